What follows belongs to an exercise in optimizing a design on an open flow for small area; a production flow would make more cautious choices. RTL that was checked went through simulation tests only; none was proved equivalent to the original. Runs are listed by start time; runs that overlapped did not see each other's results, and the first one shown may already differ from the original design. Not every run is shown, and edits may drop behaviour that the tests do not exercise. Only the layout flow was run in runs 2 to 8, 11 to 14 and 19; the RTL was not checked for function there.

==> design.v <==
module apb_i2c_master #(
  parameter int APB_ADDR_WIDTH = 8,
  parameter int CLK_DIV_WIDTH  = 16
) (
  input  logic                      pclk,
  input  logic                      presetn,
  input  logic [APB_ADDR_WIDTH-1:0] paddr,
  input  logic                      psel,
  input  logic                      penable,
  input  logic                      pwrite,
  input  logic [31:0]               pwdata,
  output logic [31:0]               prdata,
  output logic                      pready,
  output logic                      pslverr,
  input  logic                      scl_i,
  output logic                      scl_o,
  output logic                      scl_oe,
  output logic                      sda_o,
  output logic                      sda_oe,
  input  logic                      sda_i,
  output logic                      irq
);
  typedef enum logic [2:0] {
    IDLE,
    START,
    BIT_SEND,
    BIT_RECV,
    ACK_PHASE,
    STOP_WAIT,
    STOP_RELEASE,
    COMPLETE
  } state_t;
  localparam logic [APB_ADDR_WIDTH-1:0] REG_CTRL       = 8'h00;
  localparam logic [APB_ADDR_WIDTH-1:0] REG_STATUS     = 8'h04;
  localparam logic [APB_ADDR_WIDTH-1:0] REG_CLKDIV     = 8'h08;
  localparam logic [APB_ADDR_WIDTH-1:0] REG_TXDATA     = 8'h0C;
  localparam logic [APB_ADDR_WIDTH-1:0] REG_RXDATA     = 8'h10;
  localparam logic [APB_ADDR_WIDTH-1:0] REG_CMD        = 8'h14;
  localparam logic [APB_ADDR_WIDTH-1:0] REG_IRQ_STATUS = 8'h18;
  localparam logic [APB_ADDR_WIDTH-1:0] REG_IRQ_ENABLE = 8'h1C;
  typedef struct packed {
    logic enable;
    logic hold_scl_low;
    logic [29:0] rsvd;
  } ctrl_reg_t;
  typedef struct packed {
    logic busy;
    logic tip;
    logic rx_valid;
    logic tx_empty;
    logic nack_rcv;
    logic arb_lost;
    logic stretch_seen;
    logic irq_pending;
    logic cmd_error;
    logic [22:0] rsvd;
  } status_reg_t;
  ctrl_reg_t    ctrl_reg;
  status_reg_t  status_reg;
  logic [CLK_DIV_WIDTH-1:0] clk_div_reg;
  logic [7:0]               txdata_reg;
  logic [7:0]               rxdata_reg;
  logic [4:0]               cmd_reg;
  logic                     tx_buffer_valid;
  logic                     irq_status_done;
  logic                     irq_status_err;
  logic [1:0]               irq_enable_reg;
  logic cmd_start, cmd_stop, cmd_read, cmd_write, cmd_ack;
  assign {cmd_ack, cmd_write, cmd_read, cmd_stop, cmd_start} = cmd_reg;
  state_t state;
  logic   command_active;
  logic   active_stop;
  logic   active_read;
  logic   active_ack;
  logic [3:0]               bit_cnt;
  logic [7:0]               shift_reg;
  logic                     scl_drive_low;
  logic                     sda_drive_low;
  logic                     current_tx_bit;
  logic                     ack_from_slave;
  logic [2:0] scl_filter;
  logic [2:0] sda_filter;
  logic       scl_sync;
  logic       sda_sync;
  logic       scl_sync_d;
  logic       sda_sync_d;
  logic       start_detect;
  logic       stop_detect;
  logic [CLK_DIV_WIDTH-1:0] clk_cnt;
  logic                     scl_tick;
  logic                     hold_for_stretch;
  logic bus_busy;
  logic cmd_consumed;
  logic consume_tx_byte;
  logic set_rx_valid;
  logic clr_rx_valid;
  logic clear_stretch;
  logic accept_event;
  logic update_error_flags;
  logic clear_error_flags;
  logic done_event;
  logic error_event;
  logic nack_latched;
  logic cmd_error_flag;
  logic arb_lost_flag;
  wire apb_write = psel & penable & pwrite;
  wire apb_read  = psel & penable & ~pwrite;
  assign pready  = 1'b1;
  assign pslverr = 1'b0;
  assign irq = ((irq_status_done & irq_enable_reg[0]) |
                (irq_status_err  & irq_enable_reg[1])) & ctrl_reg.enable;
  always_ff @(posedge pclk or negedge presetn) begin
    if (!presetn) begin
      scl_filter <= 3'b111;
      sda_filter <= 3'b111;
      scl_sync   <= 1'b1;
      sda_sync   <= 1'b1;
    end else begin
      scl_filter <= {scl_filter[1:0], scl_i};
      sda_filter <= {sda_filter[1:0], sda_i};
      if (&scl_filter)
        scl_sync <= 1'b1;
      else if (~|scl_filter)
        scl_sync <= 1'b0;
      if (&sda_filter)
        sda_sync <= 1'b1;
      else if (~|sda_filter)
        sda_sync <= 1'b0;
    end
  end
  always_ff @(posedge pclk or negedge presetn) begin
    if (!presetn) begin
      scl_sync_d <= 1'b1;
      sda_sync_d <= 1'b1;
    end else begin
      scl_sync_d <= scl_sync;
      sda_sync_d <= sda_sync;
    end
  end
  assign start_detect = (sda_sync_d == 1'b1) && (sda_sync == 1'b0) && (scl_sync == 1'b1);
  assign stop_detect  = (sda_sync_d == 1'b0) && (sda_sync == 1'b1) && (scl_sync == 1'b1);
  assign hold_for_stretch = (~scl_drive_low) && (scl_sync == 1'b0);
  always_ff @(posedge pclk or negedge presetn) begin
    if (!presetn) begin
      clk_cnt  <= '0;
      scl_tick <= 1'b0;
    end else if (!ctrl_reg.enable) begin
      clk_cnt  <= '0;
      scl_tick <= 1'b0;
    end else if (hold_for_stretch) begin
      clk_cnt  <= clk_cnt;
      scl_tick <= 1'b0;
    end else if (state == IDLE || state == COMPLETE) begin
      clk_cnt  <= clk_div_reg;
      scl_tick <= 1'b0;
    end else if (clk_cnt == '0) begin
      clk_cnt  <= clk_div_reg;
      scl_tick <= 1'b1;
    end else begin
      clk_cnt  <= clk_cnt - 1'b1;
      scl_tick <= 1'b0;
    end
  end
  always_ff @(posedge pclk or negedge presetn) begin
    if (!presetn) begin
      bus_busy <= 1'b0;
    end else if (!ctrl_reg.enable) begin
      bus_busy <= 1'b0;
    end else begin
      if (start_detect)
        bus_busy <= 1'b1;
      if (stop_detect)
        bus_busy <= 1'b0;
    end
  end
  always_ff @(posedge pclk or negedge presetn) begin
    if (!presetn) begin
      ctrl_reg        <= '0;
      clk_div_reg     <= '0;
      txdata_reg      <= '0;
      tx_buffer_valid <= 1'b0;
      cmd_reg         <= '0;
      irq_status_done <= 1'b0;
      irq_status_err  <= 1'b0;
      irq_enable_reg  <= 2'b01;
    end else begin
      if (done_event)
        irq_status_done <= 1'b1;
      if (error_event)
        irq_status_err  <= 1'b1;
      if (cmd_consumed)
        cmd_reg <= '0;
      if (consume_tx_byte)
        tx_buffer_valid <= 1'b0;
      if (apb_write) begin
        unique case (paddr)
          REG_CTRL: begin
            ctrl_reg.enable       <= pwdata[0];
            ctrl_reg.hold_scl_low <= pwdata[2];
          end
          REG_CLKDIV: clk_div_reg <= pwdata[CLK_DIV_WIDTH-1:0];
          REG_TXDATA: begin
            txdata_reg      <= pwdata[7:0];
            tx_buffer_valid <= 1'b1;
          end
          REG_CMD: cmd_reg <= pwdata[4:0];
          REG_IRQ_STATUS: begin
            if (pwdata[0]) irq_status_done <= 1'b0;
            if (pwdata[1]) irq_status_err  <= 1'b0;
          end
          REG_IRQ_ENABLE: irq_enable_reg <= pwdata[1:0];
          default: ;
        endcase
      end
      if (!ctrl_reg.enable) begin
        cmd_reg         <= '0;
        irq_status_done <= 1'b0;
        irq_status_err  <= 1'b0;
        tx_buffer_valid <= 1'b0;
      end
    end
  end
  assign clr_rx_valid = (!ctrl_reg.enable) || (apb_read && paddr == REG_RXDATA) || accept_event;
  assign clear_stretch = done_event;
  assign update_error_flags = done_event;
  assign clear_error_flags  = accept_event || !ctrl_reg.enable;
  always_ff @(posedge pclk or negedge presetn) begin
    if (!presetn) begin
      status_reg <= '0;
    end else begin
      status_reg.tx_empty    <= (!command_active) && (cmd_reg == '0);
      status_reg.tip         <= (command_active && state != COMPLETE);
      status_reg.busy        <= bus_busy;
      status_reg.irq_pending <= irq;
      if (!ctrl_reg.enable) begin
        status_reg.stretch_seen <= 1'b0;
        status_reg.rx_valid     <= 1'b0;
        status_reg.nack_rcv     <= 1'b0;
        status_reg.cmd_error    <= 1'b0;
        status_reg.arb_lost     <= 1'b0;
      end else begin
        if (hold_for_stretch)
          status_reg.stretch_seen <= 1'b1;
        else if (clear_stretch)
          status_reg.stretch_seen <= 1'b0;
        if (set_rx_valid)
          status_reg.rx_valid <= 1'b1;
        else if (clr_rx_valid)
          status_reg.rx_valid <= 1'b0;
        if (update_error_flags) begin
          status_reg.nack_rcv  <= nack_latched;
          status_reg.cmd_error <= cmd_error_flag;
          status_reg.arb_lost  <= arb_lost_flag;
        end else if (clear_error_flags) begin
          status_reg.nack_rcv  <= 1'b0;
          status_reg.cmd_error <= 1'b0;
          status_reg.arb_lost  <= 1'b0;
        end
      end
    end
  end
  always_comb begin
    prdata = '0;
    unique case (paddr)
      REG_CTRL: begin
        prdata[0] = ctrl_reg.enable;
        prdata[2] = ctrl_reg.hold_scl_low;
      end
      REG_STATUS: begin
        prdata[0] = status_reg.busy;
        prdata[1] = status_reg.tip;
        prdata[2] = status_reg.rx_valid;
        prdata[3] = status_reg.tx_empty;
        prdata[4] = status_reg.nack_rcv;
        prdata[5] = status_reg.arb_lost;
        prdata[6] = status_reg.stretch_seen;
        prdata[7] = status_reg.irq_pending;
        prdata[8] = status_reg.cmd_error;
      end
      REG_CLKDIV: prdata[CLK_DIV_WIDTH-1:0] = clk_div_reg;
      REG_TXDATA: prdata[7:0] = txdata_reg;
      REG_RXDATA: prdata[7:0] = rxdata_reg;
      REG_CMD:    prdata[4:0] = cmd_reg;
      REG_IRQ_STATUS: begin
        prdata[0] = irq_status_done;
        prdata[1] = irq_status_err;
      end
      REG_IRQ_ENABLE: prdata[1:0] = irq_enable_reg;
      default: prdata = '0;
    endcase
  end
  always_ff @(posedge pclk or negedge presetn) begin
    if (!presetn) begin
      state            <= IDLE;
      command_active   <= 1'b0;
      active_stop      <= 1'b0;
      active_read      <= 1'b0;
      active_ack       <= 1'b0;
      bit_cnt          <= 4'd0;
      shift_reg        <= 8'h00;
      scl_drive_low    <= 1'b0;
      sda_drive_low    <= 1'b0;
      current_tx_bit   <= 1'b0;
      ack_from_slave   <= 1'b1;
      rxdata_reg       <= 8'h00;
      nack_latched     <= 1'b0;
      cmd_error_flag   <= 1'b0;
      arb_lost_flag    <= 1'b0;
      done_event       <= 1'b0;
      error_event      <= 1'b0;
      cmd_consumed     <= 1'b0;
      consume_tx_byte  <= 1'b0;
      set_rx_valid     <= 1'b0;
      accept_event     <= 1'b0;
    end else begin
      done_event      <= 1'b0;
      error_event     <= 1'b0;
      cmd_consumed    <= 1'b0;
      consume_tx_byte <= 1'b0;
      set_rx_valid    <= 1'b0;
      accept_event    <= 1'b0;
      if (!ctrl_reg.enable) begin
        state          <= IDLE;
        command_active <= 1'b0;
        scl_drive_low  <= ctrl_reg.hold_scl_low;
        sda_drive_low  <= 1'b0;
        nack_latched   <= 1'b0;
        cmd_error_flag <= 1'b0;
        arb_lost_flag  <= 1'b0;
        ack_from_slave <= 1'b1;
        active_stop    <= 1'b0;
        active_read    <= 1'b0;
        active_ack     <= 1'b0;
      end else begin
        unique case (state)
          IDLE: begin
            scl_drive_low  <= ctrl_reg.hold_scl_low;
            sda_drive_low  <= 1'b0;
            nack_latched   <= 1'b0;
            cmd_error_flag <= 1'b0;
            arb_lost_flag  <= 1'b0;
            if (cmd_reg != '0) begin
              logic illegal;
              illegal = 1'b0;
              if (cmd_write && cmd_read)
                illegal = 1'b1;
              if (cmd_ack && !cmd_read)
                illegal = 1'b1;
              if (!cmd_start && !cmd_stop && !cmd_write && !cmd_read)
                illegal = 1'b1;
              if (cmd_start && !(cmd_write || cmd_read))
                illegal = 1'b1;
              if ((cmd_write || cmd_read) && !tx_buffer_valid)
                illegal = 1'b1;
              if (illegal) begin
                command_active <= 1'b1;
                cmd_error_flag <= 1'b1;
                done_event     <= 1'b1;
                error_event    <= 1'b1;
                cmd_consumed   <= 1'b1;
                active_stop    <= 1'b0;
                active_read    <= 1'b0;
                active_ack     <= 1'b0;
                ack_from_slave <= 1'b1;
                state          <= COMPLETE;
              end else if (cmd_stop && !cmd_start && !cmd_write && !cmd_read) begin
                command_active <= 1'b1;
                active_stop    <= 1'b1;
                active_read    <= 1'b0;
                active_ack     <= 1'b0;
                cmd_consumed   <= 1'b1;
                accept_event   <= 1'b1;
                ack_from_slave <= 1'b1;
                state          <= STOP_WAIT;
              end else begin
                command_active <= 1'b1;
                active_stop    <= cmd_stop;
                active_read    <= cmd_read;
                active_ack     <= cmd_ack;
                cmd_consumed   <= 1'b1;
                accept_event   <= 1'b1;
                ack_from_slave <= 1'b1;
                if (cmd_write || cmd_read) begin
                  shift_reg        <= txdata_reg;
                  bit_cnt          <= 4'd7;
                  current_tx_bit   <= txdata_reg[7];
                  consume_tx_byte  <= 1'b1;
                end
                if (cmd_start) begin
                  state <= START;
                end else begin
                  state         <= (cmd_write || cmd_read) ? BIT_SEND : COMPLETE;
                  if (!(cmd_write || cmd_read)) begin
                    done_event <= 1'b1;
                  end
                  if (cmd_write || cmd_read)
                    scl_drive_low <= 1'b1;
                end
              end
            end
          end
          START: begin
            sda_drive_low <= 1'b1;
            scl_drive_low <= 1'b0;
            if (scl_sync && scl_tick) begin
              state         <= BIT_SEND;
              scl_drive_low <= 1'b1;
            end
          end
          BIT_SEND: begin
            if (scl_tick) begin
              logic was_low;
              was_low = scl_drive_low;
              scl_drive_low <= ~scl_drive_low;
              if (!was_low) begin
                current_tx_bit <= shift_reg[bit_cnt];
                sda_drive_low  <= ~shift_reg[bit_cnt];
              end else begin
                if (current_tx_bit && (sda_sync == 1'b0)) begin
                  arb_lost_flag <= 1'b1;
                  error_event   <= 1'b1;
                  done_event    <= 1'b1;
                  state         <= COMPLETE;
                  sda_drive_low <= 1'b0;
                  scl_drive_low <= 1'b0;
                end else begin
                  if (bit_cnt == 4'd0) begin
                    state          <= ACK_PHASE;
                    ack_from_slave <= 1'b1;
                    sda_drive_low  <= 1'b0;
                  end else begin
                    bit_cnt <= bit_cnt - 1'b1;
                  end
                end
              end
            end else if (!scl_drive_low && current_tx_bit && (sda_sync == 1'b0)) begin
              arb_lost_flag <= 1'b1;
              error_event   <= 1'b1;
              done_event    <= 1'b1;
              state         <= COMPLETE;
              sda_drive_low <= 1'b0;
              scl_drive_low <= 1'b0;
            end
          end
          ACK_PHASE: begin
            if (ack_from_slave) begin
              if (scl_tick) begin
                logic was_low;
                was_low = scl_drive_low;
                scl_drive_low <= ~scl_drive_low;
                if (!was_low) begin
                  sda_drive_low <= 1'b0;
                end else begin
                  nack_latched <= sda_sync;
                  if (sda_sync) begin
                    error_event <= 1'b1;
                  end
                  if (active_read && !sda_sync) begin
                    state   <= BIT_RECV;
                    bit_cnt <= 4'd7;
                  end else if (active_stop) begin
                    state <= STOP_WAIT;
                  end else begin
                    done_event <= 1'b1;
                    state      <= COMPLETE;
                  end
                end
              end
            end else begin
              if (scl_tick) begin
                logic was_low;
                was_low = scl_drive_low;
                scl_drive_low <= ~scl_drive_low;
                if (!was_low) begin
                  if (!active_ack)
                    sda_drive_low <= 1'b0;
                end else begin
                  if (active_stop)
                    state <= STOP_WAIT;
                  else begin
                    done_event <= 1'b1;
                    state      <= COMPLETE;
                  end
                end
              end
            end
          end
          BIT_RECV: begin
            if (scl_tick) begin
              logic was_low;
              was_low = scl_drive_low;
              scl_drive_low <= ~scl_drive_low;
              if (was_low) begin
                shift_reg[bit_cnt] <= sda_sync;
                if (bit_cnt == 4'd0) begin
                  rxdata_reg   <= {shift_reg[7:1], sda_sync};
                  set_rx_valid <= 1'b1;
                  state        <= ACK_PHASE;
                  ack_from_slave <= 1'b0;
                  sda_drive_low  <= active_ack;
                end else begin
                  bit_cnt <= bit_cnt - 1'b1;
                end
              end else begin
                if (bit_cnt == 4'd0 && !active_ack)
                  sda_drive_low <= 1'b0;
              end
            end
          end
          STOP_WAIT: begin
            scl_drive_low <= 1'b0;
            sda_drive_low <= 1'b1;
            if (scl_sync)
              state <= STOP_RELEASE;
          end
          STOP_RELEASE: begin
            scl_drive_low <= 1'b0;
            sda_drive_low <= 1'b0;
            done_event    <= 1'b1;
            state         <= COMPLETE;
          end
          COMPLETE: begin
            scl_drive_low  <= ctrl_reg.hold_scl_low;
            sda_drive_low  <= 1'b0;
            command_active <= 1'b0;
            state          <= IDLE;
            active_stop    <= 1'b0;
            active_read    <= 1'b0;
            active_ack     <= 1'b0;
            if (nack_latched || cmd_error_flag || arb_lost_flag)
              error_event <= 1'b1;
          end
          default: state <= IDLE;
        endcase
      end
    end
  end
  assign scl_o  = 1'b0;
  assign scl_oe = scl_drive_low;
  assign sda_o  = 1'b0;
  assign sda_oe = sda_drive_low;
endmodule
==> run.sh <==
#!/bin/bash
# synth_recipe.tcl (not shown) runs the flow's synth.tcl, then flattens the netlist and writes it again
# the make line also repeats each setting of config.mk as NAME=value (left out here)
make -C /OpenROAD-flow-scripts/flow DESIGN_CONFIG=/design/flow/config.mk WORK_HOME=/design/flow/orfs CLKGATE_MAP_FILE= SYNTH_SCRIPT=/design/flow/synth_recipe.tcl finish
==> config.mk <==
export PLATFORM = sky130hd
export DESIGN_NAME = apb_i2c_master
export DESIGN_NICKNAME = apb_i2c_master
export VERILOG_FILES = /design/flow/design.v
export SDC_FILE = /design/flow/constraint.sdc
export NUM_CORES = 4
export LEC_CHECK = 0
export CAP_MARGIN = 20
export CORE_MARGIN = 2
export CORE_UTILIZATION = 40
export SLEW_MARGIN = 20
==> constraint.sdc <==
create_clock -name core_clock -period 10.0 [get_ports {pclk}]
set_input_delay 2.0000 -clock core_clock [delete_from_list [all_inputs] [get_ports {pclk}]]
set_output_delay 2.0000 -clock core_clock [all_outputs]
set_load 0.01 [all_outputs]
==> results.cfg, run 1 <==
[grt]
grt.total_usage_pct = 20.59
grt_max_degree = 62
grt_pass1_vias = 5285
antenna_found_initial = 0
grt_first_pass_wirelength_um = 28750
globalRouteOverflowTotal = 0

[floorplan]
die_width_um = 131.9
num_rows = 46
initial_core_util_pct = 41.02
ios = 86
dieHeight_um = 131.9
core_area_mm2 = 0.01594
die_area_mm2 = 0.01739

[yosys]
yosysMostFrequentCell = dfrtp_1
netlist_instances = 681
syn-mean-instance-area_um2 = 9.604
synth.area.top_cells = dfrtp_1, mux2_2, dfstp_2
ys_types = 75
async_reset_ff_share_pct = 100.0
yosys_warnings = 1
synth_top_area_share_pct = 38.65
synth_edf_count = 0
synth_area_mm2 = 0.006540
ys_top_cells_by_count = dfrtp_1, nand2_1, a21oi_1
synth.ff_latch_count = 112
ys_seq_area_share_pct = 43.06
synth_ff_type = dfrtp_1
synth_largest_area_cell = dfrtp_1

[clock_network]
clock-sinks = 112
cts_tree = done
cts-resized-gates = 0
root_buffer = clkbuf_16
numCtsBuffers = 9
holdBufCountCts = 0
clk_pin_slew_ns = 0.08
cts.path.max_buffers = 2
cts.htree.levels = 3
clkLatencyLatePin_ns = 0.37
cts_setup_buffers = 0

[routing]
via_per_inst = 5.801
via_count = 5395
dr.first_iter.drc_count = 445
postRouteAntennaNets = 0
wire_per_inst_um = 18.94
dr_wl_met2_um = 8246
routedLengthMet1_um = 8299
top_layer_used = met4
firstDrtPassIters = 4
wl_um = 17620
dr_wl_met3_um = 828
drc_errors = 0

[sta]
hold_violations = 0
grt_setup_unrepaired = false
skew_ns = 0.01200
worstMarginPinSlew_ns = 0.9709
min_period_ns = 6.617
finalSetupViolCount = 0
fmax_ghz = 0.1511
slew_violations = 0
finalCritPeriodShare_pct = 66.17
tns_ns = 0
slew_headroom_pct = 35.28

[worst_setup_path]
cp_slowest_stage_delay_ns = 0.56
critPathMostFrequentCell = clkdlybuf4s50_1
worstReg2RegEnd = clk_cnt[10]$_DFFE_PN0N_
r2r_start = state[2]$_DFFE_PN0P_
worstPathRequired_ns = 8.00
worstPathArrival_ns = 4.62
slowest_stage = or4_4
worstSetupPathType = in -> out
ff2ff_setup_slack_ns = 7.15
cp_max_fo = 7
start_kind = input port
cp-end-kind = output port
reg2regPathDepth = 6
crit_path_cell_trace = clkdlybuf4s50_1, or4_4, or3_1, nor3b_2, and2_1, clkdlybuf4s50_1

[final_layout]
antennaDiodeCount = 0
syn2layout_area_growth_pct = 13.85
stdcell_count = 930
fin_nets = 762
layout-drive-gt1-share_pct = 16.39

[hold_path]
holdPathEnd = scl_filter[2]$_DFF_PN1_
hp-class = reg -> reg
hold_start = scl_filter[1]$_DFF_PN1_
whs_path_depth = 0

[job]
maxCapViolations = 0

[placed_design]
hpwl_um = 12690
gp_congestion = 0.8888
port_buffers = 49
place_inst = 914

[run_status]
status = no timing/DRC/antenna violations
[final cells by class]
class	instances	area [µm²]
tap	216	270.3
sequential	112	2816
multi-input combinational	501	3391
fill	1546	8497
inverter	25	93.84
timing repair buffer	60	570.5
clock buffer	9	225.2
clock inverter	7	78.83
[logic make-up after synthesis]
| logic type | count (synthesis) | synth area share (%) |
|---|---|---|
| adders and majority gates | 6 | 1.148 |
| xor gates and xnor gates | 1 | 0.1339 |
| and+or+nand+nor | 225 | 19.34 |
| muxes | 64 | 11.59 |
| AOI/OAI and AO/OA | 185 | 18.16 |
| DFF | 112 | 43.06 |
| buffers and inverters | 86 | 6.447 |
| other | 2 | 0.1148 |
[per-stage QoR]
step / area, µm² / util (%) / setup slack (ns) / hold slack (ns)
floorplan: 6608 / - / 4.529 / 0.3540
global placement: 7132 / 44.73 / 3.408 / 0.3569
detailed placement: 7132 / 44.73 / 3.348 / 0.3591
CTS: 7436 / 46.64 / 3.338 / 0.3749
global route: 7446 / 46.70 / 3.258 / 0.3809
finish: 7446 / 46.70 / 3.383 / 0.3731
[how the worst max path moves through the flow]
stage                      end  startpoint  slack, ns  depth (start not counted)
global placement    prdata[15]    paddr[5]       3.41                          6
detailed placement  prdata[13]    paddr[5]       3.35                          6
floorplan           prdata[10]    paddr[5]       4.53                          5
finish              prdata[13]    paddr[5]       3.38                          6
CTS                 prdata[13]    paddr[5]       3.34                          6
global route        prdata[13]    paddr[5]       3.26                          6
[per-layer routing]
layer  vias up  global-route usage, %
met1      2709                  29.46
met5         -                      0
met3        23                  3.883
met2       151                  32.15
met4         0                  5.374
li1       2512                      -
[worst max-delay path, delay by kind of cell]
| family | cells | cell delay [ns] |
|---|---|---|
| buffers and inverters | 2 | 0.94 |
| AND/OR/NAND/NOR | 4 | 1.69 |
[layout by cell type, fill, tap and decap left out, drive strengths merged, types with 4 or more instances in the layout]
master | netlist | routed
dfrtp | 101 | 101
nand2 | 54 | 54
a21oi | 50 | 50
clkdlybuf4s50 | 0 | 48
mux2 | 44 | 44
o21ai | 39 | 39
nor2 | 38 | 38
inv | 23 | 29
conb | 2 | 20
nor3 | 17 | 17
a22oi | 16 | 16
mux2i | 15 | 15
nand3 | 15 | 15
o22ai | 14 | 14
and2 | 12 | 12
buf | 34 | 12
nor3b | 12 | 12
dfstp | 11 | 11
nor2b | 10 | 10
or3 | 10 | 10
clkbuf | 27 | 9
nand4 | 9 | 9
nand2b | 8 | 8
a21o | 8 | 8
nor4 | 8 | 8
and3 | 7 | 7
a211oi | 7 | 7
o211ai | 7 | 7
nand3b | 6 | 6
o31ai | 6 | 6
ha | 6 | 6
or3b | 5 | 5
mux4 | 5 | 5
a32oi | 5 | 5
or2 | 5 | 5
a31oi | 4 | 4
Power of run 1 is not shown: the default activity estimate is doubtful for this run.
==> run 2, diff against run 1 <==
==> design.v (replaced) <==
module apb_i2c_master #(
  parameter int APB_ADDR_WIDTH = 8,
  parameter int CLK_DIV_WIDTH  = 16
) (
  input  logic                      pclk,
  input  logic                      presetn,
  input  logic [APB_ADDR_WIDTH-1:0] paddr,
  input  logic                      psel,
  input  logic                      penable,
  input  logic                      pwrite,
  input  logic [31:0]               pwdata,
  output logic [31:0]               prdata,
  output logic                      pready,
  output logic                      pslverr,
  input  logic                      scl_i,
  output logic                      scl_o,
  output logic                      scl_oe,
  output logic                      sda_o,
  output logic                      sda_oe,
  input  logic                      sda_i,
  output logic                      irq
);
  localparam logic [2:0] IDLE         = 3'd0;
  localparam logic [2:0] START        = 3'd1;
  localparam logic [2:0] BIT_SEND     = 3'd2;
  localparam logic [2:0] BIT_RECV     = 3'd3;
  localparam logic [2:0] ACK_PHASE    = 3'd4;
  localparam logic [2:0] STOP_WAIT    = 3'd5;
  localparam logic [2:0] STOP_RELEASE = 3'd6;
  localparam logic [2:0] COMPLETE     = 3'd7;
  logic                     en, hold_scl_low;
  logic [CLK_DIV_WIDTH-1:0] clk_div_reg;
  logic [7:0]               txdata_reg;
  logic [7:0]               rxdata_reg;
  logic [4:0]               cmd_reg;
  logic                     tx_buffer_valid;
  logic                     irq_done, irq_err;
  logic [1:0]               irq_en;
  logic st_busy, st_tip, st_rxv, st_txe, st_nack, st_arb, st_stretch, st_irqp, st_cmderr;
  logic [2:0] state;
  logic       active_stop, active_read, active_ack;
  logic       ack_from_slave;
  logic [2:0] bit_cnt;
  logic [7:0] shift_reg;
  logic       scl_drive_low, sda_drive_low;
  logic       nack_latched, cmd_error_flag, arb_lost_flag;
  logic       error_event, just_accepted, set_rx_valid;
  logic [2:0] scl_filter, sda_filter;
  logic       scl_sync, sda_sync, sda_sync_d;
  logic       bus_busy;
  logic [CLK_DIV_WIDTH-1:0] clk_cnt;
  logic                     scl_tick;
  wire cmd_start = cmd_reg[0];
  wire cmd_stop  = cmd_reg[1];
  wire cmd_read  = cmd_reg[2];
  wire cmd_write = cmd_reg[3];
  wire cmd_ack   = cmd_reg[4];
  wire apb_write = psel & penable & pwrite;
  wire apb_read  = psel & penable & ~pwrite;
  assign pready  = 1'b1;
  assign pslverr = 1'b0;
  assign scl_o   = 1'b0;
  assign sda_o   = 1'b0;
  assign scl_oe  = scl_drive_low;
  assign sda_oe  = sda_drive_low;
  assign irq = ((irq_done & irq_en[0]) | (irq_err & irq_en[1])) & en;
  wire st_idle     = (state == IDLE);
  wire st_complete = (state == COMPLETE);
  wire done_event  = st_complete;
  wire accept      = en & st_idle & (cmd_reg != 5'd0);
  wire accept_event    = just_accepted & ~st_complete;
  wire consume_tx_byte = just_accepted & (state == START || state == BIT_SEND);
  wire wr_ctrl   = apb_write & (paddr == 8'h00);
  wire wr_clkdiv = apb_write & (paddr == 8'h08);
  wire wr_txdata = apb_write & (paddr == 8'h0C);
  wire wr_cmd    = apb_write & (paddr == 8'h14);
  wire wr_irqst  = apb_write & (paddr == 8'h18);
  wire wr_irqen  = apb_write & (paddr == 8'h1C);
  always_ff @(posedge pclk or negedge presetn) begin
    if (!presetn) begin
      scl_filter <= 3'b111;
      sda_filter <= 3'b111;
      scl_sync   <= 1'b1;
      sda_sync   <= 1'b1;
      sda_sync_d <= 1'b1;
    end else begin
      scl_filter <= {scl_filter[1:0], scl_i};
      sda_filter <= {sda_filter[1:0], sda_i};
      if (&scl_filter)
        scl_sync <= 1'b1;
      else if (~|scl_filter)
        scl_sync <= 1'b0;
      if (&sda_filter)
        sda_sync <= 1'b1;
      else if (~|sda_filter)
        sda_sync <= 1'b0;
      sda_sync_d <= sda_sync;
    end
  end
  wire start_detect = sda_sync_d & ~sda_sync & scl_sync;
  wire stop_detect  = ~sda_sync_d & sda_sync & scl_sync;
  wire hold_for_stretch = ~scl_drive_low & ~scl_sync;
  always_ff @(posedge pclk) begin
    if (!en) begin
      clk_cnt  <= '0;
      scl_tick <= 1'b0;
    end else if (hold_for_stretch) begin
      scl_tick <= 1'b0;
    end else if (st_idle || st_complete || clk_cnt == '0) begin
      clk_cnt  <= clk_div_reg;
      scl_tick <= ~(st_idle || st_complete);
    end else begin
      clk_cnt  <= clk_cnt - 1'b1;
      scl_tick <= 1'b0;
    end
  end
  always_ff @(posedge pclk or negedge presetn) begin
    if (!presetn)
      bus_busy <= 1'b0;
    else if (!en)
      bus_busy <= 1'b0;
    else if (stop_detect)
      bus_busy <= 1'b0;
    else if (start_detect)
      bus_busy <= 1'b1;
  end
  always_ff @(posedge pclk or negedge presetn) begin
    if (!presetn) begin
      en              <= 1'b0;
      hold_scl_low    <= 1'b0;
      clk_div_reg     <= '0;
      txdata_reg      <= '0;
      tx_buffer_valid <= 1'b0;
      cmd_reg         <= '0;
      irq_done        <= 1'b0;
      irq_err         <= 1'b0;
      irq_en          <= 2'b01;
    end else begin
      if (wr_ctrl) begin
        en           <= pwdata[0];
        hold_scl_low <= pwdata[2];
      end
      if (wr_clkdiv) clk_div_reg <= pwdata[CLK_DIV_WIDTH-1:0];
      if (wr_txdata) txdata_reg <= pwdata[7:0];
      if (wr_irqen)  irq_en <= pwdata[1:0];
      if (!en)
        tx_buffer_valid <= 1'b0;
      else if (wr_txdata)
        tx_buffer_valid <= 1'b1;
      else if (consume_tx_byte)
        tx_buffer_valid <= 1'b0;
      if (!en)
        cmd_reg <= '0;
      else if (wr_cmd)
        cmd_reg <= pwdata[4:0];
      else if (just_accepted)
        cmd_reg <= '0;
      if (!en)
        irq_done <= 1'b0;
      else if (wr_irqst & pwdata[0])
        irq_done <= 1'b0;
      else if (done_event)
        irq_done <= 1'b1;
      if (!en)
        irq_err <= 1'b0;
      else if (wr_irqst & pwdata[1])
        irq_err <= 1'b0;
      else if (error_event)
        irq_err <= 1'b1;
    end
  end
  always_ff @(posedge pclk or negedge presetn) begin
    if (!presetn) begin
      st_busy    <= 1'b0;
      st_tip     <= 1'b0;
      st_rxv     <= 1'b0;
      st_txe     <= 1'b0;
      st_nack    <= 1'b0;
      st_arb     <= 1'b0;
      st_stretch <= 1'b0;
      st_irqp    <= 1'b0;
      st_cmderr  <= 1'b0;
    end else begin
      st_txe  <= st_idle & (cmd_reg == 5'd0);
      st_tip  <= ~st_idle & ~st_complete;
      st_busy <= bus_busy;
      st_irqp <= irq;
      if (!en) begin
        st_stretch <= 1'b0;
        st_rxv     <= 1'b0;
        st_nack    <= 1'b0;
        st_cmderr  <= 1'b0;
        st_arb     <= 1'b0;
      end else begin
        if (hold_for_stretch)
          st_stretch <= 1'b1;
        else if (done_event)
          st_stretch <= 1'b0;
        if (set_rx_valid)
          st_rxv <= 1'b1;
        else if ((apb_read && paddr == 8'h10) || accept_event)
          st_rxv <= 1'b0;
        if (done_event) begin
          st_nack   <= nack_latched;
          st_cmderr <= cmd_error_flag;
          st_arb    <= arb_lost_flag;
        end else if (accept_event) begin
          st_nack   <= 1'b0;
          st_cmderr <= 1'b0;
          st_arb    <= 1'b0;
        end
      end
    end
  end
  always_comb begin
    prdata = '0;
    case (paddr)
      8'h00: begin
        prdata[0] = en;
        prdata[2] = hold_scl_low;
      end
      8'h04: prdata[8:0] = {st_cmderr, st_irqp, st_stretch, st_arb, st_nack, st_txe, st_rxv, st_tip, st_busy};
      8'h08: prdata[CLK_DIV_WIDTH-1:0] = clk_div_reg;
      8'h0C: prdata[7:0] = txdata_reg;
      8'h10: prdata[7:0] = rxdata_reg;
      8'h14: prdata[4:0] = cmd_reg;
      8'h18: prdata[1:0] = {irq_err, irq_done};
      8'h1C: prdata[1:0] = irq_en;
      default: ;
    endcase
  end
  wire wr_or_rd = cmd_write | cmd_read;
  wire illegal  = (cmd_write & cmd_read) | (cmd_ack & ~cmd_read) |
                  (~cmd_start & ~cmd_stop & ~wr_or_rd) | (cmd_start & ~wr_or_rd) |
                  (wr_or_rd & ~tx_buffer_valid);
  wire stop_only = cmd_stop & ~cmd_start & ~wr_or_rd;
  always_ff @(posedge pclk) begin
    if (en) begin
      if (st_idle) begin
        nack_latched   <= 1'b0;
        arb_lost_flag  <= 1'b0;
        cmd_error_flag <= illegal;
        if (cmd_reg != 5'd0) begin
          active_stop <= cmd_stop;
          active_read <= cmd_read;
          active_ack  <= cmd_ack;
          shift_reg   <= txdata_reg;
          bit_cnt     <= 3'd7;
        end
      end
      case (state)
        BIT_SEND: begin
          if (scl_tick) begin
            if (!scl_drive_low) begin
              shift_reg <= {shift_reg[6:0], 1'b0};
            end else if (shift_reg[7] && !sda_sync) begin
              arb_lost_flag <= 1'b1;
            end else if (bit_cnt == 3'd0) begin
              ack_from_slave <= 1'b1;
            end else begin
              bit_cnt <= bit_cnt - 1'b1;
            end
          end else if (!scl_drive_low && shift_reg[7] && !sda_sync) begin
            arb_lost_flag <= 1'b1;
          end
        end
        ACK_PHASE: begin
          if (ack_from_slave && scl_tick && scl_drive_low) begin
            nack_latched <= sda_sync;
            bit_cnt      <= 3'd7;
          end
        end
        BIT_RECV: begin
          if (scl_tick && scl_drive_low) begin
            shift_reg <= {shift_reg[6:0], sda_sync};
            if (bit_cnt == 3'd0)
              ack_from_slave <= 1'b0;
            else
              bit_cnt <= bit_cnt - 1'b1;
          end
        end
        default: ;
      endcase
    end
  end
  always_ff @(posedge pclk or negedge presetn) begin
    if (!presetn) begin
      state         <= IDLE;
      scl_drive_low <= 1'b0;
      sda_drive_low <= 1'b0;
      rxdata_reg    <= 8'h00;
      error_event   <= 1'b0;
      just_accepted <= 1'b0;
      set_rx_valid  <= 1'b0;
    end else begin
      error_event   <= 1'b0;
      just_accepted <= 1'b0;
      set_rx_valid  <= 1'b0;
      if (!en) begin
        state         <= IDLE;
        scl_drive_low <= hold_scl_low;
        sda_drive_low <= 1'b0;
      end else begin
        case (state)
          IDLE: begin
            scl_drive_low <= hold_scl_low;
            sda_drive_low <= 1'b0;
            if (cmd_reg != 5'd0) begin
              just_accepted <= 1'b1;
              if (illegal) begin
                error_event <= 1'b1;
                state       <= COMPLETE;
              end else if (stop_only) begin
                state <= STOP_WAIT;
              end else if (cmd_start) begin
                state <= START;
              end else begin
                state         <= BIT_SEND;
                scl_drive_low <= 1'b1;
              end
            end
          end
          START: begin
            sda_drive_low <= 1'b1;
            scl_drive_low <= 1'b0;
            if (scl_sync && scl_tick) begin
              state         <= BIT_SEND;
              scl_drive_low <= 1'b1;
            end
          end
          BIT_SEND: begin
            if (scl_tick) begin
              scl_drive_low <= ~scl_drive_low;
              if (!scl_drive_low) begin
                sda_drive_low <= ~shift_reg[6];
              end else if (shift_reg[7] && !sda_sync) begin
                error_event   <= 1'b1;
                state         <= COMPLETE;
                sda_drive_low <= 1'b0;
                scl_drive_low <= 1'b0;
              end else if (bit_cnt == 3'd0) begin
                state         <= ACK_PHASE;
                sda_drive_low <= 1'b0;
              end
            end else if (!scl_drive_low && shift_reg[7] && !sda_sync) begin
              error_event   <= 1'b1;
              state         <= COMPLETE;
              sda_drive_low <= 1'b0;
              scl_drive_low <= 1'b0;
            end
          end
          ACK_PHASE: begin
            if (scl_tick) begin
              scl_drive_low <= ~scl_drive_low;
              if (!scl_drive_low) begin
                if (ack_from_slave || !active_ack)
                  sda_drive_low <= 1'b0;
              end else begin
                if (ack_from_slave && sda_sync)
                  error_event <= 1'b1;
                if (ack_from_slave && active_read && !sda_sync)
                  state <= BIT_RECV;
                else if (active_stop)
                  state <= STOP_WAIT;
                else
                  state <= COMPLETE;
              end
            end
          end
          BIT_RECV: begin
            if (scl_tick) begin
              scl_drive_low <= ~scl_drive_low;
              if (scl_drive_low) begin
                if (bit_cnt == 3'd0) begin
                  rxdata_reg    <= {shift_reg[6:0], sda_sync};
                  set_rx_valid  <= 1'b1;
                  state         <= ACK_PHASE;
                  sda_drive_low <= active_ack;
                end
              end else if (bit_cnt == 3'd0 && !active_ack) begin
                sda_drive_low <= 1'b0;
              end
            end
          end
          STOP_WAIT: begin
            scl_drive_low <= 1'b0;
            sda_drive_low <= 1'b1;
            if (scl_sync)
              state <= STOP_RELEASE;
          end
          STOP_RELEASE: begin
            scl_drive_low <= 1'b0;
            sda_drive_low <= 1'b0;
            state         <= COMPLETE;
          end
          default: begin  
            scl_drive_low <= hold_scl_low;
            sda_drive_low <= 1'b0;
            state         <= IDLE;
            if (nack_latched || cmd_error_flag || arb_lost_flag)
              error_event <= 1'b1;
          end
        endcase
      end
    end
  end
endmodule
==> run 2 against run 1 <==
Still clean; critical path depth is the same; first-iteration DRC count decreased by 21%; register-to-register slack improved by 0.11 ns; maximum frequency decreased by 5.5%; sequential cell count down 6; final area shrank 13%; final cell count shrank 16%; synthesized cell count decreased by 17%; via count shrank 15%; clock-buffer cell count rose by 3; critical path type unchanged; critical endpoint is now prdata[7]; highest routed layer unchanged.
==> results.cfg, run 2 <==
[grt]
grt_max_degree = 72
grt.total_usage_pct = 21.28
globalRouteOverflowTotal = 0
grt_pass1_vias = 4410
antenna_found_initial = 0
grt_first_pass_wirelength_um = 24360

[sta]
min_period_ns = 7.000
finalCritPeriodShare_pct = 70.00
fmax_ghz = 0.1428
finalSetupViolCount = 0
slew_violations = 0
skew_ns = 0.007016
tns_ns = 0
slew_headroom_pct = 29.07
hold_violations = 0
worstMarginPinSlew_ns = 1.061
grt_setup_unrepaired = false

[floorplan]
core_area_mm2 = 0.01377
num_rows = 43
initial_core_util_pct = 40.61
die_area_mm2 = 0.01494
ios = 86
die_width_um = 122.2
dieHeight_um = 122.2

[yosys]
yosys_warnings = 1
ys_types = 65
synth.ff_latch_count = 106
synth_ff_type = dfrtp_1
synth.area.top_cells = dfrtp_1, edfxtp_1, mux2_2
async_reset_ff_share_pct = 66.98
syn-mean-instance-area_um2 = 9.899
ys_top_cells_by_count = dfrtp_1, nand2_1, mux2_2
synth_area_mm2 = 0.005593
ys_seq_area_share_pct = 47.74
synth_top_area_share_pct = 27.29
yosysMostFrequentCell = dfrtp_1
synth_edf_count = 18
synth_largest_area_cell = dfrtp_1
netlist_instances = 565

[job]
maxCapViolations = 0

[final_layout]
layout-drive-gt1-share_pct = 13.81
nFillCells = 1313
antennaDiodeCount = 0
fin_nets = 647
syn2layout_area_growth_pct = 15.62
final_cell_mix = dfrtp_1, nand2_1, clkdlybuf4s50_1, mux2_2, nor2_1
final_common_cell = dfrtp_1

[placed_design]
port_buffers = 49
hpwl_um = 10650
gp_congestion = 0.8973

[routing]
wire_per_inst_um = 19.49
firstDrtPassIters = 5
postRouteAntennaNets = 0
routedLengthMet1_um = 6905
top_layer_used = met4
dr.first_iter.drc_count = 352
via_count = 4577
dr_wl_met3_um = 898
via_per_inst = 5.860
wl_um = 15220
dr_wl_met2_um = 7209
drc_errors = 0

[hold_path]
hold_start = scl_filter[1]$_DFF_PN1_
whs_path_depth = 0
hp-class = reg -> reg
holdPathEnd = scl_filter[2]$_DFF_PN1_

[worst_setup_path]
start_kind = input port
worstSetupPathType = in -> out
worstPathRequired_ns = 8.00
worstPathArrival_ns = 5.00
cp_max_fo = 22
cp-end-kind = output port
r2r_start = clk_cnt[9]$_SDFFE_PN0N_
worstReg2RegEnd = clk_cnt[8]$_SDFFE_PN0N_
reg2regPathDepth = 6
ff2ff_setup_slack_ns = 7.26

[clock_network]
clkLatencyLatePin_ns = 0.35
clk_pin_slew_ns = 0.07
cts_setup_buffers = 0
cts.path.max_buffers = 2
root_buffer = clkbuf_16
cts.htree.levels = 3
holdBufCountCts = 0
cts_tree = done
cts-resized-gates = 0
clock-sinks = 106
numCtsBuffers = 9

[run_status]
status = no timing/DRC/antenna violations
[run 2: cell types whose count changed in the layout (fill, tap and decap cells not counted), moves of 10 or more]
cell,delta
o21ai_0,-10
a22oi_1,-11
nand3_1,+13
inv_1,-11
dfxtp_1,+17
edfxtp_1,+18
dfrtp_1,-40
a21oi_1,-24
o21ai_1,+10
[run 2: how the worst max path moves through the flow]
stage / startpoint / end / slack, ns / depth (start not counted)
2_1_floorplan: paddr[5] / prdata[2] / 4.84 / 5
3_3_place_gp: paddr[3] / prdata[5] / 2.75 / 6
3_5_place_dp: paddr[3] / prdata[5] / 2.74 / 6
4_1_cts: paddr[3] / prdata[5] / 2.71 / 6
5_1_grt: paddr[3] / prdata[7] / 2.71 / 6
6_report: paddr[3] / prdata[7] / 3.00 / 6
[run 2: kinds of logic after synthesis]
logic type	Yosys count	synth area share [%]
AO/OA/AOI/OAI	134	15.66
AND/OR/NAND/NOR	202	19.24
other	2	0.1343
buffers and inverters	64	6.107
adder cells (fa/ha/maj)	4	0.8949
XOR/XNOR	3	0.4699
flip-flops	106	47.74
multiplexers	50	9.754
[run 2: stage by stage]
step	hold slack, ns	cells	utilization (%)	worst slack (ns)	instance area (µm²)
2_1_floorplan	0.3533	583	-	4.837	5660
3_3_place_gp	0.3556	765	44.53	2.753	6133
3_5_place_dp	0.3564	765	44.53	2.737	6133
4_1_cts	0.3666	781	46.88	2.707	6457
5_1_grt	0.3733	781	46.95	2.709	6466
6_report	0.3654	781	46.95	3.000	6466
[run 2: final cells by class]
class                           count  area [µm²]  share of cell area (%)
Multi-Input combinational cell    413        2680                   41.45
Sequential cell                   106        2670                   41.29
Timing Repair Buffer               53       518.0                   8.011
Clock buffer                       12       279.0                   4.315
Tap cell                          180       225.2                   3.483
Inverter                           13       48.80                  0.7546
Clock inverter                      4       45.04                  0.6966
[run 2: critical path, cell delays in order]
cell	delay (ns)
clkdlybuf4s50_1	1.01
nor4b_4	0.74
and2_1	0.39
a22oi_1	0.14
o21ai_0	0.12
clkdlybuf4s50_1	0.58
[run 2: per-layer routing]
layer  GRT usage, %  vias to the layer above
met2          34.17                      174
li1               -                     2130
met5              0                        -
met4          6.250                        0
met1          29.96                     2256
met3          3.067                       17
Power of run 2 is not shown: the default activity estimate is doubtful for this run.
==> run 3, diff against run 2 <==
==> flow/run.sh (new file) <==
#!/bin/bash
# Standard ORFS layout (standard.sh) with smaller port buffers, one shared
# tie cell per constant level and no dummy clock loads.
set -euo pipefail
export BUFFER_PORTS_ARGS="-buffer_cell sky130_fd_sc_hd__buf_1"
export SKIP_REPAIR_TIE_FANOUT=1
export CTS_ARGS="-sink_clustering_enable -repair_clock_nets -dont_use_dummy_load"
bash standard.sh > standard.log 2>&1
==> standard.sh (new file) <==
#!/bin/bash
# synth_recipe.tcl (not shown) runs the flow's synth.tcl, then flattens the netlist and writes it again
# the make line also repeats each setting of config.mk as NAME=value (left out here)
make -C /OpenROAD-flow-scripts/flow DESIGN_CONFIG=/design/flow/config.mk WORK_HOME=/design/flow/orfs CLKGATE_MAP_FILE= SYNTH_SCRIPT=/design/flow/synth_recipe.tcl "${@:-finish}"
removed: run.sh
==> run 3 against run 2 <==
First-iteration DRC count decreased by 6.8%; final area decreased by 7.2%; final cell count fell by 3.2%; global-route usage decreased by 0.87 points; area after synthesis did not move; die area is the same; maximum frequency up 12%; register-to-register slack worse by 0.02 ns; wire length down 3.4%; core utilization shrank 3.4 points; clock-buffer cell count shrank 3; sequential share of layout area up 3.2 points; largest cell class is now registers; highest routed layer unchanged.
==> results.cfg, run 3 <==
[floorplan]
initial_core_util_pct = 40.61
die_width_um = 122.2
core_area_mm2 = 0.01377
ios = 86
die_area_mm2 = 0.01494
num_rows = 43
dieHeight_um = 122.2

[routing]
via_per_inst = 6.026
postRouteAntennaNets = 0
via_count = 4556
wl_um = 14700
wire_per_inst_um = 19.44
firstDrtPassIters = 5
dr.first_iter.drc_count = 328
drc_errors = 0

[yosys]
syn-mean-instance-area_um2 = 9.899
synth_ff_type = dfrtp_1
synth_top_area_share_pct = 27.29
yosysMostFrequentCell = dfrtp_1
synth-xor-area-share_pct = 0.4698
yosys_warnings = 1
ys_seq_area_share_pct = 47.74
netlist_instances = 565
synth-simple-area-share_pct = 19.24
synth.area.top_cells = dfrtp_1, edfxtp_1, mux2_2
synth_largest_area_cell = dfrtp_1
synth_top_family_by_area = simple AND/OR/NAND/NOR gates
synth_mux_area_share_pct = 9.754
synth_edf_count = 18
async_reset_ff_share_pct = 66.98
synth.ff_latch_count = 106
synth_area_mm2 = 0.005593
ys_top_cells_by_count = dfrtp_1, nand2_1, mux2_2
synth-compound-area-share_pct = 15.66
ys_types = 65
yosys.area_share.adder_pct = 0.8949

[hold_path]
whs_path_depth = 0
hp-class = reg -> reg

[worst_setup_path]
cp_slowest_stage_delay_ns = 0.73
crit_path_cell_trace = buf_1, nor4b_4, and2_1, a22oi_1, o21ai_0, buf_1
slowest_stage = buf_1
worstSetupPathType = in -> out
worstPathArrival_ns = 4.27
start_kind = input port
worstPathRequired_ns = 8.00
path_buf_inv = 2
cp.depth = 6
reg2regPathDepth = 6
crit_family = simple AND/OR/NAND/NOR gates
cp_max_fo = 22
cp-end-kind = output port
critPathMostFrequentCell = buf_1

[clock_network]
cts.path.max_buffers = 2
clkLatencyLatePin_ns = 0.34
clock-sinks = 106
cts.htree.levels = 3
clk_pin_slew_ns = 0.07
root_buffer = clkbuf_16
cts_setup_buffers = 0
cts-resized-gates = 0
holdBufCountCts = 0
numCtsBuffers = 9
cts_tree = done

[sta]
slew_violations = 0
min_period_ns = 6.273
worstMarginPinSlew_ns = 1.084
hold_violations = 0
finalSetupViolCount = 0
skew_ns = 0.01115
tns_ns = 0
fmax_ghz = 0.1594
hold_slack_ns = 0.3664
finalCritPeriodShare_pct = 62.73
grt_setup_unrepaired = false
slew_headroom_pct = 27.58

[placed_design]
port_buffers = 49
gp_congestion = 0.8853
hpwl_um = 10290

[final_layout]
fin_nets = 629
final_cell_mix = dfrtp_1, nand2_1, buf_1, mux2_2, nor2_1
nFillCells = 1357
layout-drive-gt1-share_pct = 13.54
antennaDiodeCount = 0
syn2layout_area_growth_pct = 7.271
final_common_cell = dfrtp_1

[grt]
grt_max_degree = 72
grt_first_pass_wirelength_um = 23540
grt.total_usage_pct = 20.41
globalRouteOverflowTotal = 0
grt_pass1_vias = 4340
antenna_found_initial = 0

[run_status]
status = no timing/DRC/antenna violations

[job]
maxCapViolations = 0
run 3: cell counts after synthesis:
No cell type changed its count.
run 3: worst register-to-register path: stages (launching register included):
cell and delay (ns):
dfxtp_1 0.36, or4_4 0.59, or3_4 0.39, o21ai_4 0.68
o22ai_2 0.29, o311ai_1 0.16, o311ai_1 0.15
run 3: routing by layer:
layer | share of wire, % | track usage, % | up-vias
li1 | - | - | 2092
met1 | 46 | 28.79 | 2239
met2 | 46 | 30.97 | 196
met3 | 6.4 | 3.625 | 29
met4 | 2.4 | 8.549 | 0
met5 | 0 | 0 | -
run 3: per-stage QoR:
stage	instance area, µm²	worst slack [ns]	util, %	cells
2_1_floorplan	5593	4.837	-	565
4_1_cts	5991	3.419	43.50	756
3_5_place_dp	5766	3.444	41.86	747
3_3_place_gp	5766	3.464	41.86	747
5_1_grt	6000	3.535	43.56	756
6_report	6000	3.727	43.56	756
run 3: final cells by class:
class	instances	area (µm²)	area share, %
sequential	106	2670	44.50
multi-input combinational	395	2613	43.55
clock buffer	9	225.2	3.754
tap	180	225.2	3.754
timing repair buffer	53	217.7	3.629
inverter	13	48.80	0.8133
run 3: final timing paths:
check                                        start                   endpoint  slack, ns
setup reg to reg           clk_cnt[9]$_SDFFE_PN0N_   clk_cnt[12]$_SDFFE_PN0N_       7.24
hold reg to reg            sda_filter[1]$_DFF_PN1_    sda_filter[2]$_DFF_PN1_       0.37
setup / recovery                          paddr[3]                  prdata[7]       3.73
max in group asynchronous                  presetn  rxdata_reg[4]$_DFFE_PN0P_       7.62
hold / removal             sda_filter[1]$_DFF_PN1_    sda_filter[2]$_DFF_PN1_       0.37
min in group asynchronous                  presetn             en$_DFFE_PN0P_       1.78
run 3: cell families after synthesis:
| family | count (synthesis) |
|---|---|
| AO/OA/AOI/OAI | 134 |
| buffers and inverters | 64 |
| other | 2 |
| multiplexers | 50 |
| flip-flops | 106 |
| AND/OR/NAND/NOR | 202 |
| XOR/XNOR | 3 |
| adder cells (fa/ha/maj) | 4 |
Power of run 3 is not shown: the default activity estimate is doubtful for this run.
==> run 4, diff against run 3 <==
==> flow/run.sh (replaced) <==
#!/bin/bash
set -euo pipefail
export BUFFER_PORTS_ARGS="-buffer_cell sky130_fd_sc_hd__buf_1"
export SKIP_REPAIR_TIE_FANOUT=1
export POST_FLOORPLAN_TCL="$PWD/flow/downsize.tcl"
export CTS_ARGS="-sink_clustering_enable -repair_clock_nets -dont_use_dummy_load -buf_list sky130_fd_sc_hd__clkbuf_4 -root_buf sky130_fd_sc_hd__clkbuf_8 -sink_clustering_size 10 -sink_clustering_max_diameter 60"
bash standard.sh > standard.log 2>&1
==> flow/downsize.tcl (new file) <==
# Swap every combinational cell for the smallest cell of the same function
# (same name stem, other drive strength). Registers, tie, tap and clock
# cells are left alone; later repair steps size up whatever timing, slew or
# capacitance needs.
proc my_downsize {} {
  set block [ord::get_db_block]
  set db [ord::get_db]
  set swapped 0
  set saved 0.0
  foreach inst [$block getInsts] {
    set name [[$inst getMaster] getName]
    if { ![regexp {^(sky130_fd_sc_hd__([a-z0-9]+))_([0-9]+)$} $name -> stem fn drv] } { continue }
    if { [regexp {^(df|edf|sdf|dl|conb|tap|fill|decap|clk|lpflow|probe|diode)} $fn] } { continue }
    set cur [get_lib_cells */$name]
    if { $cur == "" } { continue }
    set best $name
    set best_area [get_property $cur area]
    foreach d {0 1 2 3 4 6 8 12 16} {
      set cand "${stem}_$d"
      if { $cand == $name } { continue }
      set lc [get_lib_cells -quiet */$cand]
      if { $lc == "" } { continue }
      if { [get_property $lc dont_use] } { continue }
      set a [get_property $lc area]
      if { $a < $best_area - 1e-6 } {
        set best $cand
        set best_area $a
      }
    }
    if { $best != $name } {
      set saved [expr { $saved + [get_property $cur area] - $best_area }]
      replace_cell [$inst getName] [get_lib_cells */$best]
      incr swapped
    }
  }
  puts "my_downsize: swapped $swapped cells, saved [format %.1f $saved] um2"
}
my_downsize
==> run 4 against run 3 <==
Still clean on timing, DRC and antenna; sequential cell count unchanged; area after synthesis is the same; clock skew increased by 0.012 ns; worst setup slack worse by 0.050 ns; critical path type unchanged; critical endpoint is now prdata[2].
==> results.cfg, run 4 <==
[yosys]
netlist_instances = 565
synth_ff_type = dfrtp_1
ys_types = 65
ys_top_cells_by_count = dfrtp_1, nand2_1, mux2_2
yosysMostFrequentCell = dfrtp_1
synth.area.top_cells = dfrtp_1, edfxtp_1, mux2_2
synth_edf_count = 18
syn-mean-instance-area_um2 = 9.899
yosys_warnings = 1
ys_seq_area_share_pct = 47.74
synth.ff_latch_count = 106
synth_largest_area_cell = dfrtp_1
synth_top_area_share_pct = 27.29
synth_area_mm2 = 0.005593
async_reset_ff_share_pct = 66.98

[run_status]
status = no timing/DRC/antenna violations

[routing]
dr.first_iter.drc_count = 381
postRouteAntennaNets = 0
firstDrtPassIters = 5
wire_per_inst_um = 19.67
wl_um = 14910
drc_errors = 0
via_per_inst = 5.938
via_count = 4501

[worst_setup_path]
worstPathRequired_ns = 8.00
ff2ff_setup_slack_ns = 7.32
cp-end-kind = output port
cp_max_fo = 22
worstPathArrival_ns = 4.32
start_kind = input port
worstSetupPathType = in -> out

[floorplan]
ios = 86
dieHeight_um = 122.2
initial_core_util_pct = 40.61
num_rows = 43
die_width_um = 122.2
core_area_mm2 = 0.01377
die_area_mm2 = 0.01494

[sta]
finalSetupViolCount = 0
worst_slack_ns = 3.678
fmax_ghz = 0.1582
slew_violations = 0
grt_setup_unrepaired = false
worstMarginPinSlew_ns = 1.011
slew_headroom_pct = 32.60
min_period_ns = 6.322
hold_violations = 0
skew_ns = 0.02273
tns_ns = 0
finalCritPeriodShare_pct = 63.22

[clock_network]
cts_setup_buffers = 0
cts.htree.levels = 3
clk_pin_slew_ns = 0.09
clock-sinks = 106
clkLatencyLatePin_ns = 0.38
holdBufCountCts = 0
root_buffer = clkbuf_8
cts_tree = done
cts-resized-gates = 0
numCtsBuffers = 9
cts.path.max_buffers = 2

[grt]
grt_max_degree = 72
grt.total_usage_pct = 21.06
antenna_found_initial = 0
grt-busiest-layer = met2
use_met3_pct = 3.578
grt_first_pass_wirelength_um = 24250
globalRouteOverflowTotal = 0
grt_pass1_vias = 4413
use_met1_pct = 29.58
use_met2_pct = 32.71

[final_layout]
fin_nets = 631
syn2layout_area_growth_pct = 4.944
antennaDiodeCount = 0
nFillCells = 1373
final_cell_mix = dfrtp_1, nand2_1, buf_1, mux2_2, nor2_1
final_common_cell = dfrtp_1
stdcell_count = 758
layout-drive-gt1-share_pct = 12.80

[placed_design]
place_inst = 749
place_ws_ns = 3.454
port_buffers = 49
hpwl_um = 10550
gp_congestion = 0.9022

[job]
maxCapViolations = 0

[hold_path]
hp-class = reg -> reg
## run 4: cell count changes in the layout (fill, tap and decap cells not counted), sizes merged
cell,before,now
buf,53,54
clkbuf,9,10
## run 4: cell type report
cell class,count,area (µm²),area share [%]
Clock buffer,9,123.9,2.110
Sequential cell,106,2670,45.49
Timing Repair Buffer,55,232.7,3.965
Inverter,13,48.80,0.8314
Multi-Input combinational cell,395,2569,43.76
Tap cell,180,225.2,3.837
## run 4: path summary, 6_finish.rpt
kind                                         start                         to  depth (start not counted)
max                                       paddr[3]                  prdata[2]                          5
min                        scl_filter[1]$_DFF_PN1_    scl_filter[2]$_DFF_PN1_                          0
max reg2reg                 cmd_reg[0]$_DFFE_PN0P_  scl_drive_low$_DFFE_PN0P_                          5
min reg2reg                scl_filter[1]$_DFF_PN1_    scl_filter[2]$_DFF_PN1_                          0
max in group asynchronous                  presetn  sda_drive_low$_DFFE_PN0P_                          1
min in group asynchronous                  presetn     cmd_reg[2]$_DFFE_PN0P_                          1
## run 4: per-stage QoR
stage | area, µm² | utilization, % | hold WS [ns]
floorplan | 5593 | - | 0.3533
global placement | 5737 | 41.65 | 0.3563
detailed placement | 5737 | 41.65 | 0.3596
CTS | 5861 | 42.55 | 0.3732
global route | 5869 | 42.61 | 0.3821
finish | 5869 | 42.61 | 0.3713
## run 4: critical path, stage by stage
cell and delay, ns:
buf_1 0.73, nor4b_4 0.76, and2_1 0.39, a221o_1 0.26, buf_1 0.18
## run 4: layer usage
layer	share of wire (%)	routed length, µm
met4	2.2	325
met3	6.9	1024
met5	0	0
met2	46	6862
met1	45	6695
## run 4: cells by family after synthesis
logic type | after synthesis | synth area share (%)
AOI/OAI and AO/OA | 134 | 15.66
xor gates and xnor gates | 3 | 0.4699
adders and majority gates | 4 | 0.8949
buffers and inverters | 64 | 6.107
DFF | 106 | 47.74
muxes | 50 | 9.754
other | 2 | 0.1343
and+or+nand+nor | 202 | 19.24
Power of run 4 is not shown: the default activity estimate is doubtful for this run.
==> run 5, diff against run 4 <==
==> flow/run.sh (replaced) <==
#!/bin/bash
set -euo pipefail
export BUFFER_PORTS_ARGS="-buffer_cell sky130_fd_sc_hd__buf_1"
export SKIP_REPAIR_TIE_FANOUT=1
export POST_FLOORPLAN_TCL="$PWD/flow/downsize.tcl"
export CTS_ARGS="-sink_clustering_enable -repair_clock_nets -dont_use_dummy_load -buf_list sky130_fd_sc_hd__clkbuf_8 -root_buf sky130_fd_sc_hd__clkbuf_8"
bash standard.sh > standard.log 2>&1
==> run 5 against run 4 <==
Still clean on timing, DRC and antenna; final area is the same; final cell count is the same; core utilization is the same; first-iteration DRC count is the same; global-route usage is the same; via count is the same; sequential share of layout area is the same; maximum frequency is the same; die area is the same; critical path depth is the same; highest routed layer unchanged.
==> results.cfg, run 5 <==
[run_status]
status = no timing/DRC/antenna violations

[sta]
finalSetupViolCount = 0
worstMarginPinSlew_ns = 1.011
tns_ns = 0
min_period_ns = 6.322
fmax_ghz = 0.1582
skew_ns = 0.02273
finalCritPeriodShare_pct = 63.22
slew_violations = 0
grt_setup_unrepaired = false
hold_violations = 0
slew_headroom_pct = 32.60

[final_layout]
final_cell_mix = dfrtp_1, nand2_1, buf_1, mux2_2, nor2_1
layout-drive-gt1-share_pct = 12.80
fin_nets = 631
ff_latch_area_mm2 = 0.002670
multiInputGateArea_mm2 = 0.002569
syn2layout_area_growth_pct = 4.944
final_common_cell = dfrtp_1
antennaDiodeCount = 0
nFillCells = 1373

[worst_setup_path]
r2r_start = cmd_reg[0]$_DFFE_PN0P_
crit_family = simple AND/OR/NAND/NOR gates
worstPathRequired_ns = 8.00
critPathMostFrequentCell = buf_1
path_buf_inv = 2
slowest_stage = nor4b_4
ff2ff_setup_slack_ns = 7.32
cp-end-kind = output port
start_kind = input port
reg2regPathDepth = 5
worstSetupPathType = in -> out
crit_path_cell_trace = buf_1, nor4b_4, and2_1, a221o_1, buf_1
worstReg2RegEnd = scl_drive_low$_DFFE_PN0P_
cp_max_fo = 22
worstPathArrival_ns = 4.32
cp_slowest_stage_delay_ns = 0.76

[yosys]
synth_area_mm2 = 0.005593
synth_edf_count = 18
yosys_warnings = 1
yosysMostFrequentCell = dfrtp_1
syn-mean-instance-area_um2 = 9.899
synth_ff_type = dfrtp_1
ys_seq_area_share_pct = 47.74
ys_types = 65
synth_top_area_share_pct = 27.29
synth.area.top_cells = dfrtp_1, edfxtp_1, mux2_2
netlist_instances = 565
synth.ff_latch_count = 106
async_reset_ff_share_pct = 66.98
ys_top_cells_by_count = dfrtp_1, nand2_1, mux2_2
synth_largest_area_cell = dfrtp_1

[floorplan]
ios = 86
initial_core_util_pct = 40.61
die_area_mm2 = 0.01494
dieHeight_um = 122.2
die_width_um = 122.2
num_rows = 43
core_area_mm2 = 0.01377

[routing]
via_count = 4501
drc_errors = 0
wl_um = 14910
dr.first_iter.drc_count = 381
firstDrtPassIters = 5
via_per_inst = 5.938
postRouteAntennaNets = 0
wire_per_inst_um = 19.67

[clock_network]
clkLatencyLatePin_ns = 0.38
holdBufCountCts = 0
cts_setup_buffers = 0
clock-sinks = 106
numCtsBuffers = 9
cts-resized-gates = 0
cts_tree = done
cts.path.max_buffers = 2
root_buffer = clkbuf_8
cts.htree.levels = 3
clk_pin_slew_ns = 0.09

[grt]
grt.total_usage_pct = 21.06
antenna_found_initial = 0
grt_max_degree = 72
grt_pass1_vias = 4413
grt_first_pass_wirelength_um = 24250
globalRouteOverflowTotal = 0

[placed_design]
hpwl_um = 10550
port_buffers = 49
gp_congestion = 0.9022

[hold_path]
hp-class = reg -> reg
hold_start = scl_filter[1]$_DFF_PN1_
whs_path_depth = 0
holdPathEnd = scl_filter[2]$_DFF_PN1_

[job]
maxCapViolations = 0
==> run 5: logic make-up after synthesis <==
logic type	share of synthesized area, %
xor gates and xnor gates	0.4699
AOI/OAI and AO/OA	15.66
and+or+nand+nor	19.24
buffers and inverters	6.107
other	0.1343
adders and majority gates	0.8949
muxes	9.754
DFF	47.74
==> run 5: worst max path at each step <==
stage / slack [ns] / depth (start not counted) / start / endpoint
floorplan: 4.84 / 5 / paddr[5] / prdata[2]
global placement: 3.48 / 5 / paddr[3] / prdata[2]
detailed placement: 3.45 / 5 / paddr[3] / prdata[2]
CTS: 3.45 / 5 / paddr[3] / prdata[2]
global route: 3.51 / 6 / paddr[3] / prdata[5]
finish: 3.68 / 5 / paddr[3] / prdata[2]
==> run 5: final cells by class <==
cell class | instances | share of cell area [%]
multi-input combinational | 395 | 43.76
timing repair buffer | 55 | 3.965
clock buffer | 9 | 2.110
inverter | 13 | 0.8314
tap | 180 | 3.837
sequential | 106 | 45.49
==> run 5: per-stage QoR <==
step | cell area (µm²) | worst slack (ns) | std cells | hold slack [ns] | utilization, %
finish | 5869 | 3.678 | 758 | 0.3713 | 42.61
global route | 5869 | 3.512 | 758 | 0.3821 | 42.61
global placement | 5737 | 3.483 | 749 | 0.3563 | 41.65
detailed placement | 5737 | 3.454 | 749 | 0.3596 | 41.65
CTS | 5861 | 3.452 | 758 | 0.3732 | 42.55
floorplan | 5593 | 4.837 | 565 | 0.3533 | -
==> run 5: per-layer routing <==
metal	vias to the layer above	global-route usage, %	part of all wire (%)
met5	-	0	0
met3	27	3.578	6.9
met1	2187	29.58	45
li1	2094	-	-
met2	193	32.71	46
met4	0	7.830	2.2
Power of run 5 is not shown: the default activity estimate is doubtful for this run.
==> run 6, diff against run 5 <==
--- a/design.v
+++ b/design.v
@@ -37,5 +37,6 @@
   logic                     irq_done, irq_err;
   logic [1:0]               irq_en;
-  logic st_busy, st_tip, st_rxv, st_txe, st_nack, st_arb, st_stretch, st_irqp, st_cmderr;
+  logic st_busy, st_tip, st_rxv, st_txe, st_stretch, st_irqp;
+  logic res_nack, res_arb, res_cmderr;
   logic [2:0] state;
   logic       active_stop, active_read, active_ack;
@@ -44,5 +45,4 @@
   logic [7:0] shift_reg;
   logic       scl_drive_low, sda_drive_low;
-  logic       nack_latched, cmd_error_flag, arb_lost_flag;
   logic       error_event, just_accepted, set_rx_valid;
   logic [2:0] scl_filter, sda_filter;
@@ -71,4 +71,7 @@
   wire accept_event    = just_accepted & ~st_complete;
   wire consume_tx_byte = just_accepted & (state == START || state == BIT_SEND);
+  wire res_show = st_idle | just_accepted;
+  wire arb_lost = (state == BIT_SEND) & shift_reg[7] & ~sda_sync & (scl_tick ? scl_drive_low : ~scl_drive_low);
+  wire ack_sample = (state == ACK_PHASE) & ack_from_slave & scl_tick & scl_drive_low;
   wire wr_ctrl   = apb_write & (paddr == 8'h00);
   wire wr_clkdiv = apb_write & (paddr == 8'h08);
@@ -83,5 +86,4 @@
       scl_sync   <= 1'b1;
       sda_sync   <= 1'b1;
-      sda_sync_d <= 1'b1;
     end else begin
       scl_filter <= {scl_filter[1:0], scl_i};
@@ -95,7 +97,8 @@
       else if (~|sda_filter)
         sda_sync <= 1'b0;
-      sda_sync_d <= sda_sync;
     end
   end
+  always_ff @(posedge pclk)
+    sda_sync_d <= sda_sync;
   wire start_detect = sda_sync_d & ~sda_sync & scl_sync;
   wire stop_detect  = ~sda_sync_d & sda_sync & scl_sync;
@@ -131,5 +134,4 @@
       clk_div_reg     <= '0;
       txdata_reg      <= '0;
-      tx_buffer_valid <= 1'b0;
       cmd_reg         <= '0;
       irq_done        <= 1'b0;
@@ -145,10 +147,4 @@
       if (wr_irqen)  irq_en <= pwdata[1:0];
       if (!en)
-        tx_buffer_valid <= 1'b0;
-      else if (wr_txdata)
-        tx_buffer_valid <= 1'b1;
-      else if (consume_tx_byte)
-        tx_buffer_valid <= 1'b0;
-      if (!en)
         cmd_reg <= '0;
       else if (wr_cmd)
@@ -170,4 +166,12 @@
     end
   end
+  always_ff @(posedge pclk) begin
+    if (!en)
+      tx_buffer_valid <= 1'b0;
+    else if (wr_txdata)
+      tx_buffer_valid <= 1'b1;
+    else if (consume_tx_byte)
+      tx_buffer_valid <= 1'b0;
+  end
   always_ff @(posedge pclk or negedge presetn) begin
     if (!presetn) begin
@@ -176,9 +180,9 @@
       st_rxv     <= 1'b0;
       st_txe     <= 1'b0;
-      st_nack    <= 1'b0;
-      st_arb     <= 1'b0;
       st_stretch <= 1'b0;
       st_irqp    <= 1'b0;
-      st_cmderr  <= 1'b0;
+      res_nack   <= 1'b0;
+      res_arb    <= 1'b0;
+      res_cmderr <= 1'b0;
     end else begin
       st_txe  <= st_idle & (cmd_reg == 5'd0);
@@ -189,7 +193,7 @@
         st_stretch <= 1'b0;
         st_rxv     <= 1'b0;
-        st_nack    <= 1'b0;
-        st_cmderr  <= 1'b0;
-        st_arb     <= 1'b0;
+        res_nack   <= 1'b0;
+        res_cmderr <= 1'b0;
+        res_arb    <= 1'b0;
       end else begin
         if (hold_for_stretch)
@@ -201,12 +205,13 @@
         else if ((apb_read && paddr == 8'h10) || accept_event)
           st_rxv <= 1'b0;
-        if (done_event) begin
-          st_nack   <= nack_latched;
-          st_cmderr <= cmd_error_flag;
-          st_arb    <= arb_lost_flag;
-        end else if (accept_event) begin
-          st_nack   <= 1'b0;
-          st_cmderr <= 1'b0;
-          st_arb    <= 1'b0;
+        if (just_accepted) begin
+          res_nack   <= 1'b0;
+          res_arb    <= 1'b0;
+          res_cmderr <= st_complete;
+        end else begin
+          if (arb_lost)
+            res_arb <= 1'b1;
+          if (ack_sample)
+            res_nack <= sda_sync;
         end
       end
@@ -220,5 +225,6 @@
         prdata[2] = hold_scl_low;
       end
-      8'h04: prdata[8:0] = {st_cmderr, st_irqp, st_stretch, st_arb, st_nack, st_txe, st_rxv, st_tip, st_busy};
+      8'h04: prdata[8:0] = {res_cmderr & res_show, st_irqp, st_stretch, res_arb & res_show,
+                            res_nack & res_show, st_txe, st_rxv, st_tip, st_busy};
       8'h08: prdata[CLK_DIV_WIDTH-1:0] = clk_div_reg;
       8'h0C: prdata[7:0] = txdata_reg;
@@ -238,7 +244,4 @@
     if (en) begin
       if (st_idle) begin
-        nack_latched   <= 1'b0;
-        arb_lost_flag  <= 1'b0;
-        cmd_error_flag <= illegal;
         if (cmd_reg != 5'd0) begin
           active_stop <= cmd_stop;
@@ -255,5 +258,4 @@
               shift_reg <= {shift_reg[6:0], 1'b0};
             end else if (shift_reg[7] && !sda_sync) begin
-              arb_lost_flag <= 1'b1;
             end else if (bit_cnt == 3'd0) begin
               ack_from_slave <= 1'b1;
@@ -261,12 +263,9 @@
               bit_cnt <= bit_cnt - 1'b1;
             end
-          end else if (!scl_drive_low && shift_reg[7] && !sda_sync) begin
-            arb_lost_flag <= 1'b1;
           end
         end
         ACK_PHASE: begin
           if (ack_from_slave && scl_tick && scl_drive_low) begin
-            nack_latched <= sda_sync;
-            bit_cnt      <= 3'd7;
+            bit_cnt <= 3'd7;
           end
         end
@@ -284,4 +283,11 @@
     end
   end
+  always_ff @(posedge pclk) begin
+    just_accepted <= accept;
+    set_rx_valid  <= en & (state == BIT_RECV) & scl_tick & scl_drive_low & (bit_cnt == 3'd0);
+    error_event   <= en & ((st_idle & (cmd_reg != 5'd0) & illegal) | arb_lost |
+                           (ack_sample & sda_sync) |
+                           (st_complete & (just_accepted | res_nack | res_arb)));
+  end
   always_ff @(posedge pclk or negedge presetn) begin
     if (!presetn) begin
@@ -290,11 +296,5 @@
       sda_drive_low <= 1'b0;
       rxdata_reg    <= 8'h00;
-      error_event   <= 1'b0;
-      just_accepted <= 1'b0;
-      set_rx_valid  <= 1'b0;
     end else begin
-      error_event   <= 1'b0;
-      just_accepted <= 1'b0;
-      set_rx_valid  <= 1'b0;
       if (!en) begin
         state         <= IDLE;
@@ -307,7 +307,5 @@
             sda_drive_low <= 1'b0;
             if (cmd_reg != 5'd0) begin
-              just_accepted <= 1'b1;
               if (illegal) begin
-                error_event <= 1'b1;
                 state       <= COMPLETE;
               end else if (stop_only) begin
@@ -335,5 +333,4 @@
                 sda_drive_low <= ~shift_reg[6];
               end else if (shift_reg[7] && !sda_sync) begin
-                error_event   <= 1'b1;
                 state         <= COMPLETE;
                 sda_drive_low <= 1'b0;
@@ -344,5 +341,4 @@
               end
             end else if (!scl_drive_low && shift_reg[7] && !sda_sync) begin
-              error_event   <= 1'b1;
               state         <= COMPLETE;
               sda_drive_low <= 1'b0;
@@ -357,6 +353,4 @@
                   sda_drive_low <= 1'b0;
               end else begin
-                if (ack_from_slave && sda_sync)
-                  error_event <= 1'b1;
                 if (ack_from_slave && active_read && !sda_sync)
                   state <= BIT_RECV;
@@ -374,5 +368,4 @@
                 if (bit_cnt == 3'd0) begin
                   rxdata_reg    <= {shift_reg[6:0], sda_sync};
-                  set_rx_valid  <= 1'b1;
                   state         <= ACK_PHASE;
                   sda_drive_low <= active_ack;
@@ -398,6 +391,4 @@
             sda_drive_low <= 1'b0;
             state         <= IDLE;
-            if (nack_latched || cmd_error_flag || arb_lost_flag)
-              error_event <= 1'b1;
           end
         endcase
==> flow/run.sh (replaced) <==
#!/bin/bash
set -euo pipefail
export BUFFER_PORTS_ARGS="-buffer_cell sky130_fd_sc_hd__buf_1"
export SKIP_REPAIR_TIE_FANOUT=1
export POST_FLOORPLAN_TCL="$PWD/flow/downsize.tcl"
export CTS_ARGS="-sink_clustering_enable -repair_clock_nets -dont_use_dummy_load -buf_list sky130_fd_sc_hd__clkbuf_4 -root_buf sky130_fd_sc_hd__clkbuf_8 -sink_clustering_size 10 -sink_clustering_max_diameter 60"
bash standard.sh > standard.log 2>&1
==> run 6 against run 5 <==
Still clean; register-to-register slack got worse by 0.26 ns; hold slack got worse by 0.0054 ns; area after synthesis increased by 0.65%; clock skew decreased by 0.0036 ns; die area increased by 0.63%; via count decreased by 0.13%; final cell count decreased by 0.53%; final area decreased by 0.66%; core utilization decreased by 0.45 points; synthesized cell count decreased by 1.9%; global-route usage decreased by 0.79 points.
==> results.cfg, run 6 <==
[run_status]
status = no timing/DRC/antenna violations

[yosys]
synth_area_mm2 = 0.005629
ys_top_cells_by_count = dfrtp_1, nand2_1, mux2_2
synth_ff_type = dfrtp_1
yosysMostFrequentCell = dfrtp_1
syn-mean-instance-area_um2 = 10.16
synth.area.top_cells = dfrtp_1, edfxtp_1, dfxtp_1
async_reset_ff_share_pct = 64.08
synth_edf_count = 15
synth.ff_latch_count = 103
synth_largest_area_cell = dfrtp_1
netlist_instances = 554
ys_types = 79
yosys_warnings = 1
synth_top_area_share_pct = 25.34
ys_seq_area_share_pct = 45.37

[final_layout]
antennaDiodeCount = 0
nFillCells = 1329
fin_nets = 629
ff_latch_area_mm2 = 0.002554
stdcell_count = 754
final_cell_mix = dfrtp_1, buf_1, nand2_1, mux2_2, nor2_1
multiInputGateArea_mm2 = 0.002603
layout-drive-gt1-share_pct = 13.07
syn2layout_area_growth_pct = 3.579
final_common_cell = dfrtp_1

[floorplan]
num_rows = 43
initial_core_util_pct = 40.71
die_area_mm2 = 0.01504
die_width_um = 122.6
core_area_mm2 = 0.01383
ios = 86
dieHeight_um = 122.6

[hold_path]
hp-class = reg -> reg
whs_path_depth = 0
hold_start = scl_filter[1]$_DFF_PN1_
holdPathEnd = scl_filter[2]$_DFF_PN1_

[routing]
via_count = 4495
dr.first_iter.drc_count = 382
via_per_inst = 5.962
firstDrtPassIters = 5
drc_errors = 0
wire_per_inst_um = 19.21
wl_um = 14480
postRouteAntennaNets = 0

[clock_network]
numCtsBuffers = 9
cts_tree = done
root_buffer = clkbuf_8
clkLatencyLatePin_ns = 0.39
cts-resized-gates = 0
clock-sinks = 103
cts_setup_buffers = 0
clk_pin_slew_ns = 0.07
cts.htree.levels = 3
holdBufCountCts = 0
cts.path.max_buffers = 2

[worst_setup_path]
crit_family = buffers and inverters
start_kind = input port
cp_max_fo = 14
ff2ff_setup_slack_ns = 7.06
worstPathArrival_ns = 4.20
r2r_start = state[0]$_DFFE_PN0P_
crit_path_cell_trace = buf_1, inv_1, nor2_1, a221oi_1, o22ai_1, buf_1
worstReg2RegEnd = clk_cnt[8]$_SDFFE_PN0N_
slowest_stage = nor2_1
worstSetupPathType = in -> out
cp_slowest_stage_delay_ns = 0.77
path_buf_inv = 3
worstPathRequired_ns = 8.00
critPathMostFrequentCell = buf_1
reg2regPathDepth = 5
cp-end-kind = output port

[placed_design]
port_buffers = 49
hpwl_um = 10390
place_inst = 743
gp_congestion = 0.8761

[sta]
slew_violations = 0
grt_setup_unrepaired = false
min_period_ns = 6.205
fmax_ghz = 0.1612
tns_ns = 0
skew_ns = 0.01915
finalCritPeriodShare_pct = 62.05
finalSetupViolCount = 0
slew_headroom_pct = 38.07
hold_violations = 0
worstMarginPinSlew_ns = 0.9255

[grt]
grt_first_pass_wirelength_um = 23160
antenna_found_initial = 0
globalRouteOverflowTotal = 0
grt_pass1_vias = 4395
grt_max_degree = 67
grt.total_usage_pct = 20.27

[job]
maxCapViolations = 0
-- run 6: cell types whose count changed after synthesis, sizes merged, moves of 7 or more --
cell | previous run | this run
mux2i | 14 | 23
nand3b | 10 | 2
nand2 | 50 | 43
o21ai | 40 | 29
clkbuf | 23 | 16
-- run 6: cell type report --
cell class              instances  area share [%]
repair buffers                 59           4.421
inverters                      18           1.159
well taps                     180           3.863
flip-flops and latches        103           43.80
multi-input cells             385           44.64
clock buffers                   9           2.124
-- run 6: worst max-delay path by stage --
| stage | endpoint | depth (start not counted) | from |
|---|---|---|---|
| final | prdata[1] | 6 | paddr[3] |
| after detailed placement | prdata[1] | 6 | paddr[3] |
| after global routing | prdata[1] | 6 | paddr[3] |
| after global placement | prdata[1] | 6 | paddr[3] |
| after CTS | prdata[1] | 6 | paddr[3] |
| after floorplan | prdata[1] | 6 | paddr[1] |
-- run 6: cell families (layout without fill, tap and decap cells) --
logic type / Yosys count / in the layout / synth area share (%)
buf+inv: 66 / 86 / 6.468
compound gates: 129 / 129 / 15.83
flops: 103 / 103 / 45.37
simple gates: 188 / 188 / 19.38
mux: 60 / 60 / 11.49
other cells: 2 / 2 / 0.1334
fa+ha+maj: 6 / 6 / 1.334
-- run 6: metrics by stage --
| stage | area, µm² | setup slack [ns] | hold slack (ns) | util (%) |
|---|---|---|---|---|
| 2_1_floorplan | 5629 | 4.737 | 0.3540 | - |
| 3_3_place_gp | 5694 | 3.864 | 0.3573 | 41.18 |
| 3_5_place_dp | 5694 | 3.831 | 0.3557 | 41.18 |
| 4_1_cts | 5818 | 3.813 | 0.3668 | 42.08 |
| 5_1_grt | 5831 | 3.607 | 0.3749 | 42.17 |
| 6_report | 5831 | 3.795 | 0.3659 | 42.17 |
-- run 6: per-layer routing --
metal | vias up | part of all wire [%] | global-route usage [%]
met5 | - | 0 | 0
met4 | 0 | 2.6 | 8.836
met3 | 23 | 5.0 | 2.928
met2 | 154 | 47 | 32.60
met1 | 2230 | 45 | 27.22
li1 | 2088 | - | -
-- run 6: worst register-to-register path: cells and delay by family, from the launching register on --
family | cells | cell delay, ns
simple gates | 3 | 1.63
compound gates | 2 | 0.49
flops | 1 | 0.72
Power of run 6 is not shown: the default activity estimate is doubtful for this run.
==> run 7, diff against run 6 <==
==> flow/run.sh (replaced) <==
#!/bin/bash
set -euo pipefail
export BUFFER_PORTS_ARGS="-buffer_cell sky130_fd_sc_hd__buf_1"
export SKIP_REPAIR_TIE_FANOUT=1
export POST_FLOORPLAN_TCL="$PWD/flow/downsize.tcl"
export CTS_ARGS="-sink_clustering_enable -repair_clock_nets -dont_use_dummy_load -buf_list sky130_fd_sc_hd__clkbuf_8 -root_buf sky130_fd_sc_hd__clkbuf_8 -sink_clustering_size 30 -sink_clustering_max_diameter 150"
bash standard.sh > standard.log 2>&1
==> run 7 against run 6 <==
Still clean; wire length unchanged; worst setup slack did not move; maximum frequency unchanged; register-to-register slack about the same; area after synthesis unchanged; final cell count stayed put; sequential cell count unchanged; synthesized cell count is the same; critical path depth stayed put; core utilization is the same; hold slack unchanged; clock skew did not move; critical endpoint unchanged; highest routed layer unchanged.
==> results.cfg, run 7 <==
[run_status]
status = no timing/DRC/antenna violations

[sta]
worst_slack_ns = 3.795
hold_violations = 0
min_period_ns = 6.205
tns_ns = 0
worstMarginPinSlew_ns = 0.9255
hold_slack_ns = 0.3659
finalSetupViolCount = 0
skew_ns = 0.01915
grt_setup_unrepaired = false
finalCritPeriodShare_pct = 62.05
slew_violations = 0
fmax_ghz = 0.1612
slew_headroom_pct = 38.07

[worst_setup_path]
slowest_stage = nor2_1
worstPathRequired_ns = 8.00
worstSetupStartpoint = paddr[3]
ff2ff_setup_slack_ns = 7.06
r2r_start = state[0]$_DFFE_PN0P_
reg2regPathDepth = 5
cp_slowest_stage_delay_ns = 0.77
worstSetupPathType = in -> out
crit_path_cell_trace = buf_1, inv_1, nor2_1, a221oi_1, o22ai_1, buf_1
worstReg2RegEnd = clk_cnt[8]$_SDFFE_PN0N_
worstPathArrival_ns = 4.20
cp_max_fo = 14
critPathMostFrequentCell = buf_1
cp-end-kind = output port
start_kind = input port

[clock_network]
clkLatencyLatePin_ns = 0.39
clk_pin_slew_ns = 0.07
cts-resized-gates = 0
cts.htree.levels = 3
numCtsBuffers = 9
clock-sinks = 103
holdBufCountCts = 0
cts.path.max_buffers = 2
cts_setup_buffers = 0
cts_tree = done
root_buffer = clkbuf_8

[yosys]
synth_largest_area_cell = dfrtp_1
async_reset_ff_share_pct = 64.08
synth_area_mm2 = 0.005629
synth.area.top_cells = dfrtp_1, edfxtp_1, dfxtp_1
synth_ff_type = dfrtp_1
ys_top_cells_by_count = dfrtp_1, nand2_1, mux2_2
ys_types = 79
synth_edf_count = 15
synth.ff_latch_count = 103
yosysMostFrequentCell = dfrtp_1
netlist_instances = 554
ys_seq_area_share_pct = 45.37
yosys_warnings = 1
syn-mean-instance-area_um2 = 10.16
synth_top_area_share_pct = 25.34

[routing]
via_count = 4495
drc_errors = 0
dr.first_iter.drc_count = 382
wl_um = 14480
postRouteAntennaNets = 0
wire_per_inst_um = 19.21
firstDrtPassIters = 5
via_per_inst = 5.962

[grt]
antenna_found_initial = 0
grt_max_degree = 67
grt.total_usage_pct = 20.27
grt_first_pass_wirelength_um = 23160
grt_pass1_vias = 4395
globalRouteOverflowTotal = 0

[floorplan]
dieHeight_um = 122.6
ios = 86
num_rows = 43
die_area_mm2 = 0.01504
initial_core_util_pct = 40.71
core_area_mm2 = 0.01383
die_width_um = 122.6

[final_layout]
syn2layout_area_growth_pct = 3.579
nFillCells = 1329
final_common_cell = dfrtp_1
layout-drive-gt1-share_pct = 13.07
fin_nets = 629
final_cell_mix = dfrtp_1, buf_1, nand2_1, mux2_2, nor2_1
multiInputGateArea_mm2 = 0.002603
ff_latch_area_mm2 = 0.002554
antennaDiodeCount = 0
final_area_mm2 = 0.005831

[hold_path]
hold_start = scl_filter[1]$_DFF_PN1_
holdPathEnd = scl_filter[2]$_DFF_PN1_
hp-class = reg -> reg
whs_path_depth = 0

[placed_design]
place_area_mm2 = 0.005694
gp_congestion = 0.8761
port_buffers = 49
place_ws_ns = 3.831
hpwl_um = 10390

[job]
maxCapViolations = 0
[run 7: cell counts after synthesis]
Identical to the previous run, type by type.
[run 7: kinds of logic after synthesis]
family,count (synthesis),synth area share [%]
simple gates,188,19.38
other cells,2,0.1334
mux,60,11.49
flops,103,45.37
compound gates,129,15.83
buf+inv,66,6.468
fa+ha+maj,6,1.334
[run 7: stage by stage]
step	cells	util [%]
2_1_floorplan	554	-
3_3_place_gp	743	41.18
3_5_place_dp	743	41.18
4_1_cts	752	42.08
5_1_grt	754	42.17
6_report	754	42.17
[run 7: cell type report]
cell class              instances  area share [%]
clock buffers                   9           2.124
inverters                      18           1.159
multi-input cells             385           44.64
flip-flops and latches        103           43.80
well taps                     180           3.863
repair buffers                 59           4.421
[run 7: routing by layer]
| layer | track usage [%] | up-vias | part of all wire, % |
|---|---|---|---|
| li1 | - | 2088 | - |
| met1 | 27.22 | 2230 | 45 |
| met2 | 32.60 | 154 | 47 |
| met3 | 2.928 | 23 | 5.0 |
| met4 | 8.836 | 0 | 2.6 |
| met5 | 0 | - | 0 |
[run 7: worst max-delay path by stage]
stage	end	slack (ns)	depth (start not counted)
after floorplan	prdata[1]	4.74	6
after global placement	prdata[1]	3.86	6
after detailed placement	prdata[1]	3.83	6
after CTS	prdata[1]	3.81	6
after global routing	prdata[1]	3.61	6
final	prdata[1]	3.80	6
[run 7: worst max-delay path, delay by kind of cell]
kind | cells | cell delay [ns]
AND/OR/NAND/NOR | 1 | 0.77
buffers and inverters | 3 | 0.98
AO/OA/AOI/OAI | 2 | 0.45
Power of run 7 is not shown: the default activity estimate is doubtful for this run.
==> run 8, diff against run 7 <==
--- a/design.v
+++ b/design.v
@@ -33,4 +33,5 @@
   logic [7:0]               txdata_reg;
   logic [7:0]               rxdata_reg;
+  logic                     clk_div_set, txdata_set, rxdata_set;
   logic [4:0]               cmd_reg;
   logic                     tx_buffer_valid;
@@ -42,6 +43,5 @@
   logic       active_stop, active_read, active_ack;
   logic       ack_from_slave;
-  logic [2:0] bit_cnt;
-  logic [7:0] shift_reg;
+  logic [8:0] shift_reg;
   logic       scl_drive_low, sda_drive_low;
   logic       error_event, just_accepted, set_rx_valid;
@@ -72,5 +72,5 @@
   wire consume_tx_byte = just_accepted & (state == START || state == BIT_SEND);
   wire res_show = st_idle | just_accepted;
-  wire arb_lost = (state == BIT_SEND) & shift_reg[7] & ~sda_sync & (scl_tick ? scl_drive_low : ~scl_drive_low);
+  wire arb_lost = (state == BIT_SEND) & shift_reg[8] & ~sda_sync & (scl_tick ? scl_drive_low : ~scl_drive_low);
   wire ack_sample = (state == ACK_PHASE) & ack_from_slave & scl_tick & scl_drive_low;
   wire wr_ctrl   = apb_write & (paddr == 8'h00);
@@ -111,5 +111,5 @@
       scl_tick <= 1'b0;
     end else if (st_idle || st_complete || clk_cnt == '0) begin
-      clk_cnt  <= clk_div_reg;
+      clk_cnt  <= clk_div_set ? clk_div_reg : '0;
       scl_tick <= ~(st_idle || st_complete);
     end else begin
@@ -132,6 +132,6 @@
       en              <= 1'b0;
       hold_scl_low    <= 1'b0;
-      clk_div_reg     <= '0;
-      txdata_reg      <= '0;
+      clk_div_set     <= 1'b0;
+      txdata_set      <= 1'b0;
       cmd_reg         <= '0;
       irq_done        <= 1'b0;
@@ -143,6 +143,6 @@
         hold_scl_low <= pwdata[2];
       end
-      if (wr_clkdiv) clk_div_reg <= pwdata[CLK_DIV_WIDTH-1:0];
-      if (wr_txdata) txdata_reg <= pwdata[7:0];
+      if (wr_clkdiv) clk_div_set <= 1'b1;
+      if (wr_txdata) txdata_set <= 1'b1;
       if (wr_irqen)  irq_en <= pwdata[1:0];
       if (!en)
@@ -167,4 +167,8 @@
   end
   always_ff @(posedge pclk) begin
+    if (wr_clkdiv) clk_div_reg <= pwdata[CLK_DIV_WIDTH-1:0];
+    if (wr_txdata) txdata_reg <= pwdata[7:0];
+  end
+  always_ff @(posedge pclk) begin
     if (!en)
       tx_buffer_valid <= 1'b0;
@@ -227,7 +231,7 @@
       8'h04: prdata[8:0] = {res_cmderr & res_show, st_irqp, st_stretch, res_arb & res_show,
                             res_nack & res_show, st_txe, st_rxv, st_tip, st_busy};
-      8'h08: prdata[CLK_DIV_WIDTH-1:0] = clk_div_reg;
-      8'h0C: prdata[7:0] = txdata_reg;
-      8'h10: prdata[7:0] = rxdata_reg;
+      8'h08: if (clk_div_set) prdata[CLK_DIV_WIDTH-1:0] = clk_div_reg;
+      8'h0C: if (txdata_set) prdata[7:0] = txdata_reg;
+      8'h10: if (rxdata_set) prdata[7:0] = rxdata_reg;
       8'h14: prdata[4:0] = cmd_reg;
       8'h18: prdata[1:0] = {irq_err, irq_done};
@@ -244,46 +248,27 @@
     if (en) begin
       if (st_idle) begin
-        if (cmd_reg != 5'd0) begin
-          active_stop <= cmd_stop;
-          active_read <= cmd_read;
-          active_ack  <= cmd_ack;
-          shift_reg   <= txdata_reg;
-          bit_cnt     <= 3'd7;
-        end
+        active_stop    <= cmd_stop;
+        active_read    <= cmd_read;
+        active_ack     <= cmd_ack;
+        ack_from_slave <= 1'b1;
+        shift_reg      <= {txdata_reg, 1'b1};
+      end
+      if (state == BIT_SEND && scl_tick && !scl_drive_low)
+        shift_reg <= {shift_reg[7:0], 1'b0};
+      if (ack_sample)
+        shift_reg <= 9'd1;
+      if (state == BIT_RECV && scl_tick && scl_drive_low) begin
+        shift_reg <= {shift_reg[7:0], sda_sync};
+        if (shift_reg[7])
+          ack_from_slave <= 1'b0;
       end
-      case (state)
-        BIT_SEND: begin
-          if (scl_tick) begin
-            if (!scl_drive_low) begin
-              shift_reg <= {shift_reg[6:0], 1'b0};
-            end else if (shift_reg[7] && !sda_sync) begin
-            end else if (bit_cnt == 3'd0) begin
-              ack_from_slave <= 1'b1;
-            end else begin
-              bit_cnt <= bit_cnt - 1'b1;
-            end
-          end
-        end
-        ACK_PHASE: begin
-          if (ack_from_slave && scl_tick && scl_drive_low) begin
-            bit_cnt <= 3'd7;
-          end
-        end
-        BIT_RECV: begin
-          if (scl_tick && scl_drive_low) begin
-            shift_reg <= {shift_reg[6:0], sda_sync};
-            if (bit_cnt == 3'd0)
-              ack_from_slave <= 1'b0;
-            else
-              bit_cnt <= bit_cnt - 1'b1;
-          end
-        end
-        default: ;
-      endcase
     end
   end
+  always_ff @(posedge pclk)
+    if (en && state == BIT_RECV && scl_tick && scl_drive_low && shift_reg[7])
+      rxdata_reg <= {shift_reg[6:0], sda_sync};
   always_ff @(posedge pclk) begin
     just_accepted <= accept;
-    set_rx_valid  <= en & (state == BIT_RECV) & scl_tick & scl_drive_low & (bit_cnt == 3'd0);
+    set_rx_valid  <= en & (state == BIT_RECV) & scl_tick & scl_drive_low & shift_reg[7];
     error_event   <= en & ((st_idle & (cmd_reg != 5'd0) & illegal) | arb_lost |
                            (ack_sample & sda_sync) |
@@ -295,5 +280,5 @@
       scl_drive_low <= 1'b0;
       sda_drive_low <= 1'b0;
-      rxdata_reg    <= 8'h00;
+      rxdata_set    <= 1'b0;
     end else begin
       if (!en) begin
@@ -331,14 +316,14 @@
               scl_drive_low <= ~scl_drive_low;
               if (!scl_drive_low) begin
-                sda_drive_low <= ~shift_reg[6];
-              end else if (shift_reg[7] && !sda_sync) begin
+                sda_drive_low <= ~shift_reg[7];
+              end else if (shift_reg[8] && !sda_sync) begin
                 state         <= COMPLETE;
                 sda_drive_low <= 1'b0;
                 scl_drive_low <= 1'b0;
-              end else if (bit_cnt == 3'd0) begin
+              end else if (shift_reg[6:0] == 7'd0) begin
                 state         <= ACK_PHASE;
                 sda_drive_low <= 1'b0;
               end
-            end else if (!scl_drive_low && shift_reg[7] && !sda_sync) begin
+            end else if (!scl_drive_low && shift_reg[8] && !sda_sync) begin
               state         <= COMPLETE;
               sda_drive_low <= 1'b0;
@@ -366,10 +351,10 @@
               scl_drive_low <= ~scl_drive_low;
               if (scl_drive_low) begin
-                if (bit_cnt == 3'd0) begin
-                  rxdata_reg    <= {shift_reg[6:0], sda_sync};
+                if (shift_reg[7]) begin
+                  rxdata_set    <= 1'b1;
                   state         <= ACK_PHASE;
                   sda_drive_low <= active_ack;
                 end
-              end else if (bit_cnt == 3'd0 && !active_ack) begin
+              end else if (shift_reg[7] && !active_ack) begin
                 sda_drive_low <= 1'b0;
               end
==> flow/run.sh (replaced) <==
#!/bin/bash
set -euo pipefail
export BUFFER_PORTS_ARGS="-buffer_cell sky130_fd_sc_hd__buf_1"
export SKIP_REPAIR_TIE_FANOUT=1
export POST_FLOORPLAN_TCL="$PWD/flow/downsize.tcl"
export CTS_ARGS="-sink_clustering_enable -repair_clock_nets -dont_use_dummy_load -buf_list sky130_fd_sc_hd__clkbuf_4 -root_buf sky130_fd_sc_hd__clkbuf_8 -sink_clustering_size 10 -sink_clustering_max_diameter 60"
bash standard.sh > standard.log 2>&1
==> run 8 against run 7 <==
Still clean; area after synthesis down 4.5%; global-route usage fell by 0.48 points; critical path depth is 1 higher; worst setup slack improved by 0.040 ns; register-to-register slack lost 0.10 ns; via count decreased by 4.3%; hold slack gained 0.0034 ns; sequential cell count rose by 1; final area decreased by 3.8%; non-clock buffer count decreased by 3; critical path type unchanged; critical endpoint is now prdata[0]; largest cell class is now registers; highest routed layer unchanged.
==> results.cfg, run 8 <==
[clock_network]
cts_tree = done
clock-sinks = 104
numCtsBuffers = 9
cts.htree.levels = 3
root_buffer = clkbuf_8
holdBufCountCts = 0
cts-resized-gates = 0
cts.path.max_buffers = 2
cts_setup_buffers = 0
clkLatencyLatePin_ns = 0.37
clk_pin_slew_ns = 0.08

[yosys]
synth_mux_area_share_pct = 4.027
yosys_warnings = 1
synth.area.top_cells = edfxtp_1, dfrtp_1, dfxtp_1
ys_seq_area_share_pct = 50.77
synth_top_area_share_pct = 25.14
synth_top_family_by_area = simple AND/OR/NAND/NOR gates
yosys.area_share.adder_pct = 0.9311
ys_types = 63
synth_largest_area_cell = edfxtp_1
synth-simple-area-share_pct = 20.48
netlist_instances = 537
synth_ff_type = edfxtp_1
synth_edf_count = 45
synth-xor-area-share_pct = 0.3259
syn-mean-instance-area_um2 = 10.01
yosysMostFrequentCell = nand2_1
async_reset_ff_share_pct = 35.58
synth-compound-area-share_pct = 17.04
ys_top_cells_by_count = nand2_1, edfxtp_1, nor2_1
synth.ff_latch_count = 104
synth_area_mm2 = 0.005375

[worst_setup_path]
start_kind = input port
cp_slowest_stage_delay_ns = 0.76
worstPathRequired_ns = 8.00
crit_path_cell_trace = buf_1, nor4_1, nand3_1, nor2_1, a22oi_1, nand3_1, buf_1
r2r_start = state[0]$_DFFE_PN0P_
worstSetupPathType = in -> out
worstSetupEndpoint = prdata[0]
worstReg2RegEnd = clk_cnt[14]$_SDFFE_PN0N_
worstSetupStartpoint = paddr[3]
slowest_stage = nor4_1
cp-end-kind = output port
worstPathArrival_ns = 4.16
ff2ff_setup_slack_ns = 6.96
reg2regPathDepth = 6
cp_max_fo = 8

[sta]
hold_violations = 0
min_period_ns = 6.165
worstMarginPinSlew_ns = 1.128
grt_setup_unrepaired = false
finalCritPeriodShare_pct = 61.65
tns_ns = 0
slew_violations = 0
skew_ns = 0.01924
slew_headroom_pct = 24.74
finalSetupViolCount = 0
fmax_ghz = 0.1622

[job]
maxCapViolations = 0

[floorplan]
num_rows = 42
dieHeight_um = 119.9
core_area_mm2 = 0.01319
die_area_mm2 = 0.01438
ios = 86
die_width_um = 119.9
initial_core_util_pct = 40.75

[routing]
wl_um = 13790
postRouteAntennaNets = 0
firstDrtPassIters = 5
via_per_inst = 5.893
wire_per_inst_um = 18.89
via_count = 4302
drc_errors = 0
dr.first_iter.drc_count = 350

[final_layout]
fin_nets = 607
multiInputGateArea_mm2 = 0.002231
syn2layout_area_growth_pct = 4.353
nFillCells = 1258
final_common_cell = nand2_1
ff_latch_area_mm2 = 0.002729
final_cell_mix = nand2_1, buf_1, edfxtp_1, nor2_1, a21oi_1
antennaDiodeCount = 0
layout-drive-gt1-share_pct = 6.679

[grt]
antenna_found_initial = 0
globalRouteOverflowTotal = 0
grt_pass1_vias = 4055
grt_first_pass_wirelength_um = 22090
grt_max_degree = 38
grt.total_usage_pct = 19.78

[placed_design]
gp_congestion = 0.9474
port_buffers = 49
hpwl_um = 10010

[run_status]
status = no timing/DRC/antenna violations

[hold_path]
hp-class = reg -> reg
==> run 8: cell types whose count changed in the layout (fill, tap and decap cells not counted), sizes merged, moves of 7 or more <==
cell,previous run,this run
edfxtp,15,45
a22o,9,0
a32o,0,8
mux2,37,5
mux2i,23,16
nand2,43,53
dfrtp,57,28
a21oi,22,32
nor2,30,44
nand3,23,16
==> run 8: routing by layer <==
metal / up-vias / track usage, % / wire length [µm]
li1: 2005 / - / -
met1: 2098 / 27.98 / 6129
met2: 174 / 30.50 / 6439
met3: 25 / 2.994 / 872
met4: 0 / 7.794 / 351
met5: - / 0 / 0
==> run 8: worst max-delay path: cells and delay by family <==
kind / cells / cell delay (ns)
AO/OA/AOI/OAI: 1 / 0.19
buffers and inverters: 2 / 0.27
AND/OR/NAND/NOR: 4 / 1.70
==> run 8: area by class of cell <==
type / instances / share of cell area, %
clock buffer: 9 / 2.208
multi-input combinational: 367 / 39.77
timing repair buffer: 56 / 4.238
tap: 176 / 3.926
inverter: 18 / 1.205
sequential: 104 / 48.65
==> run 8: cells by family after synthesis <==
family	Yosys count
DFF	104
AOI/OAI and AO/OA	137
adders and majority gates	4
buffers and inverters	66
and+or+nand+nor	201
muxes	21
other	2
xor gates and xnor gates	2
==> run 8: worst min-delay path by stage <==
stage | start | endpoint | cells after the start
6_report | sda_filter[1]$_DFF_PN1_ | sda_filter[2]$_DFF_PN1_ | 0
5_1_grt | sda_filter[1]$_DFF_PN1_ | sda_filter[2]$_DFF_PN1_ | 0
4_1_cts | sda_filter[1]$_DFF_PN1_ | sda_filter[2]$_DFF_PN1_ | 0
3_5_place_dp | sda_filter[1]$_DFF_PN1_ | sda_filter[2]$_DFF_PN1_ | 0
3_3_place_gp | sda_filter[1]$_DFF_PN1_ | sda_filter[2]$_DFF_PN1_ | 0
2_1_floorplan | scl_filter[1]$_DFF_PN1_ | scl_filter[2]$_DFF_PN1_ | 0
==> run 8: per-stage QoR <==
stage,utilization [%],worst slack [ns],instances,hold WS [ns],cell area [µm²]
6_report,42.53,3.835,730,0.3693,5609
5_1_grt,42.53,3.655,730,0.3810,5609
4_1_cts,42.53,3.901,730,0.3716,5609
3_5_place_dp,41.59,3.905,721,0.3588,5485
3_3_place_gp,41.59,3.885,721,0.3561,5485
2_1_floorplan,-,4.718,537,0.3540,5375
Power of run 8 is not shown: the default activity estimate is doubtful for this run.
==> run 9, diff against run 8 <==
--- a/design.v
+++ b/design.v
@@ -33,5 +33,4 @@
   logic [7:0]               txdata_reg;
   logic [7:0]               rxdata_reg;
-  logic                     clk_div_set, txdata_set, rxdata_set;
   logic [4:0]               cmd_reg;
   logic                     tx_buffer_valid;
@@ -111,5 +110,5 @@
       scl_tick <= 1'b0;
     end else if (st_idle || st_complete || clk_cnt == '0) begin
-      clk_cnt  <= clk_div_set ? clk_div_reg : '0;
+      clk_cnt  <= clk_div_reg;
       scl_tick <= ~(st_idle || st_complete);
     end else begin
@@ -132,6 +131,6 @@
       en              <= 1'b0;
       hold_scl_low    <= 1'b0;
-      clk_div_set     <= 1'b0;
-      txdata_set      <= 1'b0;
+      clk_div_reg     <= '0;
+      txdata_reg      <= '0;
       cmd_reg         <= '0;
       irq_done        <= 1'b0;
@@ -143,6 +142,6 @@
         hold_scl_low <= pwdata[2];
       end
-      if (wr_clkdiv) clk_div_set <= 1'b1;
-      if (wr_txdata) txdata_set <= 1'b1;
+      if (wr_clkdiv) clk_div_reg <= pwdata[CLK_DIV_WIDTH-1:0];
+      if (wr_txdata) txdata_reg <= pwdata[7:0];
       if (wr_irqen)  irq_en <= pwdata[1:0];
       if (!en)
@@ -167,8 +166,4 @@
   end
   always_ff @(posedge pclk) begin
-    if (wr_clkdiv) clk_div_reg <= pwdata[CLK_DIV_WIDTH-1:0];
-    if (wr_txdata) txdata_reg <= pwdata[7:0];
-  end
-  always_ff @(posedge pclk) begin
     if (!en)
       tx_buffer_valid <= 1'b0;
@@ -231,7 +226,7 @@
       8'h04: prdata[8:0] = {res_cmderr & res_show, st_irqp, st_stretch, res_arb & res_show,
                             res_nack & res_show, st_txe, st_rxv, st_tip, st_busy};
-      8'h08: if (clk_div_set) prdata[CLK_DIV_WIDTH-1:0] = clk_div_reg;
-      8'h0C: if (txdata_set) prdata[7:0] = txdata_reg;
-      8'h10: if (rxdata_set) prdata[7:0] = rxdata_reg;
+      8'h08: prdata[CLK_DIV_WIDTH-1:0] = clk_div_reg;
+      8'h0C: prdata[7:0] = txdata_reg;
+      8'h10: prdata[7:0] = rxdata_reg;
       8'h14: prdata[4:0] = cmd_reg;
       8'h18: prdata[1:0] = {irq_err, irq_done};
@@ -265,7 +260,4 @@
     end
   end
-  always_ff @(posedge pclk)
-    if (en && state == BIT_RECV && scl_tick && scl_drive_low && shift_reg[7])
-      rxdata_reg <= {shift_reg[6:0], sda_sync};
   always_ff @(posedge pclk) begin
     just_accepted <= accept;
@@ -280,5 +272,5 @@
       scl_drive_low <= 1'b0;
       sda_drive_low <= 1'b0;
-      rxdata_set    <= 1'b0;
+      rxdata_reg    <= 8'h00;
     end else begin
       if (!en) begin
@@ -352,5 +344,5 @@
               if (scl_drive_low) begin
                 if (shift_reg[7]) begin
-                  rxdata_set    <= 1'b1;
+                  rxdata_reg    <= {shift_reg[6:0], sda_sync};
                   state         <= ACK_PHASE;
                   sda_drive_low <= active_ack;
==> run 9 against run 8 <==
Core utilization decreased by 0.21 points; clock-buffer cell count unchanged; first-iteration DRC count increased by 12%; non-clock buffer count decreased by 3; critical path depth unchanged; die area decreased by 0.16%; via count increased by 1.5%; global-route usage decreased by 0.31 points.
==> results.cfg, run 9 <==
[run_status]
status = no timing/DRC/antenna violations

[worst_setup_path]
reg2regPathDepth = 7
slowest_stage = or4b_2
cp_max_fo = 6
r2r_start = clk_cnt[0]$_SDFFE_PN0N_
crit_path_cell_trace = buf_1, or4b_2, nor3_1, buf_2, a22o_1, a221o_1, buf_1
cp_slowest_stage_delay_ns = 0.73
worstPathArrival_ns = 4.23
start_kind = input port
worstSetupStartpoint = paddr[5]
cp-end-kind = output port
critPathMostFrequentCell = buf_1
worstSetupPathType = in -> out
ff2ff_setup_slack_ns = 6.95
worstReg2RegEnd = clk_cnt[10]$_SDFFE_PN0N_
worstSetupEndpoint = prdata[5]
worstPathRequired_ns = 8.00

[routing]
postRouteAntennaNets = 0
wl_um = 13480
via_per_inst = 6.015
wire_per_inst_um = 18.57
via_count = 4367
dr_wl_met3_um = 854
top_layer_used = met4
dr.first_iter.drc_count = 391
drc_errors = 0
firstDrtPassIters = 5
dr_wl_met2_um = 6065
routedLengthMet1_um = 6134

[clock_network]
clkLatencyLatePin_ns = 0.37
cts.htree.levels = 3
cts_setup_buffers = 0
root_buffer = clkbuf_8
cts-resized-gates = 0
numCtsBuffers = 9
holdBufCountCts = 0
clock-sinks = 101
cts_tree = done
clk_pin_slew_ns = 0.08
cts.path.max_buffers = 2

[hold_path]
hp-class = reg -> reg

[yosys]
yosysMostFrequentCell = dfrtp_1
yosys_warnings = 1
synth_ff_type = dfrtp_1
netlist_instances = 538
synth_edf_count = 13
syn-mean-instance-area_um2 = 9.975
synth.area.top_cells = dfrtp_1, dfxtp_1, mux2_2
ys_seq_area_share_pct = 46.47
synth.ff_latch_count = 101
async_reset_ff_share_pct = 65.35
synth_largest_area_cell = dfrtp_1
ys_types = 71
synth_top_area_share_pct = 26.58
ys_top_cells_by_count = dfrtp_1, nor2_1, mux2_2
synth_area_mm2 = 0.005366

[final_layout]
antennaDiodeCount = 0
final_cell_mix = dfrtp_1, buf_1, nor2_1, mux2_2, o21ai_0
final_area_mm2 = 0.005582
layout-drive-gt1-share_pct = 12.55
fin_nets = 602
final_common_cell = dfrtp_1
nFillCells = 1285
syn2layout_area_growth_pct = 4.010

[placed_design]
gp_congestion = 0.9053
hpwl_um = 9692
port_buffers = 49
place_ws_ns = 3.800
place_area_mm2 = 0.005449

[sta]
tns_ns = 0
slew_violations = 0
slew_headroom_pct = 27.40
finalCritPeriodShare_pct = 62.29
grt_setup_unrepaired = false
skew_ns = 0.02301
min_period_ns = 6.229
finalSetupViolCount = 0
worstMarginPinSlew_ns = 1.081
fmax_ghz = 0.1605
hold_violations = 0
worst_slack_ns = 3.771

[floorplan]
die_width_um = 119.8
dieHeight_um = 119.8
initial_core_util_pct = 40.68
ios = 86
core_area_mm2 = 0.01319
num_rows = 42
die_area_mm2 = 0.01436

[job]
maxCapViolations = 0

[grt]
globalRouteOverflowTotal = 0
grt.total_usage_pct = 19.47
antenna_found_initial = 0
grt_max_degree = 67
grt_first_pass_wirelength_um = 21870
grt_pass1_vias = 4021
## run 9: cell families after synthesis
group,share of synthesized area [%]
and+or+nand+nor,20.03
AOI/OAI and AO/OA,15.39
DFF,46.47
buffers and inverters,6.412
muxes,10.70
adders and majority gates,0.6995
other,0.1399
xor gates and xnor gates,0.1632
## run 9: final cells by class
cell class / instances / area, µm² / area share [%]
clock buffer: 9 / 123.9 / 2.219
inverter: 14 / 52.55 / 0.9415
multi-input combinational: 373 / 2479 / 44.41
sequential: 101 / 2494 / 44.68
tap: 176 / 220.2 / 3.945
timing repair buffer: 53 / 212.7 / 3.811
## run 9: critical path: cells and delay by family
family          cells  cell delay [ns]
buf+inv             3             0.52
compound gates      2             0.30
simple gates        2             1.41
## run 9: stage by stage
step | instances | utilization [%] | hold WS, ns
after floorplan | 538 | - | 0.3540
after global placement | 716 | 41.27 | 0.3557
after detailed placement | 717 | 41.31 | 0.3572
after CTS | 726 | 42.25 | 0.3709
after global routing | 726 | 42.32 | 0.3727
final | 726 | 42.32 | 0.3698
## run 9: how the worst min path moves through the flow
stage	start	end	slack [ns]	depth (start not counted)
3_5_place_dp	sda_filter[1]$_DFF_PN1_	sda_filter[2]$_DFF_PN1_	0.36	0
3_3_place_gp	scl_filter[1]$_DFF_PN1_	scl_filter[2]$_DFF_PN1_	0.36	0
2_1_floorplan	scl_filter[1]$_DFF_PN1_	scl_filter[2]$_DFF_PN1_	0.35	0
4_1_cts	sda_filter[1]$_DFF_PN1_	sda_filter[2]$_DFF_PN1_	0.37	0
6_report	sda_filter[1]$_DFF_PN1_	sda_filter[2]$_DFF_PN1_	0.37	0
5_1_grt	scl_filter[1]$_DFF_PN1_	scl_filter[2]$_DFF_PN1_	0.37	0
## run 9: routing by layer
layer,vias up,GRT usage (%)
li1,2017,-
met1,2148,28.41
met2,175,29.21
met3,27,1.901
met4,0,8.971
met5,-,0
Power of run 9 is not shown: the default activity estimate is doubtful for this run.
==> run 10, diff against run 9 <==
==> flow/run.sh (replaced) <==
#!/bin/bash
# Standard ORFS layout (standard.sh) with:
#  - the standard synthesis, whose combinational logic is then re-mapped for
#    area by Yosys/ABC (registers untouched, see flow/resyn.ys);
#  - the smallest drive strength for every logic cell after floorplan, the
#    later repair steps sizing up what timing, slew or capacitance need;
#  - buf_1 port buffers, one tie cell per level, no dummy clock loads.
set -euo pipefail
W=$PWD
R=$W/orfs/results/sky130hd/apb_i2c_master/base
LIB=$FLOW_HOME/platforms/sky130hd/lib/sky130_fd_sc_hd__tt_025C_1v80.lib
bash standard.sh synth > synth.log 2>&1
cp $R/1_2_yosys.v $W/standard_1_2_yosys.v
DU=""
for c in $(sed -n '/^export DONT_USE_CELLS/,/^$/p' $FLOW_HOME/platforms/sky130hd/config.mk | grep -o 'sky130_fd_sc_hd__[a-z0-9_]*'); do DU="$DU -dont_use $c"; done
sed -e "s|@LIB@|$LIB|g" -e "s|@NETLIST@|$W/standard_1_2_yosys.v|" -e "s|@DONTUSE@|$DU|" \
    -e "s|@ABC@|$W/flow/resyn.abc|" -e "s|@OUT@|$W/resyn_1_2_yosys.v|" flow/resyn.ys > $W/resyn_run.ys
yosys -s $W/resyn_run.ys > resyn.log 2>&1
cp $W/resyn_1_2_yosys.v $R/1_2_yosys.v
touch $R/1_2_yosys.v
export BUFFER_PORTS_ARGS="-buffer_cell sky130_fd_sc_hd__buf_1"
export SKIP_REPAIR_TIE_FANOUT=1
export POST_FLOORPLAN_TCL="$W/flow/downsize.tcl"
export CTS_ARGS="-sink_clustering_enable -repair_clock_nets -dont_use_dummy_load -buf_list sky130_fd_sc_hd__clkbuf_4 -root_buf sky130_fd_sc_hd__clkbuf_8 -sink_clustering_size 10 -sink_clustering_max_diameter 60"
bash standard.sh > standard.log 2>&1
==> flow/resyn.abc (new file) <==
strash
dc2
&get -n
&dch -f
&nf -R 1000 -a
&put
strash
dc2
&get -n
&dch -f
&nf -R 1000 -a
&put
==> flow/resyn.ys (new file) <==
# Re-map the standard synthesis's logic for area. The registers and tie
# cells are kept as they are (same instances, names and cell types); only
# the combinational cells between them are re-mapped.
read_liberty -ignore_miss_func @LIB@
read_verilog @NETLIST@
hierarchy -top apb_i2c_master
setattr -mod -set keep_hierarchy 1 sky130_fd_sc_hd__df* sky130_fd_sc_hd__edf* sky130_fd_sc_hd__conb*
flatten
delete t:$scopeinfo
opt -purge
abc -liberty @LIB@ @DONTUSE@ -script @ABC@
tee -o resyn_stat.txt stat -liberty @LIB@
# the mapped cells as the library's black boxes again
read_liberty -lib -overwrite @LIB@
setundef -zero
splitnets
opt_clean -purge
hilomap -singleton -hicell sky130_fd_sc_hd__conb_1 HI -locell sky130_fd_sc_hd__conb_1 LO
opt_clean -purge
check -assert
write_verilog -noattr -nohex -nodec @OUT@
==> run 10 against run 9 <==
Sequential cell count is the same; wire length down 10%; area after synthesis fell by 14%; critical endpoint unchanged; largest cell class unchanged; highest routed layer unchanged.
==> results.cfg, run 10 <==
[worst_setup_path]
worstSetupStartpoint = paddr[7]
worstPathArrival_ns = 3.87
r2r_start = clk_cnt[0]$_SDFFE_PN0N_
cp_slowest_stage_delay_ns = 0.49
start_kind = input port
slowest_stage = nor2_1
worstSetupPathType = in -> out
worstPathRequired_ns = 8.00
worstSetupEndpoint = prdata[5]
cp-end-kind = output port
ff2ff_setup_slack_ns = 6.54
cp_max_fo = 7
crit_path_cell_trace = buf_1, or3_1, nor2_1, nand2_1, nor2_1, o21a_1, a222oi_1, nand2_1, buf_1
worstReg2RegEnd = clk_cnt[13]$_SDFFE_PN0N_
reg2regPathDepth = 12

[floorplan]
num_rows = 39
initial_core_util_pct = 40.79
die_area_mm2 = 0.01247
die_width_um = 111.7
ios = 86
core_area_mm2 = 0.01137
dieHeight_um = 111.7

[sta]
finalSetupViolCount = 0
fmax_ghz = 0.1704
hold_violations = 0
grt_setup_unrepaired = false
skew_ns = 0.04023
min_period_ns = 5.870
slew_headroom_pct = 42.57
slew_violations = 0
worstMarginPinSlew_ns = 0.8615
tns_ns = 0
finalCritPeriodShare_pct = 58.70

[routing]
via_per_inst = 5.863
drc_errors = 0
postRouteAntennaNets = 0
wire_per_inst_um = 18.38
wl_um = 12070
via_count = 3852
dr.first_iter.drc_count = 342
firstDrtPassIters = 5

[final_layout]
nFillCells = 1077
final_cell_mix = nand2_1, dfrtp_1, nor2_1, buf_1, mux2_1
layout-drive-gt1-share_pct = 4.669
syn2layout_area_growth_pct = 11.30
fin_nets = 563
antennaDiodeCount = 0

[clock_network]
clock-sinks = 101
cts.path.max_buffers = 2
cts_setup_buffers = 0
clk_pin_slew_ns = 0.08
holdBufCountCts = 0
clkLatencyLatePin_ns = 0.39
cts-resized-gates = 0
root_buffer = clkbuf_8
cts.htree.levels = 3
cts_tree = done
numCtsBuffers = 9

[placed_design]
hpwl_um = 8674
port_buffers = 49
gp_congestion = 0.8328

[grt]
grt_max_degree = 67
antenna_found_initial = 0
grt_pass1_vias = 3633
grt.total_usage_pct = 20.03
grt_first_pass_wirelength_um = 19510
globalRouteOverflowTotal = 0

[job]
maxCapViolations = 0

[run_status]
status = no timing/DRC/antenna violations

[yosys]
netlist_instances = 452
yosys_warnings = 1
synth_area_mm2 = 0.004638
syn-mean-instance-area_um2 = 10.26

[hold_path]
hp-class = reg -> reg
-- run 10: worst min path at each step --
| stage | startpoint | endpoint | slack (ns) | cells after the start |
|---|---|---|---|---|
| 2_1_floorplan | scl_filter[0]$_DFF_PN1_ | scl_filter[1]$_DFF_PN1_ | 0.36 | 0 |
| 3_3_place_gp | sda_filter[1]$_DFF_PN1_ | sda_filter[2]$_DFF_PN1_ | 0.36 | 0 |
| 3_5_place_dp | sda_filter[0]$_DFF_PN1_ | sda_filter[1]$_DFF_PN1_ | 0.36 | 0 |
| 4_1_cts | scl_filter[0]$_DFF_PN1_ | scl_filter[1]$_DFF_PN1_ | 0.37 | 0 |
| 5_1_grt | scl_filter[0]$_DFF_PN1_ | scl_filter[1]$_DFF_PN1_ | 0.37 | 0 |
| 6_report | scl_filter[0]$_DFF_PN1_ | scl_filter[1]$_DFF_PN1_ | 0.36 | 0 |
-- run 10: cell type report --
| class | count | area, µm² | share of cell area (%) |
|---|---|---|---|
| repair buffers | 53 | 215.2 | 4.169 |
| flip-flops and latches | 101 | 2494 | 48.30 |
| inverters | 4 | 15.01 | 0.2908 |
| well taps | 143 | 178.9 | 3.466 |
| clock buffers | 9 | 123.9 | 2.399 |
| multi-input cells | 347 | 2136 | 41.37 |
-- run 10: stage by stage --
stage / cell area [µm²] / utilization, % / hold slack [ns] / setup slack [ns] / cells
after floorplan: 4638 / - / 0.3604 / 4.073 / 452
after global placement: 5039 / 44.32 / 0.3626 / 4.111 / 648
after detailed placement: 5039 / 44.32 / 0.3648 / 4.099 / 648
after CTS: 5162 / 45.41 / 0.3653 / 4.090 / 657
after global routing: 5162 / 45.41 / 0.3678 / 3.976 / 657
final: 5162 / 45.41 / 0.3637 / 4.130 / 657
-- run 10: metal layers --
metal | wire length (µm) | vias to the layer above | global-route usage (%)
met3 | 701 | 15 | 5.226
li1 | - | 1809 | -
met5 | 0 | - | 0
met1 | 5694 | 1887 | 28.96
met4 | 246 | 0 | 6.173
met2 | 5431 | 141 | 29.58
-- run 10: critical path, delay by kind of cell --
kind                   cells  cell delay (ns)
AND/OR/NAND/NOR            5             1.26
AO/OA/AOI/OAI              2             0.35
buffers and inverters      2             0.25
Power of run 10 is not shown: the default activity estimate is doubtful for this run.
==> run 11, diff against run 10 <==
==> design.v: back to that of run 8 <==
==> run 11 against run 10 <==
Hold slack better by 0.013 ns; area after synthesis about the same; core utilization down 0.077 points; final area down 0.17%; clock-buffer cell count unchanged; worst setup slack worse by 0.32 ns; global-route usage about the same; first-iteration DRC count down 10%; die area about the same; via count down 1.4%; non-clock buffer count down 1; critical path depth down 2.
==> results.cfg, run 11 <==
[run_status]
status = no timing/DRC/antenna violations

[clock_network]
clock-sinks = 104
holdBufCountCts = 0
cts.htree.levels = 3
clk_pin_slew_ns = 0.08
cts_tree = done
cts-resized-gates = 0
cts_setup_buffers = 0
numCtsBuffers = 9
cts.path.max_buffers = 2
clkLatencyLatePin_ns = 0.38
root_buffer = clkbuf_8

[sta]
fmax_ghz = 0.1616
grt_setup_unrepaired = false
slew_headroom_pct = 33.52
finalSetupViolCount = 0
tns_ns = 0
slew_violations = 0
worstMarginPinSlew_ns = 0.9936
hold_violations = 0
skew_ns = 0.02594
finalCritPeriodShare_pct = 61.88
min_period_ns = 6.188

[routing]
wl_um = 12060
via_per_inst = 5.917
firstDrtPassIters = 5
postRouteAntennaNets = 0
drc_errors = 0
wire_per_inst_um = 18.78
dr.first_iter.drc_count = 307
via_count = 3799

[worst_setup_path]
worstPathArrival_ns = 4.19
worstSetupPathType = in -> out
cp_max_fo = 11
start_kind = input port
cp-end-kind = output port
ff2ff_setup_slack_ns = 6.25
reg2regPathDepth = 10
worstPathRequired_ns = 8.00

[floorplan]
die_area_mm2 = 0.01248
dieHeight_um = 111.7
initial_core_util_pct = 40.81
num_rows = 39
core_area_mm2 = 0.01137
die_width_um = 111.7
ios = 86

[grt]
grt_pass1_vias = 3689
globalRouteOverflowTotal = 0
grt_first_pass_wirelength_um = 19630
grt_max_degree = 38
antenna_found_initial = 0
grt.total_usage_pct = 20.01

[yosys]
syn-mean-instance-area_um2 = 10.59
synth_area_mm2 = 0.004639
yosys_warnings = 1
netlist_instances = 438

[final_layout]
syn2layout_area_growth_pct = 11.08
nFillCells = 1135
fin_nets = 548
final_cell_mix = buf_1, nor2_1, edfxtp_1, nand2_1, o21ai_0
antennaDiodeCount = 0
final_common_cell = buf_1
layout-drive-gt1-share_pct = 4.609
final_area_mm2 = 0.005154

[job]
maxCapViolations = 0

[hold_path]
whs_path_depth = 0
hp-class = reg -> reg

[placed_design]
place_area_mm2 = 0.005026
gp_congestion = 0.8589
port_buffers = 49
hpwl_um = 8508
[run 11: worst paths after layout]
path                                      endpoint               startpoint
setup / recovery                         prdata[4]                 paddr[0]
hold / removal             scl_filter[1]$_DFF_PN1_  scl_filter[0]$_DFF_PN1_
setup reg to reg           clk_cnt[6]$_SDFFE_PN0N_  clk_cnt[2]$_SDFFE_PN0N_
hold reg to reg            scl_filter[1]$_DFF_PN1_  scl_filter[0]$_DFF_PN1_
max in group asynchronous  clk_div_set$_DFFE_PN0P_                  presetn
min in group asynchronous       st_rxv$_DFFE_PN0P_                  presetn
[run 11: worst max-delay path, cell delays in order]
cell and delay [ns]:
buf_1 0.09, nor3_1 0.58, nand2_1 0.29, nor2_1 0.68, a32oi_1 0.24, nand2_1 0.14
buf_1 0.16
[run 11: cell type report]
| type | instances | area [µm²] | area share, % |
|---|---|---|---|
| repair buffers | 52 | 207.7 | 4.030 |
| flip-flops and latches | 104 | 2729 | 52.95 |
| well taps | 143 | 178.9 | 3.472 |
| clock buffers | 9 | 123.9 | 2.404 |
| multi-input cells | 330 | 1899 | 36.85 |
| inverters | 4 | 15.01 | 0.2913 |
[run 11: metrics by stage]
| stage | setup slack [ns] | cells | hold WS [ns] | utilization (%) |
|---|---|---|---|---|
| finish | 3.812 | 642 | 0.3764 | 45.33 |
| global route | 3.486 | 642 | 0.3863 | 45.33 |
| CTS | 3.742 | 642 | 0.3798 | 45.30 |
| detailed placement | 3.736 | 633 | 0.3667 | 44.21 |
| global placement | 3.730 | 633 | 0.3629 | 44.21 |
| floorplan | 4.741 | 438 | 0.3604 | - |
[run 11: layer usage]
layer	vias up	wire [µm]	track usage [%]
met5	-	0	0
met4	0	277	9.136
met3	19	704	2.667
met2	132	5261	29.41
met1	1864	5811	29.54
li1	1784	-	-
Power of run 11 is not shown: the default activity estimate is doubtful for this run.
==> run 12, diff against run 11 <==
--- a/design.v
+++ b/design.v
@@ -42,8 +42,9 @@
   logic [2:0] state;
   logic       active_stop, active_read, active_ack;
-  logic       ack_from_slave;
   logic [8:0] shift_reg;
+  wire        ack_from_slave = shift_reg[8];
+  wire        set_rx_valid = (state == ACK_PHASE) & ~shift_reg[8] & shift_reg[7];
   logic       scl_drive_low, sda_drive_low;
-  logic       error_event, just_accepted, set_rx_valid;
+  logic       error_event, just_accepted;
   logic [2:0] scl_filter, sda_filter;
   logic       scl_sync, sda_sync, sda_sync_d;
@@ -251,16 +252,14 @@
         active_read    <= cmd_read;
         active_ack     <= cmd_ack;
-        ack_from_slave <= 1'b1;
         shift_reg      <= {txdata_reg, 1'b1};
       end
-      if (state == BIT_SEND && scl_tick && !scl_drive_low)
+      if (state == BIT_SEND && scl_tick && (!scl_drive_low || shift_reg[6:0] == 7'd0))
         shift_reg <= {shift_reg[7:0], 1'b0};
       if (ack_sample)
         shift_reg <= 9'd1;
-      if (state == BIT_RECV && scl_tick && scl_drive_low) begin
+      if (state == BIT_RECV && scl_tick && scl_drive_low && !shift_reg[7])
         shift_reg <= {shift_reg[7:0], sda_sync};
-        if (shift_reg[7])
-          ack_from_slave <= 1'b0;
-      end
+      if (set_rx_valid)
+        shift_reg[7] <= 1'b0;
     end
   end
@@ -270,5 +269,4 @@
   always_ff @(posedge pclk) begin
     just_accepted <= accept;
-    set_rx_valid  <= en & (state == BIT_RECV) & scl_tick & scl_drive_low & shift_reg[7];
     error_event   <= en & ((st_idle & (cmd_reg != 5'd0) & illegal) | arb_lost |
                            (ack_sample & sda_sync) |
==> run 12 against run 11 <==
Still clean on timing, DRC and antenna; critical path type unchanged; clock-buffer cell count unchanged; final area down 1.3%; worst setup slack better by 0.083 ns; non-clock buffer count up 2; wire length down 1.1%; highest routed layer unchanged; critical path depth up 1.
==> results.cfg, run 12 <==
[grt]
grt_first_pass_wirelength_um = 18860
antenna_found_initial = 0
use_met3_pct = 3.007
globalRouteOverflowTotal = 0
grt.total_usage_pct = 19.34
grt_max_degree = 49
use_met2_pct = 28.14
grt_pass1_vias = 3482
grt-busiest-layer = met1
use_met1_pct = 29.13

[final_layout]
syn2layout_area_growth_pct = 11.56
fin_nets = 549
layout-drive-gt1-share_pct = 5.000
antennaDiodeCount = 0
nFillCells = 1054
final_cell_mix = nand2_1, buf_1, edfxtp_1, nor2_1, o21ai_0
final_common_cell = nand2_1

[routing]
firstDrtPassIters = 5
wl_um = 11920
dr.first_iter.drc_count = 241
via_per_inst = 5.834
wire_per_inst_um = 18.62
drc_errors = 0
postRouteAntennaNets = 0
via_count = 3734

[yosys]
yosys_warnings = 1
syn-mean-instance-area_um2 = 10.43
synth_area_mm2 = 0.004558
netlist_instances = 437

[floorplan]
num_rows = 38
ios = 86
dieHeight_um = 110.8
initial_core_util_pct = 41.50
die_width_um = 110.8
core_area_mm2 = 0.01098
die_area_mm2 = 0.01227

[sta]
slew_violations = 0
finalSetupViolCount = 0
tns_ns = 0
min_period_ns = 6.105
slew_headroom_pct = 33.99
worstMarginPinSlew_ns = 0.9866
skew_ns = 0.02648
finalCritPeriodShare_pct = 61.05
fmax_ghz = 0.1638
grt_setup_unrepaired = false
hold_violations = 0

[clock_network]
cts-resized-gates = 0
numCtsBuffers = 9
root_buffer = clkbuf_8
holdBufCountCts = 0
cts_tree = done
cts.htree.levels = 3
clk_pin_slew_ns = 0.11
clkLatencyLatePin_ns = 0.37
cts_setup_buffers = 0
clock-sinks = 102
cts.path.max_buffers = 2

[worst_setup_path]
crit_family = simple AND/OR/NAND/NOR gates
crit_path_cell_trace = buf_1, nor3_1, nand3b_1, nor2_1, and2_0, a222oi_1, nand2_1, buf_1
worstPathArrival_ns = 4.10
cp-end-kind = output port
r2r_start = clk_cnt[1]$_SDFFE_PN0N_
slowest_stage = nor2_1
worstReg2RegEnd = clk_cnt[8]$_SDFFE_PN0N_
critPathMostFrequentCell = buf_1
worstPathRequired_ns = 8.00
ff2ff_setup_slack_ns = 6.27
reg2regPathDepth = 14
path_buf_inv = 2
worstSetupPathType = in -> out
start_kind = input port
cp_slowest_stage_delay_ns = 0.83
cp_max_fo = 13

[job]
maxCapViolations = 0

[run_status]
status = no timing/DRC/antenna violations

[hold_path]
hp-class = reg -> reg
hold_start = sda_filter[1]$_DFF_PN1_
whs_path_depth = 0
holdPathEnd = sda_filter[2]$_DFF_PN1_

[placed_design]
port_buffers = 49
gp_congestion = 0.8460
hpwl_um = 8402
==> run 12: layer usage <==
metal,share of wire (%),wire [µm]
met4,1.8,217
met1,49,5833
met2,43,5128
met5,0,0
met3,6.2,739
==> run 12: layout make-up <==
class                      instances  area (µm²)  share of cell area, %
tap                              140       175.2                  3.445
timing repair buffer              54       222.7                  4.380
inverter                           6       22.52                 0.4429
multi-input combinational        329        1862                  36.61
clock buffer                       9       123.9                  2.436
sequential                       102        2679                  52.68
==> run 12: stage by stage <==
| step | util, % | setup slack (ns) | cells | instance area, µm² | hold WS [ns] |
|---|---|---|---|---|---|
| final | 46.30 | 3.895 | 640 | 5085 | 0.3815 |
| after global routing | 46.30 | 3.638 | 640 | 5085 | 0.3897 |
| after CTS | 46.30 | 3.872 | 640 | 5085 | 0.3833 |
| after detailed placement | 45.17 | 3.876 | 631 | 4961 | 0.3674 |
| after global placement | 45.17 | 3.937 | 631 | 4961 | 0.3625 |
| after floorplan | - | 4.321 | 437 | 4558 | 0.3604 |
==> run 12: worst max path at each step <==
stage / startpoint / endpoint / slack, ns / depth (start not counted)
finish: paddr[1] / prdata[6] / 3.90 / 8
global placement: paddr[1] / prdata[6] / 3.94 / 8
global route: paddr[1] / prdata[6] / 3.64 / 8
CTS: paddr[1] / prdata[6] / 3.87 / 8
floorplan: paddr[1] / prdata[1] / 4.32 / 5
detailed placement: paddr[1] / prdata[6] / 3.88 / 8
Power of run 12 is not shown: the default activity estimate is doubtful for this run.
==> run 13, diff against run 12 <==
--- a/config.mk
+++ b/config.mk
@@ -8,4 +8,5 @@
 export CAP_MARGIN = 20
 export CORE_MARGIN = 2
-export CORE_UTILIZATION = 40
+export CORE_UTILIZATION = 65
+export PLACE_DENSITY = 0.8
 export SLEW_MARGIN = 20
==> run 13 against run 12 <==
Sequential share of layout area grew 0.66 points; area after synthesis unchanged; first-iteration DRC count increased by 56%; critical endpoint unchanged; maximum frequency rose by 0.14%; sequential cell count did not move; still clean; wire length shrank 4.9%; worst setup slack better by 0.0085 ns; critical path depth unchanged; hold slack got worse by 0.0026 ns; non-clock buffer count down 1; clock-buffer cell count is the same; highest routed layer unchanged; clock skew down 0.00075 ns.
==> results.cfg, run 13 <==
[run_status]
status = no timing/DRC/antenna violations

[sta]
tns_ns = 0
worst_slack_ns = 3.904
skew_ns = 0.02573
worstMarginPinSlew_ns = 1.082
finalSetupViolCount = 0
slew_violations = 0
finalCritPeriodShare_pct = 60.96
grt_setup_unrepaired = false
min_period_ns = 6.096
slew_headroom_pct = 27.11
hold_slack_ns = 0.3789
hold_violations = 0
fmax_ghz = 0.1640

[placed_design]
port_buffers = 49
gp_congestion = 0.8995
hpwl_um = 8106
place_ws_ns = 3.926
place_inst = 586

[clock_network]
numCtsBuffers = 9
cts.htree.levels = 3
cts.path.max_buffers = 2
holdBufCountCts = 0
cts_setup_buffers = 0
cts-resized-gates = 0
clk_pin_slew_ns = 0.09
root_buffer = clkbuf_8
clkLatencyLatePin_ns = 0.37
cts_tree = done
clock-sinks = 102

[routing]
via_count = 3922
dr.first_iter.drc_count = 375
firstDrtPassIters = 5
drc_errors = 0
via_per_inst = 6.592
postRouteAntennaNets = 0
wire_per_inst_um = 19.04
wl_um = 11330

[floorplan]
die_area_mm2 = 0.007698
core_area_mm2 = 0.006794
num_rows = 30
initial_core_util_pct = 67.09
dieHeight_um = 87.74
ios = 86
die_width_um = 87.74

[grt]
antenna_found_initial = 0
grt_max_degree = 49
grt_first_pass_wirelength_um = 18000
grt.total_usage_pct = 31.17
grt_pass1_vias = 3574
globalRouteOverflowTotal = 0

[worst_setup_path]
crit_family = simple AND/OR/NAND/NOR gates
worstPathRequired_ns = 8.00
slowest_stage = nor2_1
start_kind = input port
ff2ff_setup_slack_ns = 6.14
cp-end-kind = output port
cp_slowest_stage_delay_ns = 0.79
worstSetupPathType = in -> out
worstPathArrival_ns = 4.10
path_buf_inv = 2
critPathMostFrequentCell = buf_1
crit_path_cell_trace = buf_1, nor3_1, nand3b_1, nor2_1, and2_0, a222oi_1, nand2_1, buf_1
cp_max_fo = 13

[final_layout]
multiInputGateArea_mm2 = 0.001862
stdcell_count = 595
syn2layout_area_growth_pct = 10.18
fin_nets = 548
layout-drive-gt1-share_pct = 4.810
final_cell_mix = nand2_1, buf_1, edfxtp_1, nor2_1, o21ai_0
antennaDiodeCount = 0
final_common_cell = nand2_1
nFillCells = 492
ff_latch_area_mm2 = 0.002679

[job]
maxCapViolations = 0

[yosys]
yosys_warnings = 1
synth_area_mm2 = 0.004558
syn-mean-instance-area_um2 = 10.43
netlist_instances = 437

[hold_path]
hp-class = reg -> reg
-- run 13: cell type report --
| class | instances | share of cell area [%] |
|---|---|---|
| sequential | 102 | 53.34 |
| multi-input combinational | 329 | 37.07 |
| timing repair buffer | 53 | 4.285 |
| clock buffer | 9 | 2.466 |
| tap | 96 | 2.392 |
| inverter | 6 | 0.4484 |
-- run 13: path summary, 6_finish.rpt --
kind | cells past startpoint | endpoint | start
max in group asynchronous | 1 | st_txe$_DFF_PN0_ | presetn
min reg2reg | 0 | scl_filter[1]$_DFF_PN1_ | scl_filter[0]$_DFF_PN1_
max reg2reg | 14 | clk_cnt[8]$_SDFFE_PN0N_ | clk_cnt[1]$_SDFFE_PN0N_
max | 8 | prdata[6] | paddr[1]
min in group asynchronous | 1 | bus_busy$_DFFE_PN0P_ | presetn
min | 0 | scl_filter[1]$_DFF_PN1_ | scl_filter[0]$_DFF_PN1_
-- run 13: per-layer routing --
layer,part of all wire (%),routed length [µm],global-route usage (%),vias up
li1,-,-,-,1776
met1,44,4977,45.67,1913
met2,46,5168,48.00,219
met3,8.8,1002,5.749,14
met4,1.6,182,9.371,0
met5,0,0,0,-
-- run 13: metrics by stage --
stage	instance area, µm²	utilization, %
detailed placement	4898	72.10
global placement	4898	72.10
finish	5022	73.92
global route	5022	73.92
CTS	5022	73.92
floorplan	4558	-
Power of run 13 is not shown: the default activity estimate is doubtful for this run.
==> run 14, diff against run 13 <==
--- a/design.v
+++ b/design.v
@@ -105,17 +105,19 @@
   wire stop_detect  = ~sda_sync_d & sda_sync & scl_sync;
   wire hold_for_stretch = ~scl_drive_low & ~scl_sync;
+  logic                     cnt_clear;
+  logic [CLK_DIV_WIDTH:0]   cnt_borrow;
+  logic [CLK_DIV_WIDTH-1:0] cnt_dec;
+  wire  cnt_run = en & ~hold_for_stretch;
+  assign cnt_borrow[0] = cnt_run;
+  for (genvar i = 0; i < CLK_DIV_WIDTH; i++) begin : g_cnt
+    assign cnt_borrow[i+1] = cnt_borrow[i] & ~clk_cnt[i];
+    assign cnt_dec[i]      = clk_cnt[i] ^ cnt_borrow[i];
+  end
+  wire  cnt_zero = cnt_borrow[CLK_DIV_WIDTH] | (cnt_run & cnt_clear);
+  wire  cnt_load = cnt_run & (st_idle | st_complete | cnt_zero);
   always_ff @(posedge pclk) begin
-    if (!en) begin
-      clk_cnt  <= '0;
-      scl_tick <= 1'b0;
-    end else if (hold_for_stretch) begin
-      scl_tick <= 1'b0;
-    end else if (st_idle || st_complete || clk_cnt == '0) begin
-      clk_cnt  <= clk_div_set ? clk_div_reg : '0;
-      scl_tick <= ~(st_idle || st_complete);
-    end else begin
-      clk_cnt  <= clk_cnt - 1'b1;
-      scl_tick <= 1'b0;
-    end
+    cnt_clear <= ~en | (cnt_load ? ~clk_div_set : cnt_clear);
+    scl_tick  <= cnt_zero & ~st_idle & ~st_complete;
+    clk_cnt   <= cnt_load ? clk_div_reg : cnt_dec;
   end
   always_ff @(posedge pclk or negedge presetn) begin
==> run 14 against run 13 <==
First-iteration DRC count increased by 12%; critical endpoint unchanged; final cell count decreased by 6.9%; still clean; hold slack got worse by 0.0037 ns.
==> results.cfg, run 14 <==
[grt]
grt_max_degree = 38
grt.total_usage_pct = 30.30
globalRouteOverflowTotal = 0
grt_first_pass_wirelength_um = 17110
grt_pass1_vias = 3389
antenna_found_initial = 0

[worst_setup_path]
cp_max_fo = 15
worstSetupPathType = in -> out
worstPathRequired_ns = 8.00
reg2regPathDepth = 12
ff2ff_setup_slack_ns = 4.57
cp-end-kind = output port
start_kind = input port
worstReg2RegEnd = clk_cnt[12]$_DFF_P_
r2r_start = scl_drive_low$_DFFE_PN0P_
worstPathArrival_ns = 3.98

[final_layout]
nFillCells = 487
final_cell_mix = buf_1, nor2_1, edfxtp_1, nand2_1, a21oi_1
fin_nets = 523
syn2layout_area_growth_pct = 9.798
ff_latch_area_mm2 = 0.002699
final_common_cell = buf_1
multiInputGateArea_mm2 = 0.001722
utilization_pct = 72.83
layout-drive-gt1-share_pct = 4.852
antennaDiodeCount = 0

[floorplan]
ios = 86
die_width_um = 86.81
initial_core_util_pct = 66.33
core_area_mm2 = 0.006719
num_rows = 30
die_area_mm2 = 0.007535
dieHeight_um = 86.81

[hold_path]
holdPathEnd = sda_filter[2]$_DFF_PN1_
hp-class = reg -> reg
hold_start = sda_filter[1]$_DFF_PN1_
whs_path_depth = 0

[clock_network]
cts.htree.levels = 3
clk_pin_slew_ns = 0.09
numCtsBuffers = 9
clkLatencyLatePin_ns = 0.36
clock-sinks = 103
cts_setup_buffers = 0
cts-resized-gates = 0
cts_tree = done
root_buffer = clkbuf_8
cts.path.max_buffers = 2
holdBufCountCts = 0

[yosys]
netlist_instances = 413
syn-mean-instance-area_um2 = 10.79
synth_area_mm2 = 0.004457
yosys_warnings = 1

[sta]
min_period_ns = 5.978
slew_violations = 0
tns_ns = 0
grt_setup_unrepaired = false
finalSetupViolCount = 0
finalCritPeriodShare_pct = 59.78
slew_headroom_pct = 31.75
hold_violations = 0
fmax_ghz = 0.1673
worstMarginPinSlew_ns = 1.021
skew_ns = 0.02092

[run_status]
status = no timing/DRC/antenna violations

[routing]
dr.first_iter.drc_count = 420
wl_um = 10690
firstDrtPassIters = 7
postRouteAntennaNets = 0
wire_per_inst_um = 19.30
via_per_inst = 6.662
via_count = 3691
drc_errors = 0

[placed_design]
port_buffers = 49
gp_congestion = 0.8943
hpwl_um = 7637

[job]
maxCapViolations = 0
## run 14: worst max-delay path, stage by stage
cell and delay (ns):
buf_1 0.08, nor4_1 0.62, nor2b_1 0.24, and3_1 0.56
a222oi_1 0.21, nand2_1 0.11, buf_1 0.15
## run 14: per-layer routing
layer | GRT usage [%] | vias up | part of all wire [%]
met5 | 0 | - | 0
met2 | 45.80 | 223 | 47
met4 | 9.233 | 0 | 1.9
met3 | 8.190 | 25 | 9.7
li1 | - | 1674 | -
met1 | 43.27 | 1769 | 41
## run 14: per-stage QoR
step | setup slack [ns] | area [µm²] | cells | hold slack [ns]
after floorplan | 4.700 | 4457 | 413 | 0.3604
after detailed placement | 4.057 | 4770 | 545 | 0.3642
final | 4.022 | 4893 | 554 | 0.3752
after global routing | 3.852 | 4893 | 554 | 0.3766
after CTS | 4.052 | 4893 | 554 | 0.3685
after global placement | 4.098 | 4770 | 545 | 0.3631
## run 14: final cells by class
class | instances | share of cell area [%]
multi-input combinational | 299 | 35.18
clock buffer | 9 | 2.531
timing repair buffer | 52 | 4.244
tap | 80 | 2.046
inverter | 11 | 0.8438
sequential | 103 | 55.15
## run 14: worst max-delay path by stage
stage                   from   endpoint  slack (ns)  cells after the start
floorplan           paddr[5]  prdata[3]        4.70                      5
global placement    paddr[5]  prdata[3]        4.10                      7
detailed placement  paddr[4]  prdata[6]        4.06                      7
CTS                 paddr[4]  prdata[6]        4.05                      7
global route        paddr[4]  prdata[6]        3.85                      7
finish              paddr[5]  prdata[6]        4.02                      7
Power of run 14 is not shown: the default activity estimate is doubtful for this run.
==> run 15, diff against run 14 <==
--- a/design.v
+++ b/design.v
@@ -334,8 +334,5 @@
             if (scl_tick) begin
               scl_drive_low <= ~scl_drive_low;
-              if (!scl_drive_low) begin
-                if (ack_from_slave || !active_ack)
-                  sda_drive_low <= 1'b0;
-              end else begin
+              if (scl_drive_low) begin
                 if (ack_from_slave && active_read && !sda_sync)
                   state <= BIT_RECV;
@@ -356,6 +353,4 @@
                   sda_drive_low <= active_ack;
                 end
-              end else if (shift_reg[7] && !active_ack) begin
-                sda_drive_low <= 1'b0;
               end
             end
==> run 15 against run 14 <==
Synthesized cell count shrank 1.5%; sequential share of layout area rose by 0.40 points; critical endpoint is now prdata[4]; still clean; non-clock buffer count fell by 1; final cell count fell by 1.3%; critical path depth increased by 2; highest routed layer unchanged.
==> results.cfg, run 15 <==
[run_status]
status = no timing/DRC/antenna violations

[clock_network]
clock-sinks = 103
cts.path.max_buffers = 2
holdBufCountCts = 0
clk_pin_slew_ns = 0.09
numCtsBuffers = 9
cts_tree = done
clkLatencyLatePin_ns = 0.38
cts.htree.levels = 3
cts_setup_buffers = 0
root_buffer = clkbuf_8
cts-resized-gates = 0

[final_layout]
antennaDiodeCount = 0
final_cell_mix = nor2_1, buf_1, edfxtp_1, nand2_1, a21oi_1
layout-drive-gt1-share_pct = 4.711
final_common_cell = nor2_1
syn2layout_area_growth_pct = 9.689
fin_nets = 516
nFillCells = 490

[worst_setup_path]
cp-end-kind = output port
worstPathArrival_ns = 3.80
cp_slowest_stage_delay_ns = 0.42
worstSetupPathType = in -> out
start_kind = input port
crit_path_cell_trace = buf_1, nor3_1, nand2_1, nor2_1, and2_0, o21a_1, a222oi_1, nand2_1, buf_1
worstPathRequired_ns = 8.00
crit_family = simple AND/OR/NAND/NOR gates
cp_max_fo = 7
slowest_stage = and2_0
path_buf_inv = 2

[sta]
finalSetupViolCount = 0
grt_setup_unrepaired = false
slew_headroom_pct = 36.26
slew_violations = 0
tns_ns = 0
worstMarginPinSlew_ns = 0.9539
fmax_ghz = 0.1724
skew_ns = 0.04206
min_period_ns = 5.802
finalCritPeriodShare_pct = 58.02
worst_slack_ns = 4.198
hold_slack_ns = 0.3778
hold_violations = 0

[yosys]
netlist_instances = 407
yosys_warnings = 1
synth_area_mm2 = 0.004429
syn-mean-instance-area_um2 = 10.88

[routing]
wire_per_inst_um = 18.86
wl_um = 10320
drc_errors = 0
via_per_inst = 6.532
dr.first_iter.drc_count = 305
via_count = 3573
postRouteAntennaNets = 0
firstDrtPassIters = 6

[floorplan]
initial_core_util_pct = 66.29
die_area_mm2 = 0.007491
die_width_um = 86.55
ios = 86
num_rows = 30
core_area_mm2 = 0.006681
dieHeight_um = 86.55

[placed_design]
gp_congestion = 0.9127
port_buffers = 49
hpwl_um = 7440
place_ws_ns = 4.201

[grt]
grt_pass1_vias = 3267
grt.total_usage_pct = 29.05
globalRouteOverflowTotal = 0
antenna_found_initial = 0
grt_first_pass_wirelength_um = 16500
grt_max_degree = 38

[job]
maxCapViolations = 0

[hold_path]
hp-class = reg -> reg
[run 15: stage by stage]
stage | instances | instance area [µm²] | util [%]
floorplan | 407 | 4429 | -
global placement | 538 | 4735 | 70.86
detailed placement | 538 | 4735 | 70.86
CTS | 547 | 4858 | 72.72
global route | 547 | 4858 | 72.72
finish | 547 | 4858 | 72.72
[run 15: final cells by class]
type	instances	area [µm²]	area share, %
sequential	103	2699	55.55
inverter	7	26.28	0.5408
timing repair buffer	51	200.2	4.121
tap	80	100.1	2.060
clock buffer	9	123.9	2.550
multi-input combinational	297	1709	35.18
[run 15: final timing paths]
| kind | startpoint | end | slack [ns] | cells past startpoint |
|---|---|---|---|---|
| max | paddr[7] | prdata[4] | 4.20 | 9 |
| min reg2reg | sda_filter[0]$_DFF_PN1_ | sda_filter[1]$_DFF_PN1_ | 0.38 | 0 |
| max reg2reg | en$_DFFE_PN0P_ | clk_cnt[0]$_DFF_P_ | 4.59 | 11 |
| min | sda_filter[0]$_DFF_PN1_ | sda_filter[1]$_DFF_PN1_ | 0.38 | 0 |
| min in group asynchronous | presetn | st_stretch$_DFFE_PN0P_ | 1.76 | 1 |
| max in group asynchronous | presetn | state[1]$_DFFE_PN0P_ | 7.61 | 1 |
[run 15: routing by layer]
layer / wire length, µm / track usage, % / vias up
met3: 875 / 3.714 / 33
met2: 4690 / 44.06 / 198
met1: 4415 / 42.38 / 1688
met5: 0 / 0 / -
li1: - / - / 1654
met4: 334 / 13.07 / 0
Power of run 15 is not shown: the default activity estimate is doubtful for this run.
==> run 16, diff against run 15 <==
==> flow/resyn.abc (replaced) <==
strash
&get -n
&deepsyn -T 30
&put
&get -n
&dch -f
&nf -R 1000 -a
&put
==> run 16 against run 15 <==
Still clean; sequential cell count stayed put; register-to-register slack better by 0.55 ns; worst setup slack got worse by 0.12 ns; final area is 3.2% lower; die area down 3.3%; synthesized cell count decreased by 7.1%; clock-buffer cell count unchanged; sequential share of layout area rose by 1.8 points; area after synthesis down 3.5%; maximum frequency shrank 1.9%; global-route usage decreased by 0.72 points; critical endpoint is now prdata[2].
==> results.cfg, run 16 <==
[worst_setup_path]
r2r_start = en$_DFFE_PN0P_
worstReg2RegEnd = clk_cnt[15]$_DFF_P_
worstSetupEndpoint = prdata[2]
reg2regPathDepth = 13
cp_max_fo = 13
worstSetupPathType = in -> out
worstPathArrival_ns = 3.92
worstSetupStartpoint = paddr[7]
ff2ff_setup_slack_ns = 5.14
worstPathRequired_ns = 8.00
start_kind = input port
cp-end-kind = output port

[clock_network]
cts.htree.levels = 3
holdBufCountCts = 0
cts.path.max_buffers = 2
cts_setup_buffers = 0
clkLatencyLatePin_ns = 0.36
clk_pin_slew_ns = 0.09
clock-sinks = 103
cts-resized-gates = 0
cts_tree = done
numCtsBuffers = 9
root_buffer = clkbuf_8

[final_layout]
ff_latch_area_mm2 = 0.002699
antennaDiodeCount = 0
final_cell_mix = nor2_1, buf_1, edfxtp_1, nand2_1, dfrtp_1
layout-drive-gt1-share_pct = 5.251
multiInputGateArea_mm2 = 0.001551
utilization_pct = 74.09
nFillCells = 447
fin_nets = 487
syn2layout_area_growth_pct = 10.04

[routing]
drc_errors = 0
postRouteAntennaNets = 0
firstDrtPassIters = 5
wl_um = 9804
via_count = 3269
dr.first_iter.drc_count = 300
wire_per_inst_um = 19.04
via_per_inst = 6.348

[floorplan]
dieHeight_um = 85.10
core_area_mm2 = 0.006350
ios = 86
initial_core_util_pct = 67.33
die_area_mm2 = 0.007242
die_width_um = 85.10
num_rows = 29

[grt]
grt_max_degree = 38
grt_first_pass_wirelength_um = 15750
grt.total_usage_pct = 28.33
antenna_found_initial = 0
grt_pass1_vias = 3134
globalRouteOverflowTotal = 0

[placed_design]
gp_congestion = 0.9327
hpwl_um = 7073
port_buffers = 49
place_ws_ns = 4.104

[yosys]
netlist_instances = 378
yosys_warnings = 1
synth_area_mm2 = 0.004275
syn-mean-instance-area_um2 = 11.31

[sta]
min_period_ns = 5.917
grt_setup_unrepaired = false
finalSetupViolCount = 0
skew_ns = 0.02479
finalCritPeriodShare_pct = 59.17
hold_slack_ns = 0.3736
fmax_ghz = 0.1690
worstMarginPinSlew_ns = 0.9177
worst_slack_ns = 4.083
slew_violations = 0
tns_ns = 0
hold_violations = 0
slew_headroom_pct = 38.59

[run_status]
status = no timing/DRC/antenna violations

[job]
maxCapViolations = 0

[hold_path]
hp-class = reg -> reg
## run 16: worst max-delay path, cell delays in order
cell      delay [ns]
buf_1           0.07
nor3_1          0.22
nand3_1         0.29
nor2_1          0.79
a222oi_1        0.22
nand2_1         0.15
buf_1           0.17
## run 16: metrics by stage
| stage | cells | cell area [µm²] |
|---|---|---|
| 6_report | 515 | 4705 |
| 5_1_grt | 515 | 4705 |
| 4_1_cts | 515 | 4702 |
| 3_5_place_dp | 506 | 4578 |
| 3_3_place_gp | 506 | 4578 |
| 2_1_floorplan | 378 | 4275 |
## run 16: worst min-delay path by stage
stage / from / end / slack (ns) / cells past startpoint
after floorplan: sda_filter[0]$_DFF_PN1_ / sda_filter[1]$_DFF_PN1_ / 0.36 / 0
after global placement: sda_filter[0]$_DFF_PN1_ / sda_filter[1]$_DFF_PN1_ / 0.36 / 0
after detailed placement: scl_filter[0]$_DFF_PN1_ / scl_filter[1]$_DFF_PN1_ / 0.37 / 0
after CTS: sda_filter[1]$_DFF_PN1_ / sda_filter[2]$_DFF_PN1_ / 0.37 / 0
after global routing: sda_filter[1]$_DFF_PN1_ / sda_filter[2]$_DFF_PN1_ / 0.37 / 0
final: sda_filter[1]$_DFF_PN1_ / sda_filter[2]$_DFF_PN1_ / 0.37 / 0
## run 16: area by class of cell
type	instances	area share (%)
clock buffers	9	2.633
inverters	9	0.7181
multi-input cells	266	32.98
flip-flops and latches	103	57.37
well taps	77	2.048
repair buffers	51	4.255
## run 16: per-layer routing
layer / up-vias / routed length [µm] / track usage (%)
li1: 1537 / - / -
met4: 0 / 181 / 8.369
met3: 22 / 722 / 4.669
met1: 1554 / 4263 / 40.86
met5: - / 0 / 0
met2: 156 / 4637 / 45.03
Power of run 16 is not shown: the default activity estimate is doubtful for this run.
==> run 17, diff against run 16 <==
--- a/flow/run.sh
+++ b/flow/run.sh
@@ -14,8 +14,23 @@
 DU=""
 for c in $(sed -n '/^export DONT_USE_CELLS/,/^$/p' $FLOW_HOME/platforms/sky130hd/config.mk | grep -o 'sky130_fd_sc_hd__[a-z0-9_]*'); do DU="$DU -dont_use $c"; done
-sed -e "s|@LIB@|$LIB|g" -e "s|@NETLIST@|$W/standard_1_2_yosys.v|" -e "s|@DONTUSE@|$DU|" \
-    -e "s|@ABC@|$W/flow/resyn.abc|" -e "s|@OUT@|$W/resyn_1_2_yosys.v|" flow/resyn.ys > $W/resyn_run.ys
-yosys -s $W/resyn_run.ys > resyn.log 2>&1
-cp $W/resyn_1_2_yosys.v $R/1_2_yosys.v
+# four seeds of the same re-mapping in parallel; the smallest netlist is kept
+best=""; best_area=""
+for s in 1 2 3 4; do
+  sed "s|@SEED@|$s|" flow/resyn.abc.in > $W/resyn_$s.abc
+  sed -e "s|@LIB@|$LIB|g" -e "s|@NETLIST@|$W/standard_1_2_yosys.v|" -e "s|@DONTUSE@|$DU|" \
+      -e "s|@ABC@|$W/resyn_$s.abc|" -e "s|@OUT@|$W/resyn_$s.v|" -e "s|resyn_stat.txt|resyn_stat_$s.txt|" \
+      flow/resyn.ys > $W/resyn_run_$s.ys
+  yosys -s $W/resyn_run_$s.ys > resyn_$s.log 2>&1 &
+done
+wait
+for s in 1 2 3 4; do
+  a=$(sed -n "/=== apb_i2c_master ===/,/Chip area for module/p" resyn_stat_$s.txt 2>/dev/null | awk '/Chip area/ {print $NF}' || true)
+  echo "seed $s: $a" >> resyn_choice.log
+  if [[ -n "$a" && -f $W/resyn_$s.v ]] && { [[ -z "$best" ]] || awk -v a="$a" -v b="$best_area" 'BEGIN {exit !(a < b)}'; }; then
+    best=$s; best_area=$a
+  fi
+done
+echo "kept seed $best ($best_area)" >> resyn_choice.log
+cp $W/resyn_$best.v $R/1_2_yosys.v
 touch $R/1_2_yosys.v
 export BUFFER_PORTS_ARGS="-buffer_cell sky130_fd_sc_hd__buf_1"
==> flow/resyn.abc.in (new file) <==
strash
&get -n
&deepsyn -T 40 -S @SEED@
&put
&get -n
&dch -f
&nf -R 1000 -a
&put
removed: flow/resyn.abc
==> run 17 against run 16 <==
Final area is 0.35% lower; clock skew is 0.0040 ns higher; critical path depth stayed put; area after synthesis is 0.38% lower; first-iteration DRC count is 31% higher; register-to-register slack better by 0.02 ns; final cell count is 0.78% higher; clock-buffer cell count stayed put; maximum frequency is 0.31% lower; via count is 2.9% higher; non-clock buffer count stayed put; wire length is 0.87% lower; largest cell class unchanged.
==> results.cfg, run 17 <==
[worst_setup_path]
crit_family = simple AND/OR/NAND/NOR gates
worstSetupPathType = in -> out
worstReg2RegEnd = clk_cnt[15]$_DFF_P_
cp_max_fo = 13
worstPathArrival_ns = 3.94
worstPathRequired_ns = 8.00
r2r_start = en$_DFFE_PN0P_
critPathMostFrequentCell = buf_1
cp-end-kind = output port
ff2ff_setup_slack_ns = 5.16
path_buf_inv = 2
slowest_stage = nor2_1
start_kind = input port
cp_slowest_stage_delay_ns = 0.81
crit_path_cell_trace = buf_1, nor3_1, nand3_1, nor2_1, a222oi_1, nand2_1, buf_1
reg2regPathDepth = 13

[clock_network]
cts-resized-gates = 0
clk_pin_slew_ns = 0.09
clock-sinks = 103
cts_tree = done
root_buffer = clkbuf_8
numCtsBuffers = 9
cts.path.max_buffers = 2
holdBufCountCts = 0
cts.htree.levels = 3
cts_setup_buffers = 0
clkLatencyLatePin_ns = 0.36

[sta]
slew_violations = 0
hold_violations = 0
worstMarginPinSlew_ns = 0.9356
skew_ns = 0.02877
grt_setup_unrepaired = false
finalSetupViolCount = 0
tns_ns = 0
slew_headroom_pct = 37.39
min_period_ns = 5.935
finalCritPeriodShare_pct = 59.35
fmax_ghz = 0.1685

[routing]
drc_errors = 0
firstDrtPassIters = 5
wire_per_inst_um = 18.73
dr.first_iter.drc_count = 394
postRouteAntennaNets = 0
via_per_inst = 6.482
via_count = 3364
wl_um = 9719

[job]
maxCapViolations = 0

[final_layout]
antennaDiodeCount = 0
final_cell_mix = nor2_1, buf_1, edfxtp_1, nand2_1, dfrtp_1
fin_nets = 491
layout-drive-gt1-share_pct = 5.204
nFillCells = 448
final_common_cell = nor2_1
syn2layout_area_growth_pct = 10.08

[hold_path]
hold_start = sda_filter[0]$_DFF_PN1_
hp-class = reg -> reg
whs_path_depth = 0
holdPathEnd = sda_filter[1]$_DFF_PN1_

[grt]
grt_pass1_vias = 3018
grt_first_pass_wirelength_um = 15380
globalRouteOverflowTotal = 0
antenna_found_initial = 0
grt.total_usage_pct = 27.96
grt_max_degree = 38

[placed_design]
hpwl_um = 6958
gp_congestion = 0.8980
port_buffers = 49

[floorplan]
dieHeight_um = 84.95
die_width_um = 84.95
initial_core_util_pct = 67.07
core_area_mm2 = 0.006350
die_area_mm2 = 0.007216
num_rows = 29
ios = 86

[yosys]
netlist_instances = 382
syn-mean-instance-area_um2 = 11.15
synth_area_mm2 = 0.004259
yosys_warnings = 1

[run_status]
status = no timing/DRC/antenna violations
run 17: worst max path at each step:
stage,to,startpoint,depth (start not counted),slack [ns]
floorplan,prdata[2],paddr[7],5,4.84
global placement,prdata[4],paddr[7],7,4.11
detailed placement,prdata[2],paddr[7],7,4.12
CTS,prdata[4],paddr[7],7,4.12
global route,prdata[4],paddr[7],7,3.87
finish,prdata[4],paddr[7],7,4.06
run 17: routing by layer:
metal  GRT usage (%)  share of wire, %  vias to the layer above  wire [µm]
li1                -                 -                     1540          -
met1           40.55                42                     1618       4053
met2           44.18                48                      190       4644
met3           5.739               8.9                       16        869
met4           6.638               1.6                        0        152
met5               0                 0                        -          0
run 17: worst register-to-register path: stages (launching register included):
cell      delay [ns]
dfrtp_1         0.64
o21ai_0         0.42
nor4_1          0.56
nand2b_1        0.27
or4_1           0.55
nor3_1          0.36
nand2b_1        0.22
nor4_1          0.34
nand2b_1        0.18
o31ai_1         0.34
nand2b_2        0.42
o21a_1          0.26
nand2_1         0.07
o21ai_0         0.08
run 17: cell type report:
type,count,area [µm²],area share [%]
inverter,7,26.28,0.5604
timing repair buffer,51,200.2,4.270
tap,77,96.34,2.055
multi-input combinational,272,1543,32.91
clock buffer,9,123.9,2.642
sequential,103,2699,57.57
run 17: metrics by stage:
stage	area, µm²	cells	utilization, %	hold WS (ns)	worst slack, ns
3_3_place_gp	4562	510	71.84	0.3625	4.111
5_1_grt	4688	519	73.83	0.3908	3.867
4_1_cts	4686	519	73.79	0.3831	4.118
3_5_place_dp	4562	510	71.84	0.3682	4.117
2_1_floorplan	4259	382	-	0.3604	4.843
6_report	4688	519	73.83	0.3820	4.065
Power of run 17 is not shown: the default activity estimate is doubtful for this run.
==> run 18, diff against run 17 <==
--- a/design.v
+++ b/design.v
@@ -249,20 +249,18 @@
   wire stop_only = cmd_stop & ~cmd_start & ~wr_or_rd;
   always_ff @(posedge pclk) begin
-    if (en) begin
-      if (st_idle) begin
-        active_stop    <= cmd_stop;
-        active_read    <= cmd_read;
-        active_ack     <= cmd_ack;
-        shift_reg      <= {txdata_reg, 1'b1};
-      end
-      if (state == BIT_SEND && scl_tick && (!scl_drive_low || shift_reg[6:0] == 7'd0))
-        shift_reg <= {shift_reg[7:0], 1'b0};
-      if (ack_sample)
-        shift_reg <= 9'd1;
-      if (state == BIT_RECV && scl_tick && scl_drive_low && !shift_reg[7])
-        shift_reg <= {shift_reg[7:0], sda_sync};
-      if (set_rx_valid)
-        shift_reg[7] <= 1'b0;
+    if (st_idle) begin
+      active_stop    <= cmd_stop;
+      active_read    <= cmd_read;
+      active_ack     <= cmd_ack;
+      shift_reg      <= {txdata_reg, 1'b1};
     end
+    if (state == BIT_SEND && scl_tick && (!scl_drive_low || shift_reg[6:0] == 7'd0))
+      shift_reg <= {shift_reg[7:0], 1'b0};
+    if (ack_sample)
+      shift_reg <= 9'd1;
+    if (state == BIT_RECV && scl_tick && scl_drive_low && !shift_reg[7])
+      shift_reg <= {shift_reg[7:0], sda_sync};
+    if (set_rx_valid)
+      shift_reg[7] <= 1'b0;
   end
   always_ff @(posedge pclk)
==> run 18 against run 17 <==
Still clean; largest cell class unchanged; clock-buffer cell count stayed put; wire length grew 2.9%; clock skew is 0.0057 ns lower; via count fell by 2.3%; maximum frequency decreased by 0.84%; synthesized cell count down 3.4%; global-route usage rose by 1.2 points.
==> results.cfg, run 18 <==
[routing]
firstDrtPassIters = 5
dr.first_iter.drc_count = 254
wire_per_inst_um = 19.72
wl_um = 9998
drc_errors = 0
via_per_inst = 6.481
postRouteAntennaNets = 0
via_count = 3286

[floorplan]
ios = 86
initial_core_util_pct = 66.77
num_rows = 29
die_width_um = 84.53
die_area_mm2 = 0.007145
dieHeight_um = 84.53
core_area_mm2 = 0.006314

[grt]
grt_max_degree = 38
globalRouteOverflowTotal = 0
grt.total_usage_pct = 29.19
antenna_found_initial = 0
grt_pass1_vias = 3214
grt_first_pass_wirelength_um = 15990

[sta]
grt_setup_unrepaired = false
finalCritPeriodShare_pct = 59.86
min_period_ns = 5.986
hold_violations = 0
worst_slack_ns = 4.014
slew_headroom_pct = 37.58
fmax_ghz = 0.1671
worstMarginPinSlew_ns = 0.9307
slew_violations = 0
skew_ns = 0.02306
tns_ns = 0
finalSetupViolCount = 0

[clock_network]
cts_setup_buffers = 0
cts.htree.levels = 3
holdBufCountCts = 0
clkLatencyLatePin_ns = 0.37
cts_tree = done
cts.path.max_buffers = 2
root_buffer = clkbuf_8
numCtsBuffers = 9
clk_pin_slew_ns = 0.09
clock-sinks = 103
cts-resized-gates = 0

[worst_setup_path]
cp_slowest_stage_delay_ns = 0.66
critPathMostFrequentCell = buf_1
worstPathArrival_ns = 3.99
worstSetupPathType = in -> out
worstPathRequired_ns = 8.00
crit_path_cell_trace = buf_1, nor3_1, nand2_1, nor2_1, and3_1, a222oi_1, nand3_1, buf_1
start_kind = input port
cp_max_fo = 16
cp-end-kind = output port
slowest_stage = and3_1

[placed_design]
port_buffers = 49
place_ws_ns = 4.042
gp_congestion = 0.9046
hpwl_um = 7204

[yosys]
yosys_warnings = 1
syn-mean-instance-area_um2 = 11.42
netlist_instances = 369
synth_area_mm2 = 0.004215

[final_layout]
layout-drive-gt1-share_pct = 5.581
syn2layout_area_growth_pct = 10.33
multiInputGateArea_mm2 = 0.001489
nFillCells = 470
antennaDiodeCount = 0
final_common_cell = buf_1
final_cell_mix = buf_1, edfxtp_1, nor2_1, nand2_1, a21oi_1
fin_nets = 479
ff_latch_area_mm2 = 0.002689

[run_status]
status = no timing/DRC/antenna violations

[hold_path]
hp-class = reg -> reg

[job]
maxCapViolations = 0
-- run 18: cell count changes in the layout (fill, tap and decap cells not counted), sizes merged, moves of 5 or more --
cell	change
nand3	-5
nor3	-8
and3	+5
nor2	-15
clkinv	+5
a21oi	+5
-- run 18: cell type report --
class / count / area share [%]
Clock buffer: 9 / 2.663
Tap cell: 77 / 2.072
Sequential cell: 103 / 57.82
Inverter: 12 / 0.9685
Timing Repair Buffer: 52 / 4.466
Multi-Input combinational cell: 254 / 32.02
-- run 18: routing by layer --
| layer | up-vias | routed length, µm | part of all wire [%] | GRT usage [%] |
|---|---|---|---|---|
| met4 | 0 | 175 | 1.8 | 9.235 |
| met3 | 17 | 823 | 8.2 | 7.178 |
| met2 | 176 | 4912 | 49 | 47.24 |
| met1 | 1581 | 4087 | 41 | 39.48 |
| met5 | - | 0 | 0 | 0 |
| li1 | 1512 | - | - | - |
-- run 18: worst paths after layout --
kind                                              start                       end  slack, ns  cells past startpoint
min in group asynchronous                       presetn          st_tip$_DFF_PN0_       1.76                      1
worst max-delay path                           paddr[7]                 prdata[2]       4.01                      8
worst min register to register  sda_filter[0]$_DFF_PN1_   sda_filter[1]$_DFF_PN1_       0.38                      0
worst max register to register           en$_DFFE_PN0P_       clk_cnt[15]$_DFF_P_       5.01                     13
max in group asynchronous                       presetn  hold_scl_low$_DFFE_PN0P_       7.65                      1
worst min-delay path            sda_filter[0]$_DFF_PN1_   sda_filter[1]$_DFF_PN1_       0.38                      0
-- run 18: stage by stage --
stage               utilization [%]  hold WS [ns]  cell area (µm²)  cells
floorplan                         -        0.3605             4215    369
global placement              71.58        0.3643             4519    498
detailed placement            71.58        0.3677             4519    498
CTS                           73.54        0.3836             4643    507
global route                  73.66        0.3911             4651    507
finish                        73.66        0.3825             4651    507
-- run 18: critical path, delay by kind of cell --
| family | cells | cell delay [ns] |
|---|---|---|
| buffers and inverters | 2 | 0.23 |
| and+or+nand+nor | 5 | 1.50 |
| AOI/OAI and AO/OA | 1 | 0.25 |
Power of run 18 is not shown: the default activity estimate is doubtful for this run.
==> run 19, diff against run 18 <==
--- a/design.v
+++ b/design.v
@@ -108,5 +108,5 @@
   logic [CLK_DIV_WIDTH:0]   cnt_borrow;
   logic [CLK_DIV_WIDTH-1:0] cnt_dec;
-  wire  cnt_run = en & ~hold_for_stretch;
+  wire  cnt_run = ~hold_for_stretch;
   assign cnt_borrow[0] = cnt_run;
   for (genvar i = 0; i < CLK_DIV_WIDTH; i++) begin : g_cnt
@@ -118,5 +118,5 @@
   always_ff @(posedge pclk) begin
     cnt_clear <= ~en | (cnt_load ? ~clk_div_set : cnt_clear);
-    scl_tick  <= cnt_zero & ~st_idle & ~st_complete;
+    scl_tick  <= en & cnt_zero & ~st_idle & ~st_complete;
     clk_cnt   <= cnt_load ? clk_div_reg : cnt_dec;
   end
==> flow/resyn.abc.in (replaced) <==
strash
&get -n
&deepsyn -T 90 -S @SEED@
&put
&get -n
&dch -f
&nf -R 1000 -a
&put
==> run 19 against run 18 <==
Sequential share of layout area down 0.25 points; largest cell class unchanged; die area up 0.43%; critical path depth did not move; critical path type unchanged; first-iteration DRC count is 49% higher; critical endpoint unchanged.
==> results.cfg, run 19 <==
[sta]
finalSetupViolCount = 0
skew_ns = 0.02431
finalCritPeriodShare_pct = 62.80
fmax_ghz = 0.1592
tns_ns = 0
hold_violations = 0
slew_headroom_pct = 35.18
slew_violations = 0
worstMarginPinSlew_ns = 0.9648
worst_slack_ns = 3.720
grt_setup_unrepaired = false
min_period_ns = 6.280

[floorplan]
initial_core_util_pct = 67.06
die_width_um = 84.71
core_area_mm2 = 0.006314
num_rows = 29
dieHeight_um = 84.71
ios = 86
die_area_mm2 = 0.007176

[worst_setup_path]
path_buf_inv = 4
worstReg2RegEnd = clk_cnt[15]$_DFF_P_
start_kind = input port
worstSetupPathType = in -> out
reg2regPathDepth = 14
worstPathRequired_ns = 8.00
cp-end-kind = output port
ff2ff_setup_slack_ns = 5.39
crit_family = simple AND/OR/NAND/NOR gates
cp_max_fo = 9
cp_slowest_stage_delay_ns = 0.59
slowest_stage = or4_1
r2r_start = scl_sync$_DFFE_PN1P_
worstPathArrival_ns = 4.28
critPathMostFrequentCell = buf_1
cp.depth = 8
crit_path_cell_trace = buf_1, clkinv_1, or4_1, nor2_1, buf_4, a222oi_1, nand2_1, buf_1

[final_layout]
stdcell_count = 513
syn2layout_area_growth_pct = 10.31
layout-drive-gt1-share_pct = 5.505
final_cell_mix = nor2_1, buf_1, edfxtp_1, nand2_1, dfrtp_1
nFillCells = 445
final_area_mm2 = 0.004671
fin_nets = 485
antennaDiodeCount = 0
final_common_cell = nor2_1

[run_status]
status = no timing/DRC/antenna violations

[hold_path]
hp-class = reg -> reg
hold_start = sda_filter[1]$_DFF_PN1_
whs_path_depth = 0
holdPathEnd = sda_filter[2]$_DFF_PN1_

[placed_design]
hpwl_um = 6906
place_ws_ns = 3.756
port_buffers = 49
place_area_mm2 = 0.004542
place_inst = 504
gp_congestion = 0.9226

[grt]
antenna_found_initial = 0
grt_first_pass_wirelength_um = 15950
grt.total_usage_pct = 29.17
grt_pass1_vias = 3127
grt_max_degree = 38
globalRouteOverflowTotal = 0

[yosys]
synth_area_mm2 = 0.004234
yosys_warnings = 1
netlist_instances = 375
syn-mean-instance-area_um2 = 11.29

[routing]
wl_um = 9696
postRouteAntennaNets = 0
wire_per_inst_um = 18.90
via_count = 3221
dr.first_iter.drc_count = 379
via_per_inst = 6.279
firstDrtPassIters = 5
drc_errors = 0

[clock_network]
cts_tree = done
root_buffer = clkbuf_8
cts_setup_buffers = 0
clock-sinks = 103
clkLatencyLatePin_ns = 0.36
numCtsBuffers = 9
cts.htree.levels = 3
cts-resized-gates = 0
cts.path.max_buffers = 2
holdBufCountCts = 0
clk_pin_slew_ns = 0.09

[job]
maxCapViolations = 0
[run 19: cell type report]
class / instances / area (µm²) / share of cell area, %
clock buffer: 9 / 123.9 / 2.652
inverter: 6 / 22.52 / 0.4822
multi-input combinational: 266 / 1531 / 32.79
sequential: 103 / 2689 / 57.57
tap: 77 / 96.34 / 2.063
timing repair buffer: 52 / 207.7 / 4.447
[run 19: stage by stage]
step           hold WS (ns)  utilization (%)
6_report             0.3781            73.98
5_1_grt              0.3828            73.98
4_1_cts              0.3791            73.90
3_5_place_dp         0.3666            71.94
3_3_place_gp         0.3638            71.82
2_1_floorplan        0.3604                -
[run 19: metal layers]
metal	routed length (µm)	part of all wire, %	GRT usage [%]	up-vias
met2	4452	46	44.52	182
met4	122	1.3	7.359	0
met3	910	9.4	7.080	12
met1	4210	43	42.77	1509
met5	0	0	0	-
li1	-	-	-	1518
[run 19: worst max-delay path by stage]
stage | startpoint | end | slack, ns
floorplan | paddr[6] | prdata[2] | 4.48
finish | paddr[3] | prdata[2] | 3.72
global placement | paddr[3] | prdata[1] | 3.53
detailed placement | paddr[3] | prdata[2] | 3.76
CTS | paddr[3] | prdata[2] | 3.75
global route | paddr[3] | prdata[2] | 3.47
Power of run 19 is not shown: the default activity estimate is doubtful for this run.
==> run 20, diff against run 19 <==
--- a/design.v
+++ b/design.v
@@ -108,5 +108,5 @@
   logic [CLK_DIV_WIDTH:0]   cnt_borrow;
   logic [CLK_DIV_WIDTH-1:0] cnt_dec;
-  wire  cnt_run = ~hold_for_stretch;
+  wire  cnt_run = en & ~hold_for_stretch;
   assign cnt_borrow[0] = cnt_run;
   for (genvar i = 0; i < CLK_DIV_WIDTH; i++) begin : g_cnt
@@ -118,5 +118,5 @@
   always_ff @(posedge pclk) begin
     cnt_clear <= ~en | (cnt_load ? ~clk_div_set : cnt_clear);
-    scl_tick  <= en & cnt_zero & ~st_idle & ~st_complete;
+    scl_tick  <= cnt_zero & ~st_idle & ~st_complete;
     clk_cnt   <= cnt_load ? clk_div_reg : cnt_dec;
   end
==> flow/resyn.abc.in (replaced) <==
strash
&get -n
&deepsyn -T 40 -S @SEED@
&put
&get -n
&dch -f
&nf -R 1000 -a
&put
--- a/config.mk
+++ b/config.mk
@@ -8,5 +8,5 @@
 export CAP_MARGIN = 20
 export CORE_MARGIN = 2
-export CORE_UTILIZATION = 65
-export PLACE_DENSITY = 0.8
+export CORE_UTILIZATION = 75
+export PLACE_DENSITY = 0.88
 export SLEW_MARGIN = 20
==> run 20 against run 19 <==
Still clean; sequential share of layout area grew 0.33 points; critical path depth is the same; critical endpoint unchanged; largest cell class unchanged; die area is 13% lower; worst setup slack better by 0.31 ns.
==> results.cfg, run 20 <==
[worst_setup_path]
crit_family = simple AND/OR/NAND/NOR gates
worstSetupPathType = in -> out
cp_slowest_stage_delay_ns = 0.66
worstPathArrival_ns = 3.97
start_kind = input port
worstPathRequired_ns = 8.00
cp_max_fo = 16
crit_path_cell_trace = buf_1, nor3_1, nand2_1, nor2_1, and3_1, a222oi_1, nand3_1, buf_1
slowest_stage = and3_1
path_buf_inv = 2
critPathMostFrequentCell = buf_1
cp-end-kind = output port

[clock_network]
cts_setup_buffers = 0
cts-resized-gates = 0
clock-sinks = 103
clkLatencyLatePin_ns = 0.37
cts.path.max_buffers = 2
cts_tree = done
clk_pin_slew_ns = 0.09
holdBufCountCts = 0
numCtsBuffers = 9
root_buffer = clkbuf_8
cts.htree.levels = 3

[final_layout]
layout-drive-gt1-share_pct = 5.581
syn2layout_area_growth_pct = 10.18
final_cell_mix = buf_1, edfxtp_1, nor2_1, nand2_1, a21oi_1
nFillCells = 300
fin_nets = 479
antennaDiodeCount = 0
final_common_cell = buf_1

[sta]
grt_setup_unrepaired = false
hold_slack_ns = 0.3777
worstMarginPinSlew_ns = 0.9142
tns_ns = 0
fmax_ghz = 0.1676
skew_ns = 0.02690
slew_headroom_pct = 39.05
hold_violations = 0
finalSetupViolCount = 0
finalCritPeriodShare_pct = 59.66
min_period_ns = 5.966
slew_violations = 0

[floorplan]
initial_core_util_pct = 77.02
num_rows = 27
dieHeight_um = 78.97
die_area_mm2 = 0.006236
die_width_um = 78.97
ios = 86
core_area_mm2 = 0.005473

[yosys]
synth_area_mm2 = 0.004215
netlist_instances = 369
yosys_warnings = 1
syn-mean-instance-area_um2 = 11.42

[placed_design]
port_buffers = 49
gp_congestion = 0.9855
hpwl_um = 7289

[grt]
grt_first_pass_wirelength_um = 16380
globalRouteOverflowTotal = 0
grt_max_degree = 38
grt.total_usage_pct = 35.42
antenna_found_initial = 0
grt_pass1_vias = 3396

[hold_path]
hp-class = reg -> reg

[run_status]
status = no timing/DRC/antenna violations

[routing]
wire_per_inst_um = 20.37
drc_errors = 0
postRouteAntennaNets = 0
wl_um = 10220
via_per_inst = 6.807
firstDrtPassIters = 6
dr.first_iter.drc_count = 414
via_count = 3417

[job]
maxCapViolations = 0
-- run 20: stage by stage --
| stage | utilization, % | setup slack (ns) | instances | area, µm² |
|---|---|---|---|---|
| 6_report | 84.87 | 4.034 | 502 | 4644 |
| 5_1_grt | 84.87 | 3.831 | 502 | 4644 |
| 4_1_cts | 84.73 | 4.030 | 502 | 4637 |
| 3_5_place_dp | 82.46 | 4.050 | 493 | 4513 |
| 3_3_place_gp | 82.46 | 4.125 | 493 | 4513 |
| 2_1_floorplan | - | 4.580 | 369 | 4215 |
-- run 20: area by class of cell --
type                       instances  area [µm²]  share of cell area, %
timing repair buffer              52       207.7                  4.472
multi-input combinational        254        1489                  32.06
sequential                       103        2689                  57.89
inverter                          12       45.04                 0.9698
clock buffer                       9       123.9                  2.667
tap                               72       90.09                  1.940
-- run 20: path summary, 6_finish.rpt --
kind	slack [ns]	depth (start not counted)	startpoint	endpoint
setup / recovery	4.03	8	paddr[7]	prdata[2]
hold / removal	0.38	0	scl_filter[1]$_DFF_PN1_	scl_filter[2]$_DFF_PN1_
setup reg to reg	4.94	13	en$_DFFE_PN0P_	clk_cnt[15]$_DFF_P_
hold reg to reg	0.38	0	scl_filter[1]$_DFF_PN1_	scl_filter[2]$_DFF_PN1_
max in group asynchronous	7.67	1	presetn	cmd_reg[4]$_DFFE_PN0P_
min in group asynchronous	1.75	1	presetn	hold_scl_low$_DFFE_PN0P_
-- run 20: metal layers --
layer  part of all wire (%)  vias up  GRT usage, %
met5                      0        -             0
met4                    3.4        0         16.03
met3                     11       40         11.82
met2                     49      246         55.76
met1                     37     1618         45.06
li1                       -     1513             -
Power of run 20 is not shown: the default activity estimate is doubtful for this run.
==> run 21, diff against run 20 <==
--- a/config.mk
+++ b/config.mk
@@ -8,5 +8,6 @@
 export CAP_MARGIN = 20
 export CORE_MARGIN = 2
-export CORE_UTILIZATION = 75
-export PLACE_DENSITY = 0.88
+export CORE_UTILIZATION = 65
+export GPL_TIMING_DRIVEN = 0
+export PLACE_DENSITY = 0.8
 export SLEW_MARGIN = 20
==> run 21 against run 20 <==
Hold slack lost 0.029 ns; first-iteration DRC count down 23%; maximum frequency is 0.48% higher; die area grew 15%; via count fell by 2.7%; largest cell class unchanged; final area is 0.46% higher; highest routed layer unchanged; sequential share of layout area shrank 0.26 points; critical path type unchanged; register-to-register slack better by 0.13 ns; core utilization decreased by 11 points.
==> results.cfg, run 21 <==
[run_status]
status = no timing/DRC/antenna violations

[worst_setup_path]
start_kind = input port
worstSetupPathType = in -> out
slowest_stage = and3_1
worstPathArrival_ns = 3.94
cp_max_fo = 16
crit_family = simple AND/OR/NAND/NOR gates
critPathMostFrequentCell = buf_1
cp-end-kind = output port
crit_path_cell_trace = buf_1, nor3_1, nand2_1, nor2_1, and3_1, a222oi_1, nand3_1, buf_1
path_buf_inv = 2
cp_slowest_stage_delay_ns = 0.64
worstPathRequired_ns = 8.00

[placed_design]
port_buffers = 49
hpwl_um = 7174
gp_congestion = 0.9103

[routing]
via_count = 3326
postRouteAntennaNets = 0
wire_per_inst_um = 19.75
wl_um = 9976
dr.first_iter.drc_count = 320
firstDrtPassIters = 5
via_per_inst = 6.586
drc_errors = 0

[clock_network]
clk_pin_slew_ns = 0.09
clock-sinks = 103
numCtsBuffers = 9
clkLatencyLatePin_ns = 0.37
holdBufCountCts = 0
cts.htree.levels = 3
cts-resized-gates = 0
cts.path.max_buffers = 2
root_buffer = clkbuf_8
cts_tree = done
cts_setup_buffers = 0

[final_layout]
layout-drive-gt1-share_pct = 5.841
final_common_cell = buf_1
fin_nets = 477
syn2layout_area_growth_pct = 10.69
final_cell_mix = buf_1, edfxtp_1, nor2_1, nand2_1, a21oi_1
antennaDiodeCount = 0

[yosys]
netlist_instances = 369
syn-mean-instance-area_um2 = 11.42
yosys_warnings = 1
synth_area_mm2 = 0.004215

[sta]
worstMarginPinSlew_ns = 0.8977
hold_violations = 0
finalSetupViolCount = 0
skew_ns = 0.03467
finalCritPeriodShare_pct = 59.38
grt_setup_unrepaired = false
tns_ns = 0
slew_headroom_pct = 40.00
min_period_ns = 5.938
slew_violations = 0
fmax_ghz = 0.1684

[grt]
antenna_found_initial = 0
grt_first_pass_wirelength_um = 16010
globalRouteOverflowTotal = 0
grt_pass1_vias = 3239
grt.total_usage_pct = 29.16
grt_max_degree = 33

[floorplan]
num_rows = 29
dieHeight_um = 84.53
die_area_mm2 = 0.007145
initial_core_util_pct = 66.77
ios = 86
die_width_um = 84.53
core_area_mm2 = 0.006314

[job]
maxCapViolations = 0

[hold_path]
hp-class = reg -> reg
## run 21: worst paths after layout
check / start / endpoint / slack (ns) / cells past startpoint
worst max-delay path: paddr[7] / prdata[2] / 4.06 / 8
worst min-delay path: scl_filter[0]$_DFF_PN1_ / scl_filter[1]$_DFF_PN1_ / 0.35 / 0
worst max register to register: en$_DFFE_PN0P_ / clk_cnt[15]$_DFF_P_ / 5.07 / 13
worst min register to register: scl_filter[0]$_DFF_PN1_ / scl_filter[1]$_DFF_PN1_ / 0.35 / 0
max in group asynchronous: presetn / scl_filter[0]$_DFF_PN1_ / 7.96 / 2
min in group asynchronous: presetn / st_txe$_DFF_PN0_ / 1.50 / 1
## run 21: layout make-up
type / instances / area (µm²)
fillers: 481 / 1648
clock buffers: 9 / 123.9
multi-input cells: 254 / 1506
flip-flops and latches: 103 / 2689
well taps: 77 / 96.34
repair buffers: 50 / 205.2
inverters: 12 / 45.04
## run 21: through the flow
step	setup WS, ns	instance area (µm²)	std cells	util (%)	hold slack [ns]
5_1_grt	3.865	4666	505	73.90	0.3560
3_5_place_dp	4.077	4534	496	71.82	0.3675
2_1_floorplan	4.580	4215	369	-	0.3605
4_1_cts	4.059	4658	505	73.78	0.3497
3_3_place_gp	3.793	4496	495	71.20	0.3643
6_report	4.062	4666	505	73.90	0.3492
## run 21: layer usage
layer  track usage (%)  vias up  routed length, µm
met2             45.60      205               4700
met4             11.40        0                227
met3             7.178       18               1006
met1             39.88     1600               4042
li1                  -     1503                  -
met5                 0        -                  0
Power of run 21 is not shown: the default activity estimate is doubtful for this run.
==> run 22, diff against run 21 <==
--- a/design.v
+++ b/design.v
@@ -268,5 +268,5 @@
       rxdata_reg <= {shift_reg[6:0], sda_sync};
   always_ff @(posedge pclk) begin
-    just_accepted <= accept;
+    just_accepted <= st_idle & (cmd_reg != 5'd0);
     error_event   <= en & ((st_idle & (cmd_reg != 5'd0) & illegal) | arb_lost |
                            (ack_sample & sda_sync) |
--- a/config.mk
+++ b/config.mk
@@ -9,5 +9,4 @@
 export CORE_MARGIN = 2
 export CORE_UTILIZATION = 65
-export GPL_TIMING_DRIVEN = 0
 export PLACE_DENSITY = 0.8
 export SLEW_MARGIN = 20
==> run 22 against run 21 <==
Still clean; via count is 1.2% lower; wire length is 0.52% lower; global-route usage is 0.19 points lower; hold slack better by 0.029 ns; area after synthesis is 0.33% higher; critical path depth stayed put; first-iteration DRC count is 68% higher.
==> results.cfg, run 22 <==
[placed_design]
hpwl_um = 7189
place_ws_ns = 4.137
gp_congestion = 0.9332
port_buffers = 49

[sta]
slew_headroom_pct = 26.62
slew_violations = 0
fmax_ghz = 0.1674
min_period_ns = 5.975
hold_violations = 0
hold_slack_ns = 0.3787
grt_setup_unrepaired = false
finalCritPeriodShare_pct = 59.75
tns_ns = 0
finalSetupViolCount = 0
worst_slack_ns = 4.025
skew_ns = 0.01474
worstMarginPinSlew_ns = 1.092

[yosys]
synth_area_mm2 = 0.004229
netlist_instances = 380
syn-mean-instance-area_um2 = 11.13
yosys_warnings = 1

[final_layout]
layout-drive-gt1-share_pct = 5.430
final_cell_mix = nor2_1, buf_1, edfxtp_1, nand2_1, a21oi_1
final_common_cell = nor2_1
syn2layout_area_growth_pct = 10.44
fin_nets = 491
antennaDiodeCount = 0
nFillCells = 450

[worst_setup_path]
worstReg2RegEnd = clk_cnt[3]$_DFF_P_
worstPathArrival_ns = 3.97
cp_slowest_stage_delay_ns = 0.90
crit_path_cell_trace = buf_1, nor3_1, nand2_1, nor3_1, o21a_1, a222oi_1, nand2_1, buf_1
cp_max_fo = 7
reg2regPathDepth = 13
slowest_stage = nor3_1
worstSetupEndpoint = prdata[5]
worstPathRequired_ns = 8.00
start_kind = input port
cp-end-kind = output port
worstSetupPathType = in -> out
worstSetupStartpoint = paddr[6]
ff2ff_setup_slack_ns = 5.35
r2r_start = scl_sync$_DFFE_PN1P_

[clock_network]
clk_pin_slew_ns = 0.09
cts-resized-gates = 0
root_buffer = clkbuf_8
clock-sinks = 103
cts_tree = done
clkLatencyLatePin_ns = 0.36
cts.htree.levels = 3
holdBufCountCts = 0
cts_setup_buffers = 0
numCtsBuffers = 9
cts.path.max_buffers = 2

[grt]
globalRouteOverflowTotal = 0
grt_max_degree = 38
grt.total_usage_pct = 28.97
antenna_found_initial = 0
grt_pass1_vias = 3158
grt_first_pass_wirelength_um = 15850

[floorplan]
core_area_mm2 = 0.006314
ios = 86
initial_core_util_pct = 66.98
die_width_um = 84.66
die_area_mm2 = 0.007167
dieHeight_um = 84.66
num_rows = 29

[run_status]
status = no timing/DRC/antenna violations

[routing]
firstDrtPassIters = 6
postRouteAntennaNets = 0
wl_um = 9924
wire_per_inst_um = 19.12
drc_errors = 0
dr.first_iter.drc_count = 539
via_count = 3287
via_per_inst = 6.333

[hold_path]
hp-class = reg -> reg

[job]
maxCapViolations = 0
[run 22: changes by cell type in the layout (fill, tap and decap cells not counted), sizes merged, moves of 3 or more]
cell | previous run | this run
o21ai | 16 | 13
nor3 | 6 | 15
and3 | 10 | 2
nor2 | 41 | 58
clkinv | 12 | 9
nand2b | 12 | 8
nor4 | 3 | 7
a31oi | 8 | 3
nand3 | 6 | 13
and2 | 10 | 7
[run 22: area by class of cell]
cell class | instances | area, µm² | area share, %
well taps | 77 | 96.34 | 2.063
multi-input cells | 268 | 1513 | 32.39
inverters | 9 | 33.78 | 0.7233
repair buffers | 53 | 215.2 | 4.608
flip-flops and latches | 103 | 2689 | 57.57
clock buffers | 9 | 123.9 | 2.652
[run 22: per-stage QoR]
stage	area [µm²]	std cells	util, %
5_1_grt	4671	519	73.98
6_report	4671	519	73.98
2_1_floorplan	4229	380	-
4_1_cts	4671	519	73.98
3_3_place_gp	4547	510	72.02
3_5_place_dp	4547	510	72.02
[run 22: worst min-delay path by stage]
stage,startpoint,to,depth (start not counted)
after global placement,scl_filter[1]$_DFF_PN1_,scl_filter[2]$_DFF_PN1_,0
after CTS,scl_filter[0]$_DFF_PN1_,scl_filter[1]$_DFF_PN1_,0
final,scl_filter[0]$_DFF_PN1_,scl_filter[1]$_DFF_PN1_,0
after floorplan,scl_filter[1]$_DFF_PN1_,scl_filter[2]$_DFF_PN1_,0
after global routing,sda_filter[1]$_DFF_PN1_,sda_filter[2]$_DFF_PN1_,0
after detailed placement,scl_filter[0]$_DFF_PN1_,scl_filter[1]$_DFF_PN1_,0
[run 22: worst max-delay path: cells and delay by family]
kind | cells | cell delay, ns
AND/OR/NAND/NOR | 4 | 1.34
buffers and inverters | 2 | 0.22
AO/OA/AOI/OAI | 2 | 0.42
[run 22: metal layers]
layer,part of all wire [%],track usage (%),up-vias
met5,0,0,-
met4,2.2,10.25,0
met3,8.2,6.490,20
met2,47,45.03,155
met1,42,40.77,1569
li1,-,-,1543
Power of run 22 is not shown: the default activity estimate is doubtful for this run.

-- re-timing with driven ports --
The results above use ideal ports. As a check the final layouts listed here were re-extracted and re-timed, cells and wires unchanged.
Step 1 sets driving cells, clkbuf_16 on the clock port and buf_2 on the other inputs (assumed; they add their load-dependent delay and slew).
Step 2 adds t to the input delays and takes it off the output delays; t is the mean of the earliest and latest rising clock arrival at the registers after step 1. Input paths then give back, and output paths get back, about the clock's delay inside the block.
Slacks: ideal ports / drivers / drivers and shift; pairs: ideal ports / drivers.
run | t, ns | setup slack, ns | clock arrival spread, ns | worst register clock-pin slew, ns | pins driven straight from the clock port
run 1 | 0.403 | 3.383 / 3.361 / 3.361 | 0.013 / 0.012 | 0.08 / 0.08 | 1
run 2 | 0.387 | 3.000 / 2.977 / 2.977 | 0.008 / 0.008 | 0.07 / 0.07 | 1
run 3 | 0.375 | 3.727 / 3.699 / 3.699 | 0.014 / 0.014 | 0.07 / 0.07 | 1
run 4 | 0.403 | 3.678 / 3.649 / 3.649 | 0.023 / 0.023 | 0.10 / 0.10 | 1
run 5 | 0.403 | 3.678 / 3.649 / 3.649 | 0.023 / 0.023 | 0.10 / 0.10 | 1
run 6 | 0.414 | 3.795 / 3.769 / 3.769 | 0.020 / 0.020 | 0.10 / 0.10 | 1
run 7 | 0.414 | 3.795 / 3.769 / 3.769 | 0.020 / 0.020 | 0.10 / 0.10 | 1
run 8 | 0.398 | 3.835 / 3.811 / 3.811 | 0.025 / 0.025 | 0.10 / 0.10 | 1
run 9 | 0.395 | 3.771 / 3.750 / 3.750 | 0.025 / 0.025 | 0.10 / 0.10 | 1
run 10 | 0.401 | 4.130 / 4.108 / 4.108 | 0.041 / 0.041 | 0.11 / 0.11 | 1
run 11 | 0.399 | 3.812 / 3.792 / 3.792 | 0.027 / 0.027 | 0.11 / 0.11 | 1
run 12 | 0.392 | 3.895 / 3.874 / 3.874 | 0.027 / 0.027 | 0.11 / 0.11 | 1
run 13 | 0.388 | 3.904 / 3.884 / 3.884 | 0.027 / 0.026 | 0.10 / 0.10 | 1
run 14 | 0.380 | 4.022 / 4.002 / 4.002 | 0.022 / 0.022 | 0.09 / 0.09 | 1
run 15 | 0.386 | 4.198 / 4.175 / 4.175 | 0.042 / 0.042 | 0.11 / 0.11 | 1
run 16 | 0.378 | 4.083 / 4.062 / 4.062 | 0.026 / 0.026 | 0.10 / 0.10 | 1
run 17 | 0.379 | 4.065 / 4.046 / 4.046 | 0.029 / 0.029 | 0.10 / 0.10 | 1
run 18 | 0.387 | 4.014 / 3.989 / 3.989 | 0.030 / 0.030 | 0.10 / 0.10 | 1
run 19 | 0.379 | 3.720 / 3.693 / 3.693 | 0.025 / 0.025 | 0.09 / 0.09 | 1
run 20 | 0.390 | 4.034 / 4.011 / 4.011 | 0.028 / 0.027 | 0.10 / 0.10 | 1
run 21 | 0.386 | 4.062 / 4.043 / 4.043 | 0.035 / 0.035 | 0.11 / 0.11 | 1
run 22 | 0.386 | 4.025 / 4.003 / 4.003 | 0.015 / 0.014 | 0.09 / 0.09 | 1
After both steps setup and hold are still met in every run listed.
